Context: an optimization exercise on an open-source flow, tuned for small area, a short achievable clock period and few clock cycles. The choices shown serve that exercise and are no tape-out recipe.
At most, simulation tests tie the RTL to the original design; equivalence was not proved.
The runs stand in the order in which they began. Some may have run side by side, so a run need not build on the results above it, and the first need not be the original design.
Some runs may be left out. An edit can pass the tests and still lose a function that they never use.
Only the layout flow was run in runs 1 to 3; the RTL was not checked for function there.
Power is estimated from default activity; no workload was simulated.

### flow/config.mk
export PLATFORM = sky130hd
export DESIGN_NAME = core
export DESIGN_NICKNAME = core
export VERILOG_FILES = /design/flow/design.v
export SDC_FILE = /design/flow/constraint.sdc
export NUM_CORES = 4
export LEC_CHECK = 0
export CAP_MARGIN = 20
export CORE_MARGIN = 2
export CORE_UTILIZATION = 50
export SETUP_SLACK_MARGIN = 0.2
export SLEW_MARGIN = 20
### flow/constraint.sdc
create_clock -name core_clock -period 12.0 [get_ports {clk}]
set_input_delay 2.4000 -clock core_clock [delete_from_list [all_inputs] [get_ports {clk}]]
set_output_delay 2.4000 -clock core_clock [all_outputs]
set_load 0.01 [all_outputs]
### flow/design.v
package typedefs_pkg;
    typedef enum logic [3:0] {
        AND, OR, ADD, SUB, XOR, SLT, SLTU, SLL, SRL, SRA
    } aluop_sel_t;
    typedef struct packed {
        logic [6:0] funct7;
        logic [4:0] rs2;
        logic [4:0] rs1;
        logic [2:0] funct3;
        logic [4:0] rd;
        logic [6:0] opcode;
    } R_instr;
    typedef struct packed {
        logic [11:0] imm;
        logic [4:0]  rs1;
        logic [2:0]  funct3;
        logic [4:0]  rd;
        logic [6:0]  opcode;
    } I_instr;
    typedef struct packed {
        logic [6:0] imm_up;
        logic [4:0] rs2;
        logic [4:0] rs1;
        logic [2:0] funct3;
        logic [4:0] imm_dn;
        logic [6:0] opcode;
    } S_instr;
    typedef struct packed {
        logic       imm_12;
        logic [5:0] imm_10_5;
        logic [4:0] rs2;
        logic [4:0] rs1;
        logic [2:0] funct3;
        logic [3:0] imm_4_1;
        logic       imm_11;
        logic [6:0] opcode;
    } B_instr;
    typedef struct packed {
        logic [19:0] imm;
        logic [4:0]  rd;
        logic [6:0]  opcode;
    } U_instr;
    typedef struct packed {
        logic       imm_20;
        logic [9:0] imm_10_1;
        logic       imm_11;
        logic [7:0] imm_19_12;
        logic [4:0] rd;
        logic [6:0] opcode;
    } J_instr;
    typedef union packed {
        R_instr R;
        I_instr I;
        S_instr S;
        B_instr B;
        U_instr U;
        J_instr J;
    } instr_t;
    localparam logic [6:0] OP     = 7'b011_0011, OP_IMM = 7'b001_0011, LOAD = 7'b000_0011, STORE = 7'b010_0011,
                           BRANCH = 7'b110_0011, JAL    = 7'b110_1111, JALR = 7'b110_0111, LUI   = 7'b011_0111,
                           AUIPC  = 7'b001_0111;
endpackage 
module core (
    input  logic clk,
    input  logic rst_n,
    input  logic [31:0] dmem_rdata,
    output logic [31:0] dmem_wdata,
    output logic [31:0] dmem_addr,
    output logic        dmem_wen,
    output logic  [3:0] dmem_wr_mask,
    input  logic [31:0] imem_rdata,
    output logic [31:0] imem_addr
);
logic [31:0] pc_e;           
logic [31:0] a_e;            
logic [31:0] b_e;            
logic [31:0] c_e;            
logic  [4:0] rd_e;
logic  [2:0] f3_e;
logic        sub_e;
logic        we_e, st_e, jal_e, jalr_e;
logic        beq_e, bne_e, blt_e, bge_e, bltu_e, bgeu_e;
logic        r_add_e, r_and_e, r_or_e, r_xor_e, r_sll_e, r_sr_e, r_slt_e, r_sltu_e;
logic        r_tgt_e, r_pc4_e, r_ld_e, r_imm_e, sra_e;
logic [32:0] sum33;
logic [31:0] sum, x_ab, pc4, tgt;
logic        eq, ltu, lt, taken;
assign sum33 = {1'b0, a_e} + {1'b0, b_e} + {32'b0, sub_e};
assign sum   = sum33[31:0];
assign x_ab  = a_e ^ b_e;
assign eq    = &x_ab;                        
assign ltu   = ~sum33[32];
assign lt    = (a_e[31] == b_e[31]) ? a_e[31] : ltu;
logic [31:0] sh_in, sh_out, sh_rev;
logic [32:0] sh_ext;
always_comb begin
    for (int i = 0; i < 32; i++) sh_in[i] = r_sll_e ? a_e[31-i] : a_e[i];
end
assign sh_ext = $signed({sra_e & a_e[31], sh_in}) >>> b_e[4:0];
assign sh_out = sh_ext[31:0];
always_comb begin
    for (int i = 0; i < 32; i++) sh_rev[i] = sh_out[31-i];
end
logic [31:0] ld;
logic        ld_sgn;
assign ld_sgn = ~f3_e[2];
assign ld[7:0]   = dmem_rdata[7:0];
assign ld[15:8]  = (f3_e[1:0] == 2'b00) ? {8{ld_sgn & dmem_rdata[7]}} : dmem_rdata[15:8];
assign ld[31:16] = f3_e[1] ? dmem_rdata[31:16] :
                   f3_e[0] ? {16{ld_sgn & dmem_rdata[15]}} : {16{ld_sgn & dmem_rdata[7]}};
assign pc4 = pc_e + 32'd4;
assign tgt = pc_e + c_e;
logic [31:0] wb;
assign wb = ({32{r_add_e}}  & sum)
          | ({32{r_and_e}}  & (a_e & b_e))
          | ({32{r_or_e}}   & (a_e | b_e))
          | ({32{r_xor_e}}  & x_ab)
          | ({32{r_sll_e}}  & sh_rev)
          | ({32{r_sr_e}}   & sh_out)
          | {31'b0, (r_slt_e & lt) | (r_sltu_e & ltu)}
          | ({32{r_tgt_e}}  & tgt)
          | ({32{r_pc4_e}}  & pc4)
          | ({32{r_ld_e}}   & ld)
          | ({32{r_imm_e}}  & c_e);
assign taken = (beq_e & eq) | (bne_e & ~eq) | (blt_e & lt) | (bge_e & ~lt)
             | (bltu_e & ltu) | (bgeu_e & ~ltu);
logic [31:0] next_pc;
assign next_pc = jalr_e ? sum : ((jal_e | taken) ? tgt : pc4);
assign imem_addr    = next_pc;
assign dmem_addr    = sum;
assign dmem_wen     = st_e;
assign dmem_wdata   = c_e;
assign dmem_wr_mask = {f3_e[1], f3_e[1], f3_e[1] | f3_e[0], 1'b1};
logic [31:0] rf [1:31];
always_ff @(posedge clk) begin
    for (int i = 1; i < 32; i++)
        if (we_e && rd_e == 5'(i)) rf[i] <= wb;
end
logic [31:0] ins;
assign ins = imem_rdata;
logic [4:0] opc, rs1, rs2, rd;
logic [2:0] f3;
assign opc = ins[6:2];
assign rd  = ins[11:7];
assign f3  = ins[14:12];
assign rs1 = ins[19:15];
assign rs2 = ins[24:20];
logic is_op, is_opi, is_ld, is_st, is_br, is_jal, is_jalr, is_lui, is_auipc;
assign is_op    = (opc == 5'b01100);
assign is_opi   = (opc == 5'b00100);
assign is_ld    = (opc == 5'b00000);
assign is_st    = (opc == 5'b01000);
assign is_br    = (opc == 5'b11000);
assign is_jal   = (opc == 5'b11011);
assign is_jalr  = (opc == 5'b11001);
assign is_lui   = (opc == 5'b01101);
assign is_auipc = (opc == 5'b00101);
logic [31:0] imm_i, imm_s, imm_b, imm_u, imm_j;
assign imm_i = {{20{ins[31]}}, ins[31:20]};
assign imm_s = {{20{ins[31]}}, ins[31:25], ins[11:7]};
assign imm_b = {{20{ins[31]}}, ins[7], ins[30:25], ins[11:8], 1'b0};
assign imm_u = {ins[31:12], 12'b0};
assign imm_j = {{12{ins[31]}}, ins[19:12], ins[20], ins[30:21], 1'b0};
logic [31:0] rv1, rv2;
always_comb begin
    rv1 = '0;
    rv2 = '0;
    for (int i = 1; i < 32; i++) begin
        rv1 = rv1 | ({32{rs1 == 5'(i)}} & rf[i]);
        rv2 = rv2 | ({32{rs2 == 5'(i)}} & rf[i]);
    end
end
logic [31:0] s1, s2;
assign s1 = (we_e && rd_e == rs1) ? wb : rv1;
assign s2 = (we_e && rd_e == rs2) ? wb : rv2;
logic arith, d_sub, uses_imm;
assign arith    = is_op | is_opi;
assign d_sub    = (is_op & ins[30] & (f3 == 3'd0)) | (arith & (f3[2:1] == 2'b01)) | is_br;
assign uses_imm = is_opi | is_ld | is_st | is_jalr;
always_ff @(posedge clk) begin
    a_e  <= s1;
    b_e  <= (uses_imm ? (is_st ? imm_s : imm_i) : s2) ^ {32{d_sub}};
    c_e  <= is_st ? s2 : is_br ? imm_b : is_jal ? imm_j : imm_u;
    rd_e <= rd;
    f3_e <= f3;
    sub_e    <= d_sub;
    r_add_e  <= arith & (f3 == 3'd0);
    r_sll_e  <= arith & (f3 == 3'd1);
    r_slt_e  <= arith & (f3 == 3'd2);
    r_sltu_e <= arith & (f3 == 3'd3);
    r_xor_e  <= arith & (f3 == 3'd4);
    r_sr_e   <= arith & (f3 == 3'd5);
    r_or_e   <= arith & (f3 == 3'd6);
    r_and_e  <= arith & (f3 == 3'd7);
    sra_e    <= ins[30];
    r_tgt_e  <= is_auipc;
    r_pc4_e  <= is_jal | is_jalr;
    r_ld_e   <= is_ld;
    r_imm_e  <= is_lui;
end
always_ff @(posedge clk or negedge rst_n) begin
    if (!rst_n) begin
        pc_e   <= 32'hFFFF_FFFC;
        we_e   <= 1'b0;
        st_e   <= 1'b0;
        jal_e  <= 1'b0;
        jalr_e <= 1'b0;
        beq_e  <= 1'b0;
        bne_e  <= 1'b0;
        blt_e  <= 1'b0;
        bge_e  <= 1'b0;
        bltu_e <= 1'b0;
        bgeu_e <= 1'b0;
    end else begin
        pc_e   <= next_pc;
        we_e   <= (arith | is_ld | is_jal | is_jalr | is_lui | is_auipc) & (rd != 5'd0);
        st_e   <= is_st;
        jal_e  <= is_jal;
        jalr_e <= is_jalr;
        beq_e  <= is_br & (f3 == 3'd0);
        bne_e  <= is_br & (f3 == 3'd1);
        blt_e  <= is_br & (f3 == 3'd4);
        bge_e  <= is_br & (f3 == 3'd5);
        bltu_e <= is_br & (f3 == 3'd6);
        bgeu_e <= is_br & (f3 == 3'd7);
    end
end
endmodule
### flow/run.sh
#!/bin/bash
# synth_recipe.tcl (not shown) runs the flow's synth.tcl, then flattens the netlist and writes it again
# the make line also repeats each setting of config.mk as NAME=value (left out here)
make -C /OpenROAD-flow-scripts/flow DESIGN_CONFIG=/design/flow/config.mk WORK_HOME=/design/flow/orfs CLKGATE_MAP_FILE= SYNTH_SCRIPT=/design/flow/synth_recipe.tcl finish
==> results of run 1 <==
[metal layers]
metal  wire length [um]  GRT usage, %  vias up
met5                238         0.880        -
met4              33500          40.8       16
met3              52400          22.0     1809
met2             130000          73.6     6185
met1             102000          60.5    26328
li1                   -             -    20423
[logic make-up after synthesis]
logic type               synth area share, %
AO/OA/AOI/OAI                           21.3
XOR/XNOR                                1.62
multiplexers                            4.17
other                                0.00636
buffers and inverters                   3.33
AND/OR/NAND/NOR                         11.1
adder cells (fa/ha/maj)                 2.14
flip-flops                              56.4
[area by class of cell]
cell class / count / area, um2
Inverter: 105 / 394
Clock inverter: 75 / 878
Antenna cell: 16 / 40.0
Sequential cell: 1152 / 33200
Multi-Input combinational cell: 3335 / 24400
Clock buffer: 140 / 3120
Fill cell: 9639 / 49400
Tap cell: 1524 / 1910
Timing Repair Buffer: 360 / 3130
[path summary, 6_finish.rpt]
| check | from | endpoint | depth (start not counted) |
|---|---|---|---|
| setup / recovery | b_e[1] | imem_addr[13] | 14 |
| hold / removal | rf[18][7] | a_e[7] | 4 |
| setup reg to reg | b_e[1] | pc_e[13] | 13 |
| hold reg to reg | rf[18][7] | a_e[7] | 4 |
| max in group asynchronous | rst_n | we_e | 2 |
| min in group asynchronous | rst_n | jal_e | 2 |
[critical path: stages, from the launching register on]
cell and delay [ns]:
sky130_fd_sc_hd__dfxtp_2 0.31, sky130_fd_sc_hd__buf_4 0.56, sky130_fd_sc_hd__inv_2 0.44, sky130_fd_sc_hd__fa_1 0.55, sky130_fd_sc_hd__nand2b_1 0.21, sky130_fd_sc_hd__a21oi_1 0.18
sky130_fd_sc_hd__o21ai_0 0.27, sky130_fd_sc_hd__a21oi_1 0.55, sky130_fd_sc_hd__o21ai_1 0.34, sky130_fd_sc_hd__a31oi_2 0.62, sky130_fd_sc_hd__o2111a_1 1.08, sky130_fd_sc_hd__nor3_1 0.14
sky130_fd_sc_hd__buf_4 0.21, sky130_fd_sc_hd__o311ai_0 0.65, sky130_fd_sc_hd__clkdlybuf4s50_1 0.68
[registers in the layout, summed over array words and instances, names as in the netlist, 3 cells and up]
name and flops:
rd_e 5, f3_e 3, c_e 32, rf 992
a_e 32, b_e 32, pc_e 32
[power groups by stage]
stage | combinational (mW) | sequential (mW) | clock (mW)
floorplan | 1.72 | 4.78 | 0
global placement | 3.17 | 4.89 | 0
detailed placement | 3.17 | 4.88 | 0
CTS | 3.18 | 4.80 | 3.83
global route | 3.39 | 4.82 | 3.98
finish | 3.33 | 4.82 | 3.84
[synth_stat cells, types with 50 or more instances]
cell                       count  area share, %
sky130_fd_sc_hd__a21oi_1     162            1.4
sky130_fd_sc_hd__a221oi_1    150            2.2
sky130_fd_sc_hd__a222oi_1     68            1.2
sky130_fd_sc_hd__a22o_1      133            2.0
sky130_fd_sc_hd__a22oi_1     635            8.1
sky130_fd_sc_hd__and3_1       69           0.73
sky130_fd_sc_hd__clkbuf_1    310            2.0
sky130_fd_sc_hd__dfxtp_1     118            4.0
sky130_fd_sc_hd__edfxtp_1    992             51
sky130_fd_sc_hd__ha_1         96            2.0
sky130_fd_sc_hd__inv_1       100           0.64
sky130_fd_sc_hd__mux4_2       74            2.8
sky130_fd_sc_hd__nand2_1     361            2.3
sky130_fd_sc_hd__nand3_1     179            1.5
sky130_fd_sc_hd__nand4_1     129            1.4
sky130_fd_sc_hd__nor2_1      248            1.6
sky130_fd_sc_hd__nor3_1       85           0.72
sky130_fd_sc_hd__o211ai_1     50           0.64
sky130_fd_sc_hd__o21ai_0     117           0.99
sky130_fd_sc_hd__xnor2_1      64           0.95
[through the flow]
stage	hold slack [ns]	std cells	utilization (%)
after floorplan	0.618	4982	-
after global placement	0.721	6475	54.1
after detailed placement	0.727	6475	54.1
after CTS	0.719	6690	57.5
after global routing	0.797	6692	57.6
final	0.719	6707	57.6
[placed cells by master (no fill, tap or decap), types with 133 or more instances in the layout]
master	n
sky130_fd_sc_hd__clkdlybuf4s50_1	162
sky130_fd_sc_hd__buf_4	196
sky130_fd_sc_hd__a22oi_1	635
sky130_fd_sc_hd__nor2_1	176
sky130_fd_sc_hd__a22o_1	133
sky130_fd_sc_hd__nand2_1	361
sky130_fd_sc_hd__nand3_1	176
sky130_fd_sc_hd__edfxtp_1	992
sky130_fd_sc_hd__a221oi_1	150
sky130_fd_sc_hd__a21oi_1	161
==> flow_summary.json, run 1 <==
{
  "status": "timing/DRC/antenna clean",
  "clock_power_share_pct": 32.0,
  "timing.final.ws_setup_ns": 1.98,
  "rsz0062_at_grt": "no",
  "globalRouteOverflowTotal": 0,
  "synth.yosys.seq_area_share_pct": 56.4,
  "height_of_the_chip_um": 347,
  "dpl_cell_area_mm2": 0.0631,
  "netlist-cell-type-count": 104,
  "average_detailed_routed_wire_length_per_instance_um": 47.6,
  "post-place-ws_ns": 3.00,
  "antenna_nets_post_route": 0,
  "placement_rows": 125,
  "chipWidth_um": 347,
  "cts.sink_count": 1152,
  "clkSlewWorstSetupHoldPaths_ns": 0.07,
  "cp-start-kind": "flip-flop",
  "detailedRoute.firstPassIterationCount": 11,
  "drt-vias-per-instance": 8.16,
  "end_kind": "output port",
  "leakage_nw": 23.5,
  "boundaryPins": 167,
  "post-route-cell-area_mm2": 0.0672,
  "p_sw_share_pct": 34.3,
  "syn_avg_cell_area_um2": 11.8,
  "hold_path_class": "reg2reg",
  "grt_start_max_net_pins": 67,
  "dp_hpwl_um": 195000,
  "insertion_delay_ns": 0.78,
  "worstPathMaxFanout": 52,
  "route.final.wire_length_um": 319000,
  "cell_internal_power_mw": 7.89,
  "crit_type": "reg2out",
  "ir_worst_vdd_mv": 0.145,
  "drt_drc_violations_left": 0,
  "pwr_density_cell_mw_per_mm2": 179,
  "syn-cell-area_mm2": 0.0589,
  "ys_dominant_reg_cell": "sky130_fd_sc_hd__edfxtp_1",
  "grt_first_pass_wirelength_um": 424000,
  "initial_antenna_violation_count": 20,
  "setup_violation_total_in_the_final_timing_report": 0,
  "share_of_the_cycle_needed_by_the_critical_path_after_routing_pct": 83.5,
  "synth_nets": 5147,
  "worst_slew_pin_slew_ns": 1.32,
  "number_of_global_route_vias_before_repair": 50235,
  "grt_util_all_layers_pct": 51.4,
  "cts_setup_buffers": 0,
  "combPwrFrac_pct": 27.8,
  "totalNegativeSetupSlack_ns": 0,
  "worst-endpoint-required_ns": 9.60,
  "htree_levels": 3,
  "finalCriticalPeriod_ns": 10.02,
  "finalHoldViolCount": 0,
  "placeable_core_region_mm2": 0.117,
  "vias": 54761,
  "fmaxAchievable_mhz": 99.8,
  "layout.nets": 5236,
  "dieArea_mm2": 0.121,
  "timing.final.max_slew_violations": 0,
  "regToRegSetupSlack_ns": 5.61,
  "relSlewSlack_pct": 11.2,
  "synth_edf_count": 992,
  "total_switching_power_mw": 4.11,
  "cp.arrival_ns": 7.62,
  "synth-seq-cells": 1152,
  "totalPowerFinal_mw": 12.0,
  "gpl.final_weighted_congestion": 1.12,
  "finClkSkew_ns": 0.0739,
  "synth-async-reset-ratio_pct": 3.65,
  "cts-hold-fix-buffers": 0,
  "share_seq_of_total_power_pct": 40.2,
  "syn-instance-count": 4982,
  "floorplan.initialDensity_pct": 50.6,
  "io_buffers": 163,
  "initialDrtViolationCount": 12984,
  "number_of_buffers_added_by_the_clock_tree_synthesis_step": 117,
  "tritoncts": "built",
  "drive_above_1_share_pct": 12.9,
  "cts.root.buffer_cell": "sky130_fd_sc_hd__clkbuf_16",
  "cap_viol_max_count": 0,
  "maximum_buffer_depth_of_the_clock_tree": 3,
  "synth.yosys.warnings": 2,
  "cts_resized": 0,
  "synthToLayoutAreaGrowth_pct": 13.9
}
==> run 2, diff against run 1 <==
--- a/flow/config.mk
+++ b/flow/config.mk
@@ -5,8 +5,9 @@
 export SDC_FILE = /design/flow/constraint.sdc
 export NUM_CORES = 4
 export LEC_CHECK = 0
+export ABC_CLOCK_PERIOD_IN_PS = 5000
 export CAP_MARGIN = 20
 export CORE_MARGIN = 2
 export CORE_UTILIZATION = 50
-export SETUP_SLACK_MARGIN = 0.2
+export SETUP_SLACK_MARGIN = 5
 export SLEW_MARGIN = 20
==> run 2 against run 1 <==
  * Cell count grew 1.2%
  * Global-route usage grew 0.62 points
  * Highest routed layer unchanged
  * Via count grew 1.1%
  * Clock-buffer cell count is the same
  * Routed wire length grew 1.5%
  * Die area is the same
  * Critical path depth shrank 4
  * Fmax grew 39%
  * Largest cell class unchanged
  * Non-clock buffer count grew 81
  * Design area grew 2.6%
  * Combinational power grew 9.0%
==> flow_summary.json, run 2 <==
{
  "grt_util_all_layers_pct": 52.0,
  "drive_above_1_share_pct": 17.0,
  "cp.arrival_ns": 7.72,
  "crit_path_frequent_cell": "sky130_fd_sc_hd__nand3_1",
  "post-place-ws_ns": 3.00,
  "timing.final.ws_setup_ns": 4.80,
  "filler_cell_count": 9513,
  "holdWs_ns": 0.722,
  "grt.met3_usage_pct": 22.7,
  "placeable_core_region_mm2": 0.117,
  "total_switching_power_mw": 4.24,
  "synth-async-reset-ratio_pct": 3.65,
  "grtUsageMet2_pct": 73.9,
  "syn-cell-area_mm2": 0.0589,
  "number_of_buffers_added_by_the_clock_tree_synthesis_step": 117,
  "synth.yosys.seq_area_share_pct": 56.4,
  "route.final.wire_length_um": 324000,
  "met1_usage_pct": 61.0,
  "synth_top_area_share_pct": 50.5,
  "synthToLayoutAreaGrowth_pct": 16.9,
  "share_seq_of_total_power_pct": 39.2,
  "setup_violation_total_in_the_final_timing_report": 0,
  "crit_type": "in2reg",
  "critical_path_buf_inv_count": 2,
  "ys_dominant_reg_cell": "sky130_fd_sc_hd__edfxtp_1",
  "hold_path_class": "reg2reg",
  "cts-hold-fix-buffers": 0,
  "synth-xor-area-share_pct": 1.62,
  "height_of_the_chip_um": 347,
  "synth_nets": 5147,
  "worst-endpoint-required_ns": 12.52,
  "htree_levels": 3,
  "globalRouteOverflowTotal": 0,
  "drt-vias-per-instance": 8.15,
  "post-route-cell-area_mm2": 0.0689,
  "clock_power_share_pct": 31.3,
  "dpl_cell_area_mm2": 0.0631,
  "drt_drc_violations_left": 0,
  "finalHoldViolCount": 0,
  "io_buffers": 163,
  "syn_avg_cell_area_um2": 11.8,
  "layout.nets": 5319,
  "dieArea_mm2": 0.121,
  "chipWidth_um": 347,
  "gpl.final_weighted_congestion": 1.12,
  "leakage_nw": 24.2,
  "synth.mux.area_fraction_pct": 4.17,
  "layout.core_utilization_pct": 59.1,
  "cell_internal_power_mw": 8.06,
  "crit_start": "imem_rdata[21]",
  "finalCriticalPeriod_ns": 7.20,
  "synth.yosys.warnings": 2,
  "synth_area_leaders": "sky130_fd_sc_hd__edfxtp_1 (51%), sky130_fd_sc_hd__a22oi_1 (8.1%), sky130_fd_sc_hd__dfxtp_1 (4.0%)",
  "critical_path.max_stage_delay_ns": 1.00,
  "finClkSkew_ns": 0.0709,
  "tritoncts": "built",
  "cap_viol_max_count": 0,
  "clkSlewWorstSetupHoldPaths_ns": 0.07,
  "netlist.top_cell.by_area": "sky130_fd_sc_hd__edfxtp_1",
  "totalNegativeSetupSlack_ns": 0,
  "end_kind": "flip-flop",
  "grt_first_pass_wirelength_um": 429000,
  "boundaryPins": 167,
  "rr_startpoint": "b_e[0]",
  "post-synth-top-count-cell": "sky130_fd_sc_hd__edfxtp_1",
  "ir_worst_vdd_mv": 0.145,
  "synth-adder-area-share_pct": 2.14,
  "number_of_cell_instances_on_the_worst_register_to_register_path": 11,
  "synthSimpleGateAreaFrac_pct": 11.1,
  "average_detailed_routed_wire_length_per_instance_um": 47.7,
  "insertion_delay_ns": 0.77,
  "synth_edf_count": 992,
  "synth_compound_gate_area_share_pct": 21.3,
  "grt_start_max_net_pins": 67,
  "antenna_nets_post_route": 0,
  "worst_slew_pin_slew_ns": 1.35,
  "combinational_family_with_the_most_area_after_synthesis": "compound AO/OA/AOI/OAI gates",
  "cts.sink_count": 1152,
  "dp_hpwl_um": 195000,
  "regToRegSetupSlack_ns": 6.22,
  "detailedRoute.firstPassIterationCount": 14,
  "layout.cells.most_common": "sky130_fd_sc_hd__edfxtp_1",
  "cp-start-kind": "input port",
  "fmaxAchievable_mhz": 139,
  "cts.root.buffer_cell": "sky130_fd_sc_hd__clkbuf_16",
  "p_sw_share_pct": 34.5,
  "maximum_buffer_depth_of_the_clock_tree": 3,
  "critical_path_depth": 10,
  "status": "timing/DRC/antenna clean",
  "initial_antenna_violation_count": 21,
  "r2r_end": "b_e[16]",
  "timing.critical_path.max_delay_family": "simple AND/OR/NAND/NOR gates",
  "syn-instance-count": 4982,
  "floorplan.initialDensity_pct": 50.6,
  "top_register": "rf",
  "busiest_layer": "met2",
  "capturing_instance_or_port_of_the_critical_path": "c_e[4]",
  "vias": 55363,
  "timing.final.max_slew_violations": 0,
  "share_of_the_cycle_needed_by_the_critical_path_after_routing_pct": 60.0,
  "placement_rows": 125,
  "synth-seq-cells": 1152,
  "pwr_density_cell_mw_per_mm2": 178,
  "synthTopCellsByCount": "sky130_fd_sc_hd__edfxtp_1 (992), sky130_fd_sc_hd__a22oi_1 (635), sky130_fd_sc_hd__nand2_1 (361)",
  "largest_register_ffs": 992,
  "layout.cells.most_common_list": "sky130_fd_sc_hd__edfxtp_1 (992), sky130_fd_sc_hd__a22oi_1 (635), sky130_fd_sc_hd__nand2_1 (359)",
  "relSlewSlack_pct": 9.88,
  "initialDrtViolationCount": 12948,
  "rsz0062_at_grt": "yes",
  "worstPathMaxFanout": 17,
  "number_of_global_route_vias_before_repair": 50738,
  "critical_path_top_delay_cell": "sky130_fd_sc_hd__o21ai_0",
  "netlist-cell-type-count": 104,
  "combPwrFrac_pct": 29.5,
  "worstPathCellList": "clkdlybuf4s50_1, and3b_1, and2_2, buf_4, a22oi_1, nand3_1, nor4_1, nand3_1, o21ai_1, o21ai_0"
}
run 2: power by group through the flow:
stage               registers (mW)  clock network [mW]  logic (mW)
floorplan                     4.78                   0        1.72
global placement              4.89                   0        3.17
detailed placement            4.88                   0        3.17
CTS                           4.81                3.83        3.36
global route                  4.82                3.98        3.69
finish                        4.82                3.85        3.63
run 2: cells by family after synthesis:
group                    Yosys count
buffers and inverters            495
other                              1
adder cells (fa/ha/maj)           99
AO/OA/AOI/OAI                   1664
XOR/XNOR                         109
AND/OR/NAND/NOR                 1318
flip-flops                      1152
multiplexers                     144
run 2: how the worst min path moves through the flow:
stage | start | to | cells after the start
finish | rf[18][7] | a_e[7] | 4
global route | pc_e[0] | pc_e[0] | 2
CTS | rf[18][7] | a_e[7] | 4
detailed placement | pc_e[12] | pc_e[12] | 3
global placement | pc_e[12] | pc_e[12] | 3
floorplan | rf[11][19] | a_e[19] | 4
run 2: layout make-up:
class	count	area, um2	share of cell area, %
sequential	1152	33400	48.4
multi-input combinational	3337	25300	36.7
timing repair buffer	441	3940	5.72
clock buffer	140	3120	4.52
tap	1524	1910	2.77
clock inverter	75	878	1.27
inverter	105	404	0.586
antenna	16	40.0	0.0581
run 2: through the flow:
stage | power [mW] | instances
2_1_floorplan | 6.50 | 4982
3_3_place_gp | 8.06 | 6475
3_5_place_dp | 8.05 | 6475
4_1_cts | 12.0 | 6735
5_1_grt | 12.5 | 6775
6_report | 12.3 | 6790
run 2: what timing repair did:
action                     4_1_cts  5_1_grt
pin swaps                       34       29
setup endpoints to repair       55       35
resized for setup              257       60
hold endpoints to repair         0        0
cloned                           7        2
buffers inserted                38       36
run 2: per-layer routing:
| metal | wire [um] | vias up |
|---|---|---|
| met4 | 35100 | 20 |
| met3 | 55000 | 1904 |
| li1 | - | 20620 |
| met5 | 382 | - |
| met1 | 102000 | 26398 |
| met2 | 131000 | 6421 |
run 2: worst register-to-register path, cell delays in order, from the launching register on:
cell and delay (ns):
sky130_fd_sc_hd__dfxtp_4 0.43, sky130_fd_sc_hd__buf_4 0.76, sky130_fd_sc_hd__mux4_2 0.64, sky130_fd_sc_hd__mux2i_1 0.43
sky130_fd_sc_hd__nand2_1 0.16, sky130_fd_sc_hd__a31oi_1 0.57, sky130_fd_sc_hd__o221ai_1 0.19, sky130_fd_sc_hd__a311oi_1 0.96
sky130_fd_sc_hd__o211ai_1 0.44, sky130_fd_sc_hd__buf_4 0.38, sky130_fd_sc_hd__or2_0 0.26, sky130_fd_sc_hd__a221oi_1 0.40
==> run 3, diff against run 2 <==
==> flow/flow/run.sh (new file) <==
#!/bin/bash
# Layout flow: the standard ORFS flow (standard.sh, unchanged synthesis) with
# stronger timing repair. Extra make variables:
#   SETUP_SLACK_MARGIN  repair setup slack beyond the clock period's (target below)
#   MATCH_CELL_FOOTPRINT=0  let repair resize cells across footprints
#   BUFFER_PORTS_ARGS   buffer every port with a plain buffer cell
# Each tool's output goes to the ORFS logs under orfs/logs; make's own output to flow_make.log.
set -euo pipefail
MARGIN=$(cat flow/margin.txt)
EXTRA="SETUP_SLACK_MARGIN=$MARGIN MATCH_CELL_FOOTPRINT=0 'BUFFER_PORTS_ARGS=-buffer_cell sky130_fd_sc_hd__buf_4'"
sed -e "s|CLKGATE_MAP_FILE= |CLKGATE_MAP_FILE= $EXTRA |" standard.sh > flow_standard.sh
grep -q "SETUP_SLACK_MARGIN=$MARGIN" flow_standard.sh
bash flow_standard.sh > flow_make.log 2>&1
test -f out/final.def
==> flow/flow/margin.txt (new file) <==
6
==> flow/standard.sh (new file) <==
#!/bin/bash
# synth_recipe.tcl (not shown) runs the flow's synth.tcl, then flattens the netlist and writes it again
# the make line also repeats each setting of config.mk as NAME=value (left out here)
make -C /OpenROAD-flow-scripts/flow DESIGN_CONFIG=/design/flow/config.mk WORK_HOME=/design/flow/orfs CLKGATE_MAP_FILE= SYNTH_SCRIPT=/design/flow/synth_recipe.tcl "${@:-finish}"
==> flow/config.mk (replaced) <==
export PLATFORM = sky130hd
export DESIGN_NAME = core
export DESIGN_NICKNAME = core
export VERILOG_FILES = /design/flow/design.v
export SDC_FILE = /design/flow/constraint.sdc
export NUM_CORES = 4
export LEC_CHECK = 0
export CAP_MARGIN = 20
export CORE_MARGIN = 2
export CORE_UTILIZATION = 40
export SLEW_MARGIN = 20
removed: flow/run.sh
==> run 3 against run 2 <==
  * Hold slack got worse by 0.077 ns
  * Power increased by 1.9%
  * Non-clock buffer count increased by 66
  * Still clean
  * Clock skew increased by 0.0018 ns
  * Synthesized cell count unchanged
  * Critical endpoint is now imem_addr[30]
  * Clock power about the same
  * Die area increased by 25%
  * First-iteration DRC count decreased by 6.1%
  * Largest cell class unchanged
  * Cell count increased by 7.1%
  * Highest routed layer unchanged
==> flow_summary.json, run 3 <==
{
  "synth_top_area_share_pct": 50.5,
  "vias": 56213,
  "boundaryPins": 167,
  "syn_avg_cell_area_um2": 11.8,
  "share_seq_of_total_power_pct": 38.2,
  "grt_start_max_net_pins": 70,
  "post-place-ws_ns": 3.89,
  "height_of_the_chip_um": 388,
  "layout.nets": 5393,
  "timing.final.max_slew_violations": 0,
  "synth.yosys.seq_area_share_pct": 56.4,
  "synth_nets": 5147,
  "worstPathMaxFanout": 7,
  "cp.arrival_ns": 4.27,
  "worst_hold_path_ep": "pc_e[0]",
  "ys_dominant_reg_cell": "sky130_fd_sc_hd__edfxtp_1",
  "cell_internal_power_mw": 8.14,
  "placement_rows": 140,
  "largest_register_ffs": 992,
  "hold_path_class": "reg2reg",
  "globalRouteOverflowTotal": 0,
  "status": "timing/DRC/antenna clean",
  "netlist.top_cell.by_area": "sky130_fd_sc_hd__edfxtp_1",
  "synth_area_leaders": "sky130_fd_sc_hd__edfxtp_1 (51%), sky130_fd_sc_hd__a22oi_1 (8.1%), sky130_fd_sc_hd__dfxtp_1 (4.0%)",
  "share_of_the_cycle_needed_by_the_critical_path_after_routing_pct": 55.6,
  "synthTopCellsByCount": "sky130_fd_sc_hd__edfxtp_1 (992), sky130_fd_sc_hd__a22oi_1 (635), sky130_fd_sc_hd__nand2_1 (361)",
  "layout.cells.most_common": "sky130_fd_sc_hd__edfxtp_1",
  "worst_slew_pin_slew_ns": 1.27,
  "finClkSkew_ns": 0.0727,
  "crit_type": "reg2out",
  "fmaxAchievable_mhz": 150,
  "dieArea_mm2": 0.150,
  "combPwrFrac_pct": 31.3,
  "synth.yosys.warnings": 2,
  "worst-endpoint-required_ns": 9.60,
  "setup_violation_total_in_the_final_timing_report": 0,
  "clkSlewWorstSetupHoldPaths_ns": 0.07,
  "rr_startpoint": "b_e[0]",
  "grt_util_all_layers_pct": 41.9,
  "synthToLayoutAreaGrowth_pct": 19.6,
  "pwr_density_cell_mw_per_mm2": 178,
  "synth-seq-cells": 1152,
  "tritoncts": "built",
  "cap_viol_max_count": 0,
  "synth-async-reset-ratio_pct": 3.65,
  "rsz0062_at_grt": "yes",
  "chipWidth_um": 388,
  "initialDrtViolationCount": 12156,
  "timing.final.ws_setup_ns": 5.33,
  "finalCriticalPeriod_ns": 6.67,
  "cts.sink_count": 1152,
  "synth_edf_count": 992,
  "r2r_end": "b_e[9]",
  "dp_hpwl_um": 196000,
  "route.final.wire_length_um": 328000,
  "worst_hold_path.num_cells": 2,
  "floorplan.initialDensity_pct": 40.4,
  "cts-hold-fix-buffers": 0,
  "cts.root.buffer_cell": "sky130_fd_sc_hd__clkbuf_16",
  "htree_levels": 3,
  "average_detailed_routed_wire_length_per_instance_um": 45.0,
  "detailedRoute.firstPassIterationCount": 13,
  "netlist-cell-type-count": 104,
  "drive_above_1_share_pct": 22.3,
  "layout.cells.most_common_list": "sky130_fd_sc_hd__edfxtp_1 (992), sky130_fd_sc_hd__a22oi_1 (635), sky130_fd_sc_hd__buf_4 (447)",
  "holdWs_ns": 0.645,
  "syn-instance-count": 4982,
  "placeable_core_region_mm2": 0.146,
  "ir_worst_vdd_mv": 0.161,
  "syn-cell-area_mm2": 0.0589,
  "hp-start": "pc_e[0]",
  "relSlewSlack_pct": 14.6,
  "drt_drc_violations_left": 0,
  "total_switching_power_mw": 4.39,
  "end_kind": "output port",
  "clock_power_share_pct": 30.5,
  "number_of_global_route_vias_before_repair": 51677,
  "finalHoldViolCount": 0,
  "top_register": "rf",
  "totalNegativeSetupSlack_ns": 0,
  "p_sw_share_pct": 35.0,
  "cp-start-kind": "flip-flop",
  "initial_antenna_violation_count": 31,
  "grt_first_pass_wirelength_um": 436000,
  "maximum_buffer_depth_of_the_clock_tree": 3,
  "antenna_nets_post_route": 0,
  "gpl.final_weighted_congestion": 1.03,
  "regToRegSetupSlack_ns": 6.47,
  "post-synth-top-count-cell": "sky130_fd_sc_hd__edfxtp_1",
  "leakage_nw": 24.8,
  "insertion_delay_ns": 0.80,
  "number_of_buffers_added_by_the_clock_tree_synthesis_step": 119,
  "io_buffers": 163,
  "drt-vias-per-instance": 7.73,
  "number_of_cell_instances_on_the_worst_register_to_register_path": 13
}
-- run 3: power groups by stage --
stage / Sequential, mW / Combinational [mW] / Clock [mW]
6_report: 4.79 / 3.92 / 3.82
5_1_grt: 4.79 / 3.98 / 3.97
4_1_cts: 4.78 / 3.52 / 3.81
3_5_place_dp: 4.89 / 3.06 / 0
3_3_place_gp: 4.89 / 3.05 / 0
2_1_floorplan: 4.78 / 1.75 / 0
-- run 3: stage by stage --
| step | cell area (um2) | instances | total power, mW | util, % |
|---|---|---|---|---|
| 6_report | 70500 | 7274 | 12.5 | 48.3 |
| 5_1_grt | 70400 | 7254 | 12.7 | 48.3 |
| 4_1_cts | 69500 | 7201 | 12.1 | 47.6 |
| 3_5_place_dp | 63200 | 6861 | 7.94 | 43.3 |
| 3_3_place_gp | 63200 | 6861 | 7.94 | 43.3 |
| 2_1_floorplan | 59100 | 4982 | 6.52 | - |
-- run 3: how the worst max path moves through the flow --
| stage | startpoint | depth (start not counted) | to | slack, ns |
|---|---|---|---|---|
| 3_3_place_gp | a_e[13] | 12 | imem_addr[7] | 3.89 |
| 6_report | a_e[27] | 13 | imem_addr[30] | 5.33 |
| 2_1_floorplan | b_e[3] | 16 | imem_addr[12] | 6.01 |
| 4_1_cts | a_e[25] | 14 | imem_addr[4] | 5.47 |
| 3_5_place_dp | a_e[13] | 12 | imem_addr[7] | 3.89 |
| 5_1_grt | a_e[24] | 12 | imem_addr[30] | 5.27 |
-- run 3: final cells by class --
| class | instances | area, um2 |
|---|---|---|
| fillers | 13000 | 75400 |
| flip-flops and latches | 1152 | 33400 |
| multi-input cells | 3343 | 26100 |
| repair buffers | 507 | 4230 |
| clock buffers | 139 | 3080 |
| well taps | 1917 | 2400 |
| clock inverters | 87 | 882 |
| inverters | 105 | 420 |
| diodes | 24 | 60.1 |
-- run 3: timing repair --
action	4_1_cts	5_1_grt
pin swaps	71	57
setup endpoints to repair	57	50
setup buffers	103	47
gates resized for setup	284	111
cloned	11	2
-- run 3: critical path: stages, from the launching register on --
cell                       delay (ns)
sky130_fd_sc_hd__dfxtp_4         0.41
sky130_fd_sc_hd__inv_4           0.05
sky130_fd_sc_hd__ha_4            0.29
sky130_fd_sc_hd__nand4_1         0.27
sky130_fd_sc_hd__nor3_4          0.24
sky130_fd_sc_hd__nand4_1         0.25
sky130_fd_sc_hd__mux2_4          0.38
sky130_fd_sc_hd__nor4_4          0.15
sky130_fd_sc_hd__a21boi_4        0.28
sky130_fd_sc_hd__buf_6           0.13
sky130_fd_sc_hd__a31o_4          0.19
sky130_fd_sc_hd__nand3_4         0.22
sky130_fd_sc_hd__o311ai_4        0.43
sky130_fd_sc_hd__buf_6           0.16
-- run 3: per-layer routing --
metal	track usage [%]	vias up	share of wire (%)
li1	-	20785	-
met1	50.0	27026	32
met2	59.3	6421	40
met3	18.0	1953	17
met4	32.3	28	10
met5	0	-	0.055
-- run 3: cell families after synthesis --
kind of cell,count (synthesis),share of synthesized area [%]
simple gates,1318,11.1
xor+xnor,109,1.62
mux,144,4.17
fa+ha+maj,99,2.14
flops,1152,56.4
compound gates,1664,21.3
other cells,1,0.00636
buf+inv,495,3.33
==> run 4, diff against run 3 <==
--- a/flow/design.v
+++ b/flow/design.v
@@ -71,19 +71,23 @@
     input  logic [31:0] imem_rdata,
     output logic [31:0] imem_addr
 );
-logic [31:0] pc_e;           
+logic [31:0] pc_f;           
 logic [31:0] a_e;            
 logic [31:0] b_e;            
 logic [31:0] c_e;            
 logic  [4:0] rd_e;
 logic  [2:0] f3_e;
-logic        sub_e;
-logic        we_e, st_e, jal_e, jalr_e;
+logic        sub_e, sra_e, st_fwd_e;
+logic        r_add_e, r_and_e, r_or_e, r_xor_e, r_sll_e, r_sr_e, r_slt_e, r_sltu_e, r_c_e;
+logic        we_e, ld_e, st_e, jalr_e, br_e, pred_e;
 logic        beq_e, bne_e, blt_e, bge_e, bltu_e, bgeu_e;
-logic        r_add_e, r_and_e, r_or_e, r_xor_e, r_sll_e, r_sr_e, r_slt_e, r_sltu_e;
-logic        r_tgt_e, r_pc4_e, r_ld_e, r_imm_e, sra_e;
+logic [31:0] res_m;          
+logic [31:0] wd_m;           
+logic  [4:0] rd_m;
+logic  [2:0] f3_m;
+logic        we_m, ld_m, st_m;
 logic [32:0] sum33;
-logic [31:0] sum, x_ab, pc4, tgt;
+logic [31:0] sum, x_ab;
 logic        eq, ltu, lt, taken;
 assign sum33 = {1'b0, a_e} + {1'b0, b_e} + {32'b0, sub_e};
 assign sum   = sum33[31:0];
@@ -93,51 +97,52 @@
 assign lt    = (a_e[31] == b_e[31]) ? a_e[31] : ltu;
 logic [31:0] sh_in, sh_out, sh_rev;
 logic [32:0] sh_ext;
+logic signed [32:0] sh_src;
 always_comb begin
     for (int i = 0; i < 32; i++) sh_in[i] = r_sll_e ? a_e[31-i] : a_e[i];
 end
-assign sh_ext = $signed({sra_e & a_e[31], sh_in}) >>> b_e[4:0];
+assign sh_src = {sra_e & a_e[31], sh_in};
+assign sh_ext = sh_src >>> b_e[4:0];
 assign sh_out = sh_ext[31:0];
 always_comb begin
     for (int i = 0; i < 32; i++) sh_rev[i] = sh_out[31-i];
 end
+logic [31:0] res_e;
+assign res_e = ({32{r_add_e}}  & sum)
+             | ({32{r_and_e}}  & (a_e & b_e))
+             | ({32{r_or_e}}   & (a_e | b_e))
+             | ({32{r_xor_e}}  & x_ab)
+             | ({32{r_sll_e}}  & sh_rev)
+             | ({32{r_sr_e}}   & sh_out)
+             | {31'b0, (r_slt_e & lt) | (r_sltu_e & ltu)}
+             | ({32{r_c_e}}    & c_e);
+assign taken = (beq_e & eq) | (bne_e & ~eq) | (blt_e & lt) | (bge_e & ~lt)
+             | (bltu_e & ltu) | (bgeu_e & ~ltu);
+logic        redirect;
+logic [31:0] redirect_pc;
+assign redirect    = jalr_e | (br_e & (taken ^ pred_e));
+assign redirect_pc = jalr_e ? sum : c_e;
 logic [31:0] ld;
 logic        ld_sgn;
-assign ld_sgn = ~f3_e[2];
+assign ld_sgn = ~f3_m[2];
 assign ld[7:0]   = dmem_rdata[7:0];
-assign ld[15:8]  = (f3_e[1:0] == 2'b00) ? {8{ld_sgn & dmem_rdata[7]}} : dmem_rdata[15:8];
-assign ld[31:16] = f3_e[1] ? dmem_rdata[31:16] :
-                   f3_e[0] ? {16{ld_sgn & dmem_rdata[15]}} : {16{ld_sgn & dmem_rdata[7]}};
-assign pc4 = pc_e + 32'd4;
-assign tgt = pc_e + c_e;
-logic [31:0] wb;
-assign wb = ({32{r_add_e}}  & sum)
-          | ({32{r_and_e}}  & (a_e & b_e))
-          | ({32{r_or_e}}   & (a_e | b_e))
-          | ({32{r_xor_e}}  & x_ab)
-          | ({32{r_sll_e}}  & sh_rev)
-          | ({32{r_sr_e}}   & sh_out)
-          | {31'b0, (r_slt_e & lt) | (r_sltu_e & ltu)}
-          | ({32{r_tgt_e}}  & tgt)
-          | ({32{r_pc4_e}}  & pc4)
-          | ({32{r_ld_e}}   & ld)
-          | ({32{r_imm_e}}  & c_e);
-assign taken = (beq_e & eq) | (bne_e & ~eq) | (blt_e & lt) | (bge_e & ~lt)
-             | (bltu_e & ltu) | (bgeu_e & ~ltu);
-logic [31:0] next_pc;
-assign next_pc = jalr_e ? sum : ((jal_e | taken) ? tgt : pc4);
-assign imem_addr    = next_pc;
-assign dmem_addr    = sum;
-assign dmem_wen     = st_e;
-assign dmem_wdata   = c_e;
-assign dmem_wr_mask = {f3_e[1], f3_e[1], f3_e[1] | f3_e[0], 1'b1};
+assign ld[15:8]  = (f3_m[1:0] == 2'b00) ? {8{ld_sgn & dmem_rdata[7]}} : dmem_rdata[15:8];
+assign ld[31:16] = f3_m[1] ? dmem_rdata[31:16] :
+                   f3_m[0] ? {16{ld_sgn & dmem_rdata[15]}} : {16{ld_sgn & dmem_rdata[7]}};
+logic [31:0] wb_m;
+assign wb_m = ld_m ? ld : res_m;
+assign dmem_addr    = res_m;
+assign dmem_wen     = st_m;
+assign dmem_wdata   = wd_m;
+assign dmem_wr_mask = {f3_m[1], f3_m[1], f3_m[1] | f3_m[0], 1'b1};
 logic [31:0] rf [1:31];
 always_ff @(posedge clk) begin
     for (int i = 1; i < 32; i++)
-        if (we_e && rd_e == 5'(i)) rf[i] <= wb;
+        if (we_m && rd_m == 5'(i)) rf[i] <= wb_m;
 end
 logic [31:0] ins;
 assign ins = imem_rdata;
+assign imem_addr = pc_f;
 logic [4:0] opc, rs1, rs2, rd;
 logic [2:0] f3;
 assign opc = ins[6:2];
@@ -161,6 +166,13 @@
 assign imm_b = {{20{ins[31]}}, ins[7], ins[30:25], ins[11:8], 1'b0};
 assign imm_u = {ins[31:12], 12'b0};
 assign imm_j = {{12{ins[31]}}, ins[19:12], ins[20], ins[30:21], 1'b0};
+logic [31:0] pc4_d, tgt_d, tgt_j, tgt_b;
+logic        pred_d;
+assign pc4_d  = pc_f + 32'd4;
+assign tgt_j  = pc_f + imm_j;
+assign tgt_b  = pc_f + imm_b;
+assign tgt_d  = ins[3] ? tgt_j : tgt_b;
+assign pred_d  = is_jal | (is_br & ins[31]);
 logic [31:0] rv1, rv2;
 always_comb begin
     rv1 = '0;
@@ -170,21 +182,35 @@
         rv2 = rv2 | ({32{rs2 == 5'(i)}} & rf[i]);
     end
 end
-logic [31:0] s1, s2;
-assign s1 = (we_e && rd_e == rs1) ? wb : rv1;
-assign s2 = (we_e && rd_e == rs2) ? wb : rv2;
+logic use1, use2, fwd_e, e1, e2, m1, m2;
+assign use1  = ~(is_lui | is_auipc | is_jal);
+assign use2  = is_op | is_st | is_br;
+assign fwd_e = we_e & ~ld_e;
+assign e1 = fwd_e & use1 & (rd_e == rs1);
+assign e2 = fwd_e & (rd_e == rs2);
+assign m1 = we_m & use1 & (rd_m == rs1);
+assign m2 = we_m & (rd_m == rs2);
+logic [31:0] s1, s2, s2_st;
+assign s1    = e1 ? res_e : m1 ? wb_m : is_auipc ? pc_f : rv1;
+assign s2    = e2 ? res_e : m2 ? wb_m : rv2;
+assign s2_st = m2 ? wb_m : rv2;
+logic stall, bubble;
+assign stall  = we_e & ld_e & ((use1 & (rd_e == rs1)) | ((is_op | is_br) & (rd_e == rs2)));
+assign bubble = redirect | stall;
 logic arith, d_sub, uses_imm;
 assign arith    = is_op | is_opi;
 assign d_sub    = (is_op & ins[30] & (f3 == 3'd0)) | (arith & (f3[2:1] == 2'b01)) | is_br;
-assign uses_imm = is_opi | is_ld | is_st | is_jalr;
+assign uses_imm = is_opi | is_ld | is_st | is_jalr | is_auipc;
 always_ff @(posedge clk) begin
     a_e  <= s1;
-    b_e  <= (uses_imm ? (is_st ? imm_s : imm_i) : s2) ^ {32{d_sub}};
-    c_e  <= is_st ? s2 : is_br ? imm_b : is_jal ? imm_j : imm_u;
+    b_e  <= (uses_imm ? (is_st ? imm_s : is_auipc ? imm_u : imm_i) : s2) ^ {32{d_sub}};
+    c_e  <= is_st ? s2_st : is_lui ? imm_u : (is_br & ~ins[31]) ? tgt_b : pc4_d;
+    st_fwd_e <= we_e & (rd_e == rs2);
     rd_e <= rd;
     f3_e <= f3;
     sub_e    <= d_sub;
-    r_add_e  <= arith & (f3 == 3'd0);
+    sra_e    <= ins[30];
+    r_add_e  <= (arith & (f3 == 3'd0)) | is_ld | is_st | is_auipc;
     r_sll_e  <= arith & (f3 == 3'd1);
     r_slt_e  <= arith & (f3 == 3'd2);
     r_sltu_e <= arith & (f3 == 3'd3);
@@ -192,37 +218,46 @@
     r_sr_e   <= arith & (f3 == 3'd5);
     r_or_e   <= arith & (f3 == 3'd6);
     r_and_e  <= arith & (f3 == 3'd7);
-    sra_e    <= ins[30];
-    r_tgt_e  <= is_auipc;
-    r_pc4_e  <= is_jal | is_jalr;
-    r_ld_e   <= is_ld;
-    r_imm_e  <= is_lui;
+    r_c_e    <= is_lui | is_jal | is_jalr;
+    res_m <= res_e;
+    wd_m  <= st_fwd_e ? wb_m : c_e;
+    rd_m  <= rd_e;
+    f3_m  <= f3_e;
+    ld_m  <= ld_e;
 end
 always_ff @(posedge clk or negedge rst_n) begin
     if (!rst_n) begin
-        pc_e   <= 32'hFFFF_FFFC;
+        pc_f   <= 32'd0;
         we_e   <= 1'b0;
+        ld_e   <= 1'b0;
         st_e   <= 1'b0;
-        jal_e  <= 1'b0;
         jalr_e <= 1'b0;
+        br_e   <= 1'b0;
+        pred_e <= 1'b0;
         beq_e  <= 1'b0;
         bne_e  <= 1'b0;
         blt_e  <= 1'b0;
         bge_e  <= 1'b0;
         bltu_e <= 1'b0;
         bgeu_e <= 1'b0;
+        we_m   <= 1'b0;
+        st_m   <= 1'b0;
     end else begin
-        pc_e   <= next_pc;
-        we_e   <= (arith | is_ld | is_jal | is_jalr | is_lui | is_auipc) & (rd != 5'd0);
-        st_e   <= is_st;
-        jal_e  <= is_jal;
-        jalr_e <= is_jalr;
-        beq_e  <= is_br & (f3 == 3'd0);
-        bne_e  <= is_br & (f3 == 3'd1);
-        blt_e  <= is_br & (f3 == 3'd4);
-        bge_e  <= is_br & (f3 == 3'd5);
-        bltu_e <= is_br & (f3 == 3'd6);
-        bgeu_e <= is_br & (f3 == 3'd7);
+        pc_f   <= redirect ? redirect_pc : stall ? pc_f : pred_d ? tgt_d : pc4_d;
+        we_e   <= ~bubble & (arith | is_ld | is_jal | is_jalr | is_lui | is_auipc) & (rd != 5'd0);
+        ld_e   <= ~bubble & is_ld;
+        st_e   <= ~bubble & is_st;
+        jalr_e <= ~bubble & is_jalr;
+        br_e   <= ~bubble & is_br;
+        pred_e <= ~bubble & pred_d;
+        beq_e  <= ~bubble & is_br & (f3 == 3'd0);
+        bne_e  <= ~bubble & is_br & (f3 == 3'd1);
+        blt_e  <= ~bubble & is_br & (f3 == 3'd4);
+        bge_e  <= ~bubble & is_br & (f3 == 3'd5);
+        bltu_e <= ~bubble & is_br & (f3 == 3'd6);
+        bgeu_e <= ~bubble & is_br & (f3 == 3'd7);
+        we_m   <= we_e;
+        st_m   <= st_e;
     end
 end
 endmodule
==> flow/flow/margin.txt (replaced) <==
7.5
==> run 4 against run 3 <==
  * Register-to-register slack improved by 1.1 ns
  * Largest power group unchanged
  * Sequential share of layout area barely moved
  * Power rose by 11%
==> flow_summary.json, run 4 <==
{
  "post-route-cell-area_mm2": 0.0734,
  "dp_hpwl_um": 199000,
  "grt_start_max_net_pins": 65,
  "p_sw_share_pct": 37.0,
  "cts-hold-fix-buffers": 0,
  "relSlewSlack_pct": 16.7,
  "top_register": "rf",
  "finClkSkew_ns": 0.0614,
  "synth-seq-cells": 1227,
  "cap_viol_max_count": 0,
  "chipWidth_um": 396,
  "share_of_the_cycle_needed_by_the_critical_path_after_routing_pct": 38.7,
  "leakage_nw": 25.1,
  "synth.yosys.seq_area_share_pct": 56.6,
  "rsz0062_at_grt": "yes",
  "drt_drc_violations_left": 0,
  "tritoncts": "built",
  "vias": 57523,
  "synth-adder-area-share_pct": 2.33,
  "pwr_density_cell_mw_per_mm2": 189,
  "drive_above_1_share_pct": 20.3,
  "number_of_buffers_added_by_the_clock_tree_synthesis_step": 131,
  "ir_worst_vdd_mv": 0.146,
  "share_seq_of_total_power_pct": 40.6,
  "netlist-cell-type-count": 98,
  "synth.mux.area_fraction_pct": 4.05,
  "floorplan.initialDensity_pct": 40.4,
  "number_of_global_route_vias_before_repair": 52895,
  "cts.sink_count": 1227,
  "synthTopCellsByCount": "sky130_fd_sc_hd__edfxtp_1 (992), sky130_fd_sc_hd__a22oi_1 (668), sky130_fd_sc_hd__nor2_1 (386)",
  "hp-start": "f3_e[2]",
  "totalNegativeSetupSlack_ns": 0,
  "layout.cells.most_common": "sky130_fd_sc_hd__edfxtp_1",
  "setup_violation_total_in_the_final_timing_report": 0,
  "globalRouteOverflowTotal": 0,
  "synth-xor-area-share_pct": 2.21,
  "initialDrtViolationCount": 13260,
  "ys_dominant_reg_cell": "sky130_fd_sc_hd__edfxtp_1",
  "syn-cell-area_mm2": 0.0614,
  "finalCriticalPeriod_ns": 4.64,
  "rr_startpoint": "b_e[4]",
  "critical_path_buf_inv_count": 2,
  "status": "timing/DRC/antenna clean",
  "insertion_delay_ns": 0.82,
  "total_switching_power_mw": 5.13,
  "worst_slew_pin_slew_ns": 1.25,
  "syn-instance-count": 5326,
  "hold_path_class": "reg2reg",
  "grt_util_all_layers_pct": 40.6,
  "cts.root.buffer_cell": "sky130_fd_sc_hd__clkbuf_16",
  "cp.arrival_ns": 5.27,
  "clock_power_share_pct": 29.4,
  "finalHoldViolCount": 0,
  "placement_rows": 143,
  "synth_edf_count": 992,
  "dieArea_mm2": 0.157,
  "cp-start-kind": "input port",
  "timing.final.max_slew_violations": 0,
  "boundaryPins": 167,
  "combinational_family_with_the_most_area_after_synthesis": "compound AO/OA/AOI/OAI gates",
  "maximum_buffer_depth_of_the_clock_tree": 3,
  "detailedRoute.firstPassIterationCount": 11,
  "combPwrFrac_pct": 29.9,
  "htree_levels": 4,
  "synthSimpleGateAreaFrac_pct": 9.43,
  "timing.critical_path.max_delay_family": "simple AND/OR/NAND/NOR gates",
  "number_of_cell_instances_on_the_worst_register_to_register_path": 13,
  "placeable_core_region_mm2": 0.152,
  "synth_top_area_share_pct": 48.5,
  "io_buffers": 163,
  "synth_area_leaders": "sky130_fd_sc_hd__edfxtp_1 (49%), sky130_fd_sc_hd__a22oi_1 (8.2%), sky130_fd_sc_hd__dfxtp_1 (6.2%)",
  "critical_path.max_stage_delay_ns": 0.50,
  "clkSlewWorstSetupHoldPaths_ns": 0.06,
  "worstPathCellList": "buf_6, or3_4, nor2_4, buf_6, a22oi_1, nand4_1, o32ai_4, nor2_1, a21oi_1, o21ai_0",
  "fmaxAchievable_mhz": 215,
  "syn_avg_cell_area_um2": 11.5,
  "layout.nets": 5681,
  "end_kind": "flip-flop",
  "worst_hold_path.num_cells": 0,
  "synth_compound_gate_area_share_pct": 21.9,
  "crit_type": "in2reg",
  "initial_antenna_violation_count": 28,
  "height_of_the_chip_um": 396,
  "dpl_cell_area_mm2": 0.0661,
  "synth-async-reset-ratio_pct": 3.75,
  "worst-endpoint-required_ns": 12.62,
  "average_detailed_routed_wire_length_per_instance_um": 43.1,
  "critical_path_top_delay_cell": "sky130_fd_sc_hd__buf_6",
  "post-synth-top-count-cell": "sky130_fd_sc_hd__edfxtp_1",
  "grt_first_pass_wirelength_um": 439000,
  "regToRegSetupSlack_ns": 7.57,
  "netlist.top_cell.by_area": "sky130_fd_sc_hd__edfxtp_1",
  "gpl.final_weighted_congestion": 1.04,
  "worst_hold_path_ep": "f3_m[2]",
  "synth_nets": 5504,
  "drt-vias-per-instance": 7.52,
  "antenna_nets_post_route": 0,
  "r2r_end": "b_e[29]",
  "route.final.wire_length_um": 330000,
  "layout.cells.most_common_list": "sky130_fd_sc_hd__edfxtp_1 (992), sky130_fd_sc_hd__a22oi_1 (666), sky130_fd_sc_hd__buf_4 (356)",
  "worstPathMaxFanout": 25,
  "synthToLayoutAreaGrowth_pct": 19.6,
  "synth.yosys.warnings": 2,
  "largest_register_ffs": 992,
  "crit_path_frequent_cell": "sky130_fd_sc_hd__buf_6",
  "cell_internal_power_mw": 8.74
}
[run 4: cell types whose count changed in the layout (fill, tap and decap cells not counted), moves of 45 or more]
| cell | delta |
|---|---|
| sky130_fd_sc_hd__nor2_1 | +104 |
| sky130_fd_sc_hd__a21oi_1 | +128 |
| sky130_fd_sc_hd__o21ai_0 | +47 |
| sky130_fd_sc_hd__and3_1 | -55 |
| sky130_fd_sc_hd__dfxtp_1 | +106 |
| sky130_fd_sc_hd__nand3_1 | -70 |
| sky130_fd_sc_hd__buf_4 | -91 |
| sky130_fd_sc_hd__xnor2_1 | +45 |
[run 4: what timing repair did]
item                       CTS  global route
gates resized for setup    256           192
cloned                       2             0
pin swaps                   42            64
setup buffers               55            43
setup endpoints to repair  147           114
[run 4: kinds of logic (layout without fill, tap and decap cells)]
| logic type | after synthesis | after routing |
|---|---|---|
| AO/OA/AOI/OAI | 1873 | 1873 |
| adder cells (fa/ha/maj) | 112 | 112 |
| buffers and inverters | 538 | 817 |
| multiplexers | 177 | 177 |
| XOR/XNOR | 155 | 155 |
| AND/OR/NAND/NOR | 1243 | 1243 |
| other | 1 | 20 |
| flip-flops | 1227 | 1227 |
[run 4: power by group through the flow]
| stage | Clock [mW] | Sequential [mW] | Combinational, mW |
|---|---|---|---|
| 3_3_place_gp | 0 | 5.64 | 3.61 |
| 6_report | 4.08 | 5.64 | 4.15 |
| 5_1_grt | 4.23 | 5.61 | 4.29 |
| 2_1_floorplan | 0 | 5.31 | 2.12 |
| 3_5_place_dp | 0 | 5.64 | 3.61 |
| 4_1_cts | 4.06 | 5.57 | 3.78 |
[run 4: routing by layer]
layer	wire length, um	vias to the layer above	GRT usage [%]
met5	332	-	0.739
met4	32300	32	31.0
met3	58100	1978	19.7
met2	132000	6366	56.2
met1	108000	27573	48.0
li1	-	21574	-
[run 4: how the worst max path moves through the flow]
| stage | start | endpoint | slack, ns | cells past startpoint |
|---|---|---|---|---|
| final | imem_rdata[17] | a_e[6] | 7.36 | 10 |
| after global routing | imem_rdata[10] | pc_f[28] | 7.37 | 13 |
| after global placement | imem_rdata[22] | b_e[28] | 5.26 | 12 |
| after floorplan | imem_rdata[21] | pc_f[31] | 7.21 | 13 |
| after CTS | b_e[0] | pc_f[14] | 7.44 | 16 |
| after detailed placement | imem_rdata[22] | b_e[28] | 5.29 | 12 |
[run 4: area by class of cell]
type                       count  area [um2]
antenna                       19        47.5
timing repair inverter         1        5.00
clock inverter                66         681
sequential                  1227       34700
fill                       13523       78700
multi-input combinational   3561       27100
tap                         2030        2540
timing repair buffer         458        4190
clock buffer                 169        3560
inverter                     123         473
[run 4: per-stage QoR]
| stage | utilization, % | instances | hold slack, ns | worst slack, ns | total power, mW |
|---|---|---|---|---|---|
| final | 48.2 | 7654 | 0.326 | 7.36 | 13.9 |
| after floorplan | - | 5326 | 0.310 | 7.21 | 7.42 |
| after CTS | 47.4 | 7592 | 0.326 | 7.44 | 13.4 |
| after global placement | 43.4 | 7300 | 0.310 | 5.26 | 9.25 |
| after global routing | 48.2 | 7637 | 0.335 | 7.37 | 14.1 |
| after detailed placement | 43.4 | 7300 | 0.313 | 5.29 | 9.25 |
Testbench counts for the RTL of run 4, summed over its fixed seeds: cycles 77,252.
==> run 5, diff against run 4 <==
--- a/flow/design.v
+++ b/flow/design.v
@@ -166,13 +166,14 @@
 assign imm_b = {{20{ins[31]}}, ins[7], ins[30:25], ins[11:8], 1'b0};
 assign imm_u = {ins[31:12], 12'b0};
 assign imm_j = {{12{ins[31]}}, ins[19:12], ins[20], ins[30:21], 1'b0};
-logic [31:0] pc4_d, tgt_d, tgt_j, tgt_b;
+logic [31:0] pc4_d, tgt_d, tgt_j, tgt_b, pc_nt;
 logic        pred_d;
 assign pc4_d  = pc_f + 32'd4;
 assign tgt_j  = pc_f + imm_j;
 assign tgt_b  = pc_f + imm_b;
 assign tgt_d  = ins[3] ? tgt_j : tgt_b;
 assign pred_d  = is_jal | (is_br & ins[31]);
+assign pc_nt   = redirect ? redirect_pc : stall ? pc_f : pc4_d;
 logic [31:0] rv1, rv2;
 always_comb begin
     rv1 = '0;
@@ -243,7 +244,7 @@
         we_m   <= 1'b0;
         st_m   <= 1'b0;
     end else begin
-        pc_f   <= redirect ? redirect_pc : stall ? pc_f : pred_d ? tgt_d : pc4_d;
+        pc_f   <= (pred_d & ~redirect & ~stall) ? tgt_d : pc_nt;
         we_e   <= ~bubble & (arith | is_ld | is_jal | is_jalr | is_lui | is_auipc) & (rd != 5'd0);
         ld_e   <= ~bubble & is_ld;
         st_e   <= ~bubble & is_st;
==> flow/flow/run.sh (replaced) <==
#!/bin/bash
# Layout flow: the standard ORFS flow (standard.sh, unchanged synthesis) with
# stronger timing repair and a smaller clock tree. Extra make variables:
#   SETUP_SLACK_MARGIN  repair setup slack beyond the clock period's (flow/margin.txt)
#   MATCH_CELL_FOOTPRINT=0  let repair resize cells across footprints
#   BUFFER_PORTS_ARGS   buffer every port with a plain buffer cell
#   CTS_ARGS            larger sink clusters, no dummy loads
# Each tool's output goes to the ORFS logs under orfs/logs; make's own output to flow_make.log.
set -euo pipefail
MARGIN=$(cat flow/margin.txt)
EXTRA="SETUP_SLACK_MARGIN=$MARGIN MATCH_CELL_FOOTPRINT=0 'BUFFER_PORTS_ARGS=-buffer_cell sky130_fd_sc_hd__buf_4'"
EXTRA="$EXTRA 'CTS_ARGS=-sink_clustering_enable -repair_clock_nets -dont_use_dummy_load -sink_clustering_size 40 -sink_clustering_max_diameter 60'"
sed -e "s|CLKGATE_MAP_FILE= |CLKGATE_MAP_FILE= $EXTRA |" standard.sh > flow_standard.sh
grep -q "SETUP_SLACK_MARGIN=$MARGIN" flow_standard.sh
bash flow_standard.sh > flow_make.log 2>&1
test -f out/final.def
==> run 5 against run 4 <==
  * Critical path depth rose by 5
  * Die area fell by 1.4%
  * Highest routed layer unchanged
  * Hold slack improved by 0.0017 ns
  * Combinational power rose by 2%
  * Still clean
  * Area after synthesis fell by 1.4%
  * Clock skew rose by 0.059 ns
  * Global-route usage rose by 1.0 points
  * First-iteration DRC count fell by 0.38%
  * Core utilization fell by 0.23 points
  * Sequential power fell by 0.7%
==> flow_summary.json, run 5 <==
{
  "number_of_buffers_added_by_the_clock_tree_synthesis_step": 101,
  "insertion_delay_ns": 0.80,
  "clock_power_share_pct": 23.3,
  "layout.cells.most_common": "sky130_fd_sc_hd__edfxtp_1",
  "placeable_core_region_mm2": 0.150,
  "totalPowerFinal_mw": 12.8,
  "finClkSkew_ns": 0.121,
  "timing.critical_path.max_delay_family": "simple AND/OR/NAND/NOR gates",
  "grt_first_pass_wirelength_um": 437000,
  "synth.yosys.warnings": 2,
  "fmaxAchievable_mhz": 213,
  "io_buffers": 163,
  "regToRegSetupSlack_ns": 7.34,
  "drt_drc_violations_left": 0,
  "cts.root.buffer_cell": "sky130_fd_sc_hd__clkbuf_16",
  "synth_top_area_share_pct": 49.2,
  "initial_antenna_violation_count": 24,
  "initialDrtViolationCount": 13209,
  "synth_area_leaders": "sky130_fd_sc_hd__edfxtp_1 (49%), sky130_fd_sc_hd__dfxtp_1 (6.3%), sky130_fd_sc_hd__a22oi_1 (4.9%)",
  "synth_nets": 5321,
  "hold_path_class": "reg2reg",
  "antenna_nets_post_route": 0,
  "combPwrFrac_pct": 33.0,
  "cp.arrival_ns": 5.20,
  "filler_cell_count": 13346,
  "drt-vias-per-instance": 7.71,
  "dp_hpwl_um": 195000,
  "cap_viol_max_count": 0,
  "crit_type": "in2reg",
  "synthTopCellsByCount": "sky130_fd_sc_hd__edfxtp_1 (992), sky130_fd_sc_hd__a22oi_1 (395), sky130_fd_sc_hd__nor2_1 (387)",
  "worst_slew_pin_slew_ns": 1.42,
  "r2r_end": "b_e[26]",
  "instances_no_fill": 7412,
  "worstPathCellList": "buf_12, nor2_1, nand2_2, buf_4, nor2_4, buf_6, buf_6, a221oi_1, nand4_1, nor3_2, a21oi_2, nor2_1, nor2_2, o31ai_1, xnor2_1",
  "pwr_density_cell_mw_per_mm2": 178,
  "detailedRoute.firstPassIterationCount": 10,
  "rsz0062_at_grt": "yes",
  "floorplan.initialDensity_pct": 40.4,
  "setup_violation_total_in_the_final_timing_report": 0,
  "synth_edf_count": 992,
  "grt_start_max_net_pins": 65,
  "clkSlewWorstSetupHoldPaths_ns": 0.06,
  "syn-cell-area_mm2": 0.0605,
  "syn-instance-count": 5143,
  "ys_dominant_reg_cell": "sky130_fd_sc_hd__edfxtp_1",
  "placement_rows": 142,
  "route.final.wire_length_um": 337000,
  "number_of_placed_cells_counting_well_taps": 7120,
  "number_of_cell_instances_on_the_worst_register_to_register_path": 14,
  "worst_hold_path.num_cells": 0,
  "layout.cells.most_common_list": "sky130_fd_sc_hd__edfxtp_1 (992), sky130_fd_sc_hd__buf_4 (396), sky130_fd_sc_hd__a22oi_1 (394)",
  "layout.nets": 5561,
  "share_of_the_cycle_needed_by_the_critical_path_after_routing_pct": 39.1,
  "top_register": "rf",
  "p_sw_share_pct": 37.5,
  "height_of_the_chip_um": 393,
  "critical_path_buf_inv_count": 4,
  "holdWs_ns": 0.328,
  "share_seq_of_total_power_pct": 43.7,
  "timing.final.ws_setup_ns": 7.31,
  "multi_input_area_mm2": 0.0266,
  "gpl.final_weighted_congestion": 1.05,
  "hp-start": "f3_e[2]",
  "cp-start-kind": "input port",
  "grt_util_all_layers_pct": 41.6,
  "ir_worst_vdd_mv": 0.118,
  "rr_startpoint": "a_e[0]",
  "end_kind": "flip-flop",
  "finalHoldViolCount": 0,
  "totalNegativeSetupSlack_ns": 0,
  "total_switching_power_mw": 4.81,
  "largest_register_ffs": 992,
  "synth-seq-cells": 1227,
  "worstPathMaxFanout": 22,
  "leakage_nw": 24.5,
  "layout.area.seq_mm2": 0.0347,
  "status": "timing/DRC/antenna clean",
  "worst_hold_path_ep": "f3_m[2]",
  "drive_above_1_share_pct": 21.1,
  "worst-endpoint-required_ns": 12.51,
  "timing.final.max_slew_violations": 0,
  "syn_avg_cell_area_um2": 11.8,
  "globalRouteOverflowTotal": 0,
  "netlist.top_cell.by_area": "sky130_fd_sc_hd__edfxtp_1",
  "htree_levels": 3,
  "vias": 57142,
  "post-place-ws_ns": 5.40,
  "finalCriticalPeriod_ns": 4.69,
  "synthToLayoutAreaGrowth_pct": 19.0,
  "relSlewSlack_pct": 4.65,
  "chipWidth_um": 393,
  "synth.yosys.seq_area_share_pct": 57.4,
  "boundaryPins": 167,
  "average_detailed_routed_wire_length_per_instance_um": 45.5,
  "critical_path_top_delay_cell": "sky130_fd_sc_hd__buf_6",
  "tritoncts": "built",
  "cts.sink_count": 1227,
  "maximum_buffer_depth_of_the_clock_tree": 3,
  "dieArea_mm2": 0.154,
  "critical_path.max_stage_delay_ns": 0.38,
  "netlist-cell-type-count": 90,
  "number_of_global_route_vias_before_repair": 51309,
  "cell_internal_power_mw": 8.00,
  "synth-async-reset-ratio_pct": 3.75,
  "post-synth-top-count-cell": "sky130_fd_sc_hd__edfxtp_1"
}
run 5: power groups by stage:
stage / sequential [mW] / combinational, mW / clock (mW)
2_1_floorplan: 5.36 / 2.06 / 0
4_1_cts: 5.54 / 3.86 / 2.95
3_5_place_dp: 5.62 / 3.61 / 0
5_1_grt: 5.57 / 4.34 / 3.10
3_3_place_gp: 5.62 / 3.61 / 0
6_report: 5.60 / 4.23 / 2.98
run 5: cell families (layout without fill, tap and decap cells):
group           after synthesis  after routing  share of synthesized area, %
simple gates               1138           1151                          8.90
other cells                   1             16                       0.00620
compound gates             1846           1846                          22.5
fa+ha+maj                   112            112                          2.37
buf+inv                     519            743                          3.36
xor+xnor                    161            161                          2.33
flops                      1227           1227                          57.4
mux                         139            140                          3.13
run 5: worst max path at each step:
stage,start,endpoint,slack [ns],cells after the start
floorplan,imem_rdata[8],pc_f[27],7.04,13
detailed placement,imem_rdata[20],b_e[0],5.40,10
CTS,imem_rdata[8],pc_f[27],7.41,14
finish,imem_rdata[21],b_e[30],7.31,15
global placement,imem_rdata[20],b_e[0],5.41,10
global route,imem_rdata[22],pc_f[28],7.33,14
run 5: metal layers:
metal | share of wire (%) | up-vias | track usage [%]
li1 | - | 21058 | -
met1 | 32 | 27383 | 48.2
met2 | 39 | 6608 | 58.2
met3 | 18 | 2058 | 20.7
met4 | 10 | 35 | 31.8
met5 | 0.18 | - | 1.85
run 5: repair_timing:
| action | CTS | global route |
|---|---|---|
| buffers inserted | 91 | 60 |
| endpoints found under the setup margin | 148 | 111 |
| hold buffers | 0 | 0 |
| pin swaps | 83 | 113 |
| resized for setup | 357 | 202 |
| cloned | 10 | 14 |
| hold endpoints to repair | 0 | 0 |
run 5: final cells by class:
type,count,share of cell area (%)
timing repair buffer,523,7.14
sequential,1227,48.2
tap,2016,3.50
antenna,15,0.0521
multi-input combinational,3411,36.9
clock buffer,101,3.51
inverter,119,0.633
run 5: worst register-to-register path, delay by kind of cell, from the launching register on:
kind	cells	cell delay [ns]
buffers and inverters	1	0.08
flip-flops	1	0.52
adder cells (fa/ha/maj)	2	0.73
XOR/XNOR	2	0.92
AND/OR/NAND/NOR	3	0.73
AO/OA/AOI/OAI	6	1.48
run 5: metrics by stage:
| step | area (um2) | util, % |
|---|---|---|
| final | 72000 | 48.0 |
| after detailed placement | 65200 | 43.5 |
| after CTS | 70300 | 46.9 |
| after global placement | 65200 | 43.5 |
| after global routing | 72000 | 48.0 |
| after floorplan | 60900 | - |
Testbench counts for the RTL of run 5, summed over its fixed seeds: cycles 77,252.
==> run 6, diff against run 5 <==
--- a/flow/design.v
+++ b/flow/design.v
@@ -77,7 +77,8 @@
 logic [31:0] c_e;            
 logic  [4:0] rd_e;
 logic  [2:0] f3_e;
-logic        sub_e, sra_e, st_fwd_e;
+logic        sub_e, sra_e;
+logic        fa_m, fa_w, fb_m, fb_w, fc_m, fc_w;    
 logic        r_add_e, r_and_e, r_or_e, r_xor_e, r_sll_e, r_sr_e, r_slt_e, r_sltu_e, r_c_e;
 logic        we_e, ld_e, st_e, jalr_e, br_e, pred_e;
 logic        beq_e, bne_e, blt_e, bge_e, bltu_e, bgeu_e;
@@ -86,31 +87,35 @@
 logic  [4:0] rd_m;
 logic  [2:0] f3_m;
 logic        we_m, ld_m, st_m;
+logic [31:0] wv;
 logic [32:0] sum33;
 logic [31:0] sum, x_ab;
 logic        eq, ltu, lt, taken;
-assign sum33 = {1'b0, a_e} + {1'b0, b_e} + {32'b0, sub_e};
+logic [31:0] a, b;
+assign a = fa_m ? res_m : fa_w ? wv : a_e;
+assign b = (fb_m ? res_m : fb_w ? wv : b_e) ^ {32{sub_e}};
+assign sum33 = {1'b0, a} + {1'b0, b} + {32'b0, sub_e};
 assign sum   = sum33[31:0];
-assign x_ab  = a_e ^ b_e;
+assign x_ab  = a ^ b;
 assign eq    = &x_ab;                        
 assign ltu   = ~sum33[32];
-assign lt    = (a_e[31] == b_e[31]) ? a_e[31] : ltu;
+assign lt    = (a[31] == b[31]) ? a[31] : ltu;
 logic [31:0] sh_in, sh_out, sh_rev;
 logic [32:0] sh_ext;
 logic signed [32:0] sh_src;
 always_comb begin
-    for (int i = 0; i < 32; i++) sh_in[i] = r_sll_e ? a_e[31-i] : a_e[i];
-end
-assign sh_src = {sra_e & a_e[31], sh_in};
-assign sh_ext = sh_src >>> b_e[4:0];
+    for (int i = 0; i < 32; i++) sh_in[i] = r_sll_e ? a[31-i] : a[i];
+end
+assign sh_src = {sra_e & a[31], sh_in};
+assign sh_ext = sh_src >>> b[4:0];
 assign sh_out = sh_ext[31:0];
 always_comb begin
     for (int i = 0; i < 32; i++) sh_rev[i] = sh_out[31-i];
 end
 logic [31:0] res_e;
 assign res_e = ({32{r_add_e}}  & sum)
-             | ({32{r_and_e}}  & (a_e & b_e))
-             | ({32{r_or_e}}   & (a_e | b_e))
+             | ({32{r_and_e}}  & (a & b))
+             | ({32{r_or_e}}   & (a | b))
              | ({32{r_xor_e}}  & x_ab)
              | ({32{r_sll_e}}  & sh_rev)
              | ({32{r_sr_e}}   & sh_out)
@@ -183,30 +188,29 @@
         rv2 = rv2 | ({32{rs2 == 5'(i)}} & rf[i]);
     end
 end
-logic use1, use2, fwd_e, e1, e2, m1, m2;
-assign use1  = ~(is_lui | is_auipc | is_jal);
-assign use2  = is_op | is_st | is_br;
-assign fwd_e = we_e & ~ld_e;
-assign e1 = fwd_e & use1 & (rd_e == rs1);
-assign e2 = fwd_e & (rd_e == rs2);
-assign m1 = we_m & use1 & (rd_m == rs1);
-assign m2 = we_m & (rd_m == rs2);
-logic [31:0] s1, s2, s2_st;
-assign s1    = e1 ? res_e : m1 ? wb_m : is_auipc ? pc_f : rv1;
-assign s2    = e2 ? res_e : m2 ? wb_m : rv2;
-assign s2_st = m2 ? wb_m : rv2;
+logic use1, use2, fa_m_d, fb_m_d, fc_m_d;
+assign use1   = ~(is_lui | is_auipc | is_jal);
+assign use2   = is_op | is_br;
+assign fa_m_d = we_e & use1 & (rd_e == rs1);
+assign fb_m_d = we_e & use2 & (rd_e == rs2);
+assign fc_m_d = we_e & is_st & (rd_e == rs2);
 logic stall, bubble;
-assign stall  = we_e & ld_e & ((use1 & (rd_e == rs1)) | ((is_op | is_br) & (rd_e == rs2)));
+assign stall  = we_e & ld_e & ((use1 & (rd_e == rs1)) | (use2 & (rd_e == rs2)));
 assign bubble = redirect | stall;
 logic arith, d_sub, uses_imm;
 assign arith    = is_op | is_opi;
 assign d_sub    = (is_op & ins[30] & (f3 == 3'd0)) | (arith & (f3[2:1] == 2'b01)) | is_br;
 assign uses_imm = is_opi | is_ld | is_st | is_jalr | is_auipc;
 always_ff @(posedge clk) begin
-    a_e  <= s1;
-    b_e  <= (uses_imm ? (is_st ? imm_s : is_auipc ? imm_u : imm_i) : s2) ^ {32{d_sub}};
-    c_e  <= is_st ? s2_st : is_lui ? imm_u : (is_br & ~ins[31]) ? tgt_b : pc4_d;
-    st_fwd_e <= we_e & (rd_e == rs2);
+    a_e  <= is_auipc ? pc_f : rv1;
+    b_e  <= uses_imm ? (is_st ? imm_s : is_auipc ? imm_u : imm_i) : rv2;
+    c_e  <= is_st ? rv2 : is_lui ? imm_u : (is_br & ~ins[31]) ? tgt_b : pc4_d;
+    fa_m <= fa_m_d;
+    fa_w <= ~fa_m_d & we_m & use1 & (rd_m == rs1);
+    fb_m <= fb_m_d;
+    fb_w <= ~fb_m_d & we_m & use2 & (rd_m == rs2);
+    fc_m <= fc_m_d;
+    fc_w <= ~fc_m_d & we_m & is_st & (rd_m == rs2);
     rd_e <= rd;
     f3_e <= f3;
     sub_e    <= d_sub;
@@ -221,7 +225,8 @@
     r_and_e  <= arith & (f3 == 3'd7);
     r_c_e    <= is_lui | is_jal | is_jalr;
     res_m <= res_e;
-    wd_m  <= st_fwd_e ? wb_m : c_e;
+    wd_m  <= fc_m ? wb_m : fc_w ? wv : c_e;
+    wv    <= wb_m;
     rd_m  <= rd_e;
     f3_m  <= f3_e;
     ld_m  <= ld_e;
==> run 6 against run 5 <==
  * Clock skew is 0.032 ns higher
  * Clock-buffer cell count is 3 higher
  * Routed wire length is 3.1% lower
  * First-iteration DRC count is 2.8% lower
  * Design area is 0.78% higher
  * Clock power is 2% higher
  * Via count is 0.79% lower
  * Non-clock buffer count is 29 lower
  * Area after synthesis is 1.7% higher
  * Critical path type unchanged
==> flow_summary.json, run 6 <==
{
  "timing.final.max_slew_violations": 0,
  "syn-instance-count": 5222,
  "synthToLayoutAreaGrowth_pct": 17.9,
  "cp.arrival_ns": 5.26,
  "share_of_the_cycle_needed_by_the_critical_path_after_routing_pct": 39.1,
  "placement_rows": 143,
  "cap_viol_max_count": 0,
  "initial_antenna_violation_count": 20,
  "worstPathMaxFanout": 17,
  "ir_worst_vdd_mv": 0.122,
  "chipWidth_um": 396,
  "grt_util_all_layers_pct": 39.8,
  "finClkSkew_ns": 0.152,
  "post-route-cell-area_mm2": 0.0726,
  "netlist-cell-type-count": 98,
  "synth-seq-cells": 1264,
  "io_buffers": 163,
  "multi_input_area_mm2": 0.0270,
  "drt_drc_violations_left": 0,
  "layout.nets": 5617,
  "placeable_core_region_mm2": 0.152,
  "average_detailed_routed_wire_length_per_instance_um": 43.6,
  "post-synth-top-count-cell": "sky130_fd_sc_hd__edfxtp_1",
  "detailedRoute.firstPassIterationCount": 11,
  "worst-endpoint-required_ns": 12.57,
  "synth.yosys.warnings": 2,
  "instances_no_fill": 7482,
  "post-place-ws_ns": 5.58,
  "layout.cells.most_common": "sky130_fd_sc_hd__edfxtp_1",
  "cts.sink_count": 1264,
  "maximum_buffer_depth_of_the_clock_tree": 3,
  "drt-vias-per-instance": 7.58,
  "largest_register_ffs": 992,
  "netlist.top_cell.by_area": "sky130_fd_sc_hd__edfxtp_1",
  "synth.yosys.seq_area_share_pct": 57.6,
  "cp-start-kind": "input port",
  "syn-cell-area_mm2": 0.0616,
  "worst_slew_pin_slew_ns": 1.20,
  "pwr_density_cell_mw_per_mm2": 177,
  "dp_hpwl_um": 183000,
  "number_of_placed_cells_counting_well_taps": 7179,
  "insertion_delay_ns": 0.81,
  "synth_area_leaders": "sky130_fd_sc_hd__edfxtp_1 (48%), sky130_fd_sc_hd__dfxtp_1 (7.3%), sky130_fd_sc_hd__a22oi_1 (5.6%)",
  "dieArea_mm2": 0.157,
  "route.final.wire_length_um": 327000,
  "setup_violation_total_in_the_final_timing_report": 0,
  "cts-hold-fix-buffers": 0,
  "totalNegativeSetupSlack_ns": 0,
  "totalPowerFinal_mw": 12.8,
  "hold_path_class": "reg2reg",
  "antenna_nets_post_route": 0,
  "height_of_the_chip_um": 396,
  "synth_top_area_share_pct": 48.4,
  "filler_cell_count": 13613,
  "top_register": "rf",
  "globalRouteOverflowTotal": 0,
  "end_kind": "flip-flop",
  "synth_edf_count": 992,
  "ys_dominant_reg_cell": "sky130_fd_sc_hd__edfxtp_1",
  "number_of_buffers_added_by_the_clock_tree_synthesis_step": 104,
  "fmaxAchievable_mhz": 213,
  "grt_start_max_net_pins": 66,
  "htree_levels": 3,
  "gpl.final_weighted_congestion": 0.995,
  "boundaryPins": 167,
  "cts.root.buffer_cell": "sky130_fd_sc_hd__clkbuf_16",
  "clkSlewWorstSetupHoldPaths_ns": 0.07,
  "synthTopCellsByCount": "sky130_fd_sc_hd__edfxtp_1 (992), sky130_fd_sc_hd__a22oi_1 (461), sky130_fd_sc_hd__nor2_1 (384)",
  "grt_first_pass_wirelength_um": 431000,
  "finalHoldViolCount": 0,
  "layout.area.seq_mm2": 0.0355,
  "drive_above_1_share_pct": 20.3,
  "dpl_cell_area_mm2": 0.0660,
  "finalCriticalPeriod_ns": 4.69,
  "relSlewSlack_pct": 19.8,
  "layout.cells.most_common_list": "sky130_fd_sc_hd__edfxtp_1 (992), sky130_fd_sc_hd__a22oi_1 (461), sky130_fd_sc_hd__buf_4 (395)",
  "leakage_nw": 24.6,
  "initialDrtViolationCount": 12833,
  "timing.final.ws_setup_ns": 7.31,
  "number_of_global_route_vias_before_repair": 51740,
  "tritoncts": "built",
  "crit_type": "in2reg",
  "syn_avg_cell_area_um2": 11.8,
  "synth-async-reset-ratio_pct": 3.64,
  "rsz0062_at_grt": "yes",
  "floorplan.initialDensity_pct": 40.4,
  "status": "timing/DRC/antenna clean",
  "vias": 56692,
  "synth_nets": 5399
}
-- run 6: cell types whose count changed after synthesis, sizes merged, moves of 15 or more --
cell and delta:
a211oi -32, a221o +22, a221oi -32, a22o -26
a22oi +66, dfxtp +37, inv -15, mux2 -36
mux2i +104, nand2 +42, nand3 +26, o32ai -31
or4 +17
-- run 6: final timing paths --
path | startpoint | end | slack, ns | cells after the start
setup / recovery | imem_rdata[17] | a_e[21] | 7.31 | 10
hold / removal | f3_e[1] | f3_m[1] | 0.32 | 0
setup reg to reg | fb_w | pc_f[4] | 7.36 | 19
hold reg to reg | f3_e[1] | f3_m[1] | 0.32 | 0
max in group asynchronous | rst_n | jalr_e | 9.72 | 1
min in group asynchronous | rst_n | pc_f[21] | 1.72 | 1
-- run 6: routing by layer --
metal  vias to the layer above  part of all wire, %  global-route usage (%)
li1                      21241                    -                       -
met1                     27495                   33                    47.7
met2                      6091                   40                    56.2
met3                      1833                   17                    17.9
met4                        32                  9.8                    29.0
met5                         -                0.088                       0
-- run 6: cell families after synthesis --
group	share of synthesized area (%)
compound gates	21.4
xor+xnor	2.36
fa+ha+maj	2.29
buf+inv	3.16
flops	57.6
mux	4.20
other cells	0.00609
simple gates	8.99
-- run 6: worst max-delay path, stage by stage --
cell                       delay, ns
sky130_fd_sc_hd__buf_4          0.26
sky130_fd_sc_hd__nand3b_1       0.41
sky130_fd_sc_hd__nor2_4         0.03
sky130_fd_sc_hd__buf_4          0.31
sky130_fd_sc_hd__buf_4          0.36
sky130_fd_sc_hd__a22o_1         0.24
sky130_fd_sc_hd__a221oi_1       0.28
sky130_fd_sc_hd__nand4_1        0.17
sky130_fd_sc_hd__nor3_1         0.61
sky130_fd_sc_hd__nor2_1         0.14
-- run 6: layout make-up --
class / count / area share [%]
multi-input combinational: 3469 / 37.2
tap: 2030 / 3.50
clock buffer: 104 / 3.59
antenna: 14 / 0.0483
sequential: 1264 / 48.9
timing repair inverter: 5 / 0.119
inverter: 102 / 0.552
timing repair buffer: 494 / 6.11
-- run 6: power breakdown --
part	switching, mW	total [mW]	internal, mW
combinational	2.60	4.09	1.49
sequential	0.526	5.68	5.15
clock	1.54	3.05	1.51
-- run 6: per-stage QoR --
step           util [%]  hold slack (ns)
6_report           47.6            0.320
5_1_grt            47.6            0.331
4_1_cts            46.6            0.326
3_5_place_dp       43.3            0.313
3_3_place_gp       43.3            0.315
2_1_floorplan         -            0.310
-- run 6: what timing repair did --
action / 4_1_cts / 5_1_grt
resized for setup: 281 / 178
gates cloned: 14 / 6
pin swaps: 53 / 70
buffers inserted: 99 / 66
endpoints found under the setup margin: 164 / 102
Testbench counts for the RTL of run 6, summed over its fixed seeds: cycles 77,252.
==> run 7, diff against run 6 <==
--- a/flow/design.v
+++ b/flow/design.v
@@ -77,8 +77,7 @@
 logic [31:0] c_e;            
 logic  [4:0] rd_e;
 logic  [2:0] f3_e;
-logic        sub_e, sra_e;
-logic        fa_m, fa_w, fb_m, fb_w, fc_m, fc_w;    
+logic        sub_e, sra_e, st_fwd_e;
 logic        r_add_e, r_and_e, r_or_e, r_xor_e, r_sll_e, r_sr_e, r_slt_e, r_sltu_e, r_c_e;
 logic        we_e, ld_e, st_e, jalr_e, br_e, pred_e;
 logic        beq_e, bne_e, blt_e, bge_e, bltu_e, bgeu_e;
@@ -87,35 +86,31 @@
 logic  [4:0] rd_m;
 logic  [2:0] f3_m;
 logic        we_m, ld_m, st_m;
-logic [31:0] wv;
 logic [32:0] sum33;
 logic [31:0] sum, x_ab;
 logic        eq, ltu, lt, taken;
-logic [31:0] a, b;
-assign a = fa_m ? res_m : fa_w ? wv : a_e;
-assign b = (fb_m ? res_m : fb_w ? wv : b_e) ^ {32{sub_e}};
-assign sum33 = {1'b0, a} + {1'b0, b} + {32'b0, sub_e};
+assign sum33 = {1'b0, a_e} + {1'b0, b_e} + {32'b0, sub_e};
 assign sum   = sum33[31:0];
-assign x_ab  = a ^ b;
+assign x_ab  = a_e ^ b_e;
 assign eq    = &x_ab;                        
 assign ltu   = ~sum33[32];
-assign lt    = (a[31] == b[31]) ? a[31] : ltu;
+assign lt    = (a_e[31] == b_e[31]) ? a_e[31] : ltu;
 logic [31:0] sh_in, sh_out, sh_rev;
 logic [32:0] sh_ext;
 logic signed [32:0] sh_src;
 always_comb begin
-    for (int i = 0; i < 32; i++) sh_in[i] = r_sll_e ? a[31-i] : a[i];
-end
-assign sh_src = {sra_e & a[31], sh_in};
-assign sh_ext = sh_src >>> b[4:0];
+    for (int i = 0; i < 32; i++) sh_in[i] = r_sll_e ? a_e[31-i] : a_e[i];
+end
+assign sh_src = {sra_e & a_e[31], sh_in};
+assign sh_ext = sh_src >>> b_e[4:0];
 assign sh_out = sh_ext[31:0];
 always_comb begin
     for (int i = 0; i < 32; i++) sh_rev[i] = sh_out[31-i];
 end
 logic [31:0] res_e;
 assign res_e = ({32{r_add_e}}  & sum)
-             | ({32{r_and_e}}  & (a & b))
-             | ({32{r_or_e}}   & (a | b))
+             | ({32{r_and_e}}  & (a_e & b_e))
+             | ({32{r_or_e}}   & (a_e | b_e))
              | ({32{r_xor_e}}  & x_ab)
              | ({32{r_sll_e}}  & sh_rev)
              | ({32{r_sr_e}}   & sh_out)
@@ -124,9 +119,7 @@
 assign taken = (beq_e & eq) | (bne_e & ~eq) | (blt_e & lt) | (bge_e & ~lt)
              | (bltu_e & ltu) | (bgeu_e & ~ltu);
 logic        redirect;
-logic [31:0] redirect_pc;
 assign redirect    = jalr_e | (br_e & (taken ^ pred_e));
-assign redirect_pc = jalr_e ? sum : c_e;
 logic [31:0] ld;
 logic        ld_sgn;
 assign ld_sgn = ~f3_m[2];
@@ -171,14 +164,20 @@
 assign imm_b = {{20{ins[31]}}, ins[7], ins[30:25], ins[11:8], 1'b0};
 assign imm_u = {ins[31:12], 12'b0};
 assign imm_j = {{12{ins[31]}}, ins[19:12], ins[20], ins[30:21], 1'b0};
-logic [31:0] pc4_d, tgt_d, tgt_j, tgt_b, pc_nt;
-logic        pred_d;
-assign pc4_d  = pc_f + 32'd4;
-assign tgt_j  = pc_f + imm_j;
-assign tgt_b  = pc_f + imm_b;
-assign tgt_d  = ins[3] ? tgt_j : tgt_b;
-assign pred_d  = is_jal | (is_br & ins[31]);
-assign pc_nt   = redirect ? redirect_pc : stall ? pc_f : pc4_d;
+logic [31:0] pc4_d, tgt_j, tgt_b, pc_pred, pc_next;
+logic        pred_b, pred_d, sel_j, sel_b, sel_4;
+assign pc4_d   = pc_f + 32'd4;
+assign tgt_j   = pc_f + imm_j;
+assign tgt_b   = pc_f + imm_b;
+assign pred_b  = ins[31] | (f3 == 3'd1);       
+assign pred_d  = is_jal | (is_br & pred_b);
+assign sel_j   = is_jal & ~stall;
+assign sel_b   = is_br & pred_b & ~stall;
+assign sel_4   = ~stall & ~pred_d;
+assign pc_pred = ({32{sel_j}} & tgt_j) | ({32{sel_b}} & tgt_b)
+               | ({32{sel_4}} & pc4_d) | ({32{stall}} & pc_f);
+assign pc_next = ({32{jalr_e}} & sum) | ({32{redirect & ~jalr_e}} & c_e)
+               | ({32{~redirect}} & pc_pred);
 logic [31:0] rv1, rv2;
 always_comb begin
     rv1 = '0;
@@ -188,29 +187,32 @@
         rv2 = rv2 | ({32{rs2 == 5'(i)}} & rf[i]);
     end
 end
-logic use1, use2, fa_m_d, fb_m_d, fc_m_d;
-assign use1   = ~(is_lui | is_auipc | is_jal);
-assign use2   = is_op | is_br;
-assign fa_m_d = we_e & use1 & (rd_e == rs1);
-assign fb_m_d = we_e & use2 & (rd_e == rs2);
-assign fc_m_d = we_e & is_st & (rd_e == rs2);
+logic use1, use2, fwd_e, e1, e2, m1, m2;
+assign use1  = ~(is_lui | is_auipc | is_jal);
+assign use2  = is_op | is_st | is_br;
+assign fwd_e = we_e & ~ld_e;
+assign e1 = fwd_e & use1 & (rd_e == rs1);
+assign e2 = fwd_e & (rd_e == rs2);
+assign m1 = we_m & use1 & (rd_m == rs1);
+assign m2 = we_m & (rd_m == rs2);
+logic [31:0] s1, s2, s2_st;
+assign s1    = ({32{e1}} & res_e) | ({32{m1 & ~e1}} & wb_m) | ({32{is_auipc}} & pc_f)
+             | ({32{~e1 & ~m1 & ~is_auipc}} & rv1);
+assign s2    = ({32{e2}} & res_e) | ({32{m2 & ~e2}} & wb_m) | ({32{~e2 & ~m2}} & rv2);
+assign s2_st = m2 ? wb_m : rv2;
 logic stall, bubble;
-assign stall  = we_e & ld_e & ((use1 & (rd_e == rs1)) | (use2 & (rd_e == rs2)));
+assign stall  = we_e & ld_e & ((use1 & (rd_e == rs1)) | ((is_op | is_br) & (rd_e == rs2)));
 assign bubble = redirect | stall;
 logic arith, d_sub, uses_imm;
 assign arith    = is_op | is_opi;
 assign d_sub    = (is_op & ins[30] & (f3 == 3'd0)) | (arith & (f3[2:1] == 2'b01)) | is_br;
 assign uses_imm = is_opi | is_ld | is_st | is_jalr | is_auipc;
 always_ff @(posedge clk) begin
-    a_e  <= is_auipc ? pc_f : rv1;
-    b_e  <= uses_imm ? (is_st ? imm_s : is_auipc ? imm_u : imm_i) : rv2;
-    c_e  <= is_st ? rv2 : is_lui ? imm_u : (is_br & ~ins[31]) ? tgt_b : pc4_d;
-    fa_m <= fa_m_d;
-    fa_w <= ~fa_m_d & we_m & use1 & (rd_m == rs1);
-    fb_m <= fb_m_d;
-    fb_w <= ~fb_m_d & we_m & use2 & (rd_m == rs2);
-    fc_m <= fc_m_d;
-    fc_w <= ~fc_m_d & we_m & is_st & (rd_m == rs2);
+    a_e  <= s1;
+    b_e  <= (uses_imm ? (is_st ? imm_s : is_auipc ? imm_u : imm_i) : s2) ^ {32{d_sub}};
+    c_e  <= ({32{is_st}} & s2_st) | ({32{is_lui}} & imm_u) | ({32{is_br & ~pred_b}} & tgt_b)
+          | ({32{~is_st & ~is_lui & ~(is_br & ~pred_b)}} & pc4_d);
+    st_fwd_e <= we_e & (rd_e == rs2);
     rd_e <= rd;
     f3_e <= f3;
     sub_e    <= d_sub;
@@ -225,8 +227,7 @@
     r_and_e  <= arith & (f3 == 3'd7);
     r_c_e    <= is_lui | is_jal | is_jalr;
     res_m <= res_e;
-    wd_m  <= fc_m ? wb_m : fc_w ? wv : c_e;
-    wv    <= wb_m;
+    wd_m  <= st_fwd_e ? wb_m : c_e;
     rd_m  <= rd_e;
     f3_m  <= f3_e;
     ld_m  <= ld_e;
@@ -249,7 +250,7 @@
         we_m   <= 1'b0;
         st_m   <= 1'b0;
     end else begin
-        pc_f   <= (pred_d & ~redirect & ~stall) ? tgt_d : pc_nt;
+        pc_f   <= pc_next;
         we_e   <= ~bubble & (arith | is_ld | is_jal | is_jalr | is_lui | is_auipc) & (rd != 5'd0);
         ld_e   <= ~bubble & is_ld;
         st_e   <= ~bubble & is_st;
==> run 7 against run 6 <==
  * Still clean on timing, DRC and antenna
  * Flip-flop and latch count fell by 37
  * Register-to-register slack improved by 0.24 ns
  * Critical path depth up 1
  * Sequential power down 2%
  * First-iteration DRC count grew 4.9%
  * Clock skew is 0.025 ns lower
  * Core utilization hardly changed
  * Power fell by 1.1%
  * Cell count shrank 0.11%
==> flow_summary.json, run 7 <==
{
  "globalRouteOverflowTotal": 0,
  "chipWidth_um": 395,
  "combPwrFrac_pct": 32.2,
  "synth_top_area_share_pct": 48.7,
  "cell_internal_power_mw": 8.01,
  "drt-vias-per-instance": 7.67,
  "totalNegativeSetupSlack_ns": 0,
  "total_switching_power_mw": 4.67,
  "leakage_nw": 24.8,
  "synthToLayoutAreaGrowth_pct": 18.3,
  "cp.arrival_ns": 5.23,
  "placeable_core_region_mm2": 0.152,
  "hold_path_class": "reg2reg",
  "synthTopCellsByCount": "sky130_fd_sc_hd__edfxtp_1 (992), sky130_fd_sc_hd__a22oi_1 (593), sky130_fd_sc_hd__nand2_1 (347)",
  "drive_above_1_share_pct": 20.1,
  "totalPowerFinal_mw": 12.7,
  "drt_drc_violations_left": 0,
  "largest_register_ffs": 992,
  "post-synth-top-count-cell": "sky130_fd_sc_hd__edfxtp_1",
  "detailedRoute.firstPassIterationCount": 14,
  "netlist.top_cell.by_area": "sky130_fd_sc_hd__edfxtp_1",
  "status": "timing/DRC/antenna clean",
  "end_kind": "flip-flop",
  "worstPathMaxFanout": 9,
  "timing.final.max_slew_violations": 0,
  "synth_nets": 5389,
  "clkSlewWorstSetupHoldPaths_ns": 0.07,
  "number_of_buffers_added_by_the_clock_tree_synthesis_step": 104,
  "synth_edf_count": 992,
  "worst-endpoint-required_ns": 12.55,
  "synth_area_leaders": "sky130_fd_sc_hd__edfxtp_1 (49%), sky130_fd_sc_hd__a22oi_1 (7.3%), sky130_fd_sc_hd__dfxtp_1 (6.2%)",
  "cp-start-kind": "input port",
  "share_seq_of_total_power_pct": 43.9,
  "dieArea_mm2": 0.156,
  "insertion_delay_ns": 0.79,
  "setup_violation_total_in_the_final_timing_report": 0,
  "route.final.wire_length_um": 338000,
  "crit_type": "in2reg",
  "finClkSkew_ns": 0.128,
  "maximum_buffer_depth_of_the_clock_tree": 3,
  "rsz0062_at_grt": "yes",
  "syn-instance-count": 5211,
  "cap_viol_max_count": 0,
  "initialDrtViolationCount": 13466,
  "antenna_nets_post_route": 0,
  "synth-seq-cells": 1227,
  "tritoncts": "built",
  "layout.core_utilization_pct": 47.6,
  "initial_antenna_violation_count": 17,
  "grt_first_pass_wirelength_um": 441000,
  "syn-cell-area_mm2": 0.0612,
  "boundaryPins": 167,
  "layout.nets": 5607,
  "dp_hpwl_um": 188000,
  "p_sw_share_pct": 36.8,
  "io_buffers": 163,
  "worst_hold_path.num_cells": 0,
  "cts-hold-fix-buffers": 0,
  "layout.cells.most_common_list": "sky130_fd_sc_hd__edfxtp_1 (992), sky130_fd_sc_hd__a22oi_1 (587), sky130_fd_sc_hd__buf_4 (371)",
  "floorplan.initialDensity_pct": 40.3,
  "synth.yosys.seq_area_share_pct": 56.8,
  "grt_util_all_layers_pct": 40.9,
  "pwr_density_cell_mw_per_mm2": 175,
  "clock_power_share_pct": 23.9,
  "ys_dominant_reg_cell": "sky130_fd_sc_hd__edfxtp_1",
  "htree_levels": 3,
  "cts.root.buffer_cell": "sky130_fd_sc_hd__clkbuf_16",
  "height_of_the_chip_um": 395,
  "synth.yosys.warnings": 2,
  "worst_slew_pin_slew_ns": 1.34,
  "layout.cells.most_common": "sky130_fd_sc_hd__edfxtp_1",
  "syn_avg_cell_area_um2": 11.7,
  "placement_rows": 143,
  "post-route-cell-area_mm2": 0.0724,
  "cts.sink_count": 1227,
  "relSlewSlack_pct": 9.82,
  "finalHoldViolCount": 0,
  "synth-async-reset-ratio_pct": 3.75,
  "grt_start_max_net_pins": 60,
  "post-place-ws_ns": 5.53,
  "ir_worst_vdd_mv": 0.123,
  "number_of_cell_instances_on_the_worst_register_to_register_path": 16,
  "vias": 57357,
  "average_detailed_routed_wire_length_per_instance_um": 45.2,
  "timing.final.ws_setup_ns": 7.32,
  "finalCriticalPeriod_ns": 4.68,
  "share_of_the_cycle_needed_by_the_critical_path_after_routing_pct": 39.0,
  "dpl_cell_area_mm2": 0.0657,
  "top_register": "rf",
  "gpl.final_weighted_congestion": 1.00,
  "fmaxAchievable_mhz": 214,
  "netlist-cell-type-count": 92,
  "number_of_global_route_vias_before_repair": 52126
}
[run 7: cell count changes in the layout (fill, tap and decap cells not counted), sizes merged, moves of 62 or more]
cell and delta:
a22o -79, a222oi +65, mux2i -96, a22oi +132, nor2 -62, a21oi -114
[run 7: what timing repair did]
action                                  in CTS  in global routing
gates cloned                                13                 15
pin swaps                                   41                 94
gates resized for setup                    319                187
buffers inserted                            58                 92
endpoints found under the setup margin     141                 89
[run 7: through the flow]
step / instances / hold slack, ns
2_1_floorplan: 5211 / 0.310
3_3_place_gp: 7173 / 0.310
3_5_place_dp: 7173 / 0.312
4_1_cts: 7348 / 0.328
5_1_grt: 7457 / 0.351
6_report: 7474 / 0.329
[run 7: power by group through the flow]
stage	registers, mW	logic (mW)	clock network (mW)
2_1_floorplan	5.33	2.17	0
3_3_place_gp	5.62	3.57	0
3_5_place_dp	5.61	3.60	0
4_1_cts	5.52	3.72	3.00
5_1_grt	5.54	4.22	3.16
6_report	5.56	4.08	3.03
[run 7: logic make-up (layout without fill, tap and decap cells)]
kind of cell / count (synthesis) / count (layout) / synth area share (%)
flops: 1227 / 1227 / 56.8
mux: 177 / 177 / 4.10
xor+xnor: 150 / 150 / 2.15
fa+ha+maj: 112 / 112 / 2.34
other cells: 1 / 18 / 0.00613
compound gates: 1804 / 1804 / 21.9
simple gates: 1211 / 1216 / 9.30
buf+inv: 529 / 740 / 3.37
[run 7: worst max-delay path, cell delays in order]
cell,delay (ns)
sky130_fd_sc_hd__buf_16,0.13
sky130_fd_sc_hd__nand2b_4,0.18
sky130_fd_sc_hd__buf_4,0.12
sky130_fd_sc_hd__buf_12,0.10
sky130_fd_sc_hd__nor2_4,0.04
sky130_fd_sc_hd__buf_4,0.23
sky130_fd_sc_hd__a222oi_1,0.41
sky130_fd_sc_hd__nand3_1,0.14
sky130_fd_sc_hd__or4_4,0.50
sky130_fd_sc_hd__a222oi_1,0.74
sky130_fd_sc_hd__o21ai_1,0.20
[run 7: worst paths after layout]
path | start | to | slack, ns
worst max-delay path | imem_rdata[18] | a_e[4] | 7.32
worst max register to register | b_e[2] | ld_e | 7.60
worst min-delay path | f3_e[2] | f3_m[2] | 0.33
worst min register to register | f3_e[2] | f3_m[2] | 0.33
max in group asynchronous | rst_n | pc_f[17] | 9.70
min in group asynchronous | rst_n | pc_f[0] | 1.74
[run 7: final cells by class]
class                      count  area, um2
antenna                       17       42.5
clock buffer                 104       2600
fill                       13585      79600
inverter                     126        483
multi-input combinational   3460      26600
sequential                  1227      34700
tap                         2030       2540
timing repair buffer         509       5350
timing repair inverter         1       5.00
[run 7: metal layers]
metal	wire [um]	track usage, %
met1	109000	48.4
met3	58500	18.7
met4	34500	30.9
met2	136000	57.9
met5	264	0
Testbench counts for the RTL of run 7, summed over its fixed seeds: cycles 76,389.
==> run 8, diff against run 7 <==
--- a/flow/config.mk
+++ b/flow/config.mk
@@ -7,5 +7,5 @@
 export LEC_CHECK = 0
 export CAP_MARGIN = 20
 export CORE_MARGIN = 2
-export CORE_UTILIZATION = 40
+export CORE_UTILIZATION = 50
 export SLEW_MARGIN = 20
==> run 8 against run 7 <==
  * Hold slack got worse by 0.0078 ns
  * Fmax decreased by 6.4%
  * Die area decreased by 20%
  * Cell count fell by 4.7%
  * Register-to-register slack got worse by 0.24 ns
  * Clock-buffer cell count shrank 3
  * Sequential share of layout area shrank 0.14 points
  * Non-clock buffer count increased by 57
  * Power increased by 0.72%
  * Highest routed layer unchanged
==> flow_summary.json, run 8 <==
{
  "number_of_global_route_vias_before_repair": 52112,
  "largest_register_ffs": 992,
  "totalNegativeSetupSlack_ns": 0,
  "synth.yosys.seq_area_share_pct": 56.8,
  "leakage_nw": 25.2,
  "layout.cells.most_common": "sky130_fd_sc_hd__edfxtp_1",
  "status": "timing/DRC/antenna clean",
  "placement_rows": 128,
  "initialDrtViolationCount": 14135,
  "dpl_cell_area_mm2": 0.0652,
  "synthToLayoutAreaGrowth_pct": 18.7,
  "netlist-cell-type-count": 92,
  "ir_worst_vdd_mv": 0.169,
  "htree_levels": 3,
  "worst_slew_pin_slew_ns": 1.24,
  "synth-async-reset-ratio_pct": 3.75,
  "end_kind": "flip-flop",
  "synth-seq-cells": 1227,
  "vias": 57827,
  "synth_compound_gate_area_share_pct": 21.9,
  "ys_dominant_reg_cell": "sky130_fd_sc_hd__edfxtp_1",
  "setup_violation_total_in_the_final_timing_report": 0,
  "tritoncts": "built",
  "average_detailed_routed_wire_length_per_instance_um": 46.8,
  "syn-instance-count": 5211,
  "top_register": "rf",
  "synth.mux.area_fraction_pct": 4.10,
  "insertion_delay_ns": 0.78,
  "drt_drc_violations_left": 0,
  "drive_above_1_share_pct": 21.5,
  "netlist.top_cell.by_area": "sky130_fd_sc_hd__edfxtp_1",
  "route.final.wire_length_um": 333000,
  "timing.final.max_slew_violations": 0,
  "post-synth-top-count-cell": "sky130_fd_sc_hd__edfxtp_1",
  "dp_hpwl_um": 184000,
  "relSlewSlack_pct": 17.4,
  "cp-start-kind": "input port",
  "crit_start": "imem_rdata[15]",
  "post-route-cell-area_mm2": 0.0726,
  "worst-endpoint-required_ns": 12.52,
  "layout.cells.most_common_list": "sky130_fd_sc_hd__edfxtp_1 (992), sky130_fd_sc_hd__a22oi_1 (587), sky130_fd_sc_hd__buf_4 (411)",
  "pwr_density_cell_mw_per_mm2": 176,
  "dieArea_mm2": 0.125,
  "crit_type": "in2reg",
  "grt_start_max_net_pins": 47,
  "number_of_buffers_added_by_the_clock_tree_synthesis_step": 101,
  "cts.root.buffer_cell": "sky130_fd_sc_hd__clkbuf_16",
  "chipWidth_um": 354,
  "synth_area_leaders": "sky130_fd_sc_hd__edfxtp_1 (49%), sky130_fd_sc_hd__a22oi_1 (7.3%), sky130_fd_sc_hd__dfxtp_1 (6.2%)",
  "globalRouteOverflowTotal": 0,
  "hp-start": "f3_e[1]",
  "syn_avg_cell_area_um2": 11.7,
  "synthTopCellsByCount": "sky130_fd_sc_hd__edfxtp_1 (992), sky130_fd_sc_hd__a22oi_1 (593), sky130_fd_sc_hd__nand2_1 (347)",
  "rsz0062_at_grt": "yes",
  "height_of_the_chip_um": 354,
  "share_of_the_cycle_needed_by_the_critical_path_after_routing_pct": 41.7,
  "synth_edf_count": 992,
  "cp.arrival_ns": 5.53,
  "floorplan.initialDensity_pct": 50.3,
  "combinational_family_with_the_most_area_after_synthesis": "compound AO/OA/AOI/OAI gates",
  "synth_nets": 5389,
  "syn-cell-area_mm2": 0.0612,
  "synth.yosys.warnings": 2,
  "io_buffers": 163,
  "detailedRoute.firstPassIterationCount": 15,
  "rr_startpoint": "b_e[1]",
  "layout.nets": 5655,
  "maximum_buffer_depth_of_the_clock_tree": 3,
  "filler_cell_count": 9768,
  "placeable_core_region_mm2": 0.122,
  "initial_antenna_violation_count": 24,
  "cts-hold-fix-buffers": 0,
  "antenna_nets_post_route": 0,
  "cap_viol_max_count": 0,
  "clkSlewWorstSetupHoldPaths_ns": 0.06,
  "finalCriticalPeriod_ns": 5.00,
  "grt_first_pass_wirelength_um": 435000,
  "cts.sink_count": 1227,
  "worstPathMaxFanout": 29,
  "drt-vias-per-instance": 8.12,
  "hold_path_class": "reg2reg",
  "fmaxAchievable_mhz": 200,
  "grt_util_all_layers_pct": 50.7,
  "synthSimpleGateAreaFrac_pct": 9.30,
  "synth_top_area_share_pct": 48.7,
  "finalHoldViolCount": 0,
  "synth-adder-area-share_pct": 2.34,
  "synth-xor-area-share_pct": 2.15,
  "boundaryPins": 167,
  "finClkSkew_ns": 0.0909,
  "layout.core_utilization_pct": 59.7,
  "gpl.final_weighted_congestion": 1.06
}
run 8: layout make-up:
type,count,area [um2],share of cell area [%]
inverter,126,482,0.664
sequential,1227,34700,47.9
timing repair buffer,566,5880,8.10
multi-input combinational,3455,26900,37.0
antenna,21,52.6,0.0724
tap,1625,2030,2.80
clock buffer,101,2530,3.48
run 8: worst paths after layout:
path                       depth (start not counted)  slack, ns        to
max                                               10       7.00   a_e[25]
min                                                0       0.32   f3_m[1]
max reg2reg                                       13       7.36   b_e[27]
min reg2reg                                        0       0.32   f3_m[1]
max in group asynchronous                          1       9.73  pc_f[12]
min in group asynchronous                          1       1.72  pc_f[28]
run 8: worst max-delay path, cell delays in order:
cell and delay (ns):
sky130_fd_sc_hd__buf_16 0.12, sky130_fd_sc_hd__buf_4 0.15, sky130_fd_sc_hd__nand2_2 0.19, sky130_fd_sc_hd__nor2_4 0.10, sky130_fd_sc_hd__buf_8 0.24, sky130_fd_sc_hd__a221oi_2 0.28
sky130_fd_sc_hd__nand3_1 0.12, sky130_fd_sc_hd__or4_4 0.68, sky130_fd_sc_hd__a222oi_1 1.03, sky130_fd_sc_hd__o21ai_1 0.16
run 8: kinds of logic (layout without fill, tap and decap cells):
kind of cell    Yosys count  in the layout
xor+xnor                150            150
simple gates           1211           1211
flops                  1227           1227
other cells               1             22
buf+inv                 529            793
mux                     177            177
compound gates         1804           1804
fa+ha+maj               112            112
run 8: stage by stage:
stage               std cells  setup slack, ns  hold slack [ns]  power [mW]
floorplan                5211             7.13            0.310        7.50
global placement         6766             5.18            0.311        9.22
detailed placement       6766             5.18            0.316        9.24
CTS                      6977             7.43            0.324        12.2
global route             7103             7.05            0.325        13.0
finish                   7121             7.00            0.321        12.8
run 8: what timing repair did:
action	4_1_cts	5_1_grt
cloned	8	10
pin swaps	64	115
buffers inserted	102	113
resized for setup	338	247
endpoints found under the setup margin	144	90
run 8: metal layers:
metal	track usage [%]	share of wire (%)	vias up	routed length, um
met4	41.9	11	31	37100
met5	0.868	0.20	-	664
li1	-	-	21433	-
met2	71.5	40	6538	134000
met3	22.5	17	2093	56700
met1	59.5	31	27732	105000
run 8: power breakdown:
part	internal (mW)	switching (mW)	leakage (nW)
Combinational	1.57	2.62	12.7
Sequential	4.99	0.616	11.3
Clock	1.47	1.50	1.24
==> run 9, diff against run 8 <==
--- a/flow/flow/run.sh
+++ b/flow/flow/run.sh
@@ -8,7 +8,7 @@
 # Each tool's output goes to the ORFS logs under orfs/logs; make's own output to flow_make.log.
 set -euo pipefail
 MARGIN=$(cat flow/margin.txt)
-EXTRA="SETUP_SLACK_MARGIN=$MARGIN MATCH_CELL_FOOTPRINT=0 'BUFFER_PORTS_ARGS=-buffer_cell sky130_fd_sc_hd__buf_4'"
+EXTRA="SETUP_SLACK_MARGIN=$MARGIN MATCH_CELL_FOOTPRINT=0 'BUFFER_PORTS_ARGS=-buffer_cell sky130_fd_sc_hd__buf_2'"
 EXTRA="$EXTRA 'CTS_ARGS=-sink_clustering_enable -repair_clock_nets -dont_use_dummy_load -sink_clustering_size 40 -sink_clustering_max_diameter 60'"
 sed -e "s|CLKGATE_MAP_FILE= |CLKGATE_MAP_FILE= $EXTRA |" standard.sh > flow_standard.sh
 grep -q "SETUP_SLACK_MARGIN=$MARGIN" flow_standard.sh
--- a/flow/config.mk
+++ b/flow/config.mk
@@ -7,5 +7,5 @@
 export LEC_CHECK = 0
 export CAP_MARGIN = 20
 export CORE_MARGIN = 2
-export CORE_UTILIZATION = 50
+export CORE_UTILIZATION = 40
 export SLEW_MARGIN = 20
==> run 9 against run 8 <==
  * Design area is 0.14% lower
  * Sequential share of layout area is 0.064 points higher
  * Area after synthesis stayed put
  * Setup slack better by 0.36 ns
  * Clock power is 2% higher
  * Clock-buffer cell count is 3 higher
  * Non-clock buffer count is 25 lower
  * Cell count is 5.4% higher
  * Global-route usage is 11 points lower
  * Routed wire length is 0.45% higher
  * Critical endpoint is now a_e[2]
==> flow_summary.json, run 9 <==
{
  "cell_internal_power_mw": 7.99,
  "drt-vias-per-instance": 7.71,
  "finalHoldViolCount": 0,
  "layout.cells.most_common": "sky130_fd_sc_hd__edfxtp_1",
  "syn-instance-count": 5211,
  "dp_hpwl_um": 183000,
  "cp-start-kind": "input port",
  "dpl_cell_area_mm2": 0.0653,
  "filler_cell_count": 13441,
  "post-synth-top-count-cell": "sky130_fd_sc_hd__edfxtp_1",
  "crit_path_frequent_cell": "sky130_fd_sc_hd__buf_12",
  "chipWidth_um": 395,
  "finClkSkew_ns": 0.131,
  "crit_type": "in2reg",
  "boundaryPins": 167,
  "cts.root.buffer_cell": "sky130_fd_sc_hd__clkbuf_16",
  "synth_top_area_share_pct": 48.7,
  "floorplan.initialDensity_pct": 40.3,
  "initialDrtViolationCount": 13405,
  "placeable_core_region_mm2": 0.152,
  "fmaxAchievable_mhz": 216,
  "layout.cells.most_common_list": "sky130_fd_sc_hd__edfxtp_1 (992), sky130_fd_sc_hd__a22oi_1 (592), sky130_fd_sc_hd__nand2_1 (338)",
  "synth_nets": 5389,
  "grt_util_all_layers_pct": 40.0,
  "synth.yosys.seq_area_share_pct": 56.8,
  "tritoncts": "built",
  "hold_path_class": "reg2reg",
  "initial_antenna_violation_count": 26,
  "finalCriticalPeriod_ns": 4.64,
  "synth_area_leaders": "sky130_fd_sc_hd__edfxtp_1 (49%), sky130_fd_sc_hd__a22oi_1 (7.3%), sky130_fd_sc_hd__dfxtp_1 (6.2%)",
  "cts-hold-fix-buffers": 0,
  "height_of_the_chip_um": 395,
  "worstPathCellList": "buf_12, or2_4, buf_4, buf_12, nor2_4, buf_12, a222oi_1, nand3_1, or4_4, a222oi_1, o21ai_1",
  "clock_power_share_pct": 24.0,
  "antenna_nets_post_route": 0,
  "worst_slew_pin_slew_ns": 1.26,
  "netlist.top_cell.by_area": "sky130_fd_sc_hd__edfxtp_1",
  "insertion_delay_ns": 0.82,
  "synth-async-reset-ratio_pct": 3.75,
  "synth-seq-cells": 1227,
  "drive_above_1_share_pct": 20.7,
  "share_of_the_cycle_needed_by_the_critical_path_after_routing_pct": 38.7,
  "status": "timing/DRC/antenna clean",
  "number_of_global_route_vias_before_repair": 52202,
  "syn_avg_cell_area_um2": 11.7,
  "worst-endpoint-required_ns": 12.58,
  "ir_worst_vdd_mv": 0.144,
  "largest_register_ffs": 992,
  "setup_violation_total_in_the_final_timing_report": 0,
  "combPwrFrac_pct": 32.0,
  "end_kind": "flip-flop",
  "pwr_density_cell_mw_per_mm2": 175,
  "gpl.final_weighted_congestion": 1.04,
  "synth_edf_count": 992,
  "share_seq_of_total_power_pct": 44.0,
  "cts.sink_count": 1227,
  "rsz0062_at_grt": "yes",
  "maximum_buffer_depth_of_the_clock_tree": 3,
  "critical_path.max_stage_delay_ns": 0.78,
  "clkSlewWorstSetupHoldPaths_ns": 0.07,
  "synth.yosys.warnings": 2,
  "critical_path_top_delay_cell": "sky130_fd_sc_hd__a222oi_1",
  "top_register": "rf",
  "placement_rows": 143,
  "totalNegativeSetupSlack_ns": 0,
  "syn-cell-area_mm2": 0.0612,
  "detailedRoute.firstPassIterationCount": 13,
  "globalRouteOverflowTotal": 0,
  "worstPathMaxFanout": 11,
  "vias": 57857,
  "ys_dominant_reg_cell": "sky130_fd_sc_hd__edfxtp_1",
  "io_buffers": 163,
  "htree_levels": 3,
  "total_switching_power_mw": 4.70,
  "leakage_nw": 25.0,
  "grt_first_pass_wirelength_um": 433000,
  "route.final.wire_length_um": 334000,
  "layout.core_utilization_pct": 47.7,
  "layout.nets": 5637,
  "cap_viol_max_count": 0,
  "instances_no_fill": 7508,
  "post-route-cell-area_mm2": 0.0725,
  "relSlewSlack_pct": 15.9,
  "cp.arrival_ns": 5.22,
  "average_detailed_routed_wire_length_per_instance_um": 44.6,
  "grt_start_max_net_pins": 60,
  "timing.final.max_slew_violations": 0,
  "number_of_placed_cells_counting_well_taps": 7176,
  "number_of_buffers_added_by_the_clock_tree_synthesis_step": 104,
  "dieArea_mm2": 0.156,
  "synthToLayoutAreaGrowth_pct": 18.5,
  "drt_drc_violations_left": 0,
  "synthTopCellsByCount": "sky130_fd_sc_hd__edfxtp_1 (992), sky130_fd_sc_hd__a22oi_1 (593), sky130_fd_sc_hd__nand2_1 (347)",
  "p_sw_share_pct": 37.0,
  "multi_input_area_mm2": 0.0268,
  "netlist-cell-type-count": 92,
  "holdWs_ns": 0.308,
  "layout.area.seq_mm2": 0.0347
}
## run 9: cell counts after synthesis
Identical to the previous run, type by type.
## run 9: power groups by stage
stage                     clock network [mW]  registers (mW)  logic (mW)
after floorplan                            0            5.33        2.17
after global placement                     0            5.62        3.45
after detailed placement                   0            5.62        3.48
after CTS                               3.01            5.53        3.64
after global routing                    3.15            5.56        4.20
final                                   3.04            5.58        4.06
## run 9: per-stage QoR
step	power (mW)	worst slack [ns]
floorplan	7.50	7.13
global placement	9.07	5.00
detailed placement	9.10	4.97
CTS	12.2	7.44
global route	12.9	7.35
finish	12.7	7.36
## run 9: timing repair
| action | in CTS | in global routing |
|---|---|---|
| pin swaps | 42 | 114 |
| gates cloned | 4 | 23 |
| endpoints found under the setup margin | 138 | 108 |
| resized for setup | 354 | 231 |
| setup buffers | 67 | 112 |
## run 9: cells by family (layout without fill, tap and decap cells)
logic type,Yosys count,count (layout),synth area share [%]
flops,1227,1227,56.8
mux,177,177,4.10
other cells,1,22,0.00613
compound gates,1804,1804,21.9
fa+ha+maj,112,112,2.34
xor+xnor,150,150,2.15
buf+inv,529,771,3.37
simple gates,1211,1215,9.30
## run 9: worst paths after layout
path	from	end	slack (ns)	cells past startpoint
max	imem_rdata[19]	a_e[2]	7.36	11
min	f3_e[0]	f3_m[0]	0.31	0
max reg2reg	b_e[4]	pc_f[8]	7.50	14
min reg2reg	f3_e[0]	f3_m[0]	0.31	0
max in group asynchronous	rst_n	pc_f[17]	9.61	2
min in group asynchronous	rst_n	br_e	1.85	2
## run 9: metal layers
layer	global-route usage (%)	wire length (um)
met5	0.400	385
met4	30.2	35000
met3	19.1	60500
met2	56.0	133000
met1	47.3	106000
## run 9: critical path: cells and delay by family
| family | cells | cell delay, ns |
|---|---|---|
| AO/OA/AOI/OAI | 3 | 1.20 |
| AND/OR/NAND/NOR | 4 | 0.98 |
| buffers and inverters | 4 | 0.58 |
## run 9: final cells by class
cell class                 count  area share, %
sequential                  1227           47.9
multi-input combinational   3459           37.0
timing repair buffer         541           7.26
clock buffer                 104           3.59
tap                         2030           3.51
inverter                     126          0.665
antenna                       21         0.0725
==> run 10, diff against run 9 <==
--- a/flow/flow/run.sh
+++ b/flow/flow/run.sh
@@ -8,7 +8,7 @@
 # Each tool's output goes to the ORFS logs under orfs/logs; make's own output to flow_make.log.
 set -euo pipefail
 MARGIN=$(cat flow/margin.txt)
-EXTRA="SETUP_SLACK_MARGIN=$MARGIN MATCH_CELL_FOOTPRINT=0 'BUFFER_PORTS_ARGS=-buffer_cell sky130_fd_sc_hd__buf_2'"
+EXTRA="SETUP_SLACK_MARGIN=$MARGIN MATCH_CELL_FOOTPRINT=0 'BUFFER_PORTS_ARGS=-buffer_cell sky130_fd_sc_hd__buf_4'"
 EXTRA="$EXTRA 'CTS_ARGS=-sink_clustering_enable -repair_clock_nets -dont_use_dummy_load -sink_clustering_size 40 -sink_clustering_max_diameter 60'"
 sed -e "s|CLKGATE_MAP_FILE= |CLKGATE_MAP_FILE= $EXTRA |" standard.sh > flow_standard.sh
 grep -q "SETUP_SLACK_MARGIN=$MARGIN" flow_standard.sh
--- a/flow/config.mk
+++ b/flow/config.mk
@@ -7,5 +7,5 @@
 export LEC_CHECK = 0
 export CAP_MARGIN = 20
 export CORE_MARGIN = 2
-export CORE_UTILIZATION = 40
+export CORE_UTILIZATION = 33
 export SLEW_MARGIN = 20
==> run 10 against run 9 <==
  * Still clean on timing, DRC and antenna
  * Design area rose by 1.1%
  * Sequential share of layout area shrank 0.52 points
  * Non-clock buffer count up 6
  * Flip-flop and latch count unchanged
  * Fmax decreased by 3.6%
  * Setup slack worse by 0.17 ns
  * Cell count is 5.7% higher
  * Critical path type unchanged
==> flow_summary.json, run 10 <==
{
  "status": "timing/DRC/antenna clean",
  "layout.cells.most_common_list": "sky130_fd_sc_hd__edfxtp_1 (992), sky130_fd_sc_hd__a22oi_1 (591), sky130_fd_sc_hd__buf_4 (407)",
  "post-synth-top-count-cell": "sky130_fd_sc_hd__edfxtp_1",
  "grt.met3_usage_pct": 16.7,
  "route.final.wire_length_um": 344000,
  "number_of_buffers_added_by_the_clock_tree_synthesis_step": 93,
  "post-place-ws_ns": 5.40,
  "finalHoldViolCount": 0,
  "grt_first_pass_wirelength_um": 447000,
  "synthTopCellsByCount": "sky130_fd_sc_hd__edfxtp_1 (992), sky130_fd_sc_hd__a22oi_1 (593), sky130_fd_sc_hd__nand2_1 (347)",
  "leakage_nw": 24.9,
  "synth_edf_count": 992,
  "antenna_nets_post_route": 0,
  "totalPowerFinal_mw": 12.7,
  "layout.nets": 5633,
  "drt_drc_violations_left": 0,
  "largest_register_ffs": 992,
  "grt_start_max_net_pins": 60,
  "ir_worst_vdd_mv": 0.149,
  "relSlewSlack_pct": 18.1,
  "end_kind": "flip-flop",
  "io_buffers": 163,
  "regToRegSetupSlack_ns": 7.50,
  "average_detailed_routed_wire_length_per_instance_um": 43.4,
  "dp_hpwl_um": 194000,
  "detailedRoute.firstPassIterationCount": 14,
  "dpl_cell_area_mm2": 0.0664,
  "synth-async-reset-ratio_pct": 3.75,
  "layout.core_utilization_pct": 39.9,
  "grtUsageMet2_pct": 48.9,
  "globalRouteOverflowTotal": 0,
  "placeable_core_region_mm2": 0.184,
  "finClkSkew_ns": 0.129,
  "post-route-cell-area_mm2": 0.0733,
  "synth_nets": 5389,
  "setup_violation_total_in_the_final_timing_report": 0,
  "hold_path_class": "reg2reg",
  "tritoncts": "built",
  "ys_dominant_reg_cell": "sky130_fd_sc_hd__edfxtp_1",
  "cp.arrival_ns": 5.36,
  "pwr_density_cell_mw_per_mm2": 174,
  "height_of_the_chip_um": 434,
  "rsz0062_at_grt": "yes",
  "htree_levels": 3,
  "maximum_buffer_depth_of_the_clock_tree": 3,
  "gpl.final_weighted_congestion": 1.03,
  "met1_usage_pct": 41.0,
  "floorplan.initialDensity_pct": 33.3,
  "instances_no_fill": 7937,
  "chipWidth_um": 434,
  "synth_top_area_share_pct": 48.7,
  "synth.yosys.seq_area_share_pct": 56.8,
  "dieArea_mm2": 0.189,
  "holdWs_ns": 0.335,
  "syn-cell-area_mm2": 0.0612,
  "cap_viol_max_count": 0,
  "busiest_layer": "met2",
  "netlist.top_cell.by_area": "sky130_fd_sc_hd__edfxtp_1",
  "synthToLayoutAreaGrowth_pct": 19.8,
  "finalCriticalPeriod_ns": 4.81,
  "cts.root.buffer_cell": "sky130_fd_sc_hd__clkbuf_16",
  "worst-endpoint-required_ns": 12.55,
  "worstPathMaxFanout": 32,
  "cts.sink_count": 1227,
  "syn_avg_cell_area_um2": 11.7,
  "vias": 58200,
  "worst_slew_pin_slew_ns": 1.23,
  "drt-vias-per-instance": 7.33,
  "initialDrtViolationCount": 14248,
  "crit_type": "in2reg",
  "filler_cell_count": 17303,
  "synth.yosys.warnings": 2,
  "totalNegativeSetupSlack_ns": 0,
  "timing.final.ws_setup_ns": 7.19,
  "cp-start-kind": "input port",
  "grt_util_all_layers_pct": 34.6,
  "drive_above_1_share_pct": 20.9,
  "synth-seq-cells": 1227,
  "number_of_placed_cells_counting_well_taps": 7614,
  "timing.final.max_slew_violations": 0,
  "fmaxAchievable_mhz": 208,
  "share_of_the_cycle_needed_by_the_critical_path_after_routing_pct": 40.1,
  "clkSlewWorstSetupHoldPaths_ns": 0.09,
  "boundaryPins": 167,
  "layout.cells.most_common": "sky130_fd_sc_hd__edfxtp_1",
  "initial_antenna_violation_count": 29,
  "syn-instance-count": 5211,
  "synth_area_leaders": "sky130_fd_sc_hd__edfxtp_1 (49%), sky130_fd_sc_hd__a22oi_1 (7.3%), sky130_fd_sc_hd__dfxtp_1 (6.2%)",
  "netlist-cell-type-count": 92,
  "number_of_global_route_vias_before_repair": 52414,
  "insertion_delay_ns": 0.81,
  "placement_rows": 157,
  "top_register": "rf"
}
run 10: layer usage:
metal / wire length (um) / part of all wire (%)
met5: 365 / 0.11
met4: 34500 / 10
met3: 61500 / 18
met2: 137000 / 40
met1: 111000 / 32
run 10: area by class of cell:
cell class,count,area (um2),share of cell area [%]
Antenna cell,20,50.0,0.0683
Clock buffer,93,2330,3.18
Inverter,126,487,0.664
Multi-Input combinational cell,3459,26800,36.6
Sequential cell,1227,34700,47.4
Tap cell,2464,3080,4.21
Timing Repair Buffer,547,5730,7.82
Timing Repair inverter,1,5.00,0.00683
run 10: power breakdown:
| part | internal (mW) | switching, mW | leakage (nW) | total [mW] |
|---|---|---|---|---|
| Combinational | 1.56 | 2.62 | 12.5 | 4.18 |
| Sequential | 4.99 | 0.670 | 11.3 | 5.66 |
| Clock | 1.36 | 1.51 | 1.15 | 2.87 |
run 10: cells by family after synthesis:
logic type                 synth area share [%]
adders and majority gates                  2.34
DFF                                        56.8
and+or+nand+nor                            9.30
other                                   0.00613
xor gates and xnor gates                   2.15
buffers and inverters                      3.37
muxes                                      4.10
AOI/OAI and AO/OA                          21.9
run 10: worst paths after layout:
| check | endpoint | cells past startpoint | start |
|---|---|---|---|
| min in group asynchronous | pc_f[0] | 1 | rst_n |
| min | f3_m[0] | 0 | f3_e[0] |
| min reg2reg | f3_m[0] | 0 | f3_e[0] |
| max in group asynchronous | pc_f[4] | 1 | rst_n |
| max reg2reg | a_e[30] | 13 | b_e[4] |
| max | a_e[4] | 10 | imem_rdata[18] |
run 10: critical path, stage by stage:
cell                       delay, ns
sky130_fd_sc_hd__buf_16         0.13
sky130_fd_sc_hd__nand2b_4       0.16
sky130_fd_sc_hd__buf_12         0.14
sky130_fd_sc_hd__nor2_4         0.05
sky130_fd_sc_hd__buf_12         0.22
sky130_fd_sc_hd__a221oi_2       0.32
sky130_fd_sc_hd__nand3_1        0.11
sky130_fd_sc_hd__or4_4          0.64
sky130_fd_sc_hd__a222oi_1       0.96
sky130_fd_sc_hd__o21ai_1        0.16
run 10: repair_timing:
item / CTS / global route
setup buffers: 74 / 114
resized for setup: 340 / 228
hold buffers: 0 / 0
setup endpoints to repair: 143 / 99
gates cloned: 6 / 14
pin swaps: 39 / 94
==> run 11, diff against run 10 <==
--- a/flow/design.v
+++ b/flow/design.v
@@ -89,12 +89,14 @@
 logic [32:0] sum33;
 logic [31:0] sum, x_ab;
 logic        eq, ltu, lt, taken;
-assign sum33 = {1'b0, a_e} + {1'b0, b_e} + {32'b0, sub_e};
+logic [31:0] b;
+assign b     = b_e ^ {32{sub_e}};
+assign sum33 = {1'b0, a_e} + {1'b0, b} + {32'b0, sub_e};
 assign sum   = sum33[31:0];
-assign x_ab  = a_e ^ b_e;
+assign x_ab  = a_e ^ b;
 assign eq    = &x_ab;                        
 assign ltu   = ~sum33[32];
-assign lt    = (a_e[31] == b_e[31]) ? a_e[31] : ltu;
+assign lt    = (a_e[31] == b[31]) ? a_e[31] : ltu;
 logic [31:0] sh_in, sh_out, sh_rev;
 logic [32:0] sh_ext;
 logic signed [32:0] sh_src;
@@ -109,8 +111,8 @@
 end
 logic [31:0] res_e;
 assign res_e = ({32{r_add_e}}  & sum)
-             | ({32{r_and_e}}  & (a_e & b_e))
-             | ({32{r_or_e}}   & (a_e | b_e))
+             | ({32{r_and_e}}  & (a_e & b))
+             | ({32{r_or_e}}   & (a_e | b))
              | ({32{r_xor_e}}  & x_ab)
              | ({32{r_sll_e}}  & sh_rev)
              | ({32{r_sr_e}}   & sh_out)
@@ -209,7 +211,7 @@
 assign uses_imm = is_opi | is_ld | is_st | is_jalr | is_auipc;
 always_ff @(posedge clk) begin
     a_e  <= s1;
-    b_e  <= (uses_imm ? (is_st ? imm_s : is_auipc ? imm_u : imm_i) : s2) ^ {32{d_sub}};
+    b_e  <= uses_imm ? (is_st ? imm_s : is_auipc ? imm_u : imm_i) : s2;
     c_e  <= ({32{is_st}} & s2_st) | ({32{is_lui}} & imm_u) | ({32{is_br & ~pred_b}} & tgt_b)
           | ({32{~is_st & ~is_lui & ~(is_br & ~pred_b)}} & pc4_d);
     st_fwd_e <= we_e & (rd_e == rs2);
--- a/flow/config.mk
+++ b/flow/config.mk
@@ -7,5 +7,5 @@
 export LEC_CHECK = 0
 export CAP_MARGIN = 20
 export CORE_MARGIN = 2
-export CORE_UTILIZATION = 33
+export CORE_UTILIZATION = 40
 export SLEW_MARGIN = 20
==> run 11 against run 10 <==
  * Still clean on timing, DRC and antenna
  * Clock-buffer cell count increased by 4
  * Register-to-register slack improved by 0.02 ns
  * Routed wire length decreased by 3.9%
  * Non-clock buffer count decreased by 71
  * Design area decreased by 2.3%
  * Critical endpoint is now b_e[24]
  * Largest power group unchanged
==> flow_summary.json, run 11 <==
{
  "boundaryPins": 167,
  "totalNegativeSetupSlack_ns": 0,
  "end_kind": "flip-flop",
  "placement_rows": 143,
  "layout.core_utilization_pct": 47.0,
  "synth-async-reset-ratio_pct": 3.75,
  "synth_nets": 5393,
  "chipWidth_um": 396,
  "status": "timing/DRC/antenna clean",
  "finClkSkew_ns": 0.141,
  "number_of_cell_instances_on_the_worst_register_to_register_path": 10,
  "fmaxAchievable_mhz": 214,
  "layout.cells.most_common": "sky130_fd_sc_hd__edfxtp_1",
  "worst_slew_pin_slew_ns": 1.21,
  "layout.cells.most_common_list": "sky130_fd_sc_hd__edfxtp_1 (992), sky130_fd_sc_hd__a22oi_1 (591), sky130_fd_sc_hd__buf_4 (366)",
  "rr_startpoint": "r_sll_e",
  "top_register": "rf",
  "number_of_global_route_vias_before_repair": 52513,
  "tritoncts": "built",
  "regToRegSetupSlack_ns": 7.52,
  "finalCriticalPeriod_ns": 4.68,
  "post-synth-top-count-cell": "sky130_fd_sc_hd__edfxtp_1",
  "ir_worst_vdd_mv": 0.139,
  "insertion_delay_ns": 0.79,
  "grt_start_max_net_pins": 57,
  "grt_util_all_layers_pct": 40.2,
  "crit_start": "imem_rdata[22]",
  "drt_drc_violations_left": 0,
  "capturing_instance_or_port_of_the_critical_path": "b_e[24]",
  "relSlewSlack_pct": 18.9,
  "instances_no_fill": 7424,
  "leakage_nw": 24.7,
  "cap_viol_max_count": 0,
  "vias": 57241,
  "synth.yosys.seq_area_share_pct": 56.6,
  "cts.sink_count": 1227,
  "layout.nets": 5560,
  "synth.yosys.warnings": 2,
  "setup_violation_total_in_the_final_timing_report": 0,
  "critical_path_buf_inv_count": 2,
  "average_detailed_routed_wire_length_per_instance_um": 44.6,
  "synthTopCellsByCount": "sky130_fd_sc_hd__edfxtp_1 (992), sky130_fd_sc_hd__a22oi_1 (593), sky130_fd_sc_hd__nor2_1 (359)",
  "netlist-cell-type-count": 99,
  "drt-vias-per-instance": 7.71,
  "cts.root.buffer_cell": "sky130_fd_sc_hd__clkbuf_16",
  "finalHoldViolCount": 0,
  "pwr_density_cell_mw_per_mm2": 172,
  "worst-endpoint-required_ns": 12.65,
  "critical_path_top_delay_cell": "sky130_fd_sc_hd__a31oi_2",
  "detailedRoute.firstPassIterationCount": 17,
  "cp-start-kind": "input port",
  "share_of_the_cycle_needed_by_the_critical_path_after_routing_pct": 39.0,
  "worstPathCellList": "buf_8, nor3b_4, and2_2, clkbuf_8, a22oi_1, nand3_1, nor2_1, a31oi_2, a221o_1, a21o_1",
  "synth_edf_count": 992,
  "netlist.top_cell.by_area": "sky130_fd_sc_hd__edfxtp_1",
  "globalRouteOverflowTotal": 0,
  "clkSlewWorstSetupHoldPaths_ns": 0.06,
  "totalPowerFinal_mw": 12.3,
  "maximum_buffer_depth_of_the_clock_tree": 3,
  "htree_levels": 3,
  "timing.critical_path.max_delay_family": "compound AO/OA/AOI/OAI gates",
  "hold_path_class": "reg2reg",
  "grt_first_pass_wirelength_um": 435000,
  "initial_antenna_violation_count": 22,
  "initialDrtViolationCount": 12817,
  "syn-cell-area_mm2": 0.0614,
  "critical_path.max_stage_delay_ns": 0.57,
  "drive_above_1_share_pct": 19.5,
  "syn-instance-count": 5216,
  "route.final.wire_length_um": 331000,
  "critical_path_depth": 10,
  "dieArea_mm2": 0.157,
  "worstPathMaxFanout": 27,
  "antenna_nets_post_route": 0,
  "filler_cell_count": 13591,
  "ys_dominant_reg_cell": "sky130_fd_sc_hd__edfxtp_1",
  "cp.arrival_ns": 5.33,
  "synth_top_area_share_pct": 48.5,
  "io_buffers": 163,
  "height_of_the_chip_um": 396,
  "syn_avg_cell_area_um2": 11.8,
  "crit_type": "in2reg",
  "r2r_end": "b_e[28]",
  "timing.final.max_slew_violations": 0,
  "dp_hpwl_um": 190000,
  "placeable_core_region_mm2": 0.152,
  "rsz0062_at_grt": "yes",
  "largest_register_ffs": 992,
  "gpl.final_weighted_congestion": 1.00,
  "number_of_buffers_added_by_the_clock_tree_synthesis_step": 97,
  "synth_area_leaders": "sky130_fd_sc_hd__edfxtp_1 (49%), sky130_fd_sc_hd__a22oi_1 (7.3%), sky130_fd_sc_hd__dfxtp_1 (6.2%)",
  "floorplan.initialDensity_pct": 40.3,
  "synth-seq-cells": 1227,
  "synthToLayoutAreaGrowth_pct": 16.6,
  "number_of_placed_cells_counting_well_taps": 7188
}
run 11: changes by cell type in the layout (fill, tap and decap cells not counted), moves of 26 or more:
cell / delta
sky130_fd_sc_hd__o21ai_1: -30
sky130_fd_sc_hd__nor2_1: +43
sky130_fd_sc_hd__xnor2_1: -26
sky130_fd_sc_hd__nand2_1: -34
sky130_fd_sc_hd__buf_4: -41
sky130_fd_sc_hd__buf_12: -36
run 11: logic make-up (layout without fill, tap and decap cells):
logic type / count (synthesis) / after routing / synth area share [%]
AOI/OAI and AO/OA: 1828 / 1828 / 22.4
xor gates and xnor gates: 146 / 146 / 2.08
adders and majority gates: 111 / 111 / 2.30
buffers and inverters: 536 / 699 / 3.45
DFF: 1227 / 1227 / 56.6
muxes: 155 / 155 / 3.85
other: 1 / 14 / 0.00611
and+or+nand+nor: 1212 / 1214 / 9.31
run 11: per-stage QoR:
| step | worst slack (ns) | hold WS [ns] | instance area [um2] |
|---|---|---|---|
| 6_report | 7.32 | 0.328 | 71500 |
| 3_3_place_gp | 5.64 | 0.311 | 65900 |
| 4_1_cts | 7.47 | 0.330 | 70000 |
| 3_5_place_dp | 5.64 | 0.315 | 65900 |
| 5_1_grt | 7.43 | 0.341 | 71500 |
| 2_1_floorplan | 7.23 | 0.310 | 61800 |
run 11: routing by layer:
| layer | global-route usage (%) | vias up | routed length (um) |
|---|---|---|---|
| li1 | - | 21333 | - |
| met1 | 46.4 | 27574 | 105000 |
| met2 | 57.0 | 6324 | 133000 |
| met3 | 19.5 | 1998 | 57700 |
| met4 | 31.1 | 12 | 35700 |
| met5 | 0.308 | - | 176 |
run 11: worst register-to-register path: cells and delay by family (launching register included):
family	cells	cell delay, ns
buffers and inverters	1	0.67
multiplexers	2	1.05
AND/OR/NAND/NOR	1	0.24
flip-flops	1	0.47
AO/OA/AOI/OAI	6	1.93
run 11: where the power goes:
group	total (mW)	internal, mW	switching, mW
logic	3.86	1.40	2.46
clock network	2.91	1.41	1.50
registers	5.51	4.97	0.534
total	12.3	7.79	4.49
run 11: timing repair:
| item | 4_1_cts | 5_1_grt |
|---|---|---|
| hold buffers | 0 | 0 |
| buffers inserted | 60 | 56 |
| setup endpoints to repair | 142 | 118 |
| pin swaps | 29 | 57 |
| cloned | 4 | 6 |
| gates resized for setup | 256 | 210 |
run 11: how the worst min path moves through the flow:
stage             from  endpoint  slack, ns  cells after the start
6_report       f3_e[2]   f3_m[2]       0.33                      0
3_5_place_dp   f3_e[2]   f3_m[2]       0.31                      0
4_1_cts        f3_e[2]   f3_m[2]       0.33                      0
3_3_place_gp   f3_e[2]   f3_m[2]       0.31                      0
5_1_grt        f3_e[2]   f3_m[2]       0.34                      0
2_1_floorplan  f3_e[0]   f3_m[0]       0.31                      0
run 11: final cells by class:
| class | count | area (um2) | area share, % |
|---|---|---|---|
| inverter | 126 | 473 | 0.661 |
| sequential | 1227 | 34700 | 48.5 |
| timing repair buffer | 476 | 4570 | 6.38 |
| multi-input combinational | 3455 | 26800 | 37.4 |
| antenna | 13 | 32.5 | 0.0455 |
| clock buffer | 97 | 2430 | 3.39 |
| tap | 2030 | 2540 | 3.55 |
Testbench counts for the RTL of run 11, summed over its fixed seeds: cycles 76,389.
==> run 12, diff against run 11 <==
--- a/flow/config.mk
+++ b/flow/config.mk
@@ -7,5 +7,5 @@
 export LEC_CHECK = 0
 export CAP_MARGIN = 20
 export CORE_MARGIN = 2
-export CORE_UTILIZATION = 40
+export CORE_UTILIZATION = 45
 export SLEW_MARGIN = 20
==> run 12 against run 11 <==
  * Largest cell class unchanged
  * Cell count fell by 2.9%
  * Critical endpoint is now a_e[23]
  * Setup slack improved by 0.0048 ns
  * Routed wire length decreased by 0.45%
  * Register-to-register slack better by 0.09 ns
  * Combinational power about the same
  * Critical path type unchanged
  * Critical path depth stayed put
  * Clock skew is 0.0021 ns lower
  * Hold slack got worse by 0.021 ns
  * First-iteration DRC count decreased by 0.44%
  * Sequential share of layout area fell by 0.19 points
  * Still clean
==> flow_summary.json, run 12 <==
{
  "r2r_end": "b_e[16]",
  "htree_levels": 3,
  "insertion_delay_ns": 0.82,
  "synth_edf_count": 992,
  "boundaryPins": 167,
  "synthTopCellsByCount": "sky130_fd_sc_hd__edfxtp_1 (992), sky130_fd_sc_hd__a22oi_1 (593), sky130_fd_sc_hd__nor2_1 (359)",
  "largest_register_ffs": 992,
  "worst-endpoint-required_ns": 12.56,
  "antenna_nets_post_route": 0,
  "cts.sink_count": 1227,
  "number_of_placed_cells_counting_well_taps": 6931,
  "finClkSkew_ns": 0.139,
  "height_of_the_chip_um": 373,
  "synth_compound_gate_area_share_pct": 22.4,
  "dpl_cell_area_mm2": 0.0655,
  "end_kind": "flip-flop",
  "dp_hpwl_um": 186000,
  "totalNegativeSetupSlack_ns": 0,
  "syn_avg_cell_area_um2": 11.8,
  "ys_dominant_reg_cell": "sky130_fd_sc_hd__edfxtp_1",
  "syn-cell-area_mm2": 0.0614,
  "finalHoldViolCount": 0,
  "floorplan.initialDensity_pct": 45.3,
  "layout.cells.most_common": "sky130_fd_sc_hd__edfxtp_1",
  "rr_startpoint": "r_sll_e",
  "crit_path_frequent_cell": "sky130_fd_sc_hd__buf_12",
  "placeable_core_region_mm2": 0.135,
  "timing.final.ws_setup_ns": 7.32,
  "timing.critical_path.max_delay_family": "compound AO/OA/AOI/OAI gates",
  "layout.nets": 5591,
  "leakage_nw": 24.9,
  "grt_first_pass_wirelength_um": 433000,
  "number_of_global_route_vias_before_repair": 52578,
  "route.final.wire_length_um": 330000,
  "totalPowerFinal_mw": 12.4,
  "post-synth-top-count-cell": "sky130_fd_sc_hd__edfxtp_1",
  "average_detailed_routed_wire_length_per_instance_um": 45.7,
  "critical_path_buf_inv_count": 2,
  "busiest_layer": "met2",
  "synth-async-reset-ratio_pct": 3.75,
  "capturing_instance_or_port_of_the_critical_path": "a_e[23]",
  "critical_path_depth": 10,
  "cts-hold-fix-buffers": 0,
  "synth.yosys.seq_area_share_pct": 56.6,
  "pwr_density_cell_mw_per_mm2": 173,
  "cp.arrival_ns": 5.24,
  "rsz0062_at_grt": "yes",
  "worstPathMaxFanout": 13,
  "grt_util_all_layers_pct": 45.1,
  "timing.final.max_slew_violations": 0,
  "synth-seq-cells": 1227,
  "cp-start-kind": "input port",
  "vias": 57324,
  "drt-vias-per-instance": 7.95,
  "crit_type": "in2reg",
  "number_of_buffers_added_by_the_clock_tree_synthesis_step": 103,
  "relSlewSlack_pct": 21.2,
  "drt_drc_violations_left": 0,
  "initial_antenna_violation_count": 22,
  "top_register": "rf",
  "status": "timing/DRC/antenna clean",
  "worst_slew_pin_slew_ns": 1.18,
  "critical_path.max_stage_delay_ns": 0.69,
  "globalRouteOverflowTotal": 0,
  "gpl.final_weighted_congestion": 1.02,
  "synth_area_leaders": "sky130_fd_sc_hd__edfxtp_1 (49%), sky130_fd_sc_hd__a22oi_1 (7.3%), sky130_fd_sc_hd__dfxtp_1 (6.2%)",
  "setup_violation_total_in_the_final_timing_report": 0,
  "crit_start": "imem_rdata[17]",
  "detailedRoute.firstPassIterationCount": 14,
  "synth_nets": 5393,
  "grt.met3_usage_pct": 20.1,
  "syn-instance-count": 5216,
  "regToRegSetupSlack_ns": 7.61,
  "critical_path_top_delay_cell": "sky130_fd_sc_hd__a222oi_1",
  "cts.root.buffer_cell": "sky130_fd_sc_hd__clkbuf_16",
  "synthToLayoutAreaGrowth_pct": 17.0,
  "instances_no_fill": 7211,
  "worstPathCellList": "buf_12, or3b_4, nor2_4, buf_12, a22o_1, a221oi_2, nand3_1, or4_4, a222oi_1, o21ai_1",
  "hold_path_class": "reg2reg",
  "synth-xor-area-share_pct": 2.08,
  "cap_viol_max_count": 0,
  "filler_cell_count": 11621,
  "synthSimpleGateAreaFrac_pct": 9.31,
  "synth-adder-area-share_pct": 2.30,
  "share_of_the_cycle_needed_by_the_critical_path_after_routing_pct": 39.0,
  "number_of_cell_instances_on_the_worst_register_to_register_path": 9,
  "fmaxAchievable_mhz": 214,
  "met1_usage_pct": 53.2,
  "layout.cells.most_common_list": "sky130_fd_sc_hd__edfxtp_1 (992), sky130_fd_sc_hd__a22oi_1 (590), sky130_fd_sc_hd__buf_4 (380)",
  "dieArea_mm2": 0.139,
  "grtUsageMet2_pct": 63.8,
  "clkSlewWorstSetupHoldPaths_ns": 0.06,
  "synth.mux.area_fraction_pct": 3.85,
  "combinational_family_with_the_most_area_after_synthesis": "compound AO/OA/AOI/OAI gates",
  "ir_worst_vdd_mv": 0.138,
  "synth_top_area_share_pct": 48.5,
  "io_buffers": 163,
  "synth.yosys.warnings": 2,
  "chipWidth_um": 373,
  "tritoncts": "built",
  "finalCriticalPeriod_ns": 4.68,
  "drive_above_1_share_pct": 20.1,
  "netlist.top_cell.by_area": "sky130_fd_sc_hd__edfxtp_1",
  "maximum_buffer_depth_of_the_clock_tree": 3,
  "post-route-cell-area_mm2": 0.0718,
  "placement_rows": 135,
  "netlist-cell-type-count": 99,
  "post-place-ws_ns": 5.38,
  "grt_start_max_net_pins": 55,
  "initialDrtViolationCount": 12760
}
-- run 12: changes by cell type in the layout (fill, tap and decap cells not counted), sizes merged --
cell | previous run | this run
diode | 13 | 18
and3 | 19 | 18
bufbuf | 1 | 0
clkbuf | 107 | 120
buf | 465 | 485
-- run 12: worst min-delay path by stage --
stage	start	end	slack [ns]	depth (start not counted)
floorplan	f3_e[0]	f3_m[0]	0.31	0
global placement	f3_e[2]	f3_m[2]	0.31	0
global route	f3_e[2]	f3_m[2]	0.32	0
detailed placement	f3_e[1]	f3_m[1]	0.31	0
finish	f3_e[2]	f3_m[2]	0.31	0
CTS	f3_e[2]	f3_m[2]	0.31	0
-- run 12: power by group --
part	internal (mW)	switching, mW
Sequential	4.97	0.550
Combinational	1.42	2.46
Clock	1.50	1.52
-- run 12: cell type report --
cell class,count,area [um2],share of cell area [%]
Clock buffer,103,2580,3.59
Timing Repair Buffer,502,5030,7.00
Multi-Input combinational cell,3454,26700,37.2
Sequential cell,1227,34700,48.4
Tap cell,1781,2230,3.10
Antenna cell,18,45.0,0.0627
Inverter,126,473,0.658
-- run 12: cells by family after synthesis --
kind of cell | count (synthesis)
AOI/OAI and AO/OA | 1828
DFF | 1227
and+or+nand+nor | 1212
buffers and inverters | 536
muxes | 155
xor gates and xnor gates | 146
adders and majority gates | 111
other | 1
-- run 12: worst reg2reg max path, delay by kind of cell, from the launching register on --
| kind | cells | cell delay [ns] |
|---|---|---|
| AOI/OAI and AO/OA | 5 | 1.83 |
| buffers and inverters | 1 | 0.48 |
| DFF | 1 | 0.54 |
| muxes | 2 | 1.26 |
| and+or+nand+nor | 1 | 0.09 |
-- run 12: routing by layer --
metal	up-vias	wire, um
li1	21386	-
met1	27720	106000
met2	6226	133000
met3	1966	54900
met4	26	35800
met5	-	474
-- run 12: timing repair --
action | in CTS | in global routing
setup endpoints to repair | 144 | 103
pin swaps | 38 | 68
setup buffers | 60 | 82
gates cloned | 6 | 11
hold endpoints to repair | 0 | 0
resized for setup | 322 | 168
-- run 12: stage by stage --
stage                     hold WS (ns)  util, %
after floorplan                  0.310        -
after global placement           0.312     48.4
after detailed placement         0.314     48.4
after CTS                        0.307     51.7
after global routing             0.316     53.0
final                            0.307     53.0
==> run 13, diff against run 12 <==
==> flow/flow/margin.txt (replaced) <==
7.65
--- a/flow/config.mk
+++ b/flow/config.mk
@@ -7,5 +7,5 @@
 export LEC_CHECK = 0
 export CAP_MARGIN = 20
 export CORE_MARGIN = 2
-export CORE_UTILIZATION = 45
+export CORE_UTILIZATION = 40
 export SLEW_MARGIN = 20
==> run 13 against run 12 <==
  * Highest routed layer unchanged
  * Die area is 12% higher
  * Still clean
  * Synthesized cell count stayed put
  * Clock power is 3% lower
  * Largest power group unchanged
  * Setup slack better by 0.16 ns
  * Design area is 4.5% higher
==> flow_summary.json, run 13 <==
{
  "drive_above_1_share_pct": 23.8,
  "holdWs_ns": 0.325,
  "critical_path_depth": 11,
  "totalPowerFinal_mw": 12.5,
  "finalHoldViolCount": 0,
  "instances_no_fill": 7636,
  "synth.yosys.warnings": 2,
  "grt_first_pass_wirelength_um": 440000,
  "critical_path_top_delay_cell": "sky130_fd_sc_hd__or4_4",
  "vias": 59220,
  "tritoncts": "built",
  "syn_avg_cell_area_um2": 11.8,
  "setup_violation_total_in_the_final_timing_report": 0,
  "number_of_global_route_vias_before_repair": 52587,
  "status": "timing/DRC/antenna clean",
  "worst_hold_path.num_cells": 0,
  "dieArea_mm2": 0.157,
  "grt_start_max_net_pins": 55,
  "boundaryPins": 167,
  "synth-async-reset-ratio_pct": 3.75,
  "synth-seq-cells": 1227,
  "hold_path_class": "reg2reg",
  "netlist.top_cell.by_area": "sky130_fd_sc_hd__edfxtp_1",
  "average_detailed_routed_wire_length_per_instance_um": 45.5,
  "worst_hold_path_ep": "f3_m[1]",
  "number_of_placed_cells_counting_well_taps": 7182,
  "detailedRoute.firstPassIterationCount": 12,
  "route.final.wire_length_um": 348000,
  "gpl.final_weighted_congestion": 1.01,
  "hp-start": "f3_e[1]",
  "antenna_nets_post_route": 0,
  "crit_path_frequent_cell": "sky130_fd_sc_hd__buf_12",
  "rr_startpoint": "r_sll_e",
  "share_of_the_cycle_needed_by_the_critical_path_after_routing_pct": 37.7,
  "synthTopCellsByCount": "sky130_fd_sc_hd__edfxtp_1 (992), sky130_fd_sc_hd__a22oi_1 (593), sky130_fd_sc_hd__nor2_1 (359)",
  "cap_viol_max_count": 0,
  "worst_slew_pin_slew_ns": 1.27,
  "relSlewSlack_pct": 15.7,
  "post-route-cell-area_mm2": 0.0751,
  "timing.critical_path.max_delay_family": "simple AND/OR/NAND/NOR gates",
  "layout.cells.most_common": "sky130_fd_sc_hd__edfxtp_1",
  "maximum_buffer_depth_of_the_clock_tree": 3,
  "placement_rows": 143,
  "post-synth-top-count-cell": "sky130_fd_sc_hd__edfxtp_1",
  "cts.root.buffer_cell": "sky130_fd_sc_hd__clkbuf_16",
  "pwr_density_cell_mw_per_mm2": 167,
  "synthToLayoutAreaGrowth_pct": 22.3,
  "totalNegativeSetupSlack_ns": 0,
  "critical_path.max_stage_delay_ns": 0.69,
  "worst-endpoint-required_ns": 12.60,
  "io_buffers": 163,
  "cp.arrival_ns": 5.12,
  "cts.sink_count": 1227,
  "synth_edf_count": 992,
  "timing.final.ws_setup_ns": 7.48,
  "drt-vias-per-instance": 7.76,
  "floorplan.initialDensity_pct": 40.3,
  "critical_path_buf_inv_count": 4,
  "synth_area_leaders": "sky130_fd_sc_hd__edfxtp_1 (49%), sky130_fd_sc_hd__a22oi_1 (7.3%), sky130_fd_sc_hd__dfxtp_1 (6.2%)",
  "htree_levels": 3,
  "post-place-ws_ns": 5.48,
  "timing.final.max_slew_violations": 0,
  "finalCriticalPeriod_ns": 4.52,
  "synth_nets": 5393,
  "initial_antenna_violation_count": 37,
  "top_register": "rf",
  "largest_register_ffs": 992,
  "worstPathCellList": "buf_12, nand3b_1, buf_6, nor2_4, buf_12, buf_4, a22oi_1, nand3_1, or4_4, a222oi_1, o21ai_1",
  "crit_type": "in2reg",
  "layout.area.seq_mm2": 0.0347,
  "finClkSkew_ns": 0.125,
  "globalRouteOverflowTotal": 0,
  "ir_worst_vdd_mv": 0.140,
  "chipWidth_um": 396,
  "leakage_nw": 26.2,
  "rsz0062_at_grt": "yes",
  "fmaxAchievable_mhz": 221,
  "layout.cells.most_common_list": "sky130_fd_sc_hd__edfxtp_1 (992), sky130_fd_sc_hd__a22oi_1 (587), sky130_fd_sc_hd__buf_4 (478)",
  "synth.yosys.seq_area_share_pct": 56.6,
  "dp_hpwl_um": 189000,
  "filler_cell_count": 13276,
  "syn-cell-area_mm2": 0.0614,
  "netlist-cell-type-count": 99,
  "multi_input_area_mm2": 0.0274,
  "ys_dominant_reg_cell": "sky130_fd_sc_hd__edfxtp_1",
  "worstPathMaxFanout": 13,
  "layout.nets": 5760,
  "cp-start-kind": "input port",
  "initialDrtViolationCount": 13416,
  "syn-instance-count": 5216,
  "synth_top_area_share_pct": 48.5,
  "layout.core_utilization_pct": 49.4,
  "placeable_core_region_mm2": 0.152,
  "regToRegSetupSlack_ns": 7.63,
  "grt_util_all_layers_pct": 40.7,
  "end_kind": "flip-flop",
  "dpl_cell_area_mm2": 0.0661,
  "insertion_delay_ns": 0.81,
  "number_of_cell_instances_on_the_worst_register_to_register_path": 8,
  "height_of_the_chip_um": 396,
  "number_of_buffers_added_by_the_clock_tree_synthesis_step": 99,
  "clkSlewWorstSetupHoldPaths_ns": 0.10,
  "r2r_end": "b_e[1]",
  "drt_drc_violations_left": 0
}
## run 13: cell counts after synthesis
No cell type changed its count.
## run 13: worst max path at each step
stage                               from       end  slack [ns]
after global placement     imem_rdata[6]    a_e[1]        5.49
after CTS                 imem_rdata[16]   a_e[27]        7.59
final                     imem_rdata[15]   a_e[16]        7.48
after floorplan            imem_rdata[8]  pc_f[23]        7.23
after detailed placement   imem_rdata[6]    a_e[1]        5.48
after global routing      imem_rdata[23]   c_e[16]        7.52
## run 13: where the power goes
| group | leakage, nW | internal (mW) | switching, mW |
|---|---|---|---|
| clock network | 1.22 | 1.44 | 1.49 |
| logic | 13.7 | 1.53 | 2.55 |
| registers | 11.3 | 4.97 | 0.553 |
| total | 26.2 | 7.94 | 4.59 |
## run 13: what timing repair did
action	in CTS	in global routing
setup buffers	90	200
setup endpoints to repair	148	116
gates cloned	8	32
gates resized for setup	412	278
pin swaps	67	148
hold buffers	0	0
## run 13: logic make-up (layout without fill, tap and decap cells)
kind of cell,Yosys count,count (layout),synth area share [%]
buffers and inverters,536,900,3.45
AO/OA/AOI/OAI,1828,1828,22.4
multiplexers,155,155,3.85
flip-flops,1227,1227,56.6
XOR/XNOR,146,146,2.08
other,1,26,0.00611
adder cells (fa/ha/maj),111,111,2.30
AND/OR/NAND/NOR,1212,1213,9.31
## run 13: layout make-up
class,instances,share of cell area (%)
Sequential cell,1227,46.3
Multi-Input combinational cell,3454,36.5
Timing Repair Buffer,675,9.80
Tap cell,2030,3.38
Clock buffer,99,3.30
Inverter,126,0.630
Antenna cell,25,0.0833
## run 13: layer usage
layer | track usage (%) | part of all wire (%) | wire length [um] | vias to the layer above
met2 | 57.4 | 39 | 137000 | 6740
met4 | 33.2 | 11 | 39800 | 34
met3 | 18.2 | 18 | 61200 | 2239
li1 | - | - | - | 21750
met1 | 47.5 | 31 | 109000 | 28457
met5 | 0.924 | 0.12 | 422 | -
==> run 14, diff against run 13 <==
--- a/flow/config.mk
+++ b/flow/config.mk
@@ -7,5 +7,5 @@
 export LEC_CHECK = 0
 export CAP_MARGIN = 20
 export CORE_MARGIN = 2
-export CORE_UTILIZATION = 40
+export CORE_UTILIZATION = 45
 export SLEW_MARGIN = 20
==> run 14 against run 13 <==
  * Still clean
  * Critical path type unchanged
  * Clock-buffer cell count grew 1
  * Largest cell class unchanged
  * Routed wire length shrank 1.6%
  * Critical path depth grew 1
  * Critical endpoint is now a_e[25]
  * Design area shrank 0.66%
  * Power grew 0.54%
  * Hold slack lost 0.0043 ns
  * Global-route usage grew 5.5 points
==> flow_summary.json, run 14 <==
{
  "initialDrtViolationCount": 14185,
  "netlist.top_cell.by_area": "sky130_fd_sc_hd__edfxtp_1",
  "finalHoldViolCount": 0,
  "synth.yosys.warnings": 2,
  "maximum_buffer_depth_of_the_clock_tree": 3,
  "synthToLayoutAreaGrowth_pct": 21.5,
  "number_of_placed_cells_counting_well_taps": 6933,
  "average_detailed_routed_wire_length_per_instance_um": 46.5,
  "drt_drc_violations_left": 0,
  "rr_startpoint": "sub_e",
  "cap_viol_max_count": 0,
  "dieArea_mm2": 0.139,
  "vias": 59005,
  "worst_hold_path.num_cells": 0,
  "route.final.wire_length_um": 342000,
  "layout.cells.most_common": "sky130_fd_sc_hd__edfxtp_1",
  "end_kind": "flip-flop",
  "number_of_global_route_vias_before_repair": 52604,
  "io_buffers": 163,
  "leakage_nw": 26.0,
  "placement_rows": 135,
  "crit_type": "in2reg",
  "layout.cells.most_common_list": "sky130_fd_sc_hd__edfxtp_1 (992), sky130_fd_sc_hd__a22oi_1 (583), sky130_fd_sc_hd__buf_4 (469)",
  "m1WireLength_um": 107000,
  "layout.nets": 5728,
  "worst_hold_path_ep": "st_m",
  "number_of_cell_instances_on_the_worst_register_to_register_path": 13,
  "synth_top_area_share_pct": 48.5,
  "globalRouteOverflowTotal": 0,
  "worstPathMaxFanout": 6,
  "chipWidth_um": 373,
  "r2r_end": "b_e[30]",
  "dpl_cell_area_mm2": 0.0658,
  "share_of_the_cycle_needed_by_the_critical_path_after_routing_pct": 40.0,
  "timing.final.max_slew_violations": 0,
  "met3RoutedLength_um": 59100,
  "cts.root.buffer_cell": "sky130_fd_sc_hd__clkbuf_16",
  "initial_antenna_violation_count": 26,
  "synthSimpleGateAreaFrac_pct": 9.31,
  "syn-instance-count": 5216,
  "dp_hpwl_um": 190000,
  "drt-vias-per-instance": 8.02,
  "timing.final.ws_setup_ns": 7.20,
  "number_of_buffers_added_by_the_clock_tree_synthesis_step": 100,
  "finalCriticalPeriod_ns": 4.80,
  "syn-cell-area_mm2": 0.0614,
  "synth-async-reset-ratio_pct": 3.75,
  "post-route-cell-area_mm2": 0.0746,
  "fmaxAchievable_mhz": 208,
  "floorplan.initialDensity_pct": 45.3,
  "pwr_density_cell_mw_per_mm2": 169,
  "synthTopCellsByCount": "sky130_fd_sc_hd__edfxtp_1 (992), sky130_fd_sc_hd__a22oi_1 (593), sky130_fd_sc_hd__nor2_1 (359)",
  "relSlewSlack_pct": 17.2,
  "synth.yosys.seq_area_share_pct": 56.6,
  "finClkSkew_ns": 0.122,
  "clkSlewWorstSetupHoldPaths_ns": 0.08,
  "cp-start-kind": "input port",
  "htree_levels": 3,
  "insertion_delay_ns": 0.79,
  "totalNegativeSetupSlack_ns": 0,
  "setup_violation_total_in_the_final_timing_report": 0,
  "antenna_nets_post_route": 0,
  "status": "timing/DRC/antenna clean",
  "synth_nets": 5393,
  "tritoncts": "built",
  "worstPathCellList": "buf_16, nand2b_4, buf_4, nor2_4, buf_12, buf_12, buf_4, a22oi_1, nand3_1, or4_4, a222oi_1, o21ai_1",
  "hold_path_class": "reg2reg",
  "detailedRoute.firstPassIterationCount": 11,
  "post-synth-top-count-cell": "sky130_fd_sc_hd__edfxtp_1",
  "placeable_core_region_mm2": 0.135,
  "drive_above_1_share_pct": 23.9,
  "synth.mux.area_fraction_pct": 3.85,
  "synth_area_leaders": "sky130_fd_sc_hd__edfxtp_1 (49%), sky130_fd_sc_hd__a22oi_1 (7.3%), sky130_fd_sc_hd__dfxtp_1 (6.2%)",
  "rsz0062_at_grt": "yes",
  "gpl.final_weighted_congestion": 1.02,
  "grt_first_pass_wirelength_um": 444000,
  "netlist-cell-type-count": 99,
  "cts.sink_count": 1227,
  "dr.max_layer_used": "met5",
  "grt_util_all_layers_pct": 46.2,
  "dr_wl_met2_um": 137000,
  "worst_slew_pin_slew_ns": 1.24,
  "largest_register_ffs": 992,
  "synth-adder-area-share_pct": 2.30,
  "worst-endpoint-required_ns": 12.54,
  "cp.arrival_ns": 5.34,
  "synth-seq-cells": 1227,
  "top_register": "rf",
  "totalPowerFinal_mw": 12.6,
  "regToRegSetupSlack_ns": 7.58,
  "ir_worst_vdd_mv": 0.119,
  "grt_start_max_net_pins": 53,
  "syn_avg_cell_area_um2": 11.8,
  "boundaryPins": 167,
  "critical_path.max_stage_delay_ns": 0.85,
  "height_of_the_chip_um": 373,
  "ys_dominant_reg_cell": "sky130_fd_sc_hd__edfxtp_1",
  "combinational_family_with_the_most_area_after_synthesis": "compound AO/OA/AOI/OAI gates",
  "post-place-ws_ns": 5.76,
  "instances_no_fill": 7359,
  "hp-start": "st_e",
  "synth-xor-area-share_pct": 2.08,
  "synth_compound_gate_area_share_pct": 22.4,
  "synth_edf_count": 992,
  "critical_path_top_delay_cell": "sky130_fd_sc_hd__a222oi_1"
}
-- run 14: routing by layer --
| layer | vias to the layer above | GRT usage (%) |
|---|---|---|
| li1 | 21671 | - |
| met1 | 28201 | 53.1 |
| met2 | 6819 | 65.3 |
| met3 | 2288 | 21.9 |
| met4 | 26 | 38.3 |
| met5 | - | 0.309 |
-- run 14: kinds of logic after synthesis --
| group | Yosys count |
|---|---|
| adders and majority gates | 111 |
| DFF | 1227 |
| buffers and inverters | 536 |
| xor gates and xnor gates | 146 |
| AOI/OAI and AO/OA | 1828 |
| and+or+nand+nor | 1212 |
| muxes | 155 |
| other | 1 |
-- run 14: what timing repair did --
item / 4_1_cts / 5_1_grt
endpoints found under the setup margin: 151 / 125
resized for setup: 413 / 288
gates cloned: 14 / 14
pin swaps: 78 / 135
buffers inserted: 125 / 142
hold buffers: 0 / 0
-- run 14: cell type report --
class | count | area [um2]
multi-input combinational | 3454 | 27700
sequential | 1227 | 34700
tap | 1781 | 2230
clock buffer | 100 | 2500
inverter | 126 | 473
timing repair buffer | 642 | 6860
fill | 11314 | 60900
antenna | 29 | 72.6
-- run 14: worst max-delay path by stage --
stage	from	end	slack (ns)	cells after the start
floorplan	imem_rdata[8]	pc_f[23]	7.23	11
global placement	imem_rdata[18]	a_e[27]	5.74	10
detailed placement	imem_rdata[21]	b_e[16]	5.76	11
CTS	imem_rdata[18]	a_e[27]	7.61	11
global route	imem_rdata[15]	a_e[27]	7.32	11
finish	imem_rdata[18]	a_e[25]	7.20	12
-- run 14: per-stage QoR --
step                      util [%]  hold slack, ns
after floorplan                  -           0.310
after global placement        48.6           0.310
after detailed placement      48.6           0.317
after CTS                     52.8           0.324
after global routing          55.0           0.343
final                         55.0           0.321
-- run 14: critical path, delay by kind of cell --
kind	cells	cell delay (ns)
AO/OA/AOI/OAI	3	1.20
buffers and inverters	5	0.73
AND/OR/NAND/NOR	4	0.97
-- run 14: power breakdown --
group | switching (mW) | internal, mW
clock | 1.50 | 1.46
combinational | 2.57 | 1.54
sequential | 0.569 | 4.97

-- re-timing with driven ports --
How much do the figures lean on ideal ports? The routed layouts below were timed once more, with nothing changed but the port constraints. Step 1: set_driving_cell puts a clkbuf_16 on clk and a buf_2 on each other input, an assumption about the parent block. Step 2, shift: input delay + t, output delay - t, t = (earliest + latest rising clock arrival at the registers) / 2. This alone moves slack from input paths to output paths. Three values: ideal, step 1, step 2; two values: the first two.
run | t, ns | setup WS [ns] | hold slack, ns | worst register clock-pin slew, ns | pins driven straight from the clock port
run 1 | 0.818 | 1.985 / 1.906 / 2.724 | 0.719 / 0.719 / 0.719 | 0.07 / 0.07 | 1
run 2 | 0.815 | 4.798 / 4.851 / 4.036 | 0.722 / 0.722 / 0.722 | 0.07 / 0.07 | 1
run 3 | 0.843 | 5.328 / 5.249 / 5.198 | 0.645 / 0.645 / 0.645 | 0.08 / 0.08 | 1
run 4 | 0.861 | 7.355 / 7.400 / 6.539 | 0.326 / 0.326 / 0.326 | 0.07 / 0.07 | 1
run 5 | 0.816 | 7.308 / 7.329 / 6.514 | 0.328 / 0.328 / 0.328 | 0.11 / 0.11 | 1
run 6 | 0.800 | 7.310 / 7.292 / 6.491 | 0.320 / 0.320 / 0.320 | 0.10 / 0.10 | 1
run 7 | 0.805 | 7.317 / 7.305 / 6.500 | 0.329 / 0.329 / 0.329 | 0.09 / 0.09 | 1
run 8 | 0.801 | 6.996 / 6.938 / 6.137 | 0.321 / 0.321 / 0.321 | 0.11 / 0.11 | 1
run 9 | 0.838 | 7.360 / 7.305 / 6.467 | 0.308 / 0.308 / 0.308 | 0.10 / 0.10 | 1
run 10 | 0.831 | 7.189 / 7.044 / 6.213 | 0.335 / 0.335 / 0.335 | 0.10 / 0.10 | 1
run 11 | 0.806 | 7.320 / 7.345 / 6.539 | 0.328 / 0.328 / 0.328 | 0.10 / 0.10 | 1
run 12 | 0.826 | 7.324 / 7.327 / 6.501 | 0.307 / 0.307 / 0.307 | 0.09 / 0.09 | 1
run 13 | 0.817 | 7.482 / 7.412 / 6.595 | 0.325 / 0.325 / 0.325 | 0.10 / 0.10 | 1
run 14 | 0.812 | 7.202 / 7.161 / 6.349 | 0.321 / 0.321 / 0.321 | 0.10 / 0.10 | 1
After both steps setup and hold are still met in every run listed. For run 10, which loses most, drivers alone change the setup slack by -0.145 ns; drivers and shift together by -0.976 ns.
